This is an optimization exercise on Yosys and OpenROAD, whose aim is a short achievable clock period and few clock cycles, not a production implementation. Function was checked by simulation only, so behaviour that the tests miss may differ from the original. Order is by start time. A run may have started before the one above it ended, and the first run may already hold edits. Some runs may be left out. An edit can pass the tests and still lose a function that they never use. Power and IR drop assume default switching activity.

### design/flow/config.mk
export PLATFORM = sky130hd
export DESIGN_NAME = core
export DESIGN_NICKNAME = core
export VERILOG_FILES = /design/flow/design.v
export SDC_FILE = /design/flow/constraint.sdc
export NUM_CORES = 4
export LEC_CHECK = 0
export CAP_MARGIN = 20
export CORE_MARGIN = 2
export CORE_UTILIZATION = 30
export SLEW_MARGIN = 20
### design/flow/constraint.sdc
create_clock -name core_clock -period 6.8 [get_ports {i_clk}]
set_input_delay 1.3600 -clock core_clock [delete_from_list [all_inputs] [get_ports {i_clk}]]
set_output_delay 1.3600 -clock core_clock [all_outputs]
set_load 0.01 [all_outputs]
### design/flow/design.v
module core #(                              
	parameter ADDR_W = 32,
	parameter INST_W = 32,
	parameter DATA_W = 32
)(
	input                   i_clk,
	input                   i_rst_n,
	output [ ADDR_W-1 : 0 ] o_i_addr,
	input  [ INST_W-1 : 0 ] i_i_inst,
	output                  o_d_wen,
	output [ ADDR_W-1 : 0 ] o_d_addr,
	output [ DATA_W-1 : 0 ] o_d_wdata,
	input  [ DATA_W-1 : 0 ] i_d_rdata,
	output [        1 : 0 ] o_status,
	output                  o_status_valid
);
parameter IDLE = 3'd0, INST = 3'd1, ALU = 3'd2, WAIT = 3'd3, LS = 3'd4;
parameter OP_LW = 6'd1;
parameter OP_SW = 6'd2;
parameter OP_ADD = 6'd3;
parameter OP_SUB = 6'd4;
parameter OP_ADDI = 6'd5;
parameter OP_OR = 6'd6;
parameter OP_XOR = 6'd7;
parameter OP_BEQ = 6'd8;
parameter OP_BNE = 6'd9;
parameter OP_EOF = 6'd10;
parameter R_TYPE_SUCCESS = 2'd0;
parameter I_TYPE_SUCCESS = 2'd1;
parameter MIPS_OVERFLOW = 2'd2;
parameter MIPS_END = 2'd3;
reg [ ADDR_W-1 : 0 ] o_i_addr_r;
reg                  o_d_wen_r;
reg [ ADDR_W-1 : 0 ] o_d_addr_r;
reg [ DATA_W-1 : 0 ] o_d_wdata_r;
reg [        1 : 0 ] o_status_r;
reg                  o_status_valid_r;
reg [ ADDR_W-1 : 0 ] inst_tmp;
reg [2:0] state;
reg [2:0] state_n;
wire [    5 : 0 ] op;
wire [    4 : 0 ] s1;
wire [    4 : 0 ] s2;
wire [    4 : 0 ] s3;
wire [       14 : 0 ] im;
reg [   ADDR_W : 0 ] tmp;
reg [ DATA_W-1 : 0 ] reg_file [ DATA_W-1 : 0 ];
integer idx;
assign o_i_addr = o_i_addr_r;
assign o_d_wen = o_d_wen_r;
assign o_d_addr = o_d_addr_r;
assign o_d_wdata = o_d_wdata_r;
assign o_status = o_status_r;
assign o_status_valid = o_status_valid_r;
assign op = inst_tmp[31:26];
assign s2 = inst_tmp[25:21];
assign s1 = inst_tmp[20:16];
assign s3 = inst_tmp[15:11];
assign im = inst_tmp[15:0];
always@(*)begin
    case(state)
        IDLE:begin
            state_n = INST;
        end
        INST:begin
            state_n = ALU;
        end
        ALU:begin
            if(op == OP_EOF) state_n = IDLE;
            else if(op == OP_LW) state_n = WAIT;
            else state_n = LS;
        end
        WAIT:begin
            state_n = LS;
        end
        LS:begin
            state_n = INST;
        end
        default: state_n = IDLE;
    endcase 
end
always@(posedge i_clk or negedge i_rst_n) begin
    if(!i_rst_n) begin
        o_i_addr_r <= 32'd0;
        o_d_wen_r <= 1'b0;
        o_d_addr_r <= 32'd0;
        o_d_wdata_r <= 32'd0;
        o_status_r <= 2'd0;
        o_status_valid_r <= 1'b0;
        inst_tmp <= 32'd0;
        state <= IDLE;
        tmp <= 33'd0;
        for(idx = 0; idx < DATA_W; idx = idx + 1)begin
            reg_file[idx] <= 0;
        end
    end
    else begin
        state <= state_n;
        case(state)
            IDLE:begin
            end
            INST:begin
                o_status_r <= 0;
                o_status_valid_r <= 0;
                o_d_wen_r <= 0;
                inst_tmp <= i_i_inst;
            end
            ALU:begin
                case(op)
                    OP_LW:begin
                        o_d_addr_r <= reg_file[s2] + im;
                        o_i_addr_r <= o_i_addr + 32'd4;
                    end
                    OP_SW:begin
                        o_d_addr_r <= reg_file[s2] + im;
                        o_d_wdata_r <= reg_file[s1];
                        o_i_addr_r <= o_i_addr + 32'd4;
                    end
                    OP_ADD:begin
                        tmp <= reg_file[s2] + reg_file[s1];
                        o_i_addr_r <= o_i_addr + 32'd4;
                    end
                    OP_SUB:begin
                        tmp <= reg_file[s2] - reg_file[s1];
                        o_i_addr_r <= o_i_addr + 32'd4;
                    end
                    OP_ADDI:begin
                        tmp <= reg_file[s2] + im;
                        o_i_addr_r <= o_i_addr + 32'd4;
                    end
                    OP_OR:begin
                        reg_file[s3] <= reg_file[s2] | reg_file[s1];
                        o_i_addr_r <= o_i_addr + 32'd4;
                    end
                    OP_XOR:begin
                        reg_file[s3] <= reg_file[s2] ^ reg_file[s1];
                        o_i_addr_r <= o_i_addr + 32'd4;
                    end
                    OP_BEQ:begin
                        if(reg_file[s1] == reg_file[s2])begin
                            o_i_addr_r <= o_i_addr + 32'd4 + im;
                        end
                        else o_i_addr_r <= o_i_addr + 32'd4;
                    end
                    OP_BNE:begin
                        if(reg_file[s1] != reg_file[s2])begin
                            o_i_addr_r <= o_i_addr + 32'd4 + im;
                        end
                        else o_i_addr_r <= o_i_addr + 32'd4;
                    end
                    OP_EOF:begin
                        o_status_valid_r <= 1'b1;
                        o_status_r <= MIPS_END;
                    end
                    default:begin
                    end
                endcase
            end
            WAIT:begin
            end
            LS:begin
                o_status_valid_r <= 1'b1;
                case(op)
                    OP_LW:begin
                        o_status_r <= I_TYPE_SUCCESS;
                        reg_file[s1] <= i_d_rdata;
                    end
                    OP_SW:begin
                        o_status_r <= I_TYPE_SUCCESS;
                        o_d_wen_r <= 1'd1;
                    end
                    OP_ADD:begin
                        reg_file[s3] = tmp[ADDR_W-1 : 0];
                        if(tmp[ADDR_W]) o_status_r <= MIPS_OVERFLOW;
                        else o_status_r <= R_TYPE_SUCCESS;
                    end
                    OP_SUB:begin
                        reg_file[s3] <= tmp[ADDR_W-1 : 0];
                        if(reg_file[s2] < reg_file[s1]) o_status_r = MIPS_OVERFLOW;
                        else o_status_r <= R_TYPE_SUCCESS;
                    end
                    OP_ADDI:begin
                        reg_file[s1] <= tmp[ADDR_W-1 : 0];
                        if(tmp[ADDR_W]) o_status_r <= MIPS_OVERFLOW;
                        else o_status_r <= I_TYPE_SUCCESS;
                    end
                    OP_OR:begin
                        o_status_r <= R_TYPE_SUCCESS;
                    end
                    OP_XOR:begin
                        o_status_r <= R_TYPE_SUCCESS;
                    end
                    OP_BEQ:begin
                        o_status_r <= I_TYPE_SUCCESS;
                    end
                    OP_BNE:begin
                        o_status_r <= I_TYPE_SUCCESS;
                    end
                    default:begin
                    end
                endcase 
            end
        endcase
    end
end
endmodule
### design/flow/run.sh
#!/bin/bash
# synth_recipe.tcl (not shown) runs the flow's synth.tcl, then flattens the netlist and writes it again
# the make line also repeats each setting of config.mk as NAME=value (left out here)
make -C /OpenROAD-flow-scripts/flow DESIGN_CONFIG=/design/flow/config.mk WORK_HOME=/design/flow/orfs CLKGATE_MAP_FILE= SYNTH_SCRIPT=/design/flow/synth_recipe.tcl finish
==> run notes, run 1 <==
- Status: no timing/DRC/antenna violations
- Number of nets with antenna violations after routing: 0
- Routed len/inst: 34.8 um
- DPL Wire Length: 252,000 um
- Clk slew on worst S/H paths: 0.07 ns
- Reg-to-reg critical path endpoint: tmp[21]
- GPL Wtd Cong: 1.04
- Utilization after layout: 36.7%
- Num rows: 169
- Worst setup slack for register-to-register paths: 0.16 ns
- Synthesized area divided by synthesized cell count: 8.58 um2
- Final number of setup-violating endpoints: 0
- Initial DRC Count: 11,900
- Largest registers: reg_file x1024, tmp x33
- Master cell of the clock root buffer: sky130_fd_sc_hd__clkbuf_16
- Relative area change from synthesis to final layout: 22.0%
- Clock tree from TritonCTS: built
- Starting density of the core: 30.1%
- Number of max-slew violations in the final report: 0
- Maxcap violations: 0
- Warnings, synthesis: 2
- Reg with most FFs: reg_file
- Type of element capturing the critical path: register
- Total clock buffers created by CTS: 140
- Overall routing resource usage: 33.3%
- Final routed DRC violation total: 0
- Arrival time of the worst setup path: 7.30 ns
- Final number of hold-violating endpoints: 0
- Post-route design area: 77,900 um2
- Number of fill cells in the layout: 21,500
- Relative max-transition margin: 15.9%
- Worst r2r src: inst_tmp[16]
- Smallest setup slack after layout: 0.157 ns
- Number of synthesized flops with an enable pin: 0
- Synth Instances: 7,441
- First-pass GRT wire length: 510,000 um
- Top-level port count: 166
- Skew-Pair Late Insertion Delay: 0.84 ns
- Flip-flop count of the largest register, all copies and words added: 1,024
- Layout Skew: 0.0468 ns
- Highest-count cells in the layout ignoring fill and taps: sky130_fd_sc_hd__nand2_1, sky130_fd_sc_hd__o21ai_0, sky130_fd_sc_hd__dfrtp_1, sky130_fd_sc_hd__a22oi_1, sky130_fd_sc_hd__buf_4
- H-tree depth: 4
- Via count: 67,100
- Total Routed Length: 370,000 um
- Average vias per placed instance: 6.31
- Post-layout min period: 6.64 ns
- Die Height: 465 um
- Number of flip-flops and latches in the synthesized netlist: 1,192
- Port Buf Inserts: 165
- Via count of the first global-routing pass: 62,600
- Die Wd: 465 um
- Main flop type after synthesis: sky130_fd_sc_hd__dfrtp_1
- Share of final-layout standard cells stronger than drive strength 1: 13.2%
- Area of the placeable core: 212,000 um2
- Data required time at the worst endpoint: 7.46 ns
- Antenna violations before repair: 29
- Syn nets: 7,638
- Full die area: 216,000 um2
- Placed Area: 72,900 um2
- Number of nets in the layout: 7,882
- Maximum buffer depth of the clock tree: 3
- Classification of the worst setup path: register to register
- Async S/R FF share, synth: 100%
- Measured slew at the worst slew-check pin: 1.26 ns
- Startpoint Class: register
- Crit share post-route: 97.7%
- Setup repair after global routing missed its margin: false
- Synthesized cell area: 63,800 um2
- Highest attainable clock frequency: 151 MHz
- Fin Setup TNS: 0 ns
- Pin count of the biggest net entering global routing: 172
- Register area share after synthesis: 46.7%
- Distinct cells, synth: 94
- Number of cell instances on the worst register-to-register path: 26
- Number of detailed-routing iterations run before antenna repair: 12
- Crit path max fanout: 15
- Number of clock sinks: 1,192
- Total gr overflow: 0
- Hold Crit Class: primary input to asynchronous set/reset pin
- Post-place setup slack: 0.125 ns
- Most common cell after layout, fill and taps aside: sky130_fd_sc_hd__nand2_1
[how the worst max path moves through the flow]
stage	startpoint	endpoint	depth (start not counted)
global placement	inst_tmp[16]	tmp[31]	27
detailed placement	inst_tmp[16]	tmp[21]	27
CTS	inst_tmp[16]	tmp[21]	27
global route	inst_tmp[16]	tmp[21]	28
finish	inst_tmp[16]	tmp[21]	26
floorplan	inst_tmp[17]	tmp[32]	24
[final cells by class]
type | count | area [um2] | share of cell area, %
multi-input cells | 5509 | 32300 | 41.5
flip-flops and latches | 1192 | 29800 | 38.3
repair buffers | 749 | 6950 | 8.92
clock buffers | 194 | 4060 | 5.22
well taps | 2821 | 3530 | 4.53
clock inverters | 54 | 762 | 0.979
inverters | 93 | 349 | 0.448
diodes | 22 | 55.1 | 0.0707
[Yosys cell counts (34+ instances only)]
| cell type | instances | area (um2) |
|---|---|---|
| sky130_fd_sc_hd__nand2_1 | 1544 | 5800 |
| sky130_fd_sc_hd__dfrtp_1 | 1192 | 29800 |
| sky130_fd_sc_hd__o21ai_0 | 1192 | 5970 |
| sky130_fd_sc_hd__a22oi_1 | 579 | 4350 |
| sky130_fd_sc_hd__clkbuf_1 | 523 | 1960 |
| sky130_fd_sc_hd__nand3_1 | 385 | 1930 |
| sky130_fd_sc_hd__nor2_1 | 234 | 878 |
| sky130_fd_sc_hd__nand4_1 | 184 | 1150 |
| sky130_fd_sc_hd__and3_1 | 159 | 995 |
| sky130_fd_sc_hd__a21oi_1 | 143 | 716 |
| sky130_fd_sc_hd__ha_1 | 128 | 1600 |
| sky130_fd_sc_hd__inv_1 | 90 | 338 |
| sky130_fd_sc_hd__nor3_1 | 81 | 405 |
| sky130_fd_sc_hd__xnor2_1 | 71 | 622 |
| sky130_fd_sc_hd__buf_2 | 70 | 350 |
| sky130_fd_sc_hd__a31oi_1 | 61 | 382 |
| sky130_fd_sc_hd__a22o_1 | 60 | 526 |
| sky130_fd_sc_hd__a2111oi_0 | 46 | 403 |
| sky130_fd_sc_hd__a21o_1 | 38 | 285 |
| sky130_fd_sc_hd__buf_1 | 38 | 143 |
| sky130_fd_sc_hd__a221oi_1 | 35 | 307 |
| sky130_fd_sc_hd__o221ai_1 | 34 | 298 |
[critical path, cell delays in order, from the launching register on]
cell	delay [ns]
sky130_fd_sc_hd__dfrtp_2	0.54
sky130_fd_sc_hd__buf_4	0.21
sky130_fd_sc_hd__or3b_2	0.47
sky130_fd_sc_hd__nor2_2	0.19
sky130_fd_sc_hd__clkbuf_8	0.43
sky130_fd_sc_hd__a22oi_1	0.15
sky130_fd_sc_hd__and4_1	0.17
sky130_fd_sc_hd__a31oi_1	0.35
sky130_fd_sc_hd__buf_4	0.24
sky130_fd_sc_hd__inv_1	0.07
sky130_fd_sc_hd__ha_1	0.29
sky130_fd_sc_hd__a222oi_1	0.36
sky130_fd_sc_hd__buf_4	0.19
sky130_fd_sc_hd__inv_1	0.04
sky130_fd_sc_hd__ha_1	0.28
sky130_fd_sc_hd__a21o_1	0.18
sky130_fd_sc_hd__a21o_1	0.21
sky130_fd_sc_hd__a2111o_1	0.49
sky130_fd_sc_hd__nand3_1	0.19
sky130_fd_sc_hd__and2_1	0.20
sky130_fd_sc_hd__nor2b_1	0.08
sky130_fd_sc_hd__a21boi_0	0.40
sky130_fd_sc_hd__buf_4	0.20
sky130_fd_sc_hd__o21bai_1	0.06
sky130_fd_sc_hd__a21oi_1	0.18
sky130_fd_sc_hd__xor2_1	0.16
sky130_fd_sc_hd__o21ai_0	0.08
[metal layers]
| layer | up-vias | part of all wire (%) | track usage [%] |
|---|---|---|---|
| met2 | 5523 | 41 | 47.8 |
| met5 | - | 0.044 | 0.264 |
| li1 | 27400 | - | - |
| met3 | 1615 | 13 | 11.6 |
| met4 | 14 | 7.8 | 21.2 |
| met1 | 32500 | 38 | 42.3 |
[per-stage QoR]
stage,hold WS (ns),std cells
5_1_grt,0.494,10600
3_5_place_dp,0.468,10400
2_1_floorplan,0.448,7441
6_report,0.447,10600
4_1_cts,0.480,10600
3_3_place_gp,0.461,10400
[logic make-up after synthesis]
kind of cell | Yosys count | share of synthesized area, %
XOR/XNOR | 103 | 1.41
buffers and inverters | 740 | 4.64
adder cells (fa/ha/maj) | 131 | 2.60
flip-flops | 1192 | 46.7
AND/OR/NAND/NOR | 2837 | 20.3
multiplexers | 44 | 0.725
AO/OA/AOI/OAI | 2394 | 23.6
[repair_timing]
item / 4_1_cts / 5_1_grt
gates resized for setup: 0 / 4
hold buffers: 0 / 0
setup buffers: 0 / 4
endpoints found under the setup margin: 0 / 4
Testbench counts, summed over its fixed seeds: cycles 63,632.
Power of run 1 is not shown: the default activity estimate is doubtful for this run.
==> run 2: changes to the inputs <==
==> design/flow/design.v (replaced) <==
module core #(                              
	parameter ADDR_W = 32,
	parameter INST_W = 32,
	parameter DATA_W = 32
)(
	input                   i_clk,
	input                   i_rst_n,
	output [ ADDR_W-1 : 0 ] o_i_addr,
	input  [ INST_W-1 : 0 ] i_i_inst,
	output                  o_d_wen,
	output [ ADDR_W-1 : 0 ] o_d_addr,
	output [ DATA_W-1 : 0 ] o_d_wdata,
	input  [ DATA_W-1 : 0 ] i_d_rdata,
	output [        1 : 0 ] o_status,
	output                  o_status_valid
);
localparam OP_LW   = 6'd1;
localparam OP_SW   = 6'd2;
localparam OP_ADD  = 6'd3;
localparam OP_SUB  = 6'd4;
localparam OP_ADDI = 6'd5;
localparam OP_OR   = 6'd6;
localparam OP_XOR  = 6'd7;
localparam OP_BEQ  = 6'd8;
localparam OP_BNE  = 6'd9;
localparam OP_EOF  = 6'd10;
reg [31:0] rf [0:31];
reg [31:0] fpc;           
reg        halted;        
reg        x_valid;
reg        x_lw, x_sw, x_add, x_sub, x_addi, x_or, x_xor, x_beq, x_bne, x_eof;
reg        x_we;          
reg [4:0]  x_wa;          
reg [31:0] x_a, x_b;      
reg [14:0] x_imm;
reg [31:0] x_target;      
integer i;
wire [31:0] x_bi    = x_addi ? {17'd0, x_imm} : (x_sub ? ~x_b : x_b);
wire [32:0] x_sum   = {1'b0, x_a} + {1'b0, x_bi} + {32'd0, x_sub};
wire [31:0] x_daddr = x_a + {17'd0, x_imm};
wire        x_eq    = (x_a == x_b);
wire        x_taken = x_valid & ((x_beq & x_eq) | (x_bne & ~x_eq));
reg  [31:0] x_res;
always @(*) begin
	if (x_lw)       x_res = i_d_rdata;
	else if (x_or)  x_res = x_a | x_b;
	else if (x_xor) x_res = x_a ^ x_b;
	else            x_res = x_sum[31:0];
end
wire x_wen = x_valid & x_we;
reg [1:0] x_status;
always @(*) begin
	if (x_eof)                      x_status = 2'd3;
	else if (x_add | x_addi)        x_status = x_sum[32] ? 2'd2 : {1'b0, x_addi};
	else if (x_sub)                 x_status = x_sum[32] ? 2'd0 : 2'd2;
	else if (x_lw | x_sw | x_beq | x_bne) x_status = 2'd1;
	else                            x_status = 2'd0;
end
assign o_status       = x_status;
assign o_status_valid = x_valid;
assign o_d_wen        = x_valid & x_sw;
assign o_d_addr       = x_daddr;
assign o_d_wdata      = x_b;
wire [31:0] f_addr = x_taken ? x_target : fpc;
assign o_i_addr = f_addr;
wire [5:0] d_op = i_i_inst[31:26];
wire [4:0] d_rs = i_i_inst[25:21];
wire [4:0] d_rt = i_i_inst[20:16];
wire [4:0] d_rd = i_i_inst[15:11];
wire [14:0] d_imm = i_i_inst[14:0];
wire d_rtype = (d_op == OP_ADD) | (d_op == OP_SUB) | (d_op == OP_OR) | (d_op == OP_XOR);
wire d_itype = (d_op == OP_LW) | (d_op == OP_ADDI);
wire [31:0] d_a = (x_wen && x_wa == d_rs) ? x_res : rf[d_rs];
wire [31:0] d_b = (x_wen && x_wa == d_rt) ? x_res : rf[d_rt];
wire x_stop = x_valid & x_eof;
wire d_go   = ~halted & ~x_stop;
always @(posedge i_clk or negedge i_rst_n) begin
	if (!i_rst_n) begin
		fpc      <= 32'd0;
		halted   <= 1'b0;
		x_valid  <= 1'b0;
		x_lw <= 1'b0; x_sw <= 1'b0; x_add <= 1'b0; x_sub <= 1'b0; x_addi <= 1'b0;
		x_or <= 1'b0; x_xor <= 1'b0; x_beq <= 1'b0; x_bne <= 1'b0; x_eof <= 1'b0;
		x_we     <= 1'b0;
		x_wa     <= 5'd0;
		x_a      <= 32'd0;
		x_b      <= 32'd0;
		x_imm    <= 15'd0;
		x_target <= 32'd0;
	end else begin
		if (x_stop) halted <= 1'b1;
		x_valid  <= d_go;
		if (d_go) begin
			fpc      <= f_addr + 32'd4;
			x_lw     <= (d_op == OP_LW);
			x_sw     <= (d_op == OP_SW);
			x_add    <= (d_op == OP_ADD);
			x_sub    <= (d_op == OP_SUB);
			x_addi   <= (d_op == OP_ADDI);
			x_or     <= (d_op == OP_OR);
			x_xor    <= (d_op == OP_XOR);
			x_beq    <= (d_op == OP_BEQ);
			x_bne    <= (d_op == OP_BNE);
			x_eof    <= (d_op == OP_EOF);
			x_we     <= d_rtype | d_itype;
			x_wa     <= d_rtype ? d_rd : d_rt;
			x_a      <= d_a;
			x_b      <= d_b;
			x_imm    <= d_imm;
			x_target <= f_addr + 32'd4 + {17'd0, d_imm};
		end
	end
end
always @(posedge i_clk or negedge i_rst_n) begin
	if (!i_rst_n) begin
		for (i = 0; i < 32; i = i + 1) rf[i] <= 32'd0;
	end else if (x_wen) begin
		rf[x_wa] <= x_res;
	end
end
endmodule
==> run notes, run 2 <==
- Maximum cell stage delay along the critical path: 0.52 ns (-0.02 ns)
- Cell-by-cell trace of the critical path: xnor2_1 -> o21ai_0 -> fa_1 -> inv_1 -> fa_1 -> nor2b_1 -> o21a_1 -> o21ai_2 -> a21o_1 -> a21o_1 -> a31oi_1 -> buf_4 -> a211oi_1 -> or3_1 -> a211o_1 -> clkdlybuf4s50_1
- Overall power of the completed layout: 34,200 uW
- Crit share post-route: 95.4% (-2.3 points)
- Top cells by instance count after synthesis: sky130_fd_sc_hd__nand2_1, sky130_fd_sc_hd__dfrtp_1, sky130_fd_sc_hd__o21ai_0
- Average vias per placed instance: 6.34 (+0.51%)
- Clk slew on worst S/H paths: 0.06 ns (about the same)
- Initial DRC Count: 11,000 (-7.4%)
- DPL Wire Length: 197,000 um (-22%)
- Warnings, synthesis: 2 (unchanged)
- Number of fill cells in the layout: 20,800 (-3.3%)
- Distinct cells, synth: 85 (-9.6%)
- Largest cells by area after synthesis: sky130_fd_sc_hd__dfrtp_1, sky130_fd_sc_hd__nand2_1, sky130_fd_sc_hd__o21ai_0
- Clock tree from TritonCTS: built
- Combined buffer and inverter count along the critical path: 3 (-4)
- Crit path max-delay family: compound AO/OA/AOI/OAI gates
- Port Buf Inserts: 165 (unchanged)
- Classification of the worst setup path: register to primary output
- Sequential power share: 35.4%
- H-tree depth: 4 (unchanged)
- Maximum buffer depth of the clock tree: 3 (unchanged)
- Num rows: 166 (-1.8%)
- Total Routed Length: 320,000 um (-13%)
- Utilization after layout: 35.1% (-1.7 points)
- Leak Pwr: 0.0316 uW
- Layout Cells excl Fill: 9,726 (-8.5%)
- Relative max-transition margin: 11.8% (-4.1 points)
- Die Wd: 457 um (-1.7%)
- Type of element capturing the critical path: primary output
- Combinational group share of total power: 42.5%
- Hold Crit Class: register to register
- Full die area: 209,000 um2 (-3.4%)
- Starting density of the core: 30.1% (about the same)
- Clock share of power: 22.0%
- Switching Share: 46.7%
- Number of synthesized flops with an enable pin: 0 (unchanged)
- Placed cell count: 9,475 (-8.5%)
- Top-level port count: 166 (unchanged)
- Maxcap violations: 0 (unchanged)
- Via count of the first global-routing pass: 57,700 (-7.8%)
- Number of flip-flops and latches in the synthesized netlist: 1,185 (-0.59%)
- Syn nets: 7,177 (-6.0%)
- Number of nets in the layout: 7,094 (-10%)
- Die Height: 457 um (-1.7%)
- Data required time at the worst endpoint: 5.44 ns (-2.02 ns)
- Main flop type after synthesis: sky130_fd_sc_hd__dfrtp_1
- Final number of hold-violating endpoints: 0 (unchanged)
- Number of max-slew violations in the final report: 0 (unchanged)
- Async S/R FF share, synth: 100% (unchanged)
- Area of the placeable core: 204,000 um2 (-3.5%)
- Synthesized area divided by synthesized cell count: 8.79 um2 (+2.5%)
- Total clock buffers created by CTS: 135 (-3.6%)
- First-pass GRT wire length: 447,000 um (-12%)
- Pint: 18,300 uW
- Skew-Pair Late Insertion Delay: 0.82 ns (-0.02 ns)
- Synthesized cell area: 61,600 um2 (-3.5%)
- Reg with most FFs: rf
- Layout Skew: 0.0340 ns (-0.0128 ns)
- Highest attainable clock frequency: 154 MHz (+2.4%)
- Footprint of the flip-flops and latches: 29,700 um2 (-0.59%)
- Number of nets with antenna violations after routing: 0 (unchanged)
- Status: no timing/DRC/antenna violations
- Net switching power: 16,000 uW
- Library cell with the highest instance count after synthesis: sky130_fd_sc_hd__nand2_1
- Relative area change from synthesis to final layout: 16.4%
- Overall routing resource usage: 29.7% (-3.6 points)
- Most common cell after layout, fill and taps aside: sky130_fd_sc_hd__nand2_1
- Register area share after synthesis: 48.1% (+1.4 points)
- GPL Wtd Cong: 0.977 (-6.2%)
- Number of detailed-routing iterations run before antenna repair: 14 (+2)
- Startpoint Class: register
- Fin Setup TNS: 0 ns (unchanged)
- Master cell of the clock root buffer: sky130_fd_sc_hd__clkbuf_16
- Setup repair after global routing missed its margin: false
- Pin count of the biggest net entering global routing: 182 (+5.8%)
- Antenna violations before repair: 31 (+6.9%)
- Cell at the slowest stage of the critical path: sky130_fd_sc_hd__dfrtp_2
- Final number of setup-violating endpoints: 0 (unchanged)
- Worst voltage drop across the vdd grid: 0.397 mV
- Via count: 61,700 (-8.1%)
- Synth top area share: 48.1% (+1.4 points)
- Routed len/inst: 32.9 um (-5.4%)
- Crit path max fanout: 8 (-7)
- Power density over the cells: 478 nW/um2
- Flip-flop count of the largest register, all copies and words added: 1,024 (unchanged)
- Arrival time of the worst setup path: 5.12 ns (-2.18 ns)
- Number of clock sinks: 1,185 (-0.59%)
- Share of final-layout standard cells stronger than drive strength 1: 8.74% (-4.4 points)
- Final routed DRC violation total: 0 (unchanged)
- Highest-count cells in the layout ignoring fill and taps: sky130_fd_sc_hd__nand2_1, sky130_fd_sc_hd__dfrtp_1, sky130_fd_sc_hd__o21ai_0, sky130_fd_sc_hd__a22oi_1, sky130_fd_sc_hd__a21oi_1
- Measured slew at the worst slew-check pin: 1.32 ns (+0.0637 ns)
- Synth Instances: 7,011 (-5.8%)
- Post-layout min period: 6.48 ns (-0.159 ns)
- Cell type with the largest total area after synthesis: sky130_fd_sc_hd__dfrtp_1
- Total gr overflow: 0 (unchanged)
- Footprint of the multi-input gates: 30,000 um2 (-7.0%)
run 2: power by group through the flow:
| stage | clock network [uW] | registers [uW] | logic, uW |
|---|---|---|---|
| final | 7550 | 12100 | 14600 |
| after global routing | 7840 | 12300 | 15700 |
| after CTS | 7550 | 11900 | 14100 |
| after detailed placement | 0 | 12000 | 14000 |
| after global placement | 0 | 12000 | 13900 |
| after floorplan | 0 | 11200 | 8550 |
run 2: worst paths after layout:
path | start | endpoint | slack [ns] | cells past startpoint
worst max-delay path | x_sub | o_status[0] | 0.32 | 16
worst min-delay path | fpc[30] | fpc[30] | 0.48 | 2
worst max register to register | x_a[16] | x_target[29] | 0.51 | 23
worst min register to register | fpc[30] | fpc[30] | 0.48 | 2
max in group asynchronous | i_rst_n | rf[1][1] | 4.66 | 2
min in group asynchronous | i_rst_n | x_imm[2] | 0.54 | 1
run 2: what timing repair did:
action	4_1_cts	5_1_grt
setup endpoints to repair	0	1
resized for setup	0	1
buffers inserted	0	0
hold buffers	0	0
hold endpoints to repair	0	0
run 2: worst reg2reg max path, stage by stage, from the launching register on:
cell	delay [ns]
sky130_fd_sc_hd__dfrtp_1	0.44
sky130_fd_sc_hd__inv_1	0.11
sky130_fd_sc_hd__ha_1	0.31
sky130_fd_sc_hd__nor4_1	0.48
sky130_fd_sc_hd__nand4_1	0.36
sky130_fd_sc_hd__nor2_2	0.31
sky130_fd_sc_hd__mux2i_4	0.31
sky130_fd_sc_hd__mux2_2	0.40
sky130_fd_sc_hd__ha_1	0.38
sky130_fd_sc_hd__and3_1	0.22
sky130_fd_sc_hd__o21a_1	0.18
sky130_fd_sc_hd__ha_1	0.30
sky130_fd_sc_hd__o21ai_0	0.12
sky130_fd_sc_hd__a21boi_1	0.28
sky130_fd_sc_hd__buf_4	0.18
sky130_fd_sc_hd__nand2_1	0.05
sky130_fd_sc_hd__o21bai_1	0.23
sky130_fd_sc_hd__o2111ai_1	0.20
sky130_fd_sc_hd__a211oi_1	0.30
sky130_fd_sc_hd__buf_4	0.20
sky130_fd_sc_hd__nand4_1	0.28
sky130_fd_sc_hd__nor3b_2	0.28
sky130_fd_sc_hd__xor2_1	0.16
sky130_fd_sc_hd__o21ai_1	0.07
run 2: cell type report:
class	instances	share of cell area [%]
Multi-Input combinational cell	5119	41.9
Sequential cell	1185	41.4
Clock buffer	190	5.34
Timing Repair Buffer	383	5.26
Tap cell	2688	4.69
Clock inverter	48	0.867
Inverter	104	0.544
Antenna cell	9	0.0314
run 2: through the flow:
step           setup slack [ns]  hold slack [ns]  area, um2
4_1_cts                   0.162            0.480      71600
6_report                  0.316            0.480      71700
3_5_place_dp              0.516            0.462      67100
3_3_place_gp              0.592            0.463      67000
5_1_grt                  0.0920            0.505      71700
2_1_floorplan             0.905            0.440      61600
run 2: logic make-up (layout without fill, tap and decap cells):
kind of cell	count (synthesis)	in the layout	share of synthesized area, %
AOI/OAI and AO/OA	2590	2590	26.9
xor gates and xnor gates	156	156	2.22
adders and majority gates	100	100	2.08
buffers and inverters	707	725	4.42
DFF	1185	1185	48.1
muxes	57	57	0.999
other	0	9	0
and+or+nand+nor	2216	2216	15.2
run 2: per-layer routing:
layer	share of wire, %	up-vias	GRT usage (%)
met5	0.10	-	0.276
li1	-	25100	-
met3	15	1656	12.7
met2	40	5114	41.6
met4	8.0	39	19.0
met1	37	29800	37.2
Testbench counts for the RTL of run 2, summed over its fixed seeds: cycles 20,458.
==> run 3: changes to the inputs <==
==> design/flow/design.v (replaced) <==
module core #(                              
	parameter ADDR_W = 32,
	parameter INST_W = 32,
	parameter DATA_W = 32
)(
	input                   i_clk,
	input                   i_rst_n,
	output [ ADDR_W-1 : 0 ] o_i_addr,
	input  [ INST_W-1 : 0 ] i_i_inst,
	output                  o_d_wen,
	output [ ADDR_W-1 : 0 ] o_d_addr,
	output [ DATA_W-1 : 0 ] o_d_wdata,
	input  [ DATA_W-1 : 0 ] i_d_rdata,
	output [        1 : 0 ] o_status,
	output                  o_status_valid
);
localparam OP_LW   = 6'd1;
localparam OP_SW   = 6'd2;
localparam OP_ADD  = 6'd3;
localparam OP_SUB  = 6'd4;
localparam OP_ADDI = 6'd5;
localparam OP_OR   = 6'd6;
localparam OP_XOR  = 6'd7;
localparam OP_BEQ  = 6'd8;
localparam OP_BNE  = 6'd9;
localparam OP_EOF  = 6'd10;
reg [31:0] rf [0:31];
reg [31:0] pc;
reg        halted;        
reg        x_valid;
reg        x_lw, x_sw, x_add, x_sub, x_addi, x_or, x_xor, x_br, x_eof;
reg        x_chk;         
reg        x_we;
reg [4:0]  x_wa;
reg        x_fa, x_fb;    
reg [31:0] x_a, x_b;
reg [14:0] x_imm;
reg [31:0] x_alt;         
reg        w_we;
reg        w_lw;
reg [4:0]  w_wa;
reg [31:0] w_res;
reg        st_valid;
reg [1:0]  st_code;
reg        dm_wen;
reg [31:0] dm_addr;
reg [31:0] dm_wdata;
integer i;
assign o_i_addr       = pc;
assign o_status       = st_code;
assign o_status_valid = st_valid;
assign o_d_wen        = dm_wen;
assign o_d_addr       = dm_addr;
assign o_d_wdata      = dm_wdata;
wire [31:0] w_val = w_lw ? i_d_rdata : w_res;
wire [31:0] a = x_fa ? w_val : x_a;
wire [31:0] b = x_fb ? w_val : x_b;
wire [31:0] ximm = {17'd0, x_imm};
wire [31:0] s_add, s_sub, s_addi;
wire        c_add, c_sub, c_addi;
ks_add u_add  (.a(a), .b(b),    .ci(1'b0), .s(s_add),  .co(c_add));
ks_add u_sub  (.a(a), .b(~b),   .ci(1'b1), .s(s_sub),  .co(c_sub));
ks_add u_addi (.a(a), .b(ximm), .ci(1'b0), .s(s_addi), .co(c_addi));
wire eq       = (a == b);
wire mispred  = x_valid & x_chk & eq;
wire x_stop   = x_valid & x_eof;
wire [31:0] res = ({32{x_or}}   & (a | b))
                | ({32{x_xor}}  & (a ^ b))
                | ({32{x_addi}} & s_addi)
                | ({32{x_add}}  & s_add)
                | ({32{x_sub}}  & s_sub);
reg [1:0] code;
always @(*) begin
	if (x_eof)                     code = 2'd3;
	else if (x_add)                code = c_add  ? 2'd2 : 2'd0;
	else if (x_sub)                code = c_sub  ? 2'd0 : 2'd2;
	else if (x_addi)               code = c_addi ? 2'd2 : 2'd1;
	else if (x_lw | x_sw | x_br)   code = 2'd1;
	else                           code = 2'd0;
end
always @(posedge i_clk or negedge i_rst_n) begin
	if (!i_rst_n) begin
		halted   <= 1'b0;
		w_we     <= 1'b0;
		w_lw     <= 1'b0;
		w_wa     <= 5'd0;
		w_res    <= 32'd0;
		st_valid <= 1'b0;
		st_code  <= 2'd0;
		dm_wen   <= 1'b0;
		dm_addr  <= 32'd0;
		dm_wdata <= 32'd0;
	end else begin
		if (x_stop) halted <= 1'b1;
		st_valid <= x_valid;
		st_code  <= code;
		w_we     <= x_valid & x_we;
		w_lw     <= x_lw;
		w_wa     <= x_wa;
		w_res    <= res;
		dm_wen   <= x_valid & x_sw;
		dm_addr  <= s_addi;
		dm_wdata <= b;
	end
end
wire [5:0]  op  = i_i_inst[31:26];
wire [4:0]  rs  = i_i_inst[25:21];
wire [4:0]  rt  = i_i_inst[20:16];
wire [4:0]  rd  = i_i_inst[15:11];
wire [14:0] imm = i_i_inst[14:0];
wire is_lw   = (op == OP_LW);
wire is_sw   = (op == OP_SW);
wire is_add  = (op == OP_ADD);
wire is_sub  = (op == OP_SUB);
wire is_addi = (op == OP_ADDI);
wire is_or   = (op == OP_OR);
wire is_xor  = (op == OP_XOR);
wire is_beq  = (op == OP_BEQ);
wire is_bne  = (op == OP_BNE);
wire is_eof  = (op == OP_EOF);
wire same  = (rs == rt);
wire pred  = (is_beq & same) | (is_bne & ~same);    
wire [31:0] pc4 = pc + 32'd4;
wire [31:0] tgt;
ks_add u_tgt (.a(pc4), .b({17'd0, imm}), .ci(1'b0), .s(tgt), .co());
wire f_valid = ~halted & ~mispred & ~x_stop;
wire [31:0] a_rd = (w_we && w_wa == rs) ? w_val : rf[rs];
wire [31:0] b_rd = (w_we && w_wa == rt) ? w_val : rf[rt];
always @(posedge i_clk or negedge i_rst_n) begin
	if (!i_rst_n) begin
		pc      <= 32'd0;
		x_valid <= 1'b0;
		x_lw <= 1'b0; x_sw <= 1'b0; x_add <= 1'b0; x_sub <= 1'b0; x_addi <= 1'b0;
		x_or <= 1'b0; x_xor <= 1'b0; x_br <= 1'b0; x_eof <= 1'b0;
		x_chk   <= 1'b0;
		x_we    <= 1'b0;
		x_wa    <= 5'd0;
		x_fa    <= 1'b0;
		x_fb    <= 1'b0;
		x_a     <= 32'd0;
		x_b     <= 32'd0;
		x_imm   <= 15'd0;
		x_alt   <= 32'd0;
	end else begin
		x_valid <= f_valid;
		if (mispred)
			pc <= x_alt;
		else if (f_valid)
			pc <= pred ? tgt : pc4;
		x_lw    <= is_lw;
		x_sw    <= is_sw;
		x_add   <= is_add;
		x_sub   <= is_sub;
		x_addi  <= is_addi;
		x_or    <= is_or;
		x_xor   <= is_xor;
		x_br    <= is_beq | is_bne;
		x_eof   <= is_eof;
		x_chk   <= (is_beq | is_bne) & ~same & (|imm);
		x_we    <= is_lw | is_add | is_sub | is_addi | is_or | is_xor;
		x_wa    <= (is_lw | is_addi) ? rt : rd;
		x_fa    <= x_valid & x_we & (x_wa == rs);
		x_fb    <= x_valid & x_we & (x_wa == rt);
		x_a     <= a_rd;
		x_b     <= b_rd;
		x_imm   <= imm;
		x_alt   <= pred ? pc4 : tgt;
	end
end
always @(posedge i_clk or negedge i_rst_n) begin
	if (!i_rst_n) begin
		for (i = 0; i < 32; i = i + 1) rf[i] <= 32'd0;
	end else if (w_we) begin
		rf[w_wa] <= w_val;
	end
end
endmodule
module ks_add (
	input  [31:0] a,
	input  [31:0] b,
	input         ci,
	output [31:0] s,
	output        co
);
	reg [31:0] g, p, gn, pn;
	reg [31:0] p0;
	reg [32:0] c;
	integer k, d;
	always @(*) begin
		p0 = a ^ b;
		g  = a & b;
		p  = p0;
		g[0] = g[0] | (p[0] & ci);
		for (d = 1; d < 32; d = d * 2) begin
			gn = g; pn = p;
			for (k = d; k < 32; k = k + 1) begin
				gn[k] = g[k] | (p[k] & g[k-d]);
				pn[k] = p[k] & p[k-d];
			end
			g = gn; p = pn;
		end
		c[0] = ci;
		for (k = 1; k <= 32; k = k + 1) c[k] = g[k-1];
	end
	assign s  = p0 ^ c[31:0];
	assign co = c[32];
endmodule
==> design/flow/flow/run.sh (new file) <==
#!/bin/bash
# Standard layout (standard.sh), with the synthesis script replaced by
# flow/synth.tcl. All tool output goes to flow_make.log in the work folder
# (ORFS's per-step logs are under orfs/logs/).
set -euo pipefail
W=$(pwd)
bash "$W/standard.sh" SYNTH_SCRIPT="$W/flow/synth.tcl" finish > "$W/flow_make.log" 2>&1
==> design/flow/flow/fast.abc (new file) <==
strash
dch
map {D}
buffer
upsize {D}
dnsize {D}
==> design/flow/flow/synth.tcl (new file) <==
# The standard synthesis (synth_recipe.tcl), with two changes to the
# combinational mapping only: no full/half-adder cell extraction, and an ABC
# script that maps for delay (fast.abc). Registers are untouched.
set flowdir [file dirname [file normalize [info script]]]
unset -nocomplain ::env(ADDER_MAP_FILE)
proc abc {args} {
  global flowdir
  set i [lsearch -exact $args -script]
  lset args [expr {$i + 1}] $flowdir/fast.abc
  yosys abc {*}$args
}
source $flowdir/../synth_recipe.tcl
==> design/flow/standard.sh (new file) <==
#!/bin/bash
# synth_recipe.tcl (not shown) runs the flow's synth.tcl, then flattens the netlist and writes it again
# the make line also repeats each setting of config.mk as NAME=value (left out here)
make -C /OpenROAD-flow-scripts/flow DESIGN_CONFIG=/design/flow/config.mk WORK_HOME=/design/flow/orfs CLKGATE_MAP_FILE= SYNTH_SCRIPT=/design/flow/synth_recipe.tcl "${@:-finish}"
--- a/design/flow/config.mk
+++ b/design/flow/config.mk
@@ -5,7 +5,9 @@
 export SDC_FILE = /design/flow/constraint.sdc
 export NUM_CORES = 4
 export LEC_CHECK = 0
+export ABC_CLOCK_PERIOD_IN_PS = 2000
 export CAP_MARGIN = 20
 export CORE_MARGIN = 2
 export CORE_UTILIZATION = 30
+export SETUP_SLACK_MARGIN = 4
 export SLEW_MARGIN = 20
removed: design/flow/run.sh
==> run notes, run 3 <==
- Relative max-transition margin: 12.4% (+0.61 points)
- Type of element capturing the critical path: register
- Arrival time of the worst setup path: 4.11 ns (-1.01 ns)
- Hold Crit Class: register to register
- Clock share of power: 29.6% (+7.6 points)
- Die Height: 490 um (+7.2%)
- Setup repair after global routing missed its margin: true
- Starting density of the core: 30.2% (about the same)
- Crit path max fanout: 8 (unchanged)
- Main flop type after synthesis: sky130_fd_sc_hd__dfrtp_1
- Routed len/inst: 34.3 um (+4.1%)
- Final number of setup-violating endpoints: 0 (unchanged)
- Pint: 17,700 uW (-3.0%)
- Relative area change from synthesis to final layout: 47.4%
- Final number of hold-violating endpoints: 0 (unchanged)
- Reg with most FFs: rf
- GPL Wtd Cong: 1.04 (+6.7%)
- Cell at the slowest stage of the critical path: sky130_fd_sc_hd__dfrtp_4
- Number of max-slew violations in the final report: 0 (unchanged)
- Net switching power: 11,300 uW (-29%)
- Combinational group share of total power: 35.7% (-6.8 points)
- Sequential power share: 34.7% (-0.7 points)
- Antenna violations before repair: 39 (+26%)
- Final routed DRC violation total: 0 (unchanged)
- Startpoint Class: register
- Synth Instances: 9,025 (+29%)
- Average vias per placed instance: 6.36 (+0.29%)
- Most frequent cell on the critical path: sky130_fd_sc_hd__buf_12
- Overall routing resource usage: 35.8% (+6.1 points)
- Top-level port count: 166 (unchanged)
- Launch point of the worst hold path: x_lw
- Initial DRC Count: 14,800 (+34%)
- Synthesized area divided by synthesized cell count: 7.86 um2 (-11%)
- Highest-count cells in the layout ignoring fill and taps: sky130_fd_sc_hd__nand2_1, sky130_fd_sc_hd__dfrtp_1, sky130_fd_sc_hd__o21ai_0, sky130_fd_sc_hd__buf_4, sky130_fd_sc_hd__inv_1
- Layout Cells excl Fill: 13,400 (+38%)
- Measured slew at the worst slew-check pin: 1.31 ns (-0.0107 ns)
- Cell type with the largest total area after synthesis: sky130_fd_sc_hd__dfrtp_1
- Number of flip-flops and latches in the synthesized netlist: 1,294 (+9.2%)
- Hold bufs inserted after CTS: 0 (unchanged)
- Port Buf Inserts: 165 (unchanged)
- Number of nets with antenna violations after routing: 0 (unchanged)
- Synth top area share: 45.7% (-2.5 points)
- Top cells by instance count after synthesis: sky130_fd_sc_hd__nand2_1, sky130_fd_sc_hd__dfrtp_1, sky130_fd_sc_hd__o21ai_0
- Number of detailed-routing iterations run before antenna repair: 15 (+1)
- H-tree depth: 4 (unchanged)
- Maximum buffer depth of the clock tree: 3 (unchanged)
- Area of the placeable core: 235,000 um2 (+15%)
- Via count: 85,500 (+39%)
- Full die area: 240,000 um2 (+15%)
- Cell-by-cell trace of the critical path: clkinvlp_4 -> buf_6 -> buf_12 -> nand2_4 -> nand4_1 -> nand2_4 -> nand4_4 -> nor4_4 -> buf_4 -> nand3_4 -> buf_8 -> nand2_8 -> buf_12 -> buf_12 -> a21oi_2 -> nand2_1 -> nand2_1
- Total Routed Length: 461,000 um (+44%)
- Largest cells by area after synthesis: sky130_fd_sc_hd__dfrtp_1, sky130_fd_sc_hd__nand2_1, sky130_fd_sc_hd__o21ai_0
- Overall power of the completed layout: 29,100 uW (-15%)
- Placed cell count: 12,000 (+26%)
- Via count of the first global-routing pass: 78,800 (+37%)
- Power density over the cells: 278 nW/um2 (-42%)
- DPL Wire Length: 269,000 um (+37%)
- Async S/R FF share, synth: 100% (unchanged)
- Die Wd: 490 um (+7.2%)
- Switching Share: 39.1% (-7.7 points)
- Classification of the worst setup path: register to register
- Most common cell after layout, fill and taps aside: sky130_fd_sc_hd__nand2_1
- Worst voltage drop across the vdd grid: 0.306 mV (-23%)
- Distinct cells, synth: 71 (-16%)
- Worst r2r src: x_fb
- Syn nets: 9,091 (+27%)
- Highest attainable clock frequency: 299 MHz (+94%)
- Leak Pwr: 0.0451 uW (+43%)
- Status: no timing/DRC/antenna violations
- Synthesized cell area: 70,900 um2 (+15%)
- Register area share after synthesis: 45.7% (-2.5 points)
- Total clock buffers created by CTS: 153 (+13%)
- Num rows: 178 (+7.2%)
- Crit share post-route: 49.2% (-46 points)
- Maximum cell stage delay along the critical path: 0.59 ns (+0.07 ns)
- Number of synthesized flops with an enable pin: 0 (unchanged)
- Warnings, synthesis: 3 (+1)
- Clk slew on worst S/H paths: 0.06 ns (about the same)
- Share of final-layout standard cells stronger than drive strength 1: 31.2% (+22 points)
- Pin count of the biggest net entering global routing: 177 (-2.7%)
- Number of clock sinks: 1,294 (+9.2%)
- Data required time at the worst endpoint: 7.56 ns (+2.12 ns)
- Flip-flop count of the largest register, all copies and words added: 1,024 (unchanged)
- Number of fill cells in the layout: 22,400 (+7.5%)
- Post-layout min period: 3.35 ns (-3.14 ns)
- Library cell with the highest instance count after synthesis: sky130_fd_sc_hd__nand2_1
- Skew-Pair Late Insertion Delay: 0.89 ns (+0.07 ns)
- Total gr overflow: 0 (unchanged)
- Setup crit start: x_fb
- Number of nets in the layout: 10,200 (+44%)
- Layout Skew: 0.0693 ns (+0.0353 ns)
- Fin Setup TNS: 0 ns (unchanged)
- Maxcap violations: 0 (unchanged)
- Fin Hold WS: 0.403 ns (-0.0774 ns)
- First-pass GRT wire length: 614,000 um (+37%)
- Clock tree from TritonCTS: built
- Master cell of the clock root buffer: sky130_fd_sc_hd__clkbuf_16
==> run 3: path summary, 6_finish.rpt <==
check | to | slack, ns | cells past startpoint
max | pc[20] | 3.45 | 17
min in group asynchronous | rf[22][1] | 0.53 | 1
max reg2reg | pc[20] | 3.45 | 17
min reg2reg | w_lw | 0.40 | 0
max in group asynchronous | w_res[15] | 4.55 | 3
min | w_lw | 0.40 | 0
==> run 3: logic make-up (layout without fill, tap and decap cells) <==
group | Yosys count | after routing | share of synthesized area, %
simple gates | 3341 | 3351 | 20.6
xor+xnor | 30 | 30 | 0.469
compound gates | 2951 | 2952 | 25.6
other cells | 0 | 22 | 0
flops | 1294 | 1294 | 45.7
buf+inv | 1409 | 2643 | 7.71
==> run 3: metal layers <==
| metal | global-route usage, % | part of all wire, % | up-vias |
|---|---|---|---|
| li1 | - | - | 34400 |
| met1 | 44.7 | 36 | 41500 |
| met2 | 48.5 | 38 | 7401 |
| met3 | 16.1 | 16 | 2205 |
| met4 | 25.5 | 9.6 | 46 |
| met5 | 0.913 | 0.26 | - |
==> run 3: layout make-up <==
type / instances / area (um2) / area share, %
diodes: 22 / 55.1 / 0.0527
clock buffers: 217 / 4390 / 4.20
multi-input cells: 6333 / 42700 / 40.9
flip-flops and latches: 1294 / 32400 / 31.0
clock inverters: 50 / 722 / 0.691
repair inverters: 11 / 143 / 0.136
inverters: 828 / 3640 / 3.48
repair buffers: 1537 / 16500 / 15.8
well taps: 3150 / 3940 / 3.77
==> run 3: worst max-delay path, delay by kind of cell, from the launching register on <==
family,cells,cell delay [ns]
buf+inv,7,1.25
flops,1,0.59
simple gates,9,1.37
compound gates,1,0.04
==> run 3: power groups by stage <==
stage / Sequential, uW / Combinational, uW / Clock (uW)
2_1_floorplan: 9780 / 4030 / 0
3_3_place_gp: 10100 / 6600 / 0
3_5_place_dp: 10200 / 6620 / 0
4_1_cts: 9960 / 9080 / 8590
5_1_grt: 10200 / 10900 / 8920
6_report: 10100 / 10400 / 8590
==> run 3: metrics by stage <==
stage / setup slack (ns) / area (um2) / util [%]
global route: 3.41 / 104000 / 44.4
finish: 3.45 / 105000 / 44.4
global placement: 1.22 / 78100 / 33.2
floorplan: 3.69 / 73800 / -
detailed placement: 1.31 / 78100 / 33.2
CTS: 3.62 / 97700 / 41.5
==> run 3: timing repair <==
action	in CTS	in global routing
pin swaps	454	415
resized for setup	1970	725
cloned	50	16
setup endpoints to repair	759	467
buffers inserted	758	355
Testbench counts for the RTL of run 3, summed over its fixed seeds: cycles 20,832.
==> run 4: changes to the inputs <==
--- a/design/flow/design.v
+++ b/design/flow/design.v
@@ -25,21 +25,28 @@
 localparam OP_BNE  = 6'd9;
 localparam OP_EOF  = 6'd10;
 reg [31:0] rf [0:31];
-reg [31:0] pc;
+reg [31:0] pc;            
+reg [31:0] pc4;           
 reg        halted;        
 reg        x_valid;
 reg        x_lw, x_sw, x_add, x_sub, x_addi, x_or, x_xor, x_br, x_eof;
-reg        x_chk;         
 reg        x_we;
 reg [4:0]  x_wa;
-reg        x_fa, x_fb;    
+reg        x_ald, x_asum, x_algc, x_aw2, x_areg;
+reg        x_bld, x_bsum, x_blgc, x_bw2, x_breg;    
+reg        x_cld, x_csum, x_clgc, x_cw2, x_creg, x_cimm;
+reg [14:0] x_imm;
+reg        x_chk;         
 reg [31:0] x_a, x_b;
-reg [14:0] x_imm;
 reg [31:0] x_alt;         
+reg [31:0] x_alt4;        
 reg        w_we;
 reg        w_lw;
 reg [4:0]  w_wa;
-reg [31:0] w_res;
+reg [31:0] w_sum;         
+reg [31:0] w_lgc;         
+reg        w_islgc;       
+reg [31:0] w2_val;        
 reg        st_valid;
 reg [1:0]  st_code;
 reg        dm_wen;
@@ -52,29 +59,29 @@
 assign o_d_wen        = dm_wen;
 assign o_d_addr       = dm_addr;
 assign o_d_wdata      = dm_wdata;
+wire [31:0] w_res = w_islgc ? w_lgc : w_sum;
 wire [31:0] w_val = w_lw ? i_d_rdata : w_res;
-wire [31:0] a = x_fa ? w_val : x_a;
-wire [31:0] b = x_fb ? w_val : x_b;
-wire [31:0] ximm = {17'd0, x_imm};
-wire [31:0] s_add, s_sub, s_addi;
-wire        c_add, c_sub, c_addi;
-ks_add u_add  (.a(a), .b(b),    .ci(1'b0), .s(s_add),  .co(c_add));
+wire [31:0] a = ({32{x_ald}} & i_d_rdata) | ({32{x_asum}} & w_sum) | ({32{x_algc}} & w_lgc)
+              | ({32{x_aw2}} & w2_val)    | ({32{x_areg}} & x_a);
+wire [31:0] b = ({32{x_bld}} & i_d_rdata) | ({32{x_bsum}} & w_sum) | ({32{x_blgc}} & w_lgc)
+              | ({32{x_bw2}} & w2_val)    | ({32{x_breg}} & x_b);
+wire [31:0] c = ({32{x_cld}} & i_d_rdata) | ({32{x_csum}} & w_sum) | ({32{x_clgc}} & w_lgc)
+              | ({32{x_cw2}} & w2_val)    | ({32{x_creg}} & x_b)
+              | ({32{x_cimm}} & {17'd0, x_imm});
+wire [31:0] s_add, s_sub;
+wire        c_add, c_sub;
+ks_add u_add  (.a(a), .b(c),    .ci(1'b0), .s(s_add),  .co(c_add));
 ks_add u_sub  (.a(a), .b(~b),   .ci(1'b1), .s(s_sub),  .co(c_sub));
-ks_add u_addi (.a(a), .b(ximm), .ci(1'b0), .s(s_addi), .co(c_addi));
-wire eq       = (a == b);
-wire mispred  = x_valid & x_chk & eq;
+wire mispred  = x_valid & x_chk & (a == b);
 wire x_stop   = x_valid & x_eof;
-wire [31:0] res = ({32{x_or}}   & (a | b))
-                | ({32{x_xor}}  & (a ^ b))
-                | ({32{x_addi}} & s_addi)
-                | ({32{x_add}}  & s_add)
-                | ({32{x_sub}}  & s_sub);
+wire [31:0] sum = x_sub ? s_sub : s_add;
+wire [31:0] lgc = x_or ? (a | b) : (a ^ b);
 reg [1:0] code;
 always @(*) begin
 	if (x_eof)                     code = 2'd3;
-	else if (x_add)                code = c_add  ? 2'd2 : 2'd0;
-	else if (x_sub)                code = c_sub  ? 2'd0 : 2'd2;
-	else if (x_addi)               code = c_addi ? 2'd2 : 2'd1;
+	else if (x_add)                code = c_add ? 2'd2 : 2'd0;
+	else if (x_sub)                code = c_sub ? 2'd0 : 2'd2;
+	else if (x_addi)               code = c_add ? 2'd2 : 2'd1;
 	else if (x_lw | x_sw | x_br)   code = 2'd1;
 	else                           code = 2'd0;
 end
@@ -84,7 +91,10 @@
 		w_we     <= 1'b0;
 		w_lw     <= 1'b0;
 		w_wa     <= 5'd0;
-		w_res    <= 32'd0;
+		w_sum    <= 32'd0;
+		w_lgc    <= 32'd0;
+		w_islgc  <= 1'b0;
+		w2_val   <= 32'd0;
 		st_valid <= 1'b0;
 		st_code  <= 2'd0;
 		dm_wen   <= 1'b0;
@@ -97,9 +107,12 @@
 		w_we     <= x_valid & x_we;
 		w_lw     <= x_lw;
 		w_wa     <= x_wa;
-		w_res    <= res;
+		w_sum    <= sum;
+		w_lgc    <= lgc;
+		w_islgc  <= x_or | x_xor;
+		w2_val   <= w_val;
 		dm_wen   <= x_valid & x_sw;
-		dm_addr  <= s_addi;
+		dm_addr  <= s_add;
 		dm_wdata <= b;
 	end
 end
@@ -120,33 +133,48 @@
 wire is_eof  = (op == OP_EOF);
 wire same  = (rs == rt);
 wire pred  = (is_beq & same) | (is_bne & ~same);    
-wire [31:0] pc4 = pc + 32'd4;
-wire [31:0] tgt;
-ks_add u_tgt (.a(pc4), .b({17'd0, imm}), .ci(1'b0), .s(tgt), .co());
+wire [31:0] pc8 = pc4 + 32'd4;
+wire [31:0] tgt, tgt4;
+ks_add u_tgt  (.a(pc4), .b({17'd0, imm}), .ci(1'b0), .s(tgt),  .co());
+ks_add u_tgt4 (.a(pc8), .b({17'd0, imm}), .ci(1'b0), .s(tgt4), .co());
 wire f_valid = ~halted & ~mispred & ~x_stop;
-wire [31:0] a_rd = (w_we && w_wa == rs) ? w_val : rf[rs];
-wire [31:0] b_rd = (w_we && w_wa == rt) ? w_val : rf[rt];
+wire chk   = (is_beq | is_bne) & ~same & (|imm);
+wire fwd_a = x_valid & x_we & (x_wa == rs);
+wire fwd_b = x_valid & x_we & (x_wa == rt);
+wire x_lgc = x_or | x_xor;
+wire use_imm = is_addi | is_lw | is_sw;
+wire fw2_a = w_we & (w_wa == rs);
+wire fw2_b = w_we & (w_wa == rt);
+wire [31:0] a_rd = rf[rs];
+wire [31:0] b_rd = rf[rt];
 always @(posedge i_clk or negedge i_rst_n) begin
 	if (!i_rst_n) begin
 		pc      <= 32'd0;
+		pc4     <= 32'd4;
+		x_alt4  <= 32'd0;
 		x_valid <= 1'b0;
 		x_lw <= 1'b0; x_sw <= 1'b0; x_add <= 1'b0; x_sub <= 1'b0; x_addi <= 1'b0;
 		x_or <= 1'b0; x_xor <= 1'b0; x_br <= 1'b0; x_eof <= 1'b0;
-		x_chk   <= 1'b0;
 		x_we    <= 1'b0;
 		x_wa    <= 5'd0;
-		x_fa    <= 1'b0;
-		x_fb    <= 1'b0;
+		x_ald   <= 1'b0; x_asum <= 1'b0; x_algc <= 1'b0; x_aw2 <= 1'b0; x_areg <= 1'b0;
+		x_bld   <= 1'b0; x_bsum <= 1'b0; x_blgc <= 1'b0; x_bw2 <= 1'b0; x_breg <= 1'b0;
+		x_cld   <= 1'b0; x_csum <= 1'b0; x_clgc <= 1'b0; x_cw2 <= 1'b0; x_creg <= 1'b0;
+		x_cimm  <= 1'b0;
+		x_imm   <= 15'd0;
+		x_chk   <= 1'b0;
 		x_a     <= 32'd0;
 		x_b     <= 32'd0;
-		x_imm   <= 15'd0;
 		x_alt   <= 32'd0;
 	end else begin
 		x_valid <= f_valid;
-		if (mispred)
-			pc <= x_alt;
-		else if (f_valid)
-			pc <= pred ? tgt : pc4;
+		if (mispred) begin
+			pc  <= x_alt;
+			pc4 <= x_alt4;
+		end else if (f_valid) begin
+			pc  <= pred ? tgt  : pc4;
+			pc4 <= pred ? tgt4 : pc8;
+		end
 		x_lw    <= is_lw;
 		x_sw    <= is_sw;
 		x_add   <= is_add;
@@ -156,15 +184,30 @@
 		x_xor   <= is_xor;
 		x_br    <= is_beq | is_bne;
 		x_eof   <= is_eof;
-		x_chk   <= (is_beq | is_bne) & ~same & (|imm);
 		x_we    <= is_lw | is_add | is_sub | is_addi | is_or | is_xor;
 		x_wa    <= (is_lw | is_addi) ? rt : rd;
-		x_fa    <= x_valid & x_we & (x_wa == rs);
-		x_fb    <= x_valid & x_we & (x_wa == rt);
+		x_ald   <=  fwd_a &  x_lw;
+		x_asum  <=  fwd_a & ~x_lw & ~x_lgc;
+		x_algc  <=  fwd_a &  x_lgc;
+		x_aw2   <= ~fwd_a &  fw2_a;
+		x_areg  <= ~fwd_a & ~fw2_a;
+		x_bld   <=  fwd_b &  x_lw;
+		x_bsum  <=  fwd_b & ~x_lw & ~x_lgc;
+		x_blgc  <=  fwd_b &  x_lgc;
+		x_bw2   <= ~fwd_b &  fw2_b;
+		x_breg  <= ~fwd_b & ~fw2_b;
+		x_cld   <= ~use_imm &  fwd_b &  x_lw;
+		x_csum  <= ~use_imm &  fwd_b & ~x_lw & ~x_lgc;
+		x_clgc  <= ~use_imm &  fwd_b &  x_lgc;
+		x_cw2   <= ~use_imm & ~fwd_b &  fw2_b;
+		x_creg  <= ~use_imm & ~fwd_b & ~fw2_b;
+		x_cimm  <=  use_imm;
+		x_imm   <= imm;
+		x_chk   <= chk;
 		x_a     <= a_rd;
 		x_b     <= b_rd;
-		x_imm   <= imm;
 		x_alt   <= pred ? pc4 : tgt;
+		x_alt4  <= pred ? pc8 : tgt4;
 	end
 end
 always @(posedge i_clk or negedge i_rst_n) begin
==> design/flow/flow/run.sh (replaced) <==
#!/bin/bash
# Standard layout (standard.sh) with two changes to how it is made:
#  - synthesis script flow/synth.tcl (the standard flow's synthesis; combinational logic
#    mapped for delay, no adder-cell extraction; registers untouched),
#  - port buffers are buf_8 rather than the smallest buffer.
# All tool output goes to flow_make.log in the work folder (ORFS's per-step
# logs are under orfs/logs/).
set -euo pipefail
W=$(pwd)
bash "$W/standard.sh" SYNTH_SCRIPT="$W/flow/synth.tcl" \
  "BUFFER_PORTS_ARGS=-buffer_cell sky130_fd_sc_hd__buf_8" \
  finish > "$W/flow_make.log" 2>&1
--- a/design/flow/config.mk
+++ b/design/flow/config.mk
@@ -8,6 +8,6 @@
 export ABC_CLOCK_PERIOD_IN_PS = 2000
 export CAP_MARGIN = 20
 export CORE_MARGIN = 2
-export CORE_UTILIZATION = 30
+export CORE_UTILIZATION = 40
 export SETUP_SLACK_MARGIN = 4
 export SLEW_MARGIN = 20
==> run notes, run 4 <==
- Status: no timing/DRC/antenna violations
- Overall routing resource usage: 35.8% (about the same)
- Cell type with the largest total area after synthesis: sky130_fd_sc_hd__dfrtp_1
- Type of element capturing the critical path: register
- Synth top area share: 48.0% (+2.4 points)
- Antenna violations before repair: 6 (-85%)
- Flip-flop count of the largest register, all copies and words added: 1,024 (unchanged)
- Post-place setup slack: 1.58 ns (+0.267 ns)
- Number of fill cells in the layout: 17,400 (-22%)
- Via count: 77,500 (-9.4%)
- Initial DRC Count: 11,700 (-21%)
- Final number of setup-violating endpoints: 0 (unchanged)
- Data required time at the worst endpoint: 7.49 ns (-0.07 ns)
- Arrival time of the worst setup path: 3.81 ns (-0.30 ns)
- Highest attainable clock frequency: 320 MHz (+7.3%)
- Average vias per placed instance: 6.44 (+1.3%)
- Master cell of the clock root buffer: sky130_fd_sc_hd__clkbuf_16
- Clk slew on worst S/H paths: 0.07 ns (about the same)
- Maximum buffer depth of the clock tree: 3 (unchanged)
- Top-level port count: 166 (unchanged)
- Footprint of the multi-input gates: 39,600 um2 (-7.4%)
- Startpoint Class: register
- Fin Hold WS: 0.390 ns (-0.0123 ns)
- Number of detailed-routing iterations run before antenna repair: 9 (-6)
- Pin count of the biggest net entering global routing: 152 (-14%)
- Footprint of the flip-flops and latches: 36,000 um2 (+11%)
- Die Wd: 436 um (-11%)
- Warnings, synthesis: 3 (unchanged)
- First-pass GRT wire length: 506,000 um (-18%)
- Area of the placeable core: 185,000 um2 (-21%)
- Number of cell instances on the worst register-to-register path: 14 (-3)
- Distinct cells, synth: 63 (-11%)
- Relative area change from synthesis to final layout: 26.5%
- Routed len/inst: 29.7 um (-13%)
- Number of synthesized flops with an enable pin: 0 (unchanged)
- Clock tree from TritonCTS: built
- Setup repair after global routing missed its margin: true
- Die Height: 436 um (-11%)
- Starting density of the core: 40.3% (+10 points)
- Placed cell count: 11,300 (-5.5%)
- Largest cells by area after synthesis: sky130_fd_sc_hd__dfrtp_1, sky130_fd_sc_hd__nand2_1, sky130_fd_sc_hd__a22oi_1
- Reg with most FFs: rf
- Register area share after synthesis: 48.1% (+2.4 points)
- Share of final-layout standard cells stronger than drive strength 1: 20.3% (-11 points)
- Worst hold path depth: 0 (unchanged)
- Synth Instances: 9,132 (+1.2%)
- Smallest setup slack after layout: 3.68 ns (+0.227 ns)
- Hold bufs inserted after CTS: 0 (unchanged)
- Worst setup slack for register-to-register paths: 3.68 ns (+0.23 ns)
- GPL Wtd Cong: 0.997 (-4.4%)
- Full die area: 190,000 um2 (-21%)
- Worst voltage drop across the vdd grid: 0.268 mV (-12%)
- Number of max-slew violations in the final report: 0 (unchanged)
- Reg-to-reg critical path endpoint: pc4[14]
- Syn nets: 9,198 (+1.2%)
- Via count of the first global-routing pass: 72,200 (-8.3%)
- Launch point of the worst hold path: x_wa[0]
- Number of clock sinks: 1,435 (+11%)
- H-tree depth: 4 (unchanged)
- Total gr overflow: 0 (unchanged)
- Classification of the worst setup path: register to register
- Library cell with the highest instance count after synthesis: sky130_fd_sc_hd__nand2_1
- Leak Pwr: 0.0419 uW (-7.1%)
- Number of flip-flops and latches in the synthesized netlist: 1,435 (+11%)
- Total clock buffers created by CTS: 164 (+7.2%)
- Maxcap violations: 0 (unchanged)
- Final number of hold-violating endpoints: 0 (unchanged)
- Highest-count cells in the layout ignoring fill and taps: sky130_fd_sc_hd__nand2_1, sky130_fd_sc_hd__dfrtp_1, sky130_fd_sc_hd__o21ai_0, sky130_fd_sc_hd__a22oi_1, sky130_fd_sc_hd__buf_4
- Layout Skew: 0.0646 ns (-0.00465 ns)
- Top cells by instance count after synthesis: sky130_fd_sc_hd__nand2_1, sky130_fd_sc_hd__dfrtp_1, sky130_fd_sc_hd__o21ai_0
- Layout Cells excl Fill: 12,000 (-11%)
- Relative max-transition margin: 22.9% (+10 points)
- Main flop type after synthesis: sky130_fd_sc_hd__dfrtp_1
- Number of nets in the layout: 9,476 (-7.3%)
- Hold Crit Class: register to register
- Port Buf Inserts: 165 (unchanged)
- Crit path max fanout: 10 (+2)
- Final routed DRC violation total: 0 (unchanged)
- Total Routed Length: 357,000 um (-23%)
- Worst r2r src: x_asum
- DPL Wire Length: 230,000 um (-14%)
- Measured slew at the worst slew-check pin: 1.15 ns (-0.159 ns)
- Crit share post-route: 45.9% (-3.3 points)
- Synthesized cell area: 74,700 um2 (+5.4%)
- Number of nets with antenna violations after routing: 0 (unchanged)
- Num rows: 158 (-11%)
- Skew-Pair Late Insertion Delay: 0.86 ns (-0.03 ns)
- Fin Setup TNS: 0 ns (unchanged)
- Synthesized area divided by synthesized cell count: 8.18 um2 (+4.1%)
- Most common cell after layout, fill and taps aside: sky130_fd_sc_hd__nand2_1
- Async S/R FF share, synth: 100% (unchanged)
- Power density over the cells: 346 nW/um2 (+25%)
- Min-Delay Endpoint: w_wa[0]
- Post-layout min period: 3.12 ns (-0.227 ns)
==> run 4: changes by cell type in the layout (fill, tap and decap cells not counted), sizes merged, moves of 124 or more <==
cell    before   now
a21oi      434   201
o22ai      381    50
a221oi     196    72
inv        810   443
o21ai     1236  1402
dfrtp     1294  1434
nand2     1878  2115
buf       1440   725
a22oi      230   980
==> run 4: cells by family (layout without fill, tap and decap cells) <==
logic type	Yosys count	count (layout)	share of synthesized area [%]
AOI/OAI and AO/OA	2981	2981	24.7
buffers and inverters	1098	1503	5.67
xor gates and xnor gates	50	50	0.754
and+or+nand+nor	3568	3573	20.8
other	0	3	0
DFF	1435	1435	48.1
==> run 4: routing by layer <==
metal / vias up / track usage (%) / routed length (um)
li1: 33300 / - / -
met1: 37900 / 47.6 / 139000
met2: 5070 / 52.5 / 152000
met3: 1172 / 7.99 / 37200
met4: 4 / 23.1 / 28400
met5: - / 0 / 20
==> run 4: where the power goes <==
part,switching [uW],internal [uW]
combinational,7050,3870
clock,4020,5590
sequential,1880,10300
==> run 4: final cells by class <==
cell class / count / area share (%)
clock inverters: 72 / 1.21
diodes: 3 / 0.00794
well taps: 2480 / 3.28
inverters: 464 / 2.05
repair buffers: 741 / 8.60
flip-flops and latches: 1435 / 38.1
clock buffers: 226 / 4.91
multi-input cells: 6604 / 41.9
==> run 4: worst max-delay path, stage by stage (launching register included) <==
cell and delay, ns:
sky130_fd_sc_hd__dfrtp_2 0.44, sky130_fd_sc_hd__buf_12 0.16, sky130_fd_sc_hd__buf_8 0.17, sky130_fd_sc_hd__a22oi_2 0.15
sky130_fd_sc_hd__nand4_1 0.15, sky130_fd_sc_hd__nand3b_1 0.24, sky130_fd_sc_hd__nand4_1 0.22, sky130_fd_sc_hd__nor2_4 0.23
sky130_fd_sc_hd__nand3_2 0.13, sky130_fd_sc_hd__nor3_4 0.29, sky130_fd_sc_hd__buf_12 0.17, sky130_fd_sc_hd__nor2_4 0.12
sky130_fd_sc_hd__buf_8 0.21, sky130_fd_sc_hd__a22oi_1 0.16, sky130_fd_sc_hd__nand2_1 0.09
==> run 4: through the flow <==
step	area, um2	util (%)	total power [uW]
finish	94500	51.0	32700
global route	94500	51.0	34000
CTS	90400	48.8	31300
detailed placement	80500	43.4	20800
global placement	80500	43.4	20700
floorplan	75900	-	16700
==> run 4: worst max-delay path by stage <==
stage                        startpoint       to  cells after the start
after global placement     i_i_inst[31]    pc[5]                     10
after detailed placement   i_i_inst[31]    pc[1]                      9
after floorplan           i_d_rdata[15]   pc[12]                     12
after global routing              x_ald  pc4[20]                     13
after CTS                         x_ald  pc4[20]                     15
final                            x_asum  pc4[14]                     14
==> run 4: what timing repair did <==
action | CTS | global route
gates cloned | 12 | 20
resized for setup | 547 | 536
pin swaps | 157 | 202
setup buffers | 207 | 164
setup endpoints to repair | 286 | 246
Testbench counts for the RTL of run 4, summed over its fixed seeds: cycles 20,832.
==> run 5: changes to the inputs <==
--- a/design/flow/config.mk
+++ b/design/flow/config.mk
@@ -8,6 +8,6 @@
 export ABC_CLOCK_PERIOD_IN_PS = 2000
 export CAP_MARGIN = 20
 export CORE_MARGIN = 2
-export CORE_UTILIZATION = 40
+export CORE_UTILIZATION = 35
 export SETUP_SLACK_MARGIN = 4
 export SLEW_MARGIN = 20
==> run notes, run 5 <==
- Maximum buffer depth of the clock tree: 3 (unchanged)
- Synthesized area divided by synthesized cell count: 8.18 um2 (unchanged)
- Top cells by instance count after synthesis: sky130_fd_sc_hd__nand2_1, sky130_fd_sc_hd__dfrtp_1, sky130_fd_sc_hd__o21ai_0
- Net switching power: 13,000 uW (+0.68%)
- Overall power of the completed layout: 32,700 uW (about the same)
- Switching Share: 39.8% (+0.29 points)
- Most common cell after layout, fill and taps aside: sky130_fd_sc_hd__nand2_1
- Worst voltage drop across the vdd grid: 0.245 mV (-8.4%)
- Relative area change from synthesis to final layout: 28.1%
- Type of element capturing the critical path: register
- Full die area: 217,000 um2 (+14%)
- Utilization after layout: 45.1% (-5.8 points)
- Total Routed Length: 358,000 um (+0.39%)
- Footprint of the multi-input gates: 39,400 um2 (-0.42%)
- Warnings, synthesis: 3 (unchanged)
- Post-layout min period: 3.31 ns (+0.185 ns)
- Setup repair after global routing missed its margin: true
- Die Wd: 466 um (+6.8%)
- Status: no timing/DRC/antenna violations
- Combinational group share of total power: 34.2% (+0.9 points)
- Number of clock sinks: 1,435 (unchanged)
- Final number of hold-violating endpoints: 0 (unchanged)
- Skew-Pair Late Insertion Delay: 0.87 ns (about the same)
- Data required time at the worst endpoint: 7.50 ns (about the same)
- Largest cells by area after synthesis: sky130_fd_sc_hd__dfrtp_1, sky130_fd_sc_hd__nand2_1, sky130_fd_sc_hd__a22oi_1
- Fin Setup TNS: 0 ns (unchanged)
- Hold bufs inserted after CTS: 0 (unchanged)
- Clk slew on worst S/H paths: 0.06 ns (about the same)
- Number of detailed-routing iterations run before antenna repair: 10 (+1)
- Startpoint Class: register
- Post-route design area: 95,700 um2 (+1.3%)
- Number of fill cells in the layout: 20,300 (+17%)
- Reg with most FFs: rf
- Antenna violations before repair: 7 (+1)
- Share of final-layout standard cells stronger than drive strength 1: 20.7% (+0.41 points)
- Clock share of power: 28.4% (-0.9 points)
- Initial DRC Count: 11,400 (-2.6%)
- Top-level port count: 166 (unchanged)
- Smallest setup slack after layout: 3.49 ns (-0.185 ns)
- Crit share post-route: 48.6% (+2.7 points)
- Overall routing resource usage: 31.5% (-4.3 points)
- H-tree depth: 4 (unchanged)
- Clock tree from TritonCTS: built
- Main flop type after synthesis: sky130_fd_sc_hd__dfrtp_1
- Measured slew at the worst slew-check pin: 1.19 ns (+0.0328 ns)
- Routed len/inst: 28.8 um (-2.8%)
- Total clock buffers created by CTS: 165 (+0.61%)
- Synth top area share: 48.0% (unchanged)
- Final number of setup-violating endpoints: 0 (unchanged)
- Pin count of the biggest net entering global routing: 190 (+25%)
- Port Buf Inserts: 165 (unchanged)
- Async S/R FF share, synth: 100% (unchanged)
- Number of nets in the layout: 9,539 (+0.66%)
- Arrival time of the worst setup path: 4.00 ns (+0.19 ns)
- Via count of the first global-routing pass: 73,600 (+1.9%)
- Highest attainable clock frequency: 302 MHz (-5.6%)
- Distinct cells, synth: 63 (unchanged)
- Pint: 19,700 uW (-0.52%)
- Highest-count cells in the layout ignoring fill and taps: sky130_fd_sc_hd__nand2_1, sky130_fd_sc_hd__dfrtp_1, sky130_fd_sc_hd__o21ai_0, sky130_fd_sc_hd__a22oi_1, sky130_fd_sc_hd__buf_4
- Library cell with the highest instance count after synthesis: sky130_fd_sc_hd__nand2_1
- Power density over the cells: 342 nW/um2 (-1.3%)
- Register area share after synthesis: 48.1% (unchanged)
- Number of flip-flops and latches in the synthesized netlist: 1,435 (unchanged)
- First-pass GRT wire length: 508,000 um (+0.54%)
- Sequential power share: 37.4% (about the same)
- GPL Wtd Cong: 1.01 (+1.4%)
- Die Height: 466 um (+6.8%)
- DPL Wire Length: 226,000 um (-1.7%)
- Num rows: 169 (+7.0%)
- Number of synthesized flops with an enable pin: 0 (unchanged)
- Placed Area: 80,900 um2 (+0.45%)
- Synth Instances: 9,132 (unchanged)
- Via count: 77,800 (+0.37%)
- Average vias per placed instance: 6.26 (-2.9%)
- Leak Pwr: 0.0423 uW (+0.94%)
- Hold Crit Class: register to register
- Post-place setup slack: 1.33 ns (-0.256 ns)
- Number of max-slew violations in the final report: 0 (unchanged)
- Classification of the worst setup path: register to register
- Footprint of the flip-flops and latches: 36,000 um2 (about the same)
- Final routed DRC violation total: 0 (unchanged)
- Relative max-transition margin: 21.0% (-1.9 points)
- Cell type with the largest total area after synthesis: sky130_fd_sc_hd__dfrtp_1
- Layout Skew: 0.0894 ns (+0.0248 ns)
- Crit path max fanout: 7 (-3)
- Flip-flop count of the largest register, all copies and words added: 1,024 (unchanged)
- Starting density of the core: 35.2% (-5.1 points)
- Area of the placeable core: 212,000 um2 (+14%)
- Number of nets with antenna violations after routing: 0 (unchanged)
- Maxcap violations: 0 (unchanged)
- Syn nets: 9,198 (unchanged)
- Master cell of the clock root buffer: sky130_fd_sc_hd__clkbuf_16
- Synthesized cell area: 74,700 um2 (unchanged)
- Total gr overflow: 0 (unchanged)
==> run 5: cell count changes in the layout (fill, tap and decap cells not counted), sizes merged <==
cell      previous run  this run
buf                725       789
bufinv              20        12
clkinvlp            26        18
inv                443       450
clkinv              47        51
o21ai             1402      1405
nand3              371       369
bufbuf               2         1
clkbuf             240       241
diode                3         4
nand2             2115      2114
nor2               427       426
==> run 5: through the flow <==
step | cells | hold slack (ns)
CTS | 12200 | 0.365
finish | 12400 | 0.360
global route | 12400 | 0.374
detailed placement | 11700 | 0.367
global placement | 11700 | 0.364
floorplan | 9132 | 0.354
==> run 5: power by group through the flow <==
stage	Combinational [uW]	Sequential, uW	Clock [uW]
after global placement	8510	12200	0
after detailed placement	8600	12200	0
after global routing	11900	12400	9740
final	11200	12200	9290
after CTS	9860	12100	9360
after floorplan	5150	11500	0
==> run 5: critical path, stage by stage (launching register included) <==
cell and delay [ns]:
sky130_fd_sc_hd__dfrtp_4 0.61, sky130_fd_sc_hd__buf_16 0.21, sky130_fd_sc_hd__a22oi_1 0.18, sky130_fd_sc_hd__nand4_1 0.26, sky130_fd_sc_hd__nand2_2 0.19, sky130_fd_sc_hd__nand4_1 0.19, sky130_fd_sc_hd__nor2_4 0.22, sky130_fd_sc_hd__nand3_2 0.13
sky130_fd_sc_hd__nor3_4 0.25, sky130_fd_sc_hd__buf_12 0.15, sky130_fd_sc_hd__buf_12 0.10, sky130_fd_sc_hd__nor2_4 0.03, sky130_fd_sc_hd__buf_12 0.18, sky130_fd_sc_hd__buf_12 0.14, sky130_fd_sc_hd__buf_16 0.14, sky130_fd_sc_hd__o211ai_1 0.08
sky130_fd_sc_hd__nand2_1 0.07
==> run 5: layer usage <==
metal	vias up	share of wire [%]	GRT usage, %
li1	33400	-	-
met2	5283	43	47.1
met5	-	0.0033	0
met4	2	8.1	21.4
met3	1214	11	7.08
met1	37900	38	40.7
==> run 5: worst paths after layout <==
kind | cells past startpoint | endpoint | slack [ns] | startpoint
min in group asynchronous | 1 | dm_wdata[31] | 0.44 | i_rst_n
max | 16 | pc4[13] | 3.49 | x_bld
min | 0 | w_wa[0] | 0.36 | x_wa[0]
min reg2reg | 0 | w_wa[0] | 0.36 | x_wa[0]
max in group asynchronous | 3 | rf[24][2] | 4.42 | i_rst_n
max reg2reg | 16 | pc4[13] | 3.49 | x_bld
==> run 5: kinds of logic after synthesis <==
| family | share of synthesized area [%] |
|---|---|
| XOR/XNOR | 0.754 |
| buffers and inverters | 5.67 |
| AO/OA/AOI/OAI | 24.7 |
| AND/OR/NAND/NOR | 20.8 |
| flip-flops | 48.1 |
==> run 5: layout make-up <==
type | instances | area share (%)
multi-input cells | 6603 | 41.2
flip-flops and latches | 1435 | 37.6
repair buffers | 802 | 9.55
clock buffers | 229 | 4.90
well taps | 2821 | 3.69
inverters | 464 | 2.07
clock inverters | 65 | 0.970
repair inverters | 2 | 0.0261
diodes | 4 | 0.0105
==> run 5: what timing repair did <==
| action | in CTS | in global routing |
|---|---|---|
| buffers inserted | 253 | 179 |
| pin swaps | 181 | 253 |
| gates cloned | 22 | 14 |
| endpoints found under the hold margin | 0 | 0 |
| setup endpoints to repair | 1325 | 538 |
| gates resized for setup | 616 | 538 |
==> run 6: changes to the inputs <==
--- a/design/flow/design.v
+++ b/design/flow/design.v
@@ -38,8 +38,8 @@
 reg [14:0] x_imm;
 reg        x_chk;         
 reg [31:0] x_a, x_b;
-reg [31:0] x_alt;         
-reg [31:0] x_alt4;        
+reg        x_pred;
+reg [31:0] x_pc4, x_pc8, x_tgt, x_tgt4;
 reg        w_we;
 reg        w_lw;
 reg [4:0]  w_wa;
@@ -151,7 +151,11 @@
 	if (!i_rst_n) begin
 		pc      <= 32'd0;
 		pc4     <= 32'd4;
-		x_alt4  <= 32'd0;
+		x_pred  <= 1'b0;
+		x_pc4   <= 32'd0;
+		x_pc8   <= 32'd0;
+		x_tgt   <= 32'd0;
+		x_tgt4  <= 32'd0;
 		x_valid <= 1'b0;
 		x_lw <= 1'b0; x_sw <= 1'b0; x_add <= 1'b0; x_sub <= 1'b0; x_addi <= 1'b0;
 		x_or <= 1'b0; x_xor <= 1'b0; x_br <= 1'b0; x_eof <= 1'b0;
@@ -165,12 +169,11 @@
 		x_chk   <= 1'b0;
 		x_a     <= 32'd0;
 		x_b     <= 32'd0;
-		x_alt   <= 32'd0;
 	end else begin
 		x_valid <= f_valid;
 		if (mispred) begin
-			pc  <= x_alt;
-			pc4 <= x_alt4;
+			pc  <= x_pred ? x_pc4 : x_tgt;
+			pc4 <= x_pred ? x_pc8 : x_tgt4;
 		end else if (f_valid) begin
 			pc  <= pred ? tgt  : pc4;
 			pc4 <= pred ? tgt4 : pc8;
@@ -206,8 +209,11 @@
 		x_chk   <= chk;
 		x_a     <= a_rd;
 		x_b     <= b_rd;
-		x_alt   <= pred ? pc4 : tgt;
-		x_alt4  <= pred ? pc8 : tgt4;
+		x_pred  <= pred;
+		x_pc4   <= pc4;
+		x_pc8   <= pc8;
+		x_tgt   <= tgt;
+		x_tgt4  <= tgt4;
 	end
 end
 always @(posedge i_clk or negedge i_rst_n) begin
--- a/design/flow/config.mk
+++ b/design/flow/config.mk
@@ -8,6 +8,6 @@
 export ABC_CLOCK_PERIOD_IN_PS = 2000
 export CAP_MARGIN = 20
 export CORE_MARGIN = 2
-export CORE_UTILIZATION = 35
+export CORE_UTILIZATION = 40
 export SETUP_SLACK_MARGIN = 4
 export SLEW_MARGIN = 20
==> run notes, run 6 <==
- Crit share post-route: 50.1% (+1.5 points)
- Area of the placeable core: 190,000 um2 (-10%)
- Total gr overflow: 0 (unchanged)
- Main flop type after synthesis: sky130_fd_sc_hd__dfrtp_1
- Most frequent cell on the critical path: sky130_fd_sc_hd__nand4_1
- Power density over the cells: 347 nW/um2 (+1.4%)
- Flip-flop count of the largest register, all copies and words added: 1,024 (unchanged)
- Number of flip-flops and latches in the synthesized netlist: 1,498 (+4.4%)
- Worst voltage drop across the vdd grid: 0.231 mV (-5.8%)
- Top-level port count: 166 (unchanged)
- Via count of the first global-routing pass: 74,200 (+0.89%)
- Warnings, synthesis: 3 (unchanged)
- Distinct cells, synth: 70 (+11%)
- Layout Skew: 0.0551 ns (-0.0343 ns)
- Leak Pwr: 0.0437 uW (+3.4%)
- Combinational group share of total power: 33.4% (-0.8 points)
- Net switching power: 13,300 uW (+2.2%)
- Number of nets with antenna violations after routing: 0 (unchanged)
- Starting density of the core: 40.3% (+5.0 points)
- Full die area: 195,000 um2 (-10%)
- Classification of the worst setup path: register to register
- Stages on worst setup path: 16 (unchanged)
- Number of clock sinks: 1,498 (+4.4%)
- Maximum buffer depth of the clock tree: 3 (unchanged)
- Synthesized area divided by synthesized cell count: 8.34 um2 (+1.9%)
- Average vias per placed instance: 6.40 (+2.2%)
- Layout Cells excl Fill: 12,300 (-1.2%)
- Number of cell instances on the worst register-to-register path: 16 (unchanged)
- Reg-to-reg critical path endpoint: pc4[17]
- Number of max-slew violations in the final report: 0 (unchanged)
- Routed len/inst: 30.7 um (+6.5%)
- Relative area change from synthesis to final layout: 27.5%
- Data required time at the worst endpoint: 7.51 ns (about the same)
- Crit path max-delay family: simple AND/OR/NAND/NOR gates
- Largest cells by area after synthesis: sky130_fd_sc_hd__dfrtp_1, sky130_fd_sc_hd__nand2_1, sky130_fd_sc_hd__a22oi_1
- Final number of setup-violating endpoints: 0 (unchanged)
- Number of detailed-routing iterations run before antenna repair: 7 (-3)
- Relative max-transition margin: 30.7% (+9.8 points)
- Crit path max fanout: 19 (+12)
- Number of nets in the layout: 9,691 (+1.6%)
- Clock share of power: 28.7% (+0.3 points)
- Clk slew on worst S/H paths: 0.06 ns (about the same)
- Register area share after synthesis: 48.9% (+0.84 points)
- DPL Wire Length: 248,000 um (+9.8%)
- Total Routed Length: 377,000 um (+5.2%)
- Pint: 20,600 uW (+4.5%)
- Final number of hold-violating endpoints: 0 (unchanged)
- Synthesized cell area: 76,700 um2 (+2.6%)
- Skew-Pair Late Insertion Delay: 0.86 ns (about the same)
- Status: no timing/DRC/antenna violations
- Switching Share: 39.3% (-0.52 points)
- Fin Setup TNS: 0 ns (unchanged)
- Arrival time of the worst setup path: 4.12 ns (+0.12 ns)
- Highest-count cells in the layout ignoring fill and taps: sky130_fd_sc_hd__nand2_1, sky130_fd_sc_hd__dfrtp_1, sky130_fd_sc_hd__o21ai_0, sky130_fd_sc_hd__a22oi_1, sky130_fd_sc_hd__buf_4
- Number of fill cells in the layout: 17,500 (-14%)
- Library cell with the highest instance count after synthesis: sky130_fd_sc_hd__nand2_1
- Die Height: 442 um (-5.2%)
- Hold Crit Class: register to register
- Cell at the slowest stage of the critical path: sky130_fd_sc_hd__nand4_1
- Reg with most FFs: rf
- Utilization after layout: 51.3% (+6.2 points)
- Startpoint Class: register
- Total clock buffers created by CTS: 169 (+2.4%)
- First-pass GRT wire length: 536,000 um (+5.4%)
- Maxcap violations: 0 (unchanged)
- Combined buffer and inverter count along the critical path: 6 (unchanged)
- GPL Wtd Cong: 1.01 (-0.27%)
- Placed cell count: 11,400 (-1.9%)
- Die Wd: 442 um (-5.2%)
- Share of final-layout standard cells stronger than drive strength 1: 21.8% (+1.1 points)
- Worst r2r src: x_areg
- Launch point of the worst hold path: x_lw
- Port Buf Inserts: 165 (unchanged)
- Antenna violations before repair: 14 (+7)
- Post-layout min period: 3.41 ns (+0.102 ns)
- Synth Instances: 9,193 (+0.67%)
- Syn nets: 9,259 (+0.66%)
- Highest attainable clock frequency: 293 MHz (-3.0%)
- Post-place setup slack: 1.70 ns (+0.370 ns)
- Measured slew at the worst slew-check pin: 1.04 ns (-0.151 ns)
- Smallest setup slack after layout: 3.39 ns (-0.102 ns)
- Final routed DRC violation total: 0 (unchanged)
- Initial DRC Count: 11,400 (+0.19%)
- Cell type with the largest total area after synthesis: sky130_fd_sc_hd__dfrtp_1
- Sequential power share: 37.9% (+0.5 points)
- Async S/R FF share, synth: 100% (unchanged)
- Pin count of the biggest net entering global routing: 158 (-17%)
- Setup crit start: x_areg
- Clock tree from TritonCTS: built
- Number of synthesized flops with an enable pin: 0 (unchanged)
- Master cell of the clock root buffer: sky130_fd_sc_hd__clkbuf_16
- Num rows: 160 (-5.3%)
- Via count: 78,500 (+0.96%)
- Synth top area share: 48.9% (+0.84 points)
- Most common cell after layout, fill and taps aside: sky130_fd_sc_hd__nand2_1
- Type of element capturing the critical path: register
- Maximum cell stage delay along the critical path: 0.45 ns (-0.16 ns)
- Cell-by-cell trace of the critical path: buf_12 -> buf_4 -> nand2_1 -> nand4_1 -> inv_1 -> nand2_1 -> nand4_1 -> nor2_4 -> nand4_1 -> nor4_4 -> buf_4 -> buf_12 -> nor2_4 -> buf_16 -> o211ai_1 -> o211ai_1
- H-tree depth: 4 (unchanged)
- Overall routing resource usage: 37.4% (+5.8 points)
- Termination of the worst setup path: pc4[17]
- Top cells by instance count after synthesis: sky130_fd_sc_hd__nand2_1, sky130_fd_sc_hd__dfrtp_1, sky130_fd_sc_hd__o21ai_0
- Worst setup slack for register-to-register paths: 3.39 ns (-0.10 ns)
- Setup repair after global routing missed its margin: true
run 6: cell types whose count changed in the layout (fill, tap and decap cells not counted), moves of 34 or more:
cell | previous run | this run
sky130_fd_sc_hd__a31oi_1 | 56 | 14
sky130_fd_sc_hd__a22oi_1 | 907 | 873
sky130_fd_sc_hd__nand2_1 | 1955 | 2031
sky130_fd_sc_hd__o21ai_0 | 1237 | 1172
sky130_fd_sc_hd__nor2_1 | 273 | 325
sky130_fd_sc_hd__inv_1 | 409 | 367
sky130_fd_sc_hd__dfrtp_1 | 1387 | 1450
sky130_fd_sc_hd__buf_4 | 448 | 556
run 6: layer usage:
metal / vias up / share of wire (%) / GRT usage (%)
met3: 1125 / 11 / 9.86
met2: 5089 / 43 / 55.0
met4: 12 / 7.6 / 23.8
met5: - / 0.020 / 0
li1: 33700 / - / -
met1: 38600 / 38 / 48.7
run 6: worst min path at each step:
| stage | end | depth (start not counted) | slack (ns) |
|---|---|---|---|
| 2_1_floorplan | x_pc4[10] | 0 | 0.35 |
| 3_3_place_gp | w_lw | 0 | 0.42 |
| 3_5_place_dp | w_lw | 0 | 0.43 |
| 4_1_cts | w_wa[3] | 0 | 0.44 |
| 5_1_grt | w_wa[3] | 0 | 0.45 |
| 6_report | w_lw | 0 | 0.44 |
run 6: power groups by stage:
stage	combinational [uW]	sequential, uW	clock (uW)
6_report	11300	12900	9720
5_1_grt	12000	13000	10200
4_1_cts	10300	12800	9810
3_5_place_dp	8970	12900	0
3_3_place_gp	8880	12900	0
2_1_floorplan	5130	12100	0
run 6: area by class of cell:
class	count	area [um2]	share of cell area, %
Clock inverter	65	878	0.899
Antenna cell	2	5.00	0.00512
Tap cell	2511	3140	3.21
Clock buffer	243	5020	5.14
Timing Repair Buffer	882	9390	9.61
Inverter	430	1900	1.95
Sequential cell	1498	37600	38.4
Multi-Input combinational cell	6640	39800	40.7
Timing Repair inverter	4	33.8	0.0346
run 6: per-stage QoR:
step,total power [uW],cell area [um2],hold slack (ns)
2_1_floorplan,17200,77600,0.349
4_1_cts,32900,94800,0.442
3_5_place_dp,21900,82600,0.429
3_3_place_gp,21700,82500,0.415
6_report,33900,97700,0.437
5_1_grt,35200,97700,0.454
run 6: cell families (layout without fill, tap and decap cells):
logic type	count (synthesis)	in the layout	synth area share (%)
and+or+nand+nor	3719	3720	21.2
AOI/OAI and AO/OA	2856	2856	23.5
DFF	1498	1498	48.9
buffers and inverters	1056	1624	5.40
xor gates and xnor gates	59	59	0.911
muxes	5	5	0.0653
other	0	2	0
run 6: worst register-to-register path, cell delays in order, from the launching register on:
cell,delay (ns)
sky130_fd_sc_hd__dfrtp_2,0.44
sky130_fd_sc_hd__buf_12,0.20
sky130_fd_sc_hd__buf_4,0.19
sky130_fd_sc_hd__nand2_1,0.07
sky130_fd_sc_hd__nand4_1,0.17
sky130_fd_sc_hd__inv_1,0.07
sky130_fd_sc_hd__nand2_1,0.13
sky130_fd_sc_hd__nand4_1,0.23
sky130_fd_sc_hd__nor2_4,0.21
sky130_fd_sc_hd__nand4_1,0.45
sky130_fd_sc_hd__nor4_4,0.34
sky130_fd_sc_hd__buf_4,0.18
sky130_fd_sc_hd__buf_12,0.11
sky130_fd_sc_hd__nor2_4,0.08
sky130_fd_sc_hd__buf_16,0.19
sky130_fd_sc_hd__o211ai_1,0.12
sky130_fd_sc_hd__o211ai_1,0.10
run 6: timing repair:
item | in CTS | in global routing
pin swaps | 203 | 207
hold buffers | 0 | 0
setup buffers | 356 | 147
cloned | 18 | 4
resized for setup | 747 | 388
setup endpoints to repair | 272 | 235
Testbench counts for the RTL of run 6, summed over its fixed seeds: cycles 20,832.
==> run 7: changes to the inputs <==
--- a/design/flow/design.v
+++ b/design/flow/design.v
@@ -38,8 +38,8 @@
 reg [14:0] x_imm;
 reg        x_chk;         
 reg [31:0] x_a, x_b;
-reg        x_pred;
-reg [31:0] x_pc4, x_pc8, x_tgt, x_tgt4;
+reg [31:0] x_alt;         
+reg [31:0] x_alt4;        
 reg        w_we;
 reg        w_lw;
 reg [4:0]  w_wa;
@@ -151,11 +151,7 @@
 	if (!i_rst_n) begin
 		pc      <= 32'd0;
 		pc4     <= 32'd4;
-		x_pred  <= 1'b0;
-		x_pc4   <= 32'd0;
-		x_pc8   <= 32'd0;
-		x_tgt   <= 32'd0;
-		x_tgt4  <= 32'd0;
+		x_alt4  <= 32'd0;
 		x_valid <= 1'b0;
 		x_lw <= 1'b0; x_sw <= 1'b0; x_add <= 1'b0; x_sub <= 1'b0; x_addi <= 1'b0;
 		x_or <= 1'b0; x_xor <= 1'b0; x_br <= 1'b0; x_eof <= 1'b0;
@@ -169,11 +165,12 @@
 		x_chk   <= 1'b0;
 		x_a     <= 32'd0;
 		x_b     <= 32'd0;
+		x_alt   <= 32'd0;
 	end else begin
 		x_valid <= f_valid;
 		if (mispred) begin
-			pc  <= x_pred ? x_pc4 : x_tgt;
-			pc4 <= x_pred ? x_pc8 : x_tgt4;
+			pc  <= x_alt;
+			pc4 <= x_alt4;
 		end else if (f_valid) begin
 			pc  <= pred ? tgt  : pc4;
 			pc4 <= pred ? tgt4 : pc8;
@@ -209,11 +206,8 @@
 		x_chk   <= chk;
 		x_a     <= a_rd;
 		x_b     <= b_rd;
-		x_pred  <= pred;
-		x_pc4   <= pc4;
-		x_pc8   <= pc8;
-		x_tgt   <= tgt;
-		x_tgt4  <= tgt4;
+		x_alt   <= pred ? pc4 : tgt;
+		x_alt4  <= pred ? pc8 : tgt4;
 	end
 end
 always @(posedge i_clk or negedge i_rst_n) begin
--- a/design/flow/config.mk
+++ b/design/flow/config.mk
@@ -8,6 +8,6 @@
 export ABC_CLOCK_PERIOD_IN_PS = 2000
 export CAP_MARGIN = 20
 export CORE_MARGIN = 2
-export CORE_UTILIZATION = 40
+export CORE_UTILIZATION = 46
 export SETUP_SLACK_MARGIN = 4
 export SLEW_MARGIN = 20
==> run notes, run 7 <==
- Number of fill cells in the layout: 14,500 (-17%)
- Main flop type after synthesis: sky130_fd_sc_hd__dfrtp_1
- Setup repair after global routing missed its margin: true
- Arrival time of the worst setup path: 4.01 ns (-0.11 ns)
- Number of max-slew violations in the final report: 0 (unchanged)
- Starting density of the core: 46.4% (+6.2 points)
- Die Height: 407 um (-7.9%)
- Total Routed Length: 354,000 um (-6.0%)
- Num rows: 147 (-8.1%)
- Crit path max-delay family: simple AND/OR/NAND/NOR gates
- Highest attainable clock frequency: 309 MHz (+5.4%)
- Via count of the first global-routing pass: 71,800 (-3.3%)
- Average vias per placed instance: 6.63 (+3.6%)
- Top-level port count: 166 (unchanged)
- Combinational group share of total power: 33.6% (+0.2 points)
- Syn nets: 9,198 (-0.66%)
- Synthesized area divided by synthesized cell count: 8.18 um2 (-1.9%)
- Async S/R FF share, synth: 100% (unchanged)
- Final routed DRC violation total: 0 (unchanged)
- Master cell of the clock root buffer: sky130_fd_sc_hd__clkbuf_16
- Register area share after synthesis: 48.1% (-0.84 points)
- Flip-flop count of the largest register, all copies and words added: 1,024 (unchanged)
- Synth top area share: 48.0% (-0.84 points)
- Post-layout min period: 3.23 ns (-0.174 ns)
- Maximum cell stage delay along the critical path: 0.58 ns (+0.13 ns)
- Highest-count cells in the layout ignoring fill and taps: sky130_fd_sc_hd__nand2_1, sky130_fd_sc_hd__dfrtp_1, sky130_fd_sc_hd__o21ai_0, sky130_fd_sc_hd__a22oi_1, sky130_fd_sc_hd__nand4_1
- Synthesized cell area: 74,700 um2 (-2.5%)
- Initial DRC Count: 12,500 (+9.6%)
- Crit path max fanout: 7 (-12)
- Most common cell after layout, fill and taps aside: sky130_fd_sc_hd__nand2_1
- Die Wd: 407 um (-7.9%)
- Synth Instances: 9,132 (-0.66%)
- Startpoint Class: register
- H-tree depth: 4 (unchanged)
- Type of element capturing the critical path: register
- Worst setup slack for register-to-register paths: 3.57 ns (+0.17 ns)
- Cell type with the largest total area after synthesis: sky130_fd_sc_hd__dfrtp_1
- Share of final-layout standard cells stronger than drive strength 1: 19.2% (-2.6 points)
- Post-route design area: 93,300 um2 (-4.5%)
- Final number of setup-violating endpoints: 0 (unchanged)
- Top cells by instance count after synthesis: sky130_fd_sc_hd__nand2_1, sky130_fd_sc_hd__dfrtp_1, sky130_fd_sc_hd__o21ai_0
- Maxcap violations: 0 (unchanged)
- Clk slew on worst S/H paths: 0.06 ns (about the same)
- Maximum buffer depth of the clock tree: 3 (unchanged)
- Relative area change from synthesis to final layout: 24.9%
- Leak Pwr: 0.0416 uW (-4.8%)
- Smallest setup slack after layout: 3.57 ns (+0.174 ns)
- Data required time at the worst endpoint: 7.58 ns (+0.07 ns)
- Distinct cells, synth: 63 (-10%)
- Placed Area: 79,900 um2 (-3.2%)
- Number of flip-flops and latches in the synthesized netlist: 1,435 (-4.2%)
- Number of synthesized flops with an enable pin: 0 (unchanged)
- Number of nets in the layout: 9,446 (-2.5%)
- Combined buffer and inverter count along the critical path: 4 (-2)
- Skew-Pair Late Insertion Delay: 0.85 ns (about the same)
- Most frequent cell on the critical path: sky130_fd_sc_hd__nand2_4
- Number of detailed-routing iterations run before antenna repair: 9 (+2)
- Largest cells by area after synthesis: sky130_fd_sc_hd__dfrtp_1, sky130_fd_sc_hd__nand2_1, sky130_fd_sc_hd__a22oi_1
- Total gr overflow: 0 (unchanged)
- Clock tree from TritonCTS: built
- First-pass GRT wire length: 499,000 um (-6.8%)
- Warnings, synthesis: 3 (unchanged)
- Footprint of the flip-flops and latches: 36,000 um2 (-4.2%)
- Sequential power share: 38.3% (+0.4 points)
- Layout Skew: 0.0465 ns (-0.00862 ns)
- Library cell with the highest instance count after synthesis: sky130_fd_sc_hd__nand2_1
- Total clock buffers created by CTS: 160 (-5.3%)
- Final number of hold-violating endpoints: 0 (unchanged)
- Relative max-transition margin: 25.8% (-5.0 points)
- Antenna violations before repair: 7 (-7)
- Worst voltage drop across the vdd grid: 0.286 mV (+24%)
- Area of the placeable core: 161,000 um2 (-15%)
- Clock share of power: 28.1% (-0.6 points)
- Classification of the worst setup path: register to register
- Cell-by-cell trace of the critical path: buf_12 -> buf_16 -> a22oi_2 -> nand4_1 -> buf_4 -> nand2_4 -> buf_4 -> a21oi_2 -> nand2_1 -> nand2_4 -> nand2_4 -> nand3_4 -> nand4_1 -> nand3b_1 -> nand3_4 -> nand2_2
- Number of clock sinks: 1,435 (-4.2%)
- Hold Crit Class: register to register
- Routed len/inst: 30.4 um (-1.1%)
- Power density over the cells: 343 nW/um2 (-1.2%)
- Via count: 77,300 (-1.5%)
- Switching Share: 39.8% (+0.52 points)
- Footprint of the multi-input gates: 39,200 um2 (-1.4%)
- Cell at the slowest stage of the critical path: sky130_fd_sc_hd__dfrtp_4
- Number of nets with antenna violations after routing: 0 (unchanged)
- Net switching power: 12,700 uW (-4.4%)
- Post-place setup slack: 1.30 ns (-0.394 ns)
- Reg with most FFs: rf
- Status: no timing/DRC/antenna violations
- DPL Wire Length: 224,000 um (-9.6%)
- Pin count of the biggest net entering global routing: 167 (+5.7%)
- Fin Setup TNS: 0 ns (unchanged)
- GPL Wtd Cong: 1.03 (+2.0%)
- Measured slew at the worst slew-check pin: 1.11 ns (+0.0740 ns)
- Full die area: 166,000 um2 (-15%)
- Overall routing resource usage: 41.2% (+3.9 points)
- Port Buf Inserts: 165 (unchanged)
- Pint: 19,200 uW (-6.5%)
- Crit share post-route: 47.6% (-2.6 points)
## run 7: cell types whose count changed after synthesis, moves of 34 or more
cell                      previous run  this run
sky130_fd_sc_hd__nand2_1          2198      2113
sky130_fd_sc_hd__dfrtp_1          1497      1434
sky130_fd_sc_hd__o21ai_0          1296      1391
sky130_fd_sc_hd__inv_1             418       455
sky130_fd_sc_hd__a31oi_1            32        68
sky130_fd_sc_hd__a21oi_1           167       201
sky130_fd_sc_hd__a22oi_1           920       971
sky130_fd_sc_hd__nor2_1            469       419
## run 7: worst register-to-register path, delay by kind of cell (launching register included)
kind	cells	cell delay, ns
AND/OR/NAND/NOR	10	1.66
AO/OA/AOI/OAI	2	0.32
buffers and inverters	4	0.62
flip-flops	1	0.58
## run 7: path summary, 6_finish.rpt
check / to / depth (start not counted) / from
worst max-delay path: w_sum[28] / 16 / x_areg
worst min-delay path: w_lw / 0 / x_lw
worst max register to register: w_sum[28] / 16 / x_areg
worst min register to register: w_lw / 0 / x_lw
max in group asynchronous: pc4[10] / 3 / i_rst_n
min in group asynchronous: rf[28][7] / 1 / i_rst_n
## run 7: routing by layer
layer  vias to the layer above  part of all wire (%)  global-route usage (%)
li1                      33200                     -                       -
met1                     37700                    38                    55.0
met2                      5255                    42                    58.9
met3                      1179                    12                    10.7
met4                         6                   7.8                    27.6
met5                         -                 0.011                       0
## run 7: final cells by class
| class | instances | area share (%) |
|---|---|---|
| clock buffer | 232 | 4.91 |
| antenna | 6 | 0.0161 |
| tap | 2160 | 2.90 |
| timing repair inverter | 3 | 0.0335 |
| multi-input combinational | 6604 | 42.0 |
| clock inverter | 52 | 0.773 |
| timing repair buffer | 712 | 8.62 |
| sequential | 1435 | 38.5 |
| inverter | 464 | 2.16 |
## run 7: timing repair
item / in CTS / in global routing
setup endpoints to repair: 276 / 245
setup buffers: 199 / 165
hold buffers: 0 / 0
endpoints found under the hold margin: 0 / 0
gates resized for setup: 529 / 524
cloned: 13 / 20
pin swaps: 97 / 226
## run 7: cells by family (layout without fill, tap and decap cells)
family,Yosys count,in the layout,synth area share [%]
and+or+nand+nor,3568,3573,20.8
xor gates and xnor gates,50,50,0.754
other,0,6,0
DFF,1435,1435,48.1
AOI/OAI and AO/OA,2981,2981,24.7
buffers and inverters,1098,1463,5.67
## run 7: through the flow
stage               power (uW)  utilization [%]  instances  hold WS, ns
finish                   32000             58.0      11700        0.428
CTS                      30600             55.5      11500        0.433
global placement         20700             49.7      11000        0.407
global route             33200             58.0      11700        0.447
floorplan                16700                -       9132        0.354
detailed placement       20800             49.7      11000        0.419
## run 7: power groups by stage
| stage | clock network [uW] | logic (uW) | registers [uW] |
|---|---|---|---|
| floorplan | 0 | 5150 | 11500 |
| global placement | 0 | 8500 | 12200 |
| detailed placement | 0 | 8580 | 12200 |
| CTS | 9050 | 9430 | 12100 |
| global route | 9380 | 11500 | 12400 |
| finish | 8990 | 10700 | 12200 |
Testbench counts for the RTL of run 7, summed over its fixed seeds: cycles 20,832.
==> run 8: changes to the inputs <==
--- a/design/flow/config.mk
+++ b/design/flow/config.mk
@@ -8,6 +8,7 @@
 export ABC_CLOCK_PERIOD_IN_PS = 2000
 export CAP_MARGIN = 20
 export CORE_MARGIN = 2
-export CORE_UTILIZATION = 46
+export CORE_UTILIZATION = 40
+export PLACE_DENSITY = 0.72
 export SETUP_SLACK_MARGIN = 4
 export SLEW_MARGIN = 20
==> run notes, run 8 <==
- Highest attainable clock frequency: 302 MHz (-2.2%)
- Post-place setup slack: 1.21 ns (-0.0944 ns)
- Total length of routed met2 wires: 151,000 um (+1.6%)
- Top cells by instance count after synthesis: sky130_fd_sc_hd__nand2_1, sky130_fd_sc_hd__dfrtp_1, sky130_fd_sc_hd__o21ai_0
- Num rows: 158 (+7.5%)
- Share of final-layout standard cells stronger than drive strength 1: 20.1% (+0.84 points)
- Leak Pwr: 0.0417 uW (+0.10%)
- Layout Skew: 0.0860 ns (+0.0395 ns)
- Hold bufs inserted after CTS: 0 (unchanged)
- Initial DRC Count: 12,500 (+0.36%)
- Status: no timing/DRC/antenna violations
- Number of max-slew violations in the final report: 0 (unchanged)
- Hold Crit Class: register to register
- Async S/R FF share, synth: 100% (unchanged)
- Clk slew on worst S/H paths: 0.06 ns (about the same)
- Number of nets with antenna violations after routing: 0 (unchanged)
- Setup repair after global routing missed its margin: true
- Final number of hold-violating endpoints: 0 (unchanged)
- Routed len/inst: 29.6 um (-2.5%)
- Overall power of the completed layout: 32,600 uW (+2.1%)
- Port Buf Inserts: 165 (unchanged)
- Final routed DRC violation total: 0 (unchanged)
- Distinct cells, synth: 63 (unchanged)
- Antenna violations before repair: 9 (+2)
- First-pass GRT wire length: 506,000 um (+1.3%)
- Total Routed Length: 356,000 um (+0.64%)
- Largest cells by area after synthesis: sky130_fd_sc_hd__dfrtp_1, sky130_fd_sc_hd__nand2_1, sky130_fd_sc_hd__a22oi_1
- Detail Route met3 WL: 41,900 um (+0.96%)
- Top-level port count: 166 (unchanged)
- Worst voltage drop across the vdd grid: 0.259 mV (-9.4%)
- Startpoint Class: register
- Smallest setup slack after layout: 3.49 ns (-0.0732 ns)
- Area of the placeable core: 185,000 um2 (+15%)
- Cell type with the largest total area after synthesis: sky130_fd_sc_hd__dfrtp_1
- Relative area change from synthesis to final layout: 25.8%
- Register area share after synthesis: 48.1% (unchanged)
- Highest-count cells in the layout ignoring fill and taps: sky130_fd_sc_hd__nand2_1, sky130_fd_sc_hd__dfrtp_1, sky130_fd_sc_hd__o21ai_0, sky130_fd_sc_hd__a22oi_1, sky130_fd_sc_hd__buf_4
- Most common cell after layout, fill and taps aside: sky130_fd_sc_hd__nand2_1
- DPL Wire Length: 225,000 um (+0.18%)
- Total gr overflow: 0 (unchanged)
- Pin count of the biggest net entering global routing: 189 (+13%)
- Master cell of the clock root buffer: sky130_fd_sc_hd__clkbuf_16
- H-tree depth: 4 (unchanged)
- Overall routing resource usage: 35.8% (-5.4 points)
- Arrival time of the worst setup path: 4.01 ns (about the same)
- Synth top area share: 48.0% (unchanged)
- Number of clock sinks: 1,435 (unchanged)
- Starting density of the core: 40.3% (-6.1 points)
- Top Metal Used: met5
- Post-layout min period: 3.31 ns (+0.0732 ns)
- Library cell with the highest instance count after synthesis: sky130_fd_sc_hd__nand2_1
- Die Wd: 436 um (+7.2%)
- Power density over the cells: 347 nW/um2 (+1.4%)
- Reg with most FFs: rf
- Via count: 78,700 (+1.7%)
- Via count of the first global-routing pass: 73,700 (+2.7%)
- Number of synthesized flops with an enable pin: 0 (unchanged)
- Main flop type after synthesis: sky130_fd_sc_hd__dfrtp_1
- Synthesized cell area: 74,700 um2 (unchanged)
- Number of nets in the layout: 9,488 (+0.44%)
- Syn nets: 9,198 (unchanged)
- Clock tree from TritonCTS: built
- Crit share post-route: 48.6% (+1.1 points)
- Die Height: 436 um (+7.2%)
- Number of flip-flops and latches in the synthesized netlist: 1,435 (unchanged)
- GPL Wtd Cong: 1.05 (+2.6%)
- Type of element capturing the critical path: register
- Total clock buffers created by CTS: 162 (+1.3%)
- Final number of setup-violating endpoints: 0 (unchanged)
- Data required time at the worst endpoint: 7.51 ns (-0.07 ns)
- Number of detailed-routing iterations run before antenna repair: 10 (+1)
- Measured slew at the worst slew-check pin: 1.09 ns (-0.0191 ns)
- Flip-flop count of the largest register, all copies and words added: 1,024 (unchanged)
- Average vias per placed instance: 6.53 (-1.4%)
- Synthesized area divided by synthesized cell count: 8.18 um2 (unchanged)
- Full die area: 190,000 um2 (+15%)
- Crit path max fanout: 32 (+25)
- Classification of the worst setup path: register to register
- Skew-Pair Late Insertion Delay: 0.85 ns (about the same)
- Synth Instances: 9,132 (unchanged)
- DRT met1 WL: 128,000 um (-6.2%)
- Fin Setup TNS: 0 ns (unchanged)
- Relative max-transition margin: 27.0% (+1.2 points)
- Maximum buffer depth of the clock tree: 3 (unchanged)
- Warnings, synthesis: 3 (unchanged)
- Maxcap violations: 0 (unchanged)
==> run 8: cell counts after synthesis <==
Identical to the previous run, type by type.
==> run 8: logic make-up (layout without fill, tap and decap cells) <==
logic type | Yosys count | count (layout) | synth area share (%)
DFF | 1435 | 1435 | 48.1
buffers and inverters | 1098 | 1516 | 5.67
AOI/OAI and AO/OA | 2981 | 2986 | 24.7
xor gates and xnor gates | 50 | 50 | 0.754
other | 0 | 4 | 0
and+or+nand+nor | 3568 | 3571 | 20.8
==> run 8: worst paths after layout <==
path,slack [ns],startpoint,endpoint,cells after the start
setup / recovery,3.49,x_bw2,pc[5],16
hold / removal,0.39,x_wa[0],w_wa[0],0
setup reg to reg,3.49,x_bw2,pc[5],16
hold reg to reg,0.39,x_wa[0],w_wa[0],0
max in group asynchronous,4.59,i_rst_n,pc4[14],3
min in group asynchronous,0.54,i_rst_n,rf[24][4],1
==> run 8: layout make-up <==
class / instances / area, um2
Inverter: 464 / 1970
Antenna cell: 4 / 10.0
Clock inverter: 84 / 1050
Timing Repair Buffer: 752 / 8220
Sequential cell: 1435 / 36000
Fill cell: 17200 / 91400
Multi-Input combinational cell: 6607 / 39100
Clock buffer: 216 / 4570
Tap cell: 2480 / 3100
==> run 8: worst max-delay path, stage by stage, from the launching register on <==
cell and delay (ns):
sky130_fd_sc_hd__dfrtp_1 0.34, sky130_fd_sc_hd__buf_6 0.42, sky130_fd_sc_hd__nand2_1 0.16, sky130_fd_sc_hd__nand4_1 0.20, sky130_fd_sc_hd__inv_2 0.06, sky130_fd_sc_hd__nand2_2 0.11
sky130_fd_sc_hd__nand4_1 0.25, sky130_fd_sc_hd__nor2_4 0.34, sky130_fd_sc_hd__nand3_4 0.12, sky130_fd_sc_hd__nor3_4 0.21, sky130_fd_sc_hd__buf_12 0.16, sky130_fd_sc_hd__buf_12 0.12
sky130_fd_sc_hd__nor2_4 0.04, sky130_fd_sc_hd__buf_12 0.18, sky130_fd_sc_hd__buf_6 0.17, sky130_fd_sc_hd__a22oi_1 0.16, sky130_fd_sc_hd__nand2_1 0.07
==> run 8: report_power, final <==
group	internal, uW	switching [uW]
logic	3970	7170
registers	10300	1930
clock network	5220	4000
total	19500	13100
==> run 8: stage by stage <==
step	utilization [%]	hold slack, ns	cell area [um2]	instances
final	50.7	0.390	94000	12000
after global placement	43.4	0.380	80400	11300
after global routing	50.7	0.399	94000	12000
after floorplan	-	0.354	75900	9132
after detailed placement	43.4	0.377	80400	11300
after CTS	48.5	0.390	89900	11800
==> run 8: routing by layer <==
| metal | track usage [%] | vias to the layer above |
|---|---|---|
| met5 | 0.0756 | - |
| met4 | 28.3 | 6 |
| met3 | 9.36 | 1512 |
| met2 | 52.8 | 5873 |
| met1 | 44.4 | 38000 |
| li1 | - | 33300 |
==> run 8: timing repair <==
action	4_1_cts	5_1_grt
gates resized for setup	491	521
endpoints found under the setup margin	1180	242
pin swaps	118	204
setup buffers	202	203
gates cloned	12	13
==> run 9: changes to the inputs <==
==> design/flow/design.v (replaced) <==
module core #(                              
	parameter ADDR_W = 32,
	parameter INST_W = 32,
	parameter DATA_W = 32
)(
	input                   i_clk,
	input                   i_rst_n,
	output [ ADDR_W-1 : 0 ] o_i_addr,
	input  [ INST_W-1 : 0 ] i_i_inst,
	output                  o_d_wen,
	output [ ADDR_W-1 : 0 ] o_d_addr,
	output [ DATA_W-1 : 0 ] o_d_wdata,
	input  [ DATA_W-1 : 0 ] i_d_rdata,
	output [        1 : 0 ] o_status,
	output                  o_status_valid
);
localparam OP_LW   = 6'd1;
localparam OP_SW   = 6'd2;
localparam OP_ADD  = 6'd3;
localparam OP_SUB  = 6'd4;
localparam OP_ADDI = 6'd5;
localparam OP_OR   = 6'd6;
localparam OP_XOR  = 6'd7;
localparam OP_BEQ  = 6'd8;
localparam OP_BNE  = 6'd9;
localparam OP_EOF  = 6'd10;
reg [31:0] rf [0:31];
reg [31:0] pc;
reg        halted;        
reg        x_valid;
reg        x_lw, x_sw, x_add, x_sub, x_addi, x_or, x_xor, x_br, x_eof;
reg        x_we;
reg [4:0]  x_wa;
reg        x_ald, x_ares, x_areg;    
reg        x_bld, x_bres, x_breg;    
reg        e_ldb, e_resb, e_lda, e_resa, e_reg;   
reg [31:0] x_a, x_b;
reg [14:0] x_imm;
reg [31:0] x_alt;         
reg        w_we;
reg        w_lw;
reg [4:0]  w_wa;
reg [31:0] w_res;
reg        st_valid;
reg [1:0]  st_code;
reg        dm_wen;
reg [31:0] dm_addr;
reg [31:0] dm_wdata;
integer i;
assign o_i_addr       = pc;
assign o_status       = st_code;
assign o_status_valid = st_valid;
assign o_d_wen        = dm_wen;
assign o_d_addr       = dm_addr;
assign o_d_wdata      = dm_wdata;
wire [31:0] w_val = w_lw ? i_d_rdata : w_res;
wire [31:0] a = ({32{x_ald}} & i_d_rdata) | ({32{x_ares}} & w_res) | ({32{x_areg}} & x_a);
wire [31:0] b = ({32{x_bld}} & i_d_rdata) | ({32{x_bres}} & w_res) | ({32{x_breg}} & x_b);
wire [31:0] ximm = {17'd0, x_imm};
wire [31:0] s_add, s_sub, s_addi;
wire        c_add, c_sub, c_addi;
ks_add u_add  (.a(a), .b(b),    .ci(1'b0), .s(s_add),  .co(c_add));
ks_add u_sub  (.a(a), .b(~b),   .ci(1'b1), .s(s_sub),  .co(c_sub));
ks_add u_addi (.a(a), .b(ximm), .ci(1'b0), .s(s_addi), .co(c_addi));
wire eq_chk   = (e_ldb  & (i_d_rdata == x_b))
              | (e_resb & (w_res     == x_b))
              | (e_lda  & (x_a == i_d_rdata))
              | (e_resa & (x_a == w_res))
              | (e_reg  & (x_a == x_b));
wire mispred  = x_valid & eq_chk;
wire x_stop   = x_valid & x_eof;
wire [31:0] res = ({32{x_or}}   & (a | b))
                | ({32{x_xor}}  & (a ^ b))
                | ({32{x_addi}} & s_addi)
                | ({32{x_add}}  & s_add)
                | ({32{x_sub}}  & s_sub);
reg [1:0] code;
always @(*) begin
	if (x_eof)                     code = 2'd3;
	else if (x_add)                code = c_add  ? 2'd2 : 2'd0;
	else if (x_sub)                code = c_sub  ? 2'd0 : 2'd2;
	else if (x_addi)               code = c_addi ? 2'd2 : 2'd1;
	else if (x_lw | x_sw | x_br)   code = 2'd1;
	else                           code = 2'd0;
end
always @(posedge i_clk or negedge i_rst_n) begin
	if (!i_rst_n) begin
		halted   <= 1'b0;
		w_we     <= 1'b0;
		w_lw     <= 1'b0;
		w_wa     <= 5'd0;
		w_res    <= 32'd0;
		st_valid <= 1'b0;
		st_code  <= 2'd0;
		dm_wen   <= 1'b0;
		dm_addr  <= 32'd0;
		dm_wdata <= 32'd0;
	end else begin
		if (x_stop) halted <= 1'b1;
		st_valid <= x_valid;
		st_code  <= code;
		w_we     <= x_valid & x_we;
		w_lw     <= x_lw;
		w_wa     <= x_wa;
		w_res    <= res;
		dm_wen   <= x_valid & x_sw;
		dm_addr  <= s_addi;
		dm_wdata <= b;
	end
end
wire [5:0]  op  = i_i_inst[31:26];
wire [4:0]  rs  = i_i_inst[25:21];
wire [4:0]  rt  = i_i_inst[20:16];
wire [4:0]  rd  = i_i_inst[15:11];
wire [14:0] imm = i_i_inst[14:0];
wire is_lw   = (op == OP_LW);
wire is_sw   = (op == OP_SW);
wire is_add  = (op == OP_ADD);
wire is_sub  = (op == OP_SUB);
wire is_addi = (op == OP_ADDI);
wire is_or   = (op == OP_OR);
wire is_xor  = (op == OP_XOR);
wire is_beq  = (op == OP_BEQ);
wire is_bne  = (op == OP_BNE);
wire is_eof  = (op == OP_EOF);
wire same  = (rs == rt);
wire pred  = (is_beq & same) | (is_bne & ~same);    
wire [31:0] pc4 = pc + 32'd4;
wire [31:0] tgt;
ks_add u_tgt (.a(pc4), .b({17'd0, imm}), .ci(1'b0), .s(tgt), .co());
wire f_valid = ~halted & ~mispred & ~x_stop;
wire chk   = (is_beq | is_bne) & ~same & (|imm);
wire fwd_a = x_valid & x_we & (x_wa == rs);
wire fwd_b = x_valid & x_we & (x_wa == rt);
wire [31:0] a_rd = (w_we && w_wa == rs) ? w_val : rf[rs];
wire [31:0] b_rd = (w_we && w_wa == rt) ? w_val : rf[rt];
always @(posedge i_clk or negedge i_rst_n) begin
	if (!i_rst_n) begin
		pc      <= 32'd0;
		x_valid <= 1'b0;
		x_lw <= 1'b0; x_sw <= 1'b0; x_add <= 1'b0; x_sub <= 1'b0; x_addi <= 1'b0;
		x_or <= 1'b0; x_xor <= 1'b0; x_br <= 1'b0; x_eof <= 1'b0;
		x_we    <= 1'b0;
		x_wa    <= 5'd0;
		x_ald   <= 1'b0; x_ares <= 1'b0; x_areg <= 1'b0;
		x_bld   <= 1'b0; x_bres <= 1'b0; x_breg <= 1'b0;
		e_ldb   <= 1'b0; e_resb <= 1'b0; e_lda <= 1'b0; e_resa <= 1'b0; e_reg <= 1'b0;
		x_a     <= 32'd0;
		x_b     <= 32'd0;
		x_imm   <= 15'd0;
		x_alt   <= 32'd0;
	end else begin
		x_valid <= f_valid;
		if (mispred)
			pc <= x_alt;
		else if (f_valid)
			pc <= pred ? tgt : pc4;
		x_lw    <= is_lw;
		x_sw    <= is_sw;
		x_add   <= is_add;
		x_sub   <= is_sub;
		x_addi  <= is_addi;
		x_or    <= is_or;
		x_xor   <= is_xor;
		x_br    <= is_beq | is_bne;
		x_eof   <= is_eof;
		x_we    <= is_lw | is_add | is_sub | is_addi | is_or | is_xor;
		x_wa    <= (is_lw | is_addi) ? rt : rd;
		x_ald   <=  fwd_a &  x_lw;
		x_ares  <=  fwd_a & ~x_lw;
		x_areg  <= ~fwd_a;
		x_bld   <=  fwd_b &  x_lw;
		x_bres  <=  fwd_b & ~x_lw;
		x_breg  <= ~fwd_b;
		e_ldb   <= chk &  fwd_a & ~fwd_b &  x_lw;
		e_resb  <= chk &  fwd_a & ~fwd_b & ~x_lw;
		e_lda   <= chk & ~fwd_a &  fwd_b &  x_lw;
		e_resa  <= chk & ~fwd_a &  fwd_b & ~x_lw;
		e_reg   <= chk & ~fwd_a & ~fwd_b;
		x_a     <= a_rd;
		x_b     <= b_rd;
		x_imm   <= imm;
		x_alt   <= pred ? pc4 : tgt;
	end
end
always @(posedge i_clk or negedge i_rst_n) begin
	if (!i_rst_n) begin
		for (i = 0; i < 32; i = i + 1) rf[i] <= 32'd0;
	end else if (w_we) begin
		rf[w_wa] <= w_val;
	end
end
endmodule
module ks_add (
	input  [31:0] a,
	input  [31:0] b,
	input         ci,
	output [31:0] s,
	output        co
);
	reg [31:0] g, p, gn, pn;
	reg [31:0] p0;
	reg [32:0] c;
	integer k, d;
	always @(*) begin
		p0 = a ^ b;
		g  = a & b;
		p  = p0;
		g[0] = g[0] | (p[0] & ci);
		for (d = 1; d < 32; d = d * 2) begin
			gn = g; pn = p;
			for (k = d; k < 32; k = k + 1) begin
				gn[k] = g[k] | (p[k] & g[k-d]);
				pn[k] = p[k] & p[k-d];
			end
			g = gn; p = pn;
		end
		c[0] = ci;
		for (k = 1; k <= 32; k = k + 1) c[k] = g[k-1];
	end
	assign s  = p0 ^ c[31:0];
	assign co = c[32];
endmodule
--- a/design/flow/config.mk
+++ b/design/flow/config.mk
@@ -9,6 +9,5 @@
 export CAP_MARGIN = 20
 export CORE_MARGIN = 2
 export CORE_UTILIZATION = 40
-export PLACE_DENSITY = 0.72
 export SETUP_SLACK_MARGIN = 4
 export SLEW_MARGIN = 20
==> run notes, run 9 <==
- Clock tree from TritonCTS: built
- Routed len/inst: 36.8 um (+24%)
- Share of final-layout standard cells stronger than drive strength 1: 27.0% (+7.0 points)
- Classification of the worst setup path: primary input to register
- Total gr overflow: 0 (unchanged)
- Post-layout min period: 3.15 ns (-0.154 ns)
- Final number of setup-violating endpoints: 0 (unchanged)
- Cell type with the largest total area after synthesis: sky130_fd_sc_hd__dfrtp_1
- Main flop type after synthesis: sky130_fd_sc_hd__dfrtp_1
- Number of nets in the layout: 9,437 (-0.54%)
- Synthesized cell area: 70,700 um2 (-5.4%)
- Status: no timing/DRC/antenna violations
- Highest attainable clock frequency: 317 MHz (+4.9%)
- Placed cell count: 10,900 (-3.7%)
- Die Wd: 424 um (-2.7%)
- Number of detailed-routing iterations run before antenna repair: 12 (+2)
- Total Routed Length: 436,000 um (+22%)
- Relative area change from synthesis to final layout: 35.7%
- Synth top area share: 46.1% (-2.0 points)
- Reg with most FFs: rf
- Arrival time of the worst setup path: 3.85 ns (-0.16 ns)
- Synth Instances: 8,780 (-3.9%)
- Starting density of the core: 40.2% (-0.096 points)
- Maximum buffer depth of the clock tree: 3 (unchanged)
- Number of fill cells in the layout: 15,900 (-7.6%)
- Hold bufs inserted after CTS: 0 (unchanged)
- Top-level port count: 166 (unchanged)
- GPL Wtd Cong: 1.10 (+3.9%)
- Clk slew on worst S/H paths: 0.06 ns (about the same)
- Final routed DRC violation total: 0 (unchanged)
- Setup repair after global routing missed its margin: true
- Overall routing resource usage: 45.3% (+9.5 points)
- Antenna violations before repair: 27 (+18)
- Port Buf Inserts: 165 (unchanged)
- Largest cells by area after synthesis: sky130_fd_sc_hd__dfrtp_1, sky130_fd_sc_hd__nand2_1, sky130_fd_sc_hd__o21ai_0
- Top Metal Used: met5
- Leak Pwr: 0.0417 uW (about the same)
- Crit share post-route: 46.4% (-2.3 points)
- Flip-flop count of the largest register, all copies and words added: 1,024 (unchanged)
- Number of nets with antenna violations after routing: 0 (unchanged)
- Maxcap violations: 0 (unchanged)
- Distinct cells, synth: 83 (+32%)
- Initial DRC Count: 14,900 (+19%)
- Master cell of the clock root buffer: sky130_fd_sc_hd__clkbuf_16
- Final number of hold-violating endpoints: 0 (unchanged)
- Num rows: 154 (-2.5%)
- Worst voltage drop across the vdd grid: 0.219 mV (-16%)
- Type of element capturing the critical path: register
- Total length of routed met2 wires: 169,000 um (+12%)
- Skew-Pair Late Insertion Delay: 0.87 ns (+0.02 ns)
- Most common cell after layout, fill and taps aside: sky130_fd_sc_hd__nand2_1
- Detail Route met3 WL: 68,300 um (+63%)
- Via count of the first global-routing pass: 73,000 (-0.94%)
- Number of synthesized flops with an enable pin: 0 (unchanged)
- Register area share after synthesis: 46.1% (-2.0 points)
- Average vias per placed instance: 6.88 (+5.4%)
- Die Height: 424 um (-2.7%)
- Utilization after layout: 54.6% (+3.9 points)
- Number of clock sinks: 1,302 (-9.3%)
- Library cell with the highest instance count after synthesis: sky130_fd_sc_hd__nand2_1
- Area of the placeable core: 176,000 um2 (-5.1%)
- Synthesized area divided by synthesized cell count: 8.05 um2 (-1.6%)
- Top cells by instance count after synthesis: sky130_fd_sc_hd__nand2_1, sky130_fd_sc_hd__o21ai_0, sky130_fd_sc_hd__dfrtp_1
- Total clock buffers created by CTS: 151 (-6.8%)
- Warnings, synthesis: 3 (unchanged)
- Via count: 81,500 (+3.6%)
- Crit path max fanout: 8 (-75%)
- Syn nets: 8,846 (-3.8%)
- Number of flip-flops and latches in the synthesized netlist: 1,302 (-9.3%)
- Number of max-slew violations in the final report: 0 (unchanged)
- DRT met1 WL: 161,000 um (+26%)
- Hold Crit Class: register to register
- Fin Hold WS: 0.375 ns (-0.0142 ns)
- Full die area: 180,000 um2 (-5.3%)
- Highest-count cells in the layout ignoring fill and taps: sky130_fd_sc_hd__nand2_1, sky130_fd_sc_hd__dfrtp_1, sky130_fd_sc_hd__o21ai_0, sky130_fd_sc_hd__buf_4, sky130_fd_sc_hd__a22oi_1
- Relative max-transition margin: 18.4% (-8.6 points)
- Layout Cells excl Fill: 11,800 (-1.7%)
- First-pass GRT wire length: 577,000 um (+14%)
- Startpoint Class: primary input
- Layout Skew: 0.0621 ns (-0.0239 ns)
- Fin Setup TNS: 0 ns (unchanged)
- Power density over the cells: 299 nW/um2 (-14%)
- Pin count of the biggest net entering global routing: 175 (-7.4%)
- Measured slew at the worst slew-check pin: 1.22 ns (+0.135 ns)
- Async S/R FF share, synth: 100% (unchanged)
- DPL Wire Length: 266,000 um (+18%)
- H-tree depth: 4 (unchanged)
- Data required time at the worst endpoint: 7.50 ns (about the same)
-- run 9: worst max-delay path, cell delays in order --
cell,delay [ns]
sky130_fd_sc_hd__buf_8,0.11
sky130_fd_sc_hd__clkinvlp_4,0.12
sky130_fd_sc_hd__buf_12,0.12
sky130_fd_sc_hd__nor2_4,0.08
sky130_fd_sc_hd__nand3_4,0.22
sky130_fd_sc_hd__inv_16,0.08
sky130_fd_sc_hd__buf_12,0.16
sky130_fd_sc_hd__a221oi_2,0.25
sky130_fd_sc_hd__nand3_2,0.19
sky130_fd_sc_hd__nor4_4,0.69
sky130_fd_sc_hd__nand4_1,0.17
sky130_fd_sc_hd__o211ai_1,0.15
sky130_fd_sc_hd__o21ai_1,0.12
-- run 9: cells by family (layout without fill, tap and decap cells) --
| logic type | Yosys count | in the layout | synth area share [%] |
|---|---|---|---|
| AO/OA/AOI/OAI | 2919 | 2920 | 25.6 |
| XOR/XNOR | 100 | 100 | 1.42 |
| buffers and inverters | 1035 | 1728 | 5.68 |
| flip-flops | 1302 | 1302 | 46.1 |
| multiplexers | 3 | 5 | 0.0425 |
| other | 0 | 20 | 0 |
| AND/OR/NAND/NOR | 3421 | 3428 | 21.2 |
-- run 9: power breakdown --
group          switching (uW)  internal (uW)  total, uW
sequential               1640           9090      10700
clock                    3680           4900       8580
combinational            5920           3500       9420
-- run 9: what timing repair did --
action	CTS	global route
pin swaps	137	363
gates cloned	17	25
resized for setup	691	917
setup buffers	303	320
setup endpoints to repair	237	429
-- run 9: path summary, 6_finish.rpt --
path                                   start    endpoint  slack, ns  cells after the start
worst max-delay path            i_i_inst[17]      x_b[4]       3.65                     13
worst max register to register       x_a[19]  st_code[1]       3.81                     12
worst min-delay path                 x_wa[0]     w_wa[0]       0.38                      0
min in group asynchronous            i_rst_n   rf[21][2]       0.51                      1
max in group asynchronous            i_rst_n     x_a[26]       4.37                      2
worst min register to register       x_wa[0]     w_wa[0]       0.38                      0
-- run 9: metal layers --
metal  vias up  track usage [%]
met5         -            0.529
met4        34             29.0
met3      1988             18.0
met2      7367             61.0
met1     39500             59.7
li1      32700                -
-- run 9: final cells by class --
cell class	count	area, um2	share of cell area, %
clock buffer	206	4260	4.44
antenna	20	50.0	0.0521
timing repair inverter	18	274	0.286
timing repair buffer	975	10800	11.3
tap	2340	2930	3.05
inverter	470	2380	2.48
multi-input combinational	6453	41700	43.5
clock inverter	59	802	0.836
sequential	1302	32700	34.1
-- run 9: stage by stage --
step                      setup WS [ns]  total power [uW]  area [um2]
after floorplan                    3.84             14200       72900
after global placement             1.68             17500       77400
after detailed placement           1.66             17600       77400
after CTS                          3.87             27000       88400
after global routing               3.70             29500       95900
final                              3.65             28700       96000
Testbench counts for the RTL of run 9, summed over its fixed seeds: cycles 20,832.
==> run 10: changes to the inputs <==
==> design/flow/design.v: back to that of run 4 <==
--- a/design/flow/config.mk
+++ b/design/flow/config.mk
@@ -9,5 +9,6 @@
 export CAP_MARGIN = 20
 export CORE_MARGIN = 2
 export CORE_UTILIZATION = 40
+export GPL_ROUTABILITY_DRIVEN = 0
 export SETUP_SLACK_MARGIN = 4
 export SLEW_MARGIN = 20
==> run notes, run 10 <==
- Highest attainable clock frequency: 320 MHz (+0.92%)
- Die Wd: 436 um (+2.8%)
- Clock tree from TritonCTS: built
- Number of fill cells in the layout: 17,200 (+8.2%)
- Reg with most FFs: rf
- Pin count of the biggest net entering global routing: 160 (-8.6%)
- Switching Share: 39.4% (+0.29 points)
- Syn nets: 9,198 (+4.0%)
- Crit path max fanout: 51 (+43)
- Register area share after synthesis: 48.1% (+2.0 points)
- Startpoint Class: register
- Total gr overflow: 0 (unchanged)
- Leak Pwr: 0.0410 uW (-1.5%)
- Crit share post-route: 46.0% (-0.42 points)
- Hold Crit Class: register to register
- Combinational group share of total power: 32.2% (-0.6 points)
- Maxcap violations: 0 (unchanged)
- Total clock buffers created by CTS: 160 (+6.0%)
- Initial DRC Count: 12,900 (-14%)
- Number of nets in the layout: 9,382 (-0.58%)
- Master cell of the clock root buffer: sky130_fd_sc_hd__clkbuf_16
- Overall power of the completed layout: 31,500 uW (+9.7%)
- Clock share of power: 29.1% (-0.8 points)
- Synth Instances: 9,132 (+4.0%)
- Simple logic cell fraction of the synthesized area: 20.8% (-0.38 points)
- Classification of the worst setup path: register to register
- Warnings, synthesis: 3 (unchanged)
- Top-level port count: 166 (unchanged)
- Type of element capturing the critical path: register
- Main flop type after synthesis: sky130_fd_sc_hd__dfrtp_1
- Placed Area: 80,500 um2 (+4.0%)
- DPL Wire Length: 213,000 um (-20%)
- Overall routing resource usage: 33.9% (-11 points)
- Worst setup slack for register-to-register paths: 3.68 ns (-0.13 ns)
- Skew-Pair Late Insertion Delay: 0.83 ns (-0.04 ns)
- Dominant combinational cell family by area after synthesis: compound AO/OA/AOI/OAI gates
- Average vias per placed instance: 6.51 (-5.4%)
- First-pass GRT wire length: 486,000 um (-16%)
- Number of max-slew violations in the final report: 0 (unchanged)
- Antenna violations before repair: 6 (-78%)
- Die Height: 436 um (+2.8%)
- Setup repair after global routing missed its margin: true
- Relative area change from synthesis to final layout: 24.2%
- Port Buf Inserts: 165 (unchanged)
- Worst voltage drop across the vdd grid: 0.246 mV (+13%)
- Final routed DRC violation total: 0 (unchanged)
- Number of flip-flops and latches in the synthesized netlist: 1,435 (+10%)
- Post-route design area: 92,800 um2 (-3.3%)
- Share of final-layout standard cells stronger than drive strength 1: 18.1% (-8.9 points)
- XOR/XNOR Fraction of Synth Area: 0.754% (-0.66 points)
- Pint: 19,100 uW (+9.1%)
- Footprint of the multi-input gates: 38,900 um2 (-6.7%)
- Data required time at the worst endpoint: 7.49 ns (about the same)
- Final number of setup-violating endpoints: 0 (unchanged)
- Number of synthesized flops with an enable pin: 0 (unchanged)
- Via count: 77,700 (-4.7%)
- Async S/R FF share, synth: 100% (unchanged)
- Arrival time of the worst setup path: 3.81 ns (-0.04 ns)
- Total Routed Length: 343,000 um (-21%)
- Number of clock sinks: 1,435 (+10%)
- Cell type with the largest total area after synthesis: sky130_fd_sc_hd__dfrtp_1
- Area of the placeable core: 185,000 um2 (+5.4%)
- H-tree depth: 4 (unchanged)
- Highest-count cells in the layout ignoring fill and taps: sky130_fd_sc_hd__nand2_1, sky130_fd_sc_hd__dfrtp_1, sky130_fd_sc_hd__o21ai_0, sky130_fd_sc_hd__a22oi_1, sky130_fd_sc_hd__nand4_1
- Clk slew on worst S/H paths: 0.06 ns (about the same)
- Fin Setup TNS: 0 ns (unchanged)
- Relative max-transition margin: 8.29% (-10 points)
- Top cells by instance count after synthesis: sky130_fd_sc_hd__nand2_1, sky130_fd_sc_hd__dfrtp_1, sky130_fd_sc_hd__o21ai_0
- Synth top area share: 48.0% (+2.0 points)
- Final number of hold-violating endpoints: 0 (unchanged)
- Compound-cell area share of the yosys netlist: 24.7% (-0.90 points)
- Layout Skew: 0.0541 ns (-0.00796 ns)
- Power density over the cells: 340 nW/um2 (+13%)
- Status: no timing/DRC/antenna violations
- Post-layout min period: 3.12 ns (-0.0288 ns)
- Synthesized cell area: 74,700 um2 (+5.7%)
- Net switching power: 12,400 uW (+10%)
- Via count of the first global-routing pass: 71,900 (-1.6%)
- Largest cells by area after synthesis: sky130_fd_sc_hd__dfrtp_1, sky130_fd_sc_hd__nand2_1, sky130_fd_sc_hd__a22oi_1
- Full die area: 190,000 um2 (+5.6%)
- Number of detailed-routing iterations run before antenna repair: 10 (-2)
- Routed len/inst: 28.7 um (-22%)
- Synthesized area divided by synthesized cell count: 8.18 um2 (+1.6%)
- Num rows: 158 (+2.6%)
- Most common cell after layout, fill and taps aside: sky130_fd_sc_hd__nand2_1
- Sequential power share: 38.7% (+1.4 points)
- Proportion of synthesized area in mux cells: 0% (-0.042 points)
- Maximum buffer depth of the clock tree: 3 (unchanged)
- Distinct cells, synth: 63 (-24%)
- Hold bufs inserted after CTS: 0 (unchanged)
- Starting density of the core: 40.3% (+0.096 points)
- Flip-flop count of the largest register, all copies and words added: 1,024 (unchanged)
- Footprint of the flip-flops and latches: 36,000 um2 (+9.9%)
- Adder and majority gate portion of the synthesized area: 0% (unchanged)
- Number of nets with antenna violations after routing: 0 (unchanged)
- Measured slew at the worst slew-check pin: 1.38 ns (+0.151 ns)
- Library cell with the highest instance count after synthesis: sky130_fd_sc_hd__nand2_1
## run 10: cell types whose count changed after synthesis, sizes merged, moves of 52 or more
cell | before | now
a22oi | 625 | 980
clkbuf | 494 | 570
nand2 | 2015 | 2113
o22ai | 111 | 50
a221oi | 168 | 72
nand4 | 319 | 440
a21oi | 283 | 201
xnor2 | 66 | 14
dfrtp | 1302 | 1434
## run 10: area by class of cell
cell class | instances | share of cell area (%)
sequential | 1435 | 38.8
clock buffer | 236 | 5.08
timing repair inverter | 4 | 0.0432
clock inverter | 54 | 0.847
inverter | 464 | 2.14
multi-input combinational | 6608 | 42.0
antenna | 6 | 0.0162
tap | 2480 | 3.34
timing repair buffer | 643 | 7.80
## run 10: path summary, 6_finish.rpt
check,start,to,depth (start not counted)
hold / removal,x_wa[0],w_wa[0],0
max in group asynchronous,i_rst_n,dm_wdata[24],3
setup reg to reg,x_ald,pc4[16],13
hold reg to reg,x_wa[0],w_wa[0],0
setup / recovery,x_ald,pc4[16],13
min in group asynchronous,i_rst_n,rf[25][4],1
## run 10: per-stage QoR
step	util, %	instances	setup slack, ns	hold slack [ns]
floorplan	-	9132	3.57	0.354
detailed placement	43.4	11300	1.23	0.370
CTS	47.9	11700	3.80	0.383
global route	50.0	11900	3.67	0.398
finish	50.0	11900	3.68	0.393
global placement	43.4	11300	1.21	0.366
## run 10: power groups by stage
stage / logic (uW) / registers [uW] / clock network [uW]
4_1_cts: 8930 / 12100 / 9240
6_report: 10200 / 12200 / 9170
2_1_floorplan: 5150 / 11500 / 0
3_3_place_gp: 8340 / 12100 / 0
5_1_grt: 10800 / 12300 / 9610
3_5_place_dp: 8460 / 12200 / 0
## run 10: cells by family (layout without fill, tap and decap cells)
logic type,after synthesis,count (layout)
AOI/OAI and AO/OA,2981,2985
buffers and inverters,1098,1401
xor gates and xnor gates,50,50
and+or+nand+nor,3568,3573
other,0,6
DFF,1435,1435
## run 10: routing by layer
metal | vias to the layer above | track usage (%) | wire length (um)
met5 | - | 0 | 81
met3 | 1306 | 9.11 | 42200
met2 | 5660 | 49.5 | 145000
met4 | 4 | 22.5 | 28800
met1 | 37600 | 44.1 | 127000
li1 | 33100 | - | -
## run 10: timing repair
item / CTS / global route
pin swaps: 101 / 203
buffers inserted: 120 / 174
cloned: 7 / 18
setup endpoints to repair: 268 / 251
resized for setup: 407 / 503
## run 10: critical path, stage by stage (launching register included)
cell and delay, ns:
sky130_fd_sc_hd__dfrtp_2 0.49, sky130_fd_sc_hd__buf_12 0.21, sky130_fd_sc_hd__a22oi_2 0.22, sky130_fd_sc_hd__nand4_1 0.15
sky130_fd_sc_hd__nand3b_1 0.23, sky130_fd_sc_hd__nand4_1 0.27, sky130_fd_sc_hd__nor2_4 0.24, sky130_fd_sc_hd__nand3_2 0.13
sky130_fd_sc_hd__nor3_4 0.26, sky130_fd_sc_hd__buf_12 0.17, sky130_fd_sc_hd__nor2_4 0.04, sky130_fd_sc_hd__buf_12 0.18
sky130_fd_sc_hd__a22oi_1 0.21, sky130_fd_sc_hd__o21ai_1 0.08
Testbench counts for the RTL of run 10, summed over its fixed seeds: cycles 20,832.
==> run 11: changes to the inputs <==
--- a/design/flow/config.mk
+++ b/design/flow/config.mk
@@ -9,6 +9,5 @@
 export CAP_MARGIN = 20
 export CORE_MARGIN = 2
 export CORE_UTILIZATION = 40
-export GPL_ROUTABILITY_DRIVEN = 0
-export SETUP_SLACK_MARGIN = 4
+export SETUP_SLACK_MARGIN = 4.5
 export SLEW_MARGIN = 20
==> run notes, run 11 <==
- Footprint of the flip-flops and latches: 36,000 um2 (about the same)
- Number of detailed-routing iterations run before antenna repair: 7 (-3)
- Synthesized cell area: 74,700 um2 (unchanged)
- Launch point of the worst hold path: x_wa[0]
- Total clock buffers created by CTS: 166 (+3.8%)
- Skew-Pair Late Insertion Delay: 0.87 ns (+0.04 ns)
- Warnings, synthesis: 3 (unchanged)
- Routed len/inst: 32.1 um (+12%)
- Number of clock sinks: 1,435 (unchanged)
- Crit path max fanout: 26 (-49%)
- Layout Skew: 0.0681 ns (+0.0140 ns)
- Number of nets in the layout: 9,961 (+6.2%)
- Classification of the worst setup path: register to register
- Maxcap violations: 0 (unchanged)
- Setup repair after global routing missed its margin: true
- Syn nets: 9,198 (unchanged)
- Reg with most FFs: rf
- Crit share post-route: 46.4% (+0.41 points)
- Num rows: 158 (unchanged)
- Library cell with the highest instance count after synthesis: sky130_fd_sc_hd__nand2_1
- Worst voltage drop across the vdd grid: 0.231 mV (-6.2%)
- Setup crit start: x_ald
- Synth Instances: 9,132 (unchanged)
- Worst r2r src: x_ald
- Overall routing resource usage: 39.7% (+5.7 points)
- DPL Wire Length: 235,000 um (+10%)
- Final routed DRC violation total: 0 (unchanged)
- Share of final-layout standard cells stronger than drive strength 1: 29.4% (+11 points)
- Number of cell instances on the worst register-to-register path: 13 (unchanged)
- Master cell of the clock root buffer: sky130_fd_sc_hd__clkbuf_16
- Pin count of the biggest net entering global routing: 150 (-6.3%)
- Async S/R FF share, synth: 100% (unchanged)
- Main flop type after synthesis: sky130_fd_sc_hd__dfrtp_1
- Highest-count cells in the layout ignoring fill and taps: sky130_fd_sc_hd__nand2_1, sky130_fd_sc_hd__dfrtp_1, sky130_fd_sc_hd__o21ai_0, sky130_fd_sc_hd__a22oi_1, sky130_fd_sc_hd__buf_4
- Hold bufs inserted after CTS: 0 (unchanged)
- Status: no timing/DRC/antenna violations
- Number of synthesized flops with an enable pin: 0 (unchanged)
- Flip-flop count of the largest register, all copies and words added: 1,024 (unchanged)
- Number of flip-flops and latches in the synthesized netlist: 1,435 (unchanged)
- First-pass GRT wire length: 552,000 um (+14%)
- H-tree depth: 4 (unchanged)
- Type of element capturing the critical path: register
- GPL Wtd Cong: 1.03
- Port Buf Inserts: 165 (unchanged)
- Initial DRC Count: 13,300 (+3.6%)
- Most common cell after layout, fill and taps aside: sky130_fd_sc_hd__nand2_1
- Via count of the first global-routing pass: 76,100 (+5.9%)
- Worst hold path depth: 0 (unchanged)
- Register area share after synthesis: 48.1% (unchanged)
- Synthesized area divided by synthesized cell count: 8.18 um2 (unchanged)
- Post-layout min period: 3.15 ns (+0.0277 ns)
- Highest attainable clock frequency: 317 MHz (-0.88%)
- Relative max-transition margin: 34.8% (+27 points)
- Via count: 82,400 (+6.0%)
- Number of nets with antenna violations after routing: 0 (unchanged)
- Distinct cells, synth: 63 (unchanged)
- Maximum buffer depth of the clock tree: 3 (unchanged)
- Final number of hold-violating endpoints: 0 (unchanged)
- Leak Pwr: 0.0463 uW (+13%)
- Cell type with the largest total area after synthesis: sky130_fd_sc_hd__dfrtp_1
- Starting density of the core: 40.3% (unchanged)
- Relative area change from synthesis to final layout: 41.1%
- Fin Setup TNS: 0 ns (unchanged)
- Synth top area share: 48.0% (unchanged)
- Clk slew on worst S/H paths: 0.06 ns (about the same)
- Clock tree from TritonCTS: built
- Full die area: 190,000 um2 (unchanged)
- Measured slew at the worst slew-check pin: 0.977 ns (-0.398 ns)
- Total gr overflow: 0 (unchanged)
- Average vias per placed instance: 6.58 (+1.1%)
- Startpoint Class: register
- Final number of setup-violating endpoints: 0 (unchanged)
- Footprint of the multi-input gates: 43,500 um2 (+12%)
- Area of the placeable core: 185,000 um2 (unchanged)
- Number of fill cells in the layout: 16,200 (-6.3%)
- Die Height: 436 um (unchanged)
- Power density over the cells: 326 nW/um2 (-3.9%)
- Largest cells by area after synthesis: sky130_fd_sc_hd__dfrtp_1, sky130_fd_sc_hd__nand2_1, sky130_fd_sc_hd__a22oi_1
- Number of max-slew violations in the final report: 0 (unchanged)
- Die Wd: 436 um (unchanged)
- Utilization after layout: 56.9% (+6.8 points)
- Top cells by instance count after synthesis: sky130_fd_sc_hd__nand2_1, sky130_fd_sc_hd__dfrtp_1, sky130_fd_sc_hd__o21ai_0
- Antenna violations before repair: 14 (+8)
- Total Routed Length: 401,000 um (+17%)
- Top-level port count: 166 (unchanged)
- Hold Crit Class: register to register
- Data required time at the worst endpoint: 7.48 ns (about the same)
- Arrival time of the worst setup path: 3.83 ns (+0.02 ns)
## run 11: cell count changes in the layout (fill, tap and decap cells not counted), sizes merged, moves of 2 or more
| cell | previous run | this run |
|---|---|---|
| buf | 631 | 1170 |
| bufbuf | 0 | 9 |
| inv | 444 | 447 |
| bufinv | 13 | 11 |
| clkinvlp | 28 | 17 |
| clkinv | 37 | 70 |
| clkbuf | 248 | 252 |
| o21ai | 1406 | 1409 |
## run 11: what timing repair did
item / CTS / global route
resized for setup: 1386 / 616
gates cloned: 71 / 26
setup buffers: 566 / 238
setup endpoints to repair: 626 / 697
pin swaps: 443 / 381
## run 11: final timing paths
path | to | slack, ns
worst max-delay path | pc4[29] | 3.65
worst min-delay path | w_wa[0] | 0.40
worst max register to register | pc4[29] | 3.65
worst min register to register | w_wa[0] | 0.40
max in group asynchronous | pc4[14] | 4.79
min in group asynchronous | rf[26][4] | 0.53
## run 11: worst max-delay path: stages (launching register included)
cell and delay [ns]:
sky130_fd_sc_hd__dfrtp_2 0.50, sky130_fd_sc_hd__clkbuf_16 0.23, sky130_fd_sc_hd__a22oi_1 0.27, sky130_fd_sc_hd__o2111ai_2 0.21, sky130_fd_sc_hd__nand2_2 0.20, sky130_fd_sc_hd__nand4_1 0.22, sky130_fd_sc_hd__nor2_4 0.24, sky130_fd_sc_hd__nand3_2 0.14
sky130_fd_sc_hd__nor3_4 0.18, sky130_fd_sc_hd__buf_12 0.17, sky130_fd_sc_hd__nor2_4 0.09, sky130_fd_sc_hd__buf_12 0.21, sky130_fd_sc_hd__a22oi_1 0.16, sky130_fd_sc_hd__o21ai_1 0.10
## run 11: cell families (layout without fill, tap and decap cells)
| group | Yosys count | in the layout | synth area share, % |
|---|---|---|---|
| flops | 1435 | 1435 | 48.1 |
| compound gates | 2981 | 2989 | 24.7 |
| simple gates | 3568 | 3573 | 20.8 |
| xor+xnor | 50 | 51 | 0.754 |
| other cells | 0 | 6 | 0 |
| buf+inv | 1098 | 1976 | 5.67 |
## run 11: metal layers
metal | global-route usage, % | vias to the layer above | wire, um
met5 | 0 | - | 333
met4 | 26.0 | 11 | 32800
met3 | 12.0 | 1544 | 50000
met2 | 57.3 | 5969 | 168000
met1 | 51.3 | 40500 | 150000
li1 | - | 34300 | -
## run 11: area by class of cell
cell class | count | area share, %
Clock buffer | 232 | 4.48
Inverter | 464 | 2.07
Tap cell | 2480 | 2.94
Multi-Input combinational cell | 6613 | 41.3
Antenna cell | 6 | 0.0142
Clock inverter | 65 | 0.828
Sequential cell | 1435 | 34.1
Timing Repair inverter | 16 | 0.332
Timing Repair Buffer | 1199 | 13.9
## run 11: per-stage QoR
stage	worst slack [ns]	cell area (um2)	hold slack (ns)	std cells	power, uW
6_report	3.65	105000	0.404	12500	34400
5_1_grt	3.53	105000	0.410	12500	35600
4_1_cts	3.79	99800	0.397	12200	32800
3_5_place_dp	1.81	81600	0.382	11300	21200
3_3_place_gp	1.11	81600	0.361	11300	21100
2_1_floorplan	3.57	78100	0.354	9132	16900
## run 11: report_power, final
part,total (uW),switching (uW),internal (uW)
logic,12800,8060,4750
clock network,9300,4000,5310
registers,12300,1970,10300
==> run 12: changes to the inputs <==
==> design/flow/flow/fast.abc (replaced) <==
strash
dch
map {D}
buffer
upsize {D}
--- a/design/flow/config.mk
+++ b/design/flow/config.mk
@@ -9,5 +9,5 @@
 export CAP_MARGIN = 20
 export CORE_MARGIN = 2
 export CORE_UTILIZATION = 40
-export SETUP_SLACK_MARGIN = 4.5
+export SETUP_SLACK_MARGIN = 4
 export SLEW_MARGIN = 20
==> run notes, run 12 <==
- Final routed DRC violation total: 0 (unchanged)
- Synth Instances: 9,132 (unchanged)
- Distinct cells, synth: 82 (+30%)
- Library cell with the highest instance count after synthesis: sky130_fd_sc_hd__nand2_1
- Total Routed Length: 367,000 um (-8.7%)
- Routed len/inst: 29.9 um (-6.7%)
- Master cell of the clock root buffer: sky130_fd_sc_hd__clkbuf_16
- Relative area change from synthesis to final layout: 20.4%
- Pin count of the biggest net entering global routing: 173 (+15%)
- Syn nets: 9,198 (unchanged)
- Number of nets in the layout: 9,503 (-4.6%)
- Cell type with the largest total area after synthesis: sky130_fd_sc_hd__dfrtp_1
- Fin Hold WS: 0.378 ns (-0.0255 ns)
- Most common cell after layout, fill and taps aside: sky130_fd_sc_hd__nand2_1
- DPL Wire Length: 236,000 um (+0.34%)
- Skew-Pair Late Insertion Delay: 0.86 ns (about the same)
- Die Height: 452 um (+3.6%)
- Die Wd: 452 um (+3.6%)
- Share of final-layout standard cells stronger than drive strength 1: 23.1% (-6.4 points)
- Status: no timing/DRC/antenna violations
- Number of clock sinks: 1,435 (unchanged)
- Fin Setup TNS: 0 ns (unchanged)
- Average vias per placed instance: 6.34 (-3.7%)
- Crit path max fanout: 5 (-81%)
- Final number of hold-violating endpoints: 0 (unchanged)
- Main flop type after synthesis: sky130_fd_sc_hd__dfrtp_1
- Num rows: 164 (+3.8%)
- Data required time at the worst endpoint: 7.53 ns (+0.05 ns)
- Final number of setup-violating endpoints: 0 (unchanged)
- Maxcap violations: 0 (unchanged)
- Worst voltage drop across the vdd grid: 0.264 mV (+14%)
- Cell at the slowest stage of the critical path: sky130_fd_sc_hd__dfrtp_4
- Full die area: 204,000 um2 (+7.3%)
- H-tree depth: 4 (unchanged)
- Largest cells by area after synthesis: sky130_fd_sc_hd__dfrtp_1, sky130_fd_sc_hd__nand2_1, sky130_fd_sc_hd__o21ai_0
- Initial DRC Count: 10,700 (-19%)
- Overall routing resource usage: 34.4% (-5.3 points)
- Warnings, synthesis: 3 (unchanged)
- Total gr overflow: 0 (unchanged)
- Number of synthesized flops with an enable pin: 0 (unchanged)
- Port Buf Inserts: 165 (unchanged)
- Layout Skew: 0.0781 ns (+0.0100 ns)
- Crit share post-route: 47.3% (+0.95 points)
- Number of fill cells in the layout: 18,700 (+16%)
- Number of flip-flops and latches in the synthesized netlist: 1,435 (unchanged)
- GPL Wtd Cong: 1.01 (-2.5%)
- Synthesized area divided by synthesized cell count: 8.79 um2 (+7.4%)
- Post-layout min period: 3.22 ns (+0.0643 ns)
- Highest-count cells in the layout ignoring fill and taps: sky130_fd_sc_hd__nand2_1, sky130_fd_sc_hd__dfrtp_1, sky130_fd_sc_hd__o21ai_0, sky130_fd_sc_hd__a22oi_1, sky130_fd_sc_hd__buf_4
- Measured slew at the worst slew-check pin: 1.22 ns (+0.244 ns)
- Clk slew on worst S/H paths: 0.06 ns (about the same)
- Reg with most FFs: rf
- Flip-flop count of the largest register, all copies and words added: 1,024 (unchanged)
- Highest attainable clock frequency: 311 MHz (-2.0%)
- Most frequent cell on the critical path: sky130_fd_sc_hd__nand4_1
- Via count: 77,600 (-5.8%)
- Via count of the first global-routing pass: 73,000 (-4.1%)
- Arrival time of the worst setup path: 3.94 ns (+0.11 ns)
- Maximum cell stage delay along the critical path: 0.50 ns (about the same)
- Clock tree from TritonCTS: built
- Top-level port count: 166 (unchanged)
- Register area share after synthesis: 44.8% (-3.3 points)
- Synth top area share: 44.7% (-3.3 points)
- Number of max-slew violations in the final report: 0 (unchanged)
- Total clock buffers created by CTS: 166 (unchanged)
- Top cells by instance count after synthesis: sky130_fd_sc_hd__nand2_1, sky130_fd_sc_hd__dfrtp_1, sky130_fd_sc_hd__o21ai_0
- Power density over the cells: 344 nW/um2 (+5.3%)
- Async S/R FF share, synth: 100% (unchanged)
- First-pass GRT wire length: 517,000 um (-6.3%)
- Area of the placeable core: 199,000 um2 (+7.6%)
- Setup repair after global routing missed its margin: true
- Maximum buffer depth of the clock tree: 3 (unchanged)
- Relative max-transition margin: 18.5% (-16 points)
- Cell-by-cell trace of the critical path: buf_12 -> clkbuf_16 -> a22oi_2 -> nand4_1 -> nand3b_1 -> nand4_1 -> buf_4 -> nor2_4 -> nand4_1 -> a21oi_4 -> o21ai_2 -> nand3_1 -> nand2_1
- Hold Crit Class: register to register
- Type of element capturing the critical path: register
- Classification of the worst setup path: register to register
- Startpoint Class: register
- Synthesized cell area: 80,200 um2 (+7.4%)
- Leak Pwr: 0.0424 uW (-8.4%)
- Number of detailed-routing iterations run before antenna repair: 11 (+4)
- Starting density of the core: 40.2% (-0.071 points)
- Number of nets with antenna violations after routing: 0 (unchanged)
- Antenna violations before repair: 7 (-7)
[run 12: worst paths after layout]
| check | start | endpoint | slack [ns] | cells past startpoint |
|---|---|---|---|---|
| setup / recovery | x_ald | w_sum[27] | 3.58 | 13 |
| hold / removal | x_wa[0] | w_wa[0] | 0.38 | 0 |
| setup reg to reg | x_ald | w_sum[27] | 3.58 | 13 |
| hold reg to reg | x_wa[0] | w_wa[0] | 0.38 | 0 |
| max in group asynchronous | i_rst_n | rf[21][16] | 4.54 | 2 |
| min in group asynchronous | i_rst_n | rf[24][3] | 0.48 | 1 |
[run 12: report_power, final]
group	internal, uW	switching (uW)	total, uW	leakage, uW
registers	10300	1900	12200	0.0148
clock network	5810	4000	9810	0.00291
logic	3930	7220	11100	0.0247
[run 12: timing repair]
item                                    4_1_cts  5_1_grt
gates resized for setup                     544      453
cloned                                       15       22
hold buffers                                  0        0
endpoints found under the setup margin     1086      270
buffers inserted                            211      182
pin swaps                                   128      266
[run 12: logic make-up after synthesis]
| logic type | Yosys count | synth area share [%] |
|---|---|---|
| AO/OA/AOI/OAI | 2981 | 23.6 |
| XOR/XNOR | 50 | 0.741 |
| buffers and inverters | 1098 | 10.5 |
| flip-flops | 1435 | 44.8 |
| AND/OR/NAND/NOR | 3568 | 20.4 |
[run 12: critical path: cells and delay by family (launching register included)]
kind / cells / cell delay, ns
simple gates: 7 / 1.35
compound gates: 3 / 0.66
buf+inv: 3 / 0.60
flops: 1 / 0.50
[run 12: stage by stage]
stage	setup slack [ns]	power, uW	cells	instance area, um2	util, %
after CTS	3.60	32100	12000	92700	46.5
after global routing	3.53	34500	12200	96600	48.4
final	3.58	33200	12200	96600	48.4
after detailed placement	1.62	21300	11500	82300	41.2
after floorplan	3.49	17200	9132	81500	-
after global placement	0.368	21200	11500	82200	41.2
[run 12: final cells by class]
type	count	area, um2	share of cell area, %
Multi-Input combinational cell	6605	40700	42.1
Sequential cell	1435	36000	37.3
Timing Repair Buffer	763	8640	8.94
Clock buffer	224	4750	4.91
Tap cell	2656	3320	3.44
Inverter	464	1950	2.02
Clock inverter	76	1220	1.27
Antenna cell	14	35.0	0.0363
Timing Repair inverter	2	17.5	0.0181
[run 12: per-layer routing]
layer	vias to the layer above	part of all wire (%)	track usage, %
li1	33300	-	-
met1	38100	38	44.5
met2	4941	43	50.7
met3	1226	10	7.53
met4	0	8.5	24.8
met5	-	0	0
==> run 13: changes to the inputs <==
--- a/design/flow/design.v
+++ b/design/flow/design.v
@@ -32,9 +32,9 @@
 reg        x_lw, x_sw, x_add, x_sub, x_addi, x_or, x_xor, x_br, x_eof;
 reg        x_we;
 reg [4:0]  x_wa;
-reg        x_ald, x_asum, x_algc, x_aw2, x_areg;
-reg        x_bld, x_bsum, x_blgc, x_bw2, x_breg;    
-reg        x_cld, x_csum, x_clgc, x_cw2, x_creg, x_cimm;
+reg        x_ald, x_asum, x_algc, x_areg;
+reg        x_bld, x_bsum, x_blgc, x_breg;    
+reg        x_cld, x_csum, x_clgc, x_creg, x_cimm;
 reg [14:0] x_imm;
 reg        x_chk;         
 reg [31:0] x_a, x_b;
@@ -46,7 +46,6 @@
 reg [31:0] w_sum;         
 reg [31:0] w_lgc;         
 reg        w_islgc;       
-reg [31:0] w2_val;        
 reg        st_valid;
 reg [1:0]  st_code;
 reg        dm_wen;
@@ -62,11 +61,11 @@
 wire [31:0] w_res = w_islgc ? w_lgc : w_sum;
 wire [31:0] w_val = w_lw ? i_d_rdata : w_res;
 wire [31:0] a = ({32{x_ald}} & i_d_rdata) | ({32{x_asum}} & w_sum) | ({32{x_algc}} & w_lgc)
-              | ({32{x_aw2}} & w2_val)    | ({32{x_areg}} & x_a);
+              | ({32{x_areg}} & x_a);
 wire [31:0] b = ({32{x_bld}} & i_d_rdata) | ({32{x_bsum}} & w_sum) | ({32{x_blgc}} & w_lgc)
-              | ({32{x_bw2}} & w2_val)    | ({32{x_breg}} & x_b);
+              | ({32{x_breg}} & x_b);
 wire [31:0] c = ({32{x_cld}} & i_d_rdata) | ({32{x_csum}} & w_sum) | ({32{x_clgc}} & w_lgc)
-              | ({32{x_cw2}} & w2_val)    | ({32{x_creg}} & x_b)
+              | ({32{x_creg}} & x_b)
               | ({32{x_cimm}} & {17'd0, x_imm});
 wire [31:0] s_add, s_sub;
 wire        c_add, c_sub;
@@ -94,7 +93,6 @@
 		w_sum    <= 32'd0;
 		w_lgc    <= 32'd0;
 		w_islgc  <= 1'b0;
-		w2_val   <= 32'd0;
 		st_valid <= 1'b0;
 		st_code  <= 2'd0;
 		dm_wen   <= 1'b0;
@@ -110,7 +108,6 @@
 		w_sum    <= sum;
 		w_lgc    <= lgc;
 		w_islgc  <= x_or | x_xor;
-		w2_val   <= w_val;
 		dm_wen   <= x_valid & x_sw;
 		dm_addr  <= s_add;
 		dm_wdata <= b;
@@ -145,8 +142,8 @@
 wire use_imm = is_addi | is_lw | is_sw;
 wire fw2_a = w_we & (w_wa == rs);
 wire fw2_b = w_we & (w_wa == rt);
-wire [31:0] a_rd = rf[rs];
-wire [31:0] b_rd = rf[rt];
+wire [31:0] a_rd = fw2_a ? w_val : rf[rs];
+wire [31:0] b_rd = fw2_b ? w_val : rf[rt];
 always @(posedge i_clk or negedge i_rst_n) begin
 	if (!i_rst_n) begin
 		pc      <= 32'd0;
@@ -157,9 +154,9 @@
 		x_or <= 1'b0; x_xor <= 1'b0; x_br <= 1'b0; x_eof <= 1'b0;
 		x_we    <= 1'b0;
 		x_wa    <= 5'd0;
-		x_ald   <= 1'b0; x_asum <= 1'b0; x_algc <= 1'b0; x_aw2 <= 1'b0; x_areg <= 1'b0;
-		x_bld   <= 1'b0; x_bsum <= 1'b0; x_blgc <= 1'b0; x_bw2 <= 1'b0; x_breg <= 1'b0;
-		x_cld   <= 1'b0; x_csum <= 1'b0; x_clgc <= 1'b0; x_cw2 <= 1'b0; x_creg <= 1'b0;
+		x_ald   <= 1'b0; x_asum <= 1'b0; x_algc <= 1'b0; x_areg <= 1'b0;
+		x_bld   <= 1'b0; x_bsum <= 1'b0; x_blgc <= 1'b0; x_breg <= 1'b0;
+		x_cld   <= 1'b0; x_csum <= 1'b0; x_clgc <= 1'b0; x_creg <= 1'b0;
 		x_cimm  <= 1'b0;
 		x_imm   <= 15'd0;
 		x_chk   <= 1'b0;
@@ -189,18 +186,15 @@
 		x_ald   <=  fwd_a &  x_lw;
 		x_asum  <=  fwd_a & ~x_lw & ~x_lgc;
 		x_algc  <=  fwd_a &  x_lgc;
-		x_aw2   <= ~fwd_a &  fw2_a;
-		x_areg  <= ~fwd_a & ~fw2_a;
+		x_areg  <= ~fwd_a;
 		x_bld   <=  fwd_b &  x_lw;
 		x_bsum  <=  fwd_b & ~x_lw & ~x_lgc;
 		x_blgc  <=  fwd_b &  x_lgc;
-		x_bw2   <= ~fwd_b &  fw2_b;
-		x_breg  <= ~fwd_b & ~fw2_b;
+		x_breg  <= ~fwd_b;
 		x_cld   <= ~use_imm &  fwd_b &  x_lw;
 		x_csum  <= ~use_imm &  fwd_b & ~x_lw & ~x_lgc;
 		x_clgc  <= ~use_imm &  fwd_b &  x_lgc;
-		x_cw2   <= ~use_imm & ~fwd_b &  fw2_b;
-		x_creg  <= ~use_imm & ~fwd_b & ~fw2_b;
+		x_creg  <= ~use_imm & ~fwd_b;
 		x_cimm  <=  use_imm;
 		x_imm   <= imm;
 		x_chk   <= chk;
==> design/flow/flow/fast.abc (replaced) <==
strash
dch
map {D}
buffer
upsize {D}
dnsize {D}
==> run notes, run 13 <==
- First Error: ERROR: ABC script did not complete successfully
- Warnings, synthesis: 3 (unchanged)
- Stop stage: synthesis
- Status: stopped before the end
Testbench counts for the RTL of run 13, summed over its fixed seeds: cycles 20,832.
==> run 14: changes to the inputs <==
==> design/flow/flow/fast.abc (replaced) <==
strash
&get -n
&dch
&put
map {D}
buffer
upsize {D}
dnsize {D}
==> run notes, run 14 <==
- Warnings, synthesis: 3 (unchanged)
- Stop stage: synthesis
- First Error: ERROR: ABC script did not complete successfully
- Status: stopped before the end
==> run 15: changes to the inputs <==
==> design/flow/flow/fast.abc (replaced) <==
strash
&get -n
&dch -f
&put
map {D}
buffer
upsize {D}
dnsize {D}
==> run notes, run 15 <==
- Crit share post-route: 47.0%
- Distinct cells, synth: 63
- Hold bufs inserted after CTS: 0
- Fin Hold WS: 0.436 ns
- Master cell of the clock root buffer: sky130_fd_sc_hd__clkbuf_16
- First-pass GRT wire length: 552,000 um
- Syn nets: 9,196
- Placed cell count: 11,200
- Number of flip-flops and latches in the synthesized netlist: 1,400
- Area of the placeable core: 182,000 um2
- Setup crit start: i_i_inst[21]
- Final number of setup-violating endpoints: 0
- DRT met1 WL: 149,000 um
- Num rows: 157
- Average vias per placed instance: 6.58
- Number of synthesized flops with an enable pin: 0
- Type of element capturing the critical path: register
- Top-level port count: 166
- Via count: 81,200
- Detail Route met3 WL: 56,200 um
- Number of max-slew violations in the final report: 0
- Register area share after synthesis: 47.8%
- Fin Setup TNS: 0 ns
- Maximum buffer depth of the clock tree: 3
- Die Wd: 432 um
- Post-layout min period: 3.20 ns
- Largest cells by area after synthesis: sky130_fd_sc_hd__dfrtp_1, sky130_fd_sc_hd__nand2_1, sky130_fd_sc_hd__o21ai_0
- Total clock buffers created by CTS: 162
- Startpoint Class: primary input
- Antenna violations before repair: 16
- Leak Pwr: 0.0450 uW
- Async S/R FF share, synth: 100%
- Clk slew on worst S/H paths: 0.06 ns
- Crit path max fanout: 6
- Utilization after layout: 54.6%
- Top cells by instance count after synthesis: sky130_fd_sc_hd__nand2_1, sky130_fd_sc_hd__o21ai_0, sky130_fd_sc_hd__dfrtp_1
- Total Routed Length: 402,000 um
- Share of final-layout standard cells stronger than drive strength 1: 25.8%
- Power density over the cells: 318 nW/um2
- Main flop type after synthesis: sky130_fd_sc_hd__dfrtp_1
- Via count of the first global-routing pass: 74,400
- Worst setup slack for register-to-register paths: 3.66 ns
- Data required time at the worst endpoint: 7.52 ns
- Most common cell after layout, fill and taps aside: sky130_fd_sc_hd__nand2_1
- Arrival time of the worst setup path: 3.92 ns
- Skew-Pair Late Insertion Delay: 0.86 ns
- Overall routing resource usage: 41.1%
- Reg-to-reg critical path endpoint: w_sum[26]
- Final number of hold-violating endpoints: 0
- Pin count of the biggest net entering global routing: 157
- Synth Instances: 9,130
- Setup repair after global routing missed its margin: true
- Worst hold path depth: 0
- Synthesized cell area: 73,300 um2
- Port Buf Inserts: 165
- Warnings, synthesis: 3 (unchanged)
- Classification of the worst setup path: primary input to register
- Initial DRC Count: 13,600
- Worst r2r src: x_algc
- GPL Wtd Cong: 1.02
- Highest attainable clock frequency: 313 MHz
- Layout Skew: 0.0474 ns
- Library cell with the highest instance count after synthesis: sky130_fd_sc_hd__nand2_1
- Maxcap violations: 0
- Reg with most FFs: rf
- Total length of routed met2 wires: 164,000 um
- Number of cell instances on the worst register-to-register path: 16
- Routed len/inst: 32.6 um
- Full die area: 187,000 um2
- Cell-by-cell trace of the critical path: buf_12 -> clkinvlp_4 -> nor2_4 -> buf_12 -> nand3_4 -> buf_4 -> buf_6 -> buf_8 -> nor2_4 -> a221oi_2 -> o2111ai_2 -> a2111oi_4 -> nand3_1 -> o211ai_1 -> o21ai_2
- Number of detailed-routing iterations run before antenna repair: 9
- Starting density of the core: 40.1%
- Number of clock sinks: 1,400
- Worst voltage drop across the vdd grid: 0.210 mV
- Number of nets in the layout: 9,879
- Hold Crit Class: register to register
- Flip-flop count of the largest register, all copies and words added: 1,024
- DPL Wire Length: 241,000 um
- Final routed DRC violation total: 0
- Cell type with the largest total area after synthesis: sky130_fd_sc_hd__dfrtp_1
- Number of nets with antenna violations after routing: 0
- H-tree depth: 4
- Cell at the slowest stage of the critical path: sky130_fd_sc_hd__a2111oi_4
- Maximum cell stage delay along the critical path: 0.67 ns
- Measured slew at the worst slew-check pin: 1.09 ns
- Status: no timing/DRC/antenna violations
- Total gr overflow: 0
- Highest-count cells in the layout ignoring fill and taps: sky130_fd_sc_hd__nand2_1, sky130_fd_sc_hd__dfrtp_1, sky130_fd_sc_hd__o21ai_0, sky130_fd_sc_hd__buf_4, sky130_fd_sc_hd__a22oi_1
- Die Height: 432 um
- Layout Cells excl Fill: 12,300
- Termination of the worst setup path: x_a[26]
- Clock tree from TritonCTS: built
- Relative max-transition margin: 27.2%
- Relative area change from synthesis to final layout: 36.1%
- Synth top area share: 47.8%
- Top Metal Used: met5
- Synthesized area divided by synthesized cell count: 8.02 um2
-- run 15: cells by family (layout without fill, tap and decap cells) --
| group | count (synthesis) | count (layout) | synth area share [%] |
|---|---|---|---|
| AO/OA/AOI/OAI | 2815 | 2815 | 23.5 |
| XOR/XNOR | 66 | 66 | 0.903 |
| buffers and inverters | 1066 | 1881 | 5.59 |
| flip-flops | 1400 | 1400 | 47.8 |
| multiplexers | 32 | 32 | 0.437 |
| other | 0 | 10 | 0 |
| AND/OR/NAND/NOR | 3751 | 3753 | 21.7 |
-- run 15: how the worst min path moves through the flow --
stage / start / end / slack [ns]
after floorplan: x_wa[3] / w_wa[3] / 0.37
after global placement: x_wa[3] / w_wa[3] / 0.42
after detailed placement: x_wa[3] / w_wa[3] / 0.40
after CTS: x_wa[3] / w_wa[3] / 0.42
after global routing: x_wa[3] / w_wa[3] / 0.43
final: x_wa[3] / w_wa[3] / 0.44
-- run 15: cell type report --
type / instances / area (um2)
Antenna cell: 10 / 25.0
Clock buffer: 235 / 4650
Clock inverter: 63 / 838
Fill cell: 16200 / 82800
Inverter: 462 / 2460
Multi-Input combinational cell: 6666 / 41100
Sequential cell: 1400 / 35100
Tap cell: 2385 / 2980
Timing Repair Buffer: 1099 / 12300
Timing Repair inverter: 22 / 275
-- run 15: metrics by stage --
step	instance area, um2	total power, uW	setup slack [ns]
after floorplan	76300	15800	3.64
after global placement	80300	19900	1.58
after detailed placement	80300	19900	1.90
after CTS	94400	30300	3.74
after global routing	99700	32800	3.60
final	99700	31700	3.60
-- run 15: timing repair --
| action | in CTS | in global routing |
|---|---|---|
| pin swaps | 275 | 357 |
| buffers inserted | 478 | 266 |
| gates resized for setup | 913 | 591 |
| gates cloned | 30 | 19 |
| endpoints found under the setup margin | 274 | 239 |
-- run 15: critical path: cells and delay by family --
kind,cells,cell delay [ns]
AO/OA/AOI/OAI,5,1.37
buffers and inverters,6,0.75
AND/OR/NAND/NOR,4,0.41
-- run 15: layer usage --
layer  global-route usage (%)  up-vias
li1                         -    33700
met4                     25.4       24
met5                     1.22        -
met1                     53.5    39400
met3                     14.1     1581
met2                     58.3     6449
-- run 15: where the power goes --
| group | switching, uW | leakage (uW) | internal, uW |
|---|---|---|---|
| registers | 1620 | 0.0142 | 9830 |
| clock network | 3940 | 0.00268 | 5290 |
| logic | 7140 | 0.0282 | 3900 |
| total | 12700 | 0.0450 | 19000 |

-- static timing again, ports no longer ideal --
In the flow no input, the clock included, has a driving cell. The finished layouts below were timed again as built, in two steps. Step 1 assumes that a clkbuf_16 drives the clock port and a buf_2 every other input. Step 2 moves the port delays by t, midway between the first and last clock arrival at a register: inputs arrive t later, outputs are due t later. That takes back most of the time a late clock gives input paths. a / b / c = ideal ports / drivers / drivers and shift; a / b = the first two.
run	shift t [ns]	setup slack, ns	worst setup path at the end	latest minus earliest clock arrival (ns)	cell pins on the clock port's net
run 1	0.911	0.157 / 0.157 / 0.157	register to register	0.047 / 0.047	1
run 2	0.889	0.316 / 0.227 / 0.509	register to register	0.038 / 0.039	1
run 3	0.939	3.451 / 3.451 / 2.667	input to register	0.073 / 0.073	1
run 4	0.914	3.678 / 3.678 / 2.840	input to register	0.065 / 0.066	1
run 5	0.910	3.494 / 3.494 / 2.786	input to register	0.093 / 0.093	1
run 6	0.924	3.392 / 3.392 / 2.575	input to register	0.060 / 0.060	1
run 7	0.925	3.566 / 3.566 / 2.812	input to register	0.048 / 0.049	1
run 8	0.903	3.493 / 3.493 / 2.703	input to register	0.103 / 0.103	1
run 9	0.939	3.646 / 3.635 / 2.696	input to register	0.062 / 0.062	1
run 10	0.887	3.675 / 3.675 / 2.817	input to register	0.059 / 0.058	1
run 11	0.929	3.648 / 3.648 / 2.810	input to register	0.072 / 0.071	1
run 12	0.910	3.583 / 3.583 / 2.863	input to register	0.080 / 0.080	1
run 15	0.944	3.602 / 3.556 / 2.613	input to register	0.057 / 0.057	1
After both steps every run listed still meets setup and hold. The setup slack of run 15, which loses most, moves by -0.046 ns with the drivers and by -0.989 ns with both steps.
